This design comes from an exercise in tuning for small area on the open sky130 flow, not from production work.
Where RTL was checked, it was by simulation tests only, not by an equivalence proof against the original.
Order is by start time. A run may have started before the one above it ended, and the first run may already hold edits.
The series may have gaps, and a smaller design here may also do less where the tests do not look.
For runs 1 to 3 and 11, only the layout was checked, not whether the RTL still works.

### design.v
module memory (
    input [3:0] addr1,
    input [3:0] addr2,
    input [3:0] addr3,
    input [2:0] opcode,
    input [15:0] valorGuardarRAM,
    input [2:0] stateCPU,
    input clk,
    input rst,
    output [15:0] v1RAM, 
	 output [15:0] v2RAM,
    output stored, read, cleared
);
	 reg [15:0] v1RAMReg;
	 reg [15:0] v2RAMReg;
	 reg storedReg;
	 reg readReg;
	 reg clearedReg;
    parameter OFF = 3'b000,
              FETCH = 3'b001,
              DECODE = 3'b010,
              READ = 3'b011,
              CALC = 3'b100,
				  WAIT = 3'b101,
				  STORE = 3'b110,
              SHOW = 3'b111;
    parameter LOAD = 3'b000,
              ADD = 3'b001,
              ADDI = 3'b010,
              SUB = 3'b011,
              SUBI = 3'b100,
              MUL = 3'b101,
              CLEAR = 3'b110,
              DISPLAY = 3'b111;
    reg [15:0] ram [15:0];  
    integer i;
	 integer j;
    always @ (posedge clk) begin
        if (rst) readReg <= 1'b0;
        else if (stateCPU == READ) begin
            case(opcode)
                ADD: begin
                    v1RAMReg <= ram[addr1];
                    v2RAMReg <= ram[addr2];
                end
                ADDI: v1RAMReg <= ram[addr1];
                SUB: begin
                    v1RAMReg <= ram[addr1];
                    v2RAMReg <= ram[addr2];
                end
                SUBI: v1RAMReg <= ram[addr1];
                MUL: v1RAMReg <= ram[addr1];
                DISPLAY: v1RAMReg <= ram[addr1];
                default: begin end  
            endcase
				readReg <= 1'b1;
        end
        else readReg <= 1'b0;
    end
    always @ (posedge clk) begin
        if (rst) begin
            storedReg <= 1'b0;
            clearedReg <= 1'b0;
        end
        else if (stateCPU == STORE) begin
            case(opcode)
                LOAD: ram[addr1] <= valorGuardarRAM;
                ADD: ram[addr3] <= valorGuardarRAM;
                ADDI: ram[addr2] <= valorGuardarRAM;
                SUB: ram[addr3] <= valorGuardarRAM;
                SUBI: ram[addr2] <= valorGuardarRAM;
                MUL: ram[addr2] <= valorGuardarRAM;
                CLEAR: for (i = 0; i < 16; i = i + 1) ram[i] <= 16'b0000000000000000;
                default: begin end  
            endcase
				storedReg <= 1'b1;
        end
		  else if (stateCPU == OFF && ~clearedReg) begin
			 for (j = 0; j < 16; j = j + 1) ram[j] <= 16'b0000000000000000;
		  end
		  else if (stateCPU == FETCH) begin
				storedReg <= 1'b0;
				clearedReg <= 1'b0;
		  end
    end
	 assign stored = storedReg;
	 assign read = readReg;
	 assign cleared = clearedReg;
	 assign v2RAM = v2RAMReg;
	 assign v1RAM = v1RAMReg;
endmodule
module module_alu (
    input [2:0] opcode,
    input sinalImm,
    input [5:0] Imm,
    input [15:0] v1ULA,
    input [15:0] v2ULA,
    input [2:0] stateCPU,
    input clk,
    input rst,
    output [15:0] valorGuardarULA,
    output decoded,
    output calculated
);
	 reg decodedReg;
	 reg calculatedReg;
	 reg [15:0] resultReg;
    parameter OFF = 3'b000,
              FETCH = 3'b001,
              DECODE = 3'b010,
              READ = 3'b011,
              CALC = 3'b100,
				  WAIT = 3'b101,
				  STORE = 3'b110,
              SHOW = 3'b111;
    parameter LOAD = 3'b000,
              ADD = 3'b001,
              ADDI = 3'b010,
              SUB = 3'b011,
              SUBI = 3'b100,
              MUL = 3'b101,
              CLEAR = 3'b110,
              DISPLAY = 3'b111;
    reg [2:0] state;  
    always @ (posedge clk) begin
        if (rst) decodedReg <= 1'b0;
        else if (stateCPU == DECODE) begin
            case(opcode)
                LOAD: state <= LOAD;
                ADD: state <= ADD;
                ADDI: state <= ADDI;
                SUB: state <= SUB;
                SUBI: state <= SUBI;
                MUL: state <= MUL;
                CLEAR: state <= CLEAR;
                DISPLAY: state <= DISPLAY;
            endcase
            decodedReg <= 1'b1;
        end
        else decodedReg <= 1'b0;
    end
    always @ (posedge clk) begin
        if (rst) calculatedReg <= 1'b0;
        else if (stateCPU == CALC) begin
            case(state)
                LOAD: resultReg <= {sinalImm, Imm}; 
                ADD: resultReg <= v1ULA + v2ULA;
                ADDI: begin
                    if (sinalImm) resultReg <= v1ULA - Imm;
                    else resultReg <= v1ULA + Imm;
                end
                SUB: resultReg <= v1ULA - v2ULA;
                SUBI: begin
                    if (sinalImm) resultReg <= v1ULA + Imm;
                    else resultReg <= v1ULA - Imm;
                end
                MUL: begin
                    if (sinalImm) resultReg <= v1ULA * Imm * -1;
                    else resultReg <= v1ULA * Imm;
                end
                CLEAR: resultReg <= 16'b0000000000000000;
                DISPLAY: resultReg <= v1ULA;
            endcase
            calculatedReg <= 1'b1;
        end
        else calculatedReg <= 1'b0;
    end
	 assign valorGuardarULA = resultReg;
	 assign calculated = calculatedReg;
	 assign decoded = decodedReg;
endmodule
module module_mini_cpu (
    input [2:0] opcode,
    input [3:0] addr1,
    input [3:0] addr2,
    input [6:0] addr3OuImm,  
    input ligar, enviar, clk,
    input rst,
    output [15:0] result,
	 output on,
	 output [2:0] estado,
	 output reg EN, RW, RS,
	 output reg [7:0] saidaLCD
);
    parameter OFF = 3'b000,
              FETCH = 3'b001,
              DECODE = 3'b010,
              READ = 3'b011,
              CALC = 3'b100,
			     ESPERA = 3'b101,
			     STORE = 3'b110,
              SHOW = 3'b111;
    parameter LOAD = 3'b000,
              ADD = 3'b001,
              ADDI = 3'b010,                                             
              SUB = 3'b011,
              SUBI = 3'b100,
              MUL = 3'b101,                                                               
              CLEAR = 3'b110,
              DISPLAY = 3'b111;
	 parameter MS = 5;
    parameter WRITE = 0, WAIT = 1;
    reg stateLCD;
    reg [7:0] instructions;
    reg [31:0] counter;
    reg [7:0] d_milhar, milhar, centena, dezena, unidade, dm, m, c, d, u;
    reg sinal;		  
    wire [15:0] resultadoULA; 
    wire [15:0] v1RAMpULALCD, v2RAMpULALCD; 
    reg [2:0] state;
    reg ligarApertou, enviarApertou; 
	 reg done;
	 reg doneligou;
	 reg ligou;
	 reg [2:0] opcodeReg; 
	 reg [3:0] addr1Reg;
	 reg [3:0] addr2Reg;
	 reg [6:0] addr3OuImmReg;
	 reg onReg;
	 reg [2:0] estadoReg;
	 reg signed [15:0] valorAbs;
	 reg signed [15:0] resultReg;
    wire decoded;
    wire calculated;
    wire stored;
    wire read;
	 wire cleared;
    memory memoriaRAM (
        .addr1(addr1Reg),
        .addr2(addr2Reg),
        .addr3(addr3OuImmReg[6:3]),
        .opcode(opcodeReg),
        .valorGuardarRAM(resultadoULA),
		  .stateCPU(state),
        .clk(clk),
        .rst(rst),
        .v1RAM(v1RAMpULALCD),
        .v2RAM(v2RAMpULALCD),
        .stored(stored),
        .read(read),
		  .cleared(cleared)
    );
    module_alu ula (
        .opcode(opcodeReg),
        .sinalImm(addr3OuImmReg[6]),
        .Imm(addr3OuImmReg[5:0]),
        .v1ULA(v1RAMpULALCD),
        .v2ULA(v2RAMpULALCD),
        .clk(clk),
        .rst(rst),
		  .stateCPU(state),
        .valorGuardarULA(resultadoULA),
        .decoded(decoded),
        .calculated(calculated)
    );
    always @ (posedge clk) begin
      if (rst) begin
        state <= OFF;
        ligou <= 0;
        ligarApertou <= 1'b0;
        enviarApertou <= 1'b0;
        onReg <= 1'b0;
        estadoReg <= OFF;
        resultReg <= 16'b0000000000000000;
      end else begin
        case(state)
            FETCH: begin   
					  if (~enviar) enviarApertou <= 1'b1;
					  else begin
							if (enviarApertou) begin
									enviarApertou <= 1'b0;
									opcodeReg <= opcode;
									addr1Reg <= addr1;
									addr2Reg <= addr2;
									addr3OuImmReg <= addr3OuImm;
									if (ligou) begin 
										state <= DECODE;
									end
									else begin 
										state <= DECODE;
									end
							end
					  end
					 onReg <= 1'b0;
					 estadoReg <= state;
            end
            DECODE: begin		
					 ligou <= 0;
					 if (decoded) state <= READ;
					 onReg <= 1'b0;
					 estadoReg <= state;
            end
            READ: begin
                if (read) state <= CALC;
					 onReg <= 1'b0;
					 estadoReg <= state;
            end
            CALC: begin
					if (calculated) state <= ESPERA;
					onReg <= 1'b0;
					estadoReg <= state;
            end
				ESPERA: begin
					state <= STORE;
				end
				STORE: begin
					if (stored) state <= SHOW;
					onReg <= 1'b0;
					estadoReg <= state;
				end
            SHOW: begin
				    resultReg <= resultadoULA;
					 if (done) state <= FETCH;
					 onReg <= 1'b0;
					 estadoReg <= state;
            end
            OFF: begin 
					 onReg <= 1'b1;
					 estadoReg <= state;
					 resultReg <= 16'b0000000000000000;
            end
        endcase
		  if (~ligar) ligarApertou <= 1'b1;
		  else begin
				if (ligarApertou) begin
						ligarApertou <= 1'b0;
						if (state == OFF) begin
							state <= FETCH;
							ligou <= 1;
						end
						else begin
							state <= OFF;
						end
				end
		  end
      end
    end
    always @ (posedge clk) begin
        if (rst) begin
            stateLCD <= WRITE;
            instructions <= 0;
            counter <= 0;
            done <= 0;
            doneligou <= 0;
        end
        else if (state == OFF) begin 
            case(stateLCD)
                WRITE: begin
                    if (counter == MS - 1) begin
                        counter <= 0;
                        stateLCD <= WAIT;
                    end
                    else counter <= counter + 1;
                end
                WAIT : begin
                    if(counter == MS - 1) begin
                        counter <= 0;
                        stateLCD <= WRITE;
                        if (instructions <=  1) instructions <= instructions + 1;
								else begin 
                            instructions <= 0;
                        end
                    end
                    else counter <= counter + 1;
                end
                default: begin end
            endcase
        end
        else if (state == SHOW) begin
            case(stateLCD)
                WRITE: begin
                    if(counter == MS - 1) begin
                        counter <= 0;
                        stateLCD <= WAIT;
                    end
                    else counter <= counter + 1;
                end
                WAIT: begin
                    if(counter == MS - 1) begin
                        counter <= 0;
                        stateLCD <= WRITE;
                        if (instructions < 40) instructions <= instructions + 1;
                        else begin 
								    done <= 1;
                            instructions <= 0;
                        end
                    end
                    else counter <= counter + 1;
                end
                default: begin end
            endcase
        end
		  else if (ligou && state == FETCH) begin
            case(stateLCD)
                WRITE: begin
                    if(counter == MS - 1) begin
                        counter <= 0;
                        stateLCD <= WAIT;
                    end
                    else counter <= counter + 1;
                end
                WAIT: begin
                    if(counter == MS - 1) begin
                        counter <= 0;
                        stateLCD <= WRITE;
                        if (instructions < 40) instructions <= instructions + 1;
                        else begin 
								    doneligou <= 1;
                            instructions <= 0;
                        end
                    end
                    else counter <= counter + 1;
                end
                default: begin end
            endcase
        end
		  else if (state == FETCH) begin
				done <= 0;
            instructions <= 0;
				stateLCD <= WRITE;
				counter <= 0;
		  end
		  else if (state == DECODE) begin
				doneligou <= 0;
		  end
	 end
    always @ (posedge clk) begin
		if (rst) begin
			d_milhar <= 0;
			milhar <= 0;
			centena <= 0;
			dezena <= 0;
			unidade <= 0;
			sinal <= 0;
			EN <= 0;
			RW <= 0;
			RS <= 0;
			saidaLCD <= 0;
		end
		else if (state == OFF || state == STORE) begin 
			 case (stateLCD)
				  WRITE: EN <= 1;
				  WAIT: EN <= 0;
				  default: EN <= EN;
			 endcase
			 case (instructions) 
				  1: begin saidaLCD <= 8'h08; RS <= 0; end  
			 endcase
		end
		else if (ligou && ~doneligou) begin
			case (stateLCD)
				  WRITE: EN <= 1;
				  WAIT: EN <= 0;
				  default: EN <= EN;
			endcase
		   case (instructions)
				1: begin saidaLCD <= 8'h38; RS <= 0; end  
				2: begin saidaLCD <= 8'h0E; RS <= 0; end  
				3: begin saidaLCD <= 8'h01; RS <= 0; end  
				4: begin saidaLCD <= 8'h02; RS <= 0; end  
				5: begin saidaLCD <= 8'h06; RS <= 0; end  
				6: begin saidaLCD <= 8'h2D; RS <= 1; end
				7: begin saidaLCD <= 8'h2D; RS <= 1; end
				8: begin saidaLCD <= 8'h2D; RS <= 1; end
				9: begin saidaLCD <= 8'h2D; RS <= 1; end
				10: begin saidaLCD <= 8'h20; RS <= 1; end  
				11: begin saidaLCD <= 8'h20; RS <= 1; end  
				12: begin saidaLCD <= 8'h20; RS <= 1; end  
				13: begin saidaLCD <= 8'h20; RS <= 1; end  
				14: begin saidaLCD <= 8'h20; RS <= 1; end  
				15: begin saidaLCD <= 8'h20; RS <= 1; end  
				16: begin saidaLCD <= 8'h5B; RS <= 1; end  
				17: begin saidaLCD <= 8'h2D; RS <= 1; end
				18: begin saidaLCD <= 8'h2D; RS <= 1; end
				19: begin saidaLCD <= 8'h2D; RS <= 1; end
				20: begin saidaLCD <= 8'h2D; RS <= 1; end
				21: begin saidaLCD <= 8'h5D; RS <= 1; end  
				22: begin saidaLCD <= 8'hC0; RS <= 0; end 
				23: begin saidaLCD <= 8'h20; RS <= 1; end  
				24: begin saidaLCD <= 8'h20; RS <= 1; end  
				25: begin saidaLCD <= 8'h20; RS <= 1; end  
				26: begin saidaLCD <= 8'h20; RS <= 1; end  
				27: begin saidaLCD <= 8'h20; RS <= 1; end  
				28: begin saidaLCD <= 8'h20; RS <= 1; end  
				29: begin saidaLCD <= 8'h20; RS <= 1; end  
				30: begin saidaLCD <= 8'h20; RS <= 1; end  
				31: begin saidaLCD <= 8'h20; RS <= 1; end  
				32: begin saidaLCD <= 8'h20; RS <= 1; end  
				33: begin saidaLCD <= 8'h2B; RS <= 1; end       
				34: begin saidaLCD <= 8'h30; RS <= 1; end
				35: begin saidaLCD <= 8'h30; RS <= 1; end
				36: begin saidaLCD <= 8'h30; RS <= 1; end
				37: begin saidaLCD <= 8'h30; RS <= 1; end
				38: begin saidaLCD <= 8'h30; RS <= 1; end
				39: begin saidaLCD <= 8'h0C; RS <= 0; end
			endcase
		end
		else if (state == SHOW) begin
			 case (stateLCD)
				  WRITE: EN <= 1;
				  WAIT: EN <= 0;
				  default: EN <= EN;
			 endcase
				  sinal <= resultReg < 0;
				  valorAbs = resultReg < 0 ? -resultReg : resultReg;
              unidade  <= valorAbs % 10;
              dezena   <= (valorAbs / 10) % 10;
              centena  <= (valorAbs / 100) % 10;
              milhar   <= (valorAbs / 1000) % 10;
              d_milhar <= (valorAbs / 10000) % 10;
				  case (instructions)
						1: begin saidaLCD <= 8'h38; RS <= 0; end  
						2: begin saidaLCD <= 8'h0E; RS <= 0; end  
						3: begin saidaLCD <= 8'h01; RS <= 0; end  
						4: begin saidaLCD <= 8'h02; RS <= 0; end  
						5: begin saidaLCD <= 8'h06; RS <= 0; end  
						6: begin 
							 if (opcodeReg == ADDI || opcodeReg == ADD) begin saidaLCD <= 8'h41; RS <= 1; end  
							 else if (opcodeReg == SUBI || opcodeReg == SUB) begin saidaLCD <= 8'h53; RS <= 1; end  
							 else if (opcodeReg == MUL) begin saidaLCD <= 8'h4D; RS <= 1; end  
							 else if (opcodeReg == DISPLAY) begin saidaLCD <= 8'h44; RS <= 1; end  
							 else if (opcodeReg == CLEAR) begin saidaLCD <= 8'h43; RS <= 1; end    
							 else if (opcodeReg == LOAD) begin saidaLCD <= 8'h4C; RS <= 1; end    
						end 
						7: begin 
							 if (opcodeReg == ADDI || opcodeReg == ADD) begin saidaLCD <= 8'h44; RS <= 1; end  
							 else if (opcodeReg == SUBI || opcodeReg == SUB || opcodeReg == MUL) begin saidaLCD <= 8'h55; RS <= 1; end  
							 else if (opcodeReg == DISPLAY) begin saidaLCD <= 8'h50; RS <= 1; end  
							 else if (opcodeReg == CLEAR) begin saidaLCD <= 8'h4C; RS <= 1; end  
										else if (opcodeReg == LOAD) begin saidaLCD <= 8'h4F; RS <= 1; end  
						end
						8:  begin 
							 if (opcodeReg == ADDI || opcodeReg == ADD) begin saidaLCD <= 8'h44; RS <= 1; end  
							 else if (opcodeReg == SUB || opcodeReg == SUBI) begin saidaLCD <= 8'h42; RS <= 1; end  
							 else if (opcodeReg == MUL || opcodeReg == DISPLAY) begin saidaLCD <= 8'h4C; RS <= 1; end  
							 else if (opcodeReg == CLEAR) begin saidaLCD <= 8'h45; RS <= 1; end  
										else if (opcodeReg == LOAD) begin saidaLCD <= 8'h41; RS <= 1; end  
						end
						9: begin 
							 if (opcodeReg == ADDI || opcodeReg == SUBI) begin saidaLCD <= 8'h49; RS <= 1; end    
							 else if (opcodeReg == CLEAR) begin saidaLCD <= 8'h41; RS <= 1; end  
										else if (opcodeReg == LOAD) begin saidaLCD <= 8'h44; RS <= 1; end  
							 else begin saidaLCD <= 8'h20; RS <= 1; end                                     
						end
						10: begin
							 if(opcodeReg == CLEAR) begin saidaLCD <= 8'h52; RS <= 1; end 
										else if (opcodeReg == LOAD) begin saidaLCD <= 8'h20; RS <= 1; end    
							 else begin saidaLCD <= 8'h20; RS <= 1; end  
						end
						11: begin saidaLCD <= 8'h20; RS <= 1; end  
						12: begin saidaLCD <= 8'h20; RS <= 1; end  
						13: begin saidaLCD <= 8'h20; RS <= 1; end  
						14: begin saidaLCD <= 8'h20; RS <= 1; end  
						15: begin saidaLCD <= 8'h20; RS <= 1; end  
						16: begin 
							 if (opcodeReg == CLEAR) begin saidaLCD <= 8'h20; RS <= 1; end  
							 else begin saidaLCD <= 8'h5B; RS <= 1; end  
						end
						17: begin 
							 if (opcodeReg == ADD || opcodeReg == SUB) begin
								  saidaLCD <= addr3OuImmReg[6]?8'h31 : 8'h30; RS <= 1;
							 end
							 else if (opcodeReg == ADDI || opcodeReg == SUBI || opcodeReg == MUL) begin 
								  saidaLCD <= addr2Reg[3]?8'h31 : 8'h30; RS <= 1;
							 end
							 else if (opcodeReg == DISPLAY || opcodeReg == LOAD) begin
								  saidaLCD <= addr1Reg[3]?8'h31 : 8'h30; RS <= 1;
							 end
							 else if (opcodeReg == CLEAR) begin 
								  saidaLCD <= 8'h20; RS <= 1;      
							 end 
						end
						18: begin
							 if (opcodeReg == ADD || opcodeReg == SUB) begin
								  saidaLCD <= addr3OuImmReg[5]?8'h31 : 8'h30; RS <= 1;
							 end
							 else if (opcodeReg == ADDI || opcodeReg == SUBI || opcodeReg == MUL) begin 
								  saidaLCD <= addr2Reg[2]?8'h31 : 8'h30; RS <= 1;
							 end
							 else if (opcodeReg == DISPLAY || opcodeReg == LOAD) begin
								  saidaLCD <= addr1Reg[2]?8'h31 : 8'h30; RS <= 1;
							 end
							 else if (opcodeReg == CLEAR) begin 
								  saidaLCD <= 8'h20; RS <= 1;      
							 end 
						end
						19: begin 
							 if (opcodeReg == ADD || opcodeReg == SUB) begin
								  saidaLCD <= addr3OuImmReg[4]?8'h31 : 8'h30; RS <= 1;
							 end
							 else if (opcodeReg == ADDI || opcodeReg == SUBI || opcodeReg == MUL) begin 
								  saidaLCD <= addr2Reg[1]?8'h31 : 8'h30; RS <= 1;
							 end
							 else if (opcodeReg == DISPLAY || opcodeReg == LOAD) begin
								  saidaLCD <= addr1Reg[1]?8'h31 : 8'h30; RS <= 1;
							 end
							 else if (opcodeReg == CLEAR) begin 
								  saidaLCD <= 8'h20; RS <= 1;      
							 end 
						end
						20: begin 
							 if (opcodeReg == ADD || opcodeReg == SUB) begin
								  saidaLCD <= addr3OuImmReg[3]?8'h31 : 8'h30; RS <= 1;
							 end
							 else if (opcodeReg == ADDI || opcodeReg == SUBI || opcodeReg == MUL) begin 
								  saidaLCD <= addr2Reg[0]?8'h31 : 8'h30; RS <= 1;
							 end
							 else if (opcodeReg == DISPLAY || opcodeReg == LOAD) begin
								  saidaLCD <= addr1Reg[0]?8'h31 : 8'h30; RS <= 1;
							 end
							 else if (opcodeReg == CLEAR) begin 
								  saidaLCD <= 8'h20; RS <= 1;      
							 end 
						end
						21: begin 
							 if (opcodeReg == CLEAR) begin saidaLCD <= 8'h20; RS <= 1; end  
							 else begin saidaLCD <= 8'h5D; RS <= 1; end  
						end
						22: begin saidaLCD <= 8'hC0; RS <= 0; end 
						23: begin saidaLCD <= 8'h20; RS <= 1; end  
						24: begin saidaLCD <= 8'h20; RS <= 1; end  
						25: begin saidaLCD <= 8'h20; RS <= 1; end  
						26: begin saidaLCD <= 8'h20; RS <= 1; end  
						27: begin saidaLCD <= 8'h20; RS <= 1; end  
						28: begin saidaLCD <= 8'h20; RS <= 1; end  
						29: begin saidaLCD <= 8'h20; RS <= 1; end  
						30: begin saidaLCD <= 8'h20; RS <= 1; end  
						31: begin saidaLCD <= 8'h20; RS <= 1; end  
						32: begin saidaLCD <= 8'h20; RS <= 1; end  
						33: begin 
							 if (opcodeReg == CLEAR) begin saidaLCD <= 8'h20; RS <= 1; end  
							 else begin
								  if (sinal == 0) begin  saidaLCD <= 8'h2B; RS <= 1; end        
								  else begin saidaLCD <= 8'h2D; RS <= 1; end                    
							 end
						end
						34: begin 
							 if (opcodeReg == CLEAR) begin saidaLCD <= 8'h20; RS <= 1; end  
							 else begin saidaLCD <= 8'h30 + d_milhar; RS <= 1; end
						end
						35: begin 
							 if (opcodeReg == CLEAR) begin saidaLCD <= 8'h20; RS <= 1; end  
							 else begin saidaLCD <= 8'h30 + milhar; RS <= 1; end
						end
						36: begin 
							 if (opcodeReg == CLEAR) begin saidaLCD <= 8'h20; RS <= 1; end  
							 else begin saidaLCD <= 8'h30 + centena; RS <= 1; end
						end
						37: begin 
							 if (opcodeReg == CLEAR) begin saidaLCD <= 8'h20; RS <= 1; end  
							 else begin saidaLCD <= 8'h30 + dezena; RS <= 1; end
						end
						38: begin 
							 if (opcodeReg == CLEAR) begin saidaLCD <= 8'h20; RS <= 1; end  
							 else begin saidaLCD <= 8'h30 + unidade; RS <= 1; end
						end
						39: begin
							 saidaLCD <= 8'h0C; RS <= 0; 
						end
				  endcase  
		end
   end
	 assign on = onReg;
	 assign result = resultReg;
	 assign estado = estadoReg;
endmodule
### run.sh
#!/bin/bash
# synth_recipe.tcl (not shown) runs the flow's synth.tcl, then flattens the netlist and writes it again
# the make line also repeats each setting of config.mk as NAME=value (left out here)
make -C /OpenROAD-flow-scripts/flow DESIGN_CONFIG=/design/flow/config.mk WORK_HOME=/design/flow/orfs CLKGATE_MAP_FILE= SYNTH_SCRIPT=/design/flow/synth_recipe.tcl finish
### config.mk
export PLATFORM = sky130hd
export DESIGN_NAME = module_mini_cpu
export DESIGN_NICKNAME = module_mini_cpu
export VERILOG_FILES = /design/flow/design.v
export SDC_FILE = /design/flow/constraint.sdc
export NUM_CORES = 4
export LEC_CHECK = 0
export CAP_MARGIN = 20
export CORE_MARGIN = 2
export CORE_UTILIZATION = 40
export SLEW_MARGIN = 20
### constraint.sdc
create_clock -name core_clock -period 12.0 [get_ports {clk}]
set_input_delay 2.4000 -clock core_clock [delete_from_list [all_inputs] [get_ports {clk}]]
set_output_delay 2.4000 -clock core_clock [all_outputs]
set_load 0.01 [all_outputs]
==> notes.md, run 1 <==
critical path's top delay family: compound AO/OA/AOI/OAI gates
hold path depth: 2
Syn Nets: 4128
worst rel slew slack: 35.0%
Post-Synth Adder-Cell Area: 6.26%
fin crit period: 11360 ps
Die ar.: 89300 µm²
Worst Tran Pin Value: 968 ps
Tcrit/Tclk final: 94.6%
clock buffer depth: 3
Pre-Repair DR Iteration Count: 6
Worst path max stage delay: 460 ps
largest family of logic cells by synthesized area: multiplexers
met2 GRT Util: 36.0%
skew final: 44.0 ps
register area share after synthesis: 27.8%
Synth async-reset ratio: 0%
min-delay src: centena[3]
most frequent CP cell: buf_4
area leader, netlist: dfxtp_1
most numerous cell in the Yosys netlist: nor2_1
top post-synthesis cells by area: dfxtp_1 (22%), mux4_2 (10%), mux2i_1 (8.5%)
IO Pins: 53
CTS Buf Count: 49
Skew-Pair Late Insertion Delay: 620 ps
Post-Synthesis Cells: 3966
fillcell total: 8433
post-synthesis compound-gate area fraction: 18.0%
Worst EP required: 12440 ps
final setup fails: 0
worst r2r src: resultReg[1]
DP Worst Slack: 18.7 ps
wire per inst: 20.1 µm
die width: 299 µm
DRT iter0 DRCs: 2975
clk root buf: clkbuf_16
FP Rows: 108
distinct cell type count after synthesis: 137
Top FF cell, synth: dfxtp_1
Final Hold Violating Endpoints: 0
critical path's slowest cell: a2111o_1
mux share of post-synthesis cell area: 19.3%
reg2reg setup slack: 640 ps
Via density: 5.91
met1 usage in global routing: 31.7%
first-pass GRT wire length: 163000 µm
GR Layer Usage met3: 2.45%
via count: 30400
max_cap viols: 0
post-cts hold buffer count: 0
post-synth top area share: 21.9%
CP Capture Type: register
Max Slew Vio Count: 0
Yosys reg bits: 449
starting density of the core: 40.2%
DRC: 0
NumNets Final: 4106
via count of the first global-routing pass: 28500
CTS sink cnt: 449
Synth Area in Simple Gates: 19.0%
most frequent cells after synthesis: nor2_1 (571), dfxtp_1 (380), nand2_1 (348)
fraction of layout cells with a size suffix above 1: 15.2%
EDFF count, synth: 69
kind of critical path: reg2reg
initial antenna violation count: 1
Min-Delay Path Class: reg2reg
Post-Synth XOR/XNOR Area: 4.79%
outcome: timing/DRC/antenna clean
Setup crit start kind: register
DRT Wirelength: 103000 µm
hpwl dp: 71000 µm
routability congestion estimate: 0.917
pin count of the biggest net entering global routing: 93
worst setup margin: 645 ps
Core Area: 86500 µm²
critical path arrival: 11790 ps
ANT cells: 0
crit path max fanout: 12
Endpoint, Worst Hold: centena[3]
post-route ant nets: 0
R2R depth: 57
Area growth, synth to finish: 12.1%
die height: 299 µm
syn_area_per_cell: 8.77 µm²
r2r endpoint: dezena[6]
htree depth: 2
TNS Setup: 0 ps
Fmax: 88.1 MHz
Yosys warning count: 3
global routing's busiest layer: met2
Tot GR Track Use: 22.4%
CP bufs+invs: 8
CTS tree: built
mapped cell area: 34800 µm²
Port-buffer cells: 51
Worst-path clk slew: 60 ps
GR Overflow Total: 0
==> worst max path at each step <==
stage | startpoint | endpoint | cells after the start
2_1_floorplan | resultReg[0] | dezena[6] | 55
3_3_place_gp | resultReg[0] | dezena[6] | 54
3_5_place_dp | resultReg[0] | dezena[6] | 54
4_1_cts | resultReg[0] | dezena[6] | 53
5_1_grt | resultReg[0] | dezena[6] | 58
6_report | resultReg[1] | dezena[6] | 57
==> state kept, by name, indices dropped and copies added, names as in the netlist, 16 cells and up <==
register             count
memoriaRAM.ram         256
counter                 32
memoriaRAM.v1RAMReg     16
memoriaRAM.v2RAMReg     16
resultReg               16
ula.resultReg           16
==> tightest hold or removal path, cell delays in order (launching register included) <==
cell and delay (ps):
dfxtp_1 310, nand2_1 50, a21oi_1 50
==> per-stage QoR <==
| stage | util [%] | hold slack, ps | cells | cell area (µm²) |
|---|---|---|---|---|
| CTS | 44.4 | 458 | 5114 | 38400 |
| floorplan | - | 424 | 3966 | 34800 |
| finish | 45.1 | 456 | 5138 | 39000 |
| detailed placement | 42.4 | 449 | 5024 | 36700 |
| global placement | 42.4 | 440 | 5024 | 36700 |
| global route | 45.1 | 476 | 5138 | 39000 |
==> cell type report <==
| cell class | count | area (µm²) | area share, % |
|---|---|---|---|
| sequential | 449 | 9680 | 24.8 |
| tap | 1155 | 1450 | 3.71 |
| timing repair buffer | 222 | 1810 | 4.64 |
| clock inverter | 17 | 264 | 0.677 |
| clock buffer | 73 | 1420 | 3.64 |
| inverter | 127 | 478 | 1.23 |
| multi-input combinational | 3095 | 23900 | 61.3 |
==> cell usage in the layout, fill, tap and decap left out, types with 41 or more instances in the layout <==
cell               n
nor2_1           559
dfxtp_1          380
nand2_1          348
mux2i_1          291
a21oi_1          193
buf_4            168
mux4_2           160
o21ai_0          148
inv_1            125
xnor2_1          119
nand3_1           96
ha_1              89
nor3_1            86
edfxtp_1          69
xor2_1            56
clkbuf_16         50
clkdlybuf4s50_1   50
fa_1              48
a211oi_1          41
==> per-layer routing <==
metal | share of wire, % | routed length (µm) | vias up
met3 | 5.7 | 5850 | 190
li1 | - | - | 14500
met5 | 0 | 0 | -
met4 | 2.9 | 3030 | 0
met2 | 45 | 47000 | 972
met1 | 46 | 47600 | 14700
==> timing repair <==
item                       4_1_cts  5_1_grt
setup buffers                    0       23
setup endpoints to repair        1       12
resized for setup                1       76
gates cloned                     0        1
pin swaps                        1       21
==> logic make-up (layout without fill, tap and decap cells) <==
logic type,after synthesis,after routing
other cells,1,1
xor+xnor,185,185
compound gates,874,875
fa+ha+maj,146,146
mux,467,467
buf+inv,423,439
simple gates,1421,1421
flops,449,449
Power of run 1 is not shown: the default activity estimate is doubtful for this run.
==> run 2, diff against run 1 <==
==> design.v (replaced) <==
module memory (
    input             clk,
    input      [3:0]  wr_hit,    
    input      [15:0] wdata,
    output     [63:0] heads      
);
    reg [255:0] ring;
    genvar b;
    generate
        for (b = 0; b < 4; b = b + 1) begin : bank
            always @(posedge clk) begin
                ring[b*64 +: 16]      <= ring[b*64 + 16 +: 16];
                ring[b*64 + 16 +: 16] <= ring[b*64 + 32 +: 16];
                ring[b*64 + 32 +: 16] <= ring[b*64 + 48 +: 16];
                ring[b*64 + 48 +: 16] <= wr_hit[b] ? wdata : ring[b*64 +: 16];
            end
            assign heads[b*16 +: 16] = ring[b*64 +: 16];
        end
    endgenerate
endmodule
module module_alu (
    input  [15:0] a,
    input  [15:0] b,
    input         sub,
    output [15:0] sum
);
    assign sum = a + (b ^ {16{sub}}) + {15'd0, sub};
endmodule
module module_mini_cpu (
    input [2:0] opcode,
    input [3:0] addr1,
    input [3:0] addr2,
    input [6:0] addr3OuImm,
    input ligar, enviar, clk,
    input rst,
    output [15:0] result,
    output on,
    output [2:0] estado,
    output reg EN,
    output RW,
    output reg RS,
    output reg [7:0] saidaLCD
);
    localparam OFF = 3'd0, FETCH = 3'd1, DECODE = 3'd2, READ = 3'd3,
               CALC = 3'd4, ESPERA = 3'd5, STORE = 3'd6, SHOW = 3'd7;
    localparam LOAD = 3'd0, ADD = 3'd1, ADDI = 3'd2, SUB = 3'd3,
               SUBI = 3'd4, MUL = 3'd5, CLEAR = 3'd6, DISPLAY = 3'd7;
    assign RW = 1'b0;
    reg [2:0] state, estadoReg;
    reg onReg, ligou, ligarApertou, enviarApertou;
    reg [2:0] opR;
    reg [3:0] a1R, a2R;
    reg [6:0] a3R;
    reg [15:0] resultReg;
    reg [15:0] R;             
    wire done;
    always @(posedge clk) begin
        if (rst) begin
            state <= OFF;
            ligou <= 1'b0;
            ligarApertou <= 1'b0;
            enviarApertou <= 1'b0;
            onReg <= 1'b0;
            estadoReg <= OFF;
            resultReg <= 16'd0;
        end else begin
            onReg <= (state == OFF);
            if (state != ESPERA) estadoReg <= state;
            case (state)
                FETCH:
                    if (~enviar) enviarApertou <= 1'b1;
                    else if (enviarApertou) begin
                        enviarApertou <= 1'b0;
                        opR <= opcode;
                        a1R <= addr1;
                        a2R <= addr2;
                        a3R <= addr3OuImm;
                        state <= DECODE;
                    end
                DECODE: begin
                    ligou <= 1'b0;
                    if (estadoReg == DECODE) state <= READ;
                end
                READ:   if (estadoReg == READ) state <= CALC;
                CALC:   if (estadoReg == CALC) state <= ESPERA;
                ESPERA: state <= STORE;
                STORE:  if (estadoReg == STORE) state <= SHOW;
                SHOW: begin
                    resultReg <= R;
                    if (done) state <= FETCH;
                end
                OFF: resultReg <= 16'd0;
            endcase
            if (~ligar) ligarApertou <= 1'b1;
            else if (ligarApertou) begin
                ligarApertou <= 1'b0;
                if (state == OFF) begin
                    state <= FETCH;
                    ligou <= 1'b1;
                end else state <= OFF;
            end
        end
    end
    assign on = onReg;
    assign estado = estadoReg;
    assign result = resultReg;
    reg [1:0] phase;
    reg [15:0] V;
    wire [63:0] heads;
    wire isLOAD = (opR == LOAD), isADD = (opR == ADD), isADDI = (opR == ADDI),
         isSUB = (opR == SUB), isSUBI = (opR == SUBI), isMUL = (opR == MUL),
         isCLEAR = (opR == CLEAR), isDISP = (opR == DISPLAY);
    wire sDEC = (state == DECODE), sREAD = (state == READ), sCALC = (state == CALC),
         sESP = (state == ESPERA), sSTORE = (state == STORE), sSHOW = (state == SHOW),
         sFETCH = (state == FETCH), sOFF = (state == OFF);
    wire c5 = sCALC & (estadoReg != CALC);
    wire c6 = sCALC & (estadoReg == CALC);
    wire c8 = sSTORE & (estadoReg != STORE);
    wire c9 = sSTORE & (estadoReg == STORE);
    wire W1 = sDEC | sREAD;
    wire W2 = sCALC | sESP | c8;
    wire WS = sCALC | sESP | sSTORE;
    wire hit1 = W1 & (phase == a1R[3:2]);
    wire hit2 = W2 & (phase == a2R[3:2]);
    wire [1:0] rbank = W1 ? a1R[1:0] : a2R[1:0];
    wire [15:0] tap = ligou ? 16'd0 : heads[rbank*16 +: 16];
    wire immk = c5 ? a3R[4] : c6 ? a3R[3] : sESP ? a3R[2] : c8 ? a3R[1] : a3R[0];
    wire zap = sOFF | (ligou & sFETCH);
    reg upd, sub;
    reg [1:0] asel;           
    reg [1:0] bsel;           
    always @* begin
        upd = 1'b0; sub = 1'b0; asel = 2'd0; bsel = 2'd0;
        if (zap) upd = 1'b1;
        else case (opR)
            LOAD, CLEAR: if (c5) begin upd = 1'b1; bsel = isLOAD ? 2'd3 : 2'd0; end
            DISPLAY: if (hit1) begin upd = 1'b1; bsel = 2'd1; end
            ADD, SUB: begin
                if (hit1) begin upd = 1'b1; bsel = 2'd1; end
                else if (hit2) begin upd = 1'b1; asel = 2'd1; bsel = 2'd1; sub = isSUB; end
            end
            ADDI, SUBI: begin
                if (hit1) begin upd = 1'b1; bsel = 2'd1; end
                else if (c5) begin upd = 1'b1; asel = 2'd1; bsel = 2'd3; sub = a3R[6] ^ isSUBI; end
            end
            MUL: begin
                sub = a3R[6];
                if (hit1) begin upd = 1'b1; bsel = a3R[5] ? 2'd1 : 2'd0; end
                else if (WS) begin upd = 1'b1; asel = 2'd2; bsel = immk ? 2'd2 : 2'd0; end
            end
        endcase
    end
    wire [15:0] imm = isLOAD ? {9'd0, a3R} : {10'd0, a3R[5:0]};
    wire [15:0] opa = (asel == 2'd1) ? R : (asel == 2'd2) ? {R[14:0], 1'b0} : 16'd0;
    wire [15:0] opb = (bsel == 2'd1) ? tap : (bsel == 2'd2) ? V : (bsel == 2'd3) ? imm : 16'd0;
    wire [15:0] sum;
    module_alu ula (.a(opa), .b(opb), .sub(sub), .sum(sum));
    wire [15:0] Rnext = upd ? sum : R;
    always @(posedge clk) begin
        R <= Rnext;
        if (hit1) V <= tap;
        phase <= rst ? 2'd0 : phase + 2'd1;
    end
    wire Wwr = c9 | sSHOW | (sFETCH & ~ligou);
    wire clr = sOFF | (ligou & (sFETCH | sDEC)) | (Wwr & isCLEAR);
    wire [3:0] dest = isLOAD ? a1R : (isADD | isSUB) ? a3R[6:3] : a2R;
    wire wen = Wwr & ~isCLEAR & ~isDISP & (phase == dest[3:2]);
    wire [3:0] wr_hit;
    assign wr_hit[0] = clr | (wen & (dest[1:0] == 2'd0));
    assign wr_hit[1] = clr | (wen & (dest[1:0] == 2'd1));
    assign wr_hit[2] = clr | (wen & (dest[1:0] == 2'd2));
    assign wr_hit[3] = clr | (wen & (dest[1:0] == 2'd3));
    memory memoriaRAM (.clk(clk), .wr_hit(wr_hit), .wdata(Rnext), .heads(heads));
    parameter MS = 5;
    reg stateLCD;             
    reg [5:0] instructions;
    reg [2:0] counter;
    reg doneR, doneligou;
    assign done = doneR;
    always @(posedge clk) begin
        if (rst) begin
            stateLCD <= 1'b0;
            instructions <= 6'd0;
            counter <= 3'd0;
            doneR <= 1'b0;
            doneligou <= 1'b0;
        end else if (sOFF | sSHOW | (ligou & sFETCH)) begin
            if (counter == MS - 1) begin
                counter <= 3'd0;
                stateLCD <= ~stateLCD;
                if (stateLCD) begin
                    if (sOFF) instructions <= (instructions <= 6'd1) ? instructions + 6'd1 : 6'd0;
                    else if (instructions < 6'd40) instructions <= instructions + 6'd1;
                    else begin
                        instructions <= 6'd0;
                        if (sSHOW) doneR <= 1'b1;
                        else doneligou <= 1'b1;
                    end
                end
            end else counter <= counter + 3'd1;
        end else if (sFETCH) begin
            doneR <= 1'b0;
            instructions <= 6'd0;
            stateLCD <= 1'b0;
            counter <= 3'd0;
        end else if (sDEC) begin
            doneligou <= 1'b0;
        end
    end
    reg [18:0] X;
    wire [15:0] rmag = resultReg[15] ? (~resultReg + 16'd1) : resultReg;
    reg [8:0] hbcd;
    integer i;
    always @* begin
        hbcd = 9'd0;
        for (i = 14; i >= 8; i = i - 1) begin
            if (hbcd[3:0] >= 5) hbcd[3:0] = hbcd[3:0] + 4'd3;
            if (hbcd[7:4] >= 5) hbcd[7:4] = hbcd[7:4] + 4'd3;
            hbcd = {hbcd[7:0], rmag[i]};
        end
    end
    wire [18:0] Xnext = {resultReg[15], rmag[15], hbcd, rmag[7:0]};
    wire neg = X[18];
    wire special = X[17];
    reg [17:0] bcd;
    always @* begin
        bcd = {9'd0, X[16:8]};
        for (i = 7; i >= 0; i = i - 1) begin
            if (bcd[3:0] >= 5) bcd[3:0] = bcd[3:0] + 4'd3;
            if (bcd[7:4] >= 5) bcd[7:4] = bcd[7:4] + 4'd3;
            if (bcd[11:8] >= 5) bcd[11:8] = bcd[11:8] + 4'd3;
            if (bcd[15:12] >= 5) bcd[15:12] = bcd[15:12] + 4'd3;
            bcd = {bcd[16:0], X[i]};
        end
    end
    wire startup = ligou & ~doneligou;
    reg [3:0] dig;
    reg [7:0] spc;
    always @* begin
        case (instructions[2:0])
            3'd2: begin dig = {2'd0, bcd[17:16]}; spc = 8'h2D; end    
            3'd3: begin dig = bcd[15:12]; spc = 8'h2E; end    
            3'd4: begin dig = bcd[11:8];  spc = 8'h29; end    
            3'd5: begin dig = bcd[7:4];   spc = 8'h2A; end    
            default: begin dig = bcd[3:0]; spc = 8'h28; end   
        endcase
    end
    wire [7:0] digchar = (special & ~startup) ? spc : {4'h3, dig & {4{~startup}}};
    reg [3:0] abit;
    always @* begin
        case (opR)
            ADD, SUB: abit = a3R[6:3];
            ADDI, SUBI, MUL: abit = a2R;
            default: abit = a1R;
        endcase
    end
    wire clrc = isCLEAR & ~startup;    
    reg [7:0] opc;
    always @* begin
        case (instructions[1:0])
            2'd2: case (opR)             
                ADD, ADDI: opc = 8'h41;
                SUB, SUBI: opc = 8'h53;
                MUL: opc = 8'h4D;
                DISPLAY: opc = 8'h44;
                CLEAR: opc = 8'h43;
                default: opc = 8'h4C;
            endcase
            2'd3: case (opR)             
                ADD, ADDI: opc = 8'h44;
                SUB, SUBI, MUL: opc = 8'h55;
                DISPLAY: opc = 8'h50;
                CLEAR: opc = 8'h4C;
                default: opc = 8'h4F;
            endcase
            2'd0: case (opR)             
                ADD, ADDI: opc = 8'h44;
                SUB, SUBI: opc = 8'h42;
                MUL, DISPLAY: opc = 8'h4C;
                CLEAR: opc = 8'h45;
                default: opc = 8'h41;
            endcase
            default: case (opR)          
                ADDI, SUBI: opc = 8'h49;
                CLEAR: opc = 8'h41;
                LOAD: opc = 8'h44;
                default: opc = 8'h20;
            endcase
        endcase
    end
    always @(posedge clk) begin
        if (rst) begin
            X <= 19'd0;
            EN <= 1'b0;
            RS <= 1'b0;
            saidaLCD <= 8'd0;
        end else if (sOFF | sSTORE) begin
            EN <= ~stateLCD;
            if (instructions == 6'd1) begin saidaLCD <= 8'h08; RS <= 1'b0; end
        end else if (startup | sSHOW) begin
            EN <= ~stateLCD;
            if (~startup) X <= Xnext;
            case (instructions)
                1: begin saidaLCD <= 8'h38; RS <= 0; end
                2: begin saidaLCD <= 8'h0E; RS <= 0; end
                3: begin saidaLCD <= 8'h01; RS <= 0; end
                4: begin saidaLCD <= 8'h02; RS <= 0; end
                5: begin saidaLCD <= 8'h06; RS <= 0; end
                6, 7, 8, 9: begin RS <= 1; saidaLCD <= startup ? 8'h2D : opc; end
                10: begin RS <= 1; saidaLCD <= clrc ? 8'h52 : 8'h20; end
                11, 12, 13, 14, 15, 23, 24, 25, 26, 27, 28, 29, 30, 31, 32:
                    begin saidaLCD <= 8'h20; RS <= 1; end
                16: begin RS <= 1; saidaLCD <= clrc ? 8'h20 : 8'h5B; end
                17: begin RS <= 1; saidaLCD <= startup ? 8'h2D : isCLEAR ? 8'h20 : {7'h18, abit[3]}; end
                18: begin RS <= 1; saidaLCD <= startup ? 8'h2D : isCLEAR ? 8'h20 : {7'h18, abit[2]}; end
                19: begin RS <= 1; saidaLCD <= startup ? 8'h2D : isCLEAR ? 8'h20 : {7'h18, abit[1]}; end
                20: begin RS <= 1; saidaLCD <= startup ? 8'h2D : isCLEAR ? 8'h20 : {7'h18, abit[0]}; end
                21: begin RS <= 1; saidaLCD <= clrc ? 8'h20 : 8'h5D; end
                22: begin saidaLCD <= 8'hC0; RS <= 0; end
                33: begin RS <= 1; saidaLCD <= clrc ? 8'h20 : ((neg & ~startup) ? 8'h2D : 8'h2B); end
                34, 35, 36, 37, 38: begin RS <= 1; saidaLCD <= clrc ? 8'h20 : digchar; end
                39: begin saidaLCD <= 8'h0C; RS <= 0; end
                default: ;
            endcase
        end
    end
endmodule
--- a/config.mk
+++ b/config.mk
@@ -5,7 +5,8 @@
 export SDC_FILE = /design/flow/constraint.sdc
 export NUM_CORES = 4
 export LEC_CHECK = 0
+export ABC_AREA = 1
 export CAP_MARGIN = 20
 export CORE_MARGIN = 2
-export CORE_UTILIZATION = 40
+export CORE_UTILIZATION = 60
 export SLEW_MARGIN = 20
==> run 2 against run 1 <==
Net effect:
- synthesized area is 52% lower
- critical endpoint is now saidaLCD[1]
- worst hold slack worse by 130 ps
- cell count decreased by 49%
- register-to-register slack improved by 4200 ps
- via count fell by 53%
- first-iteration DRC count shrank 62%
- routed wire length is 61% lower
- setup slack better by 4200 ps
- critical path depth decreased by 1
- clock skew is 16 ps lower
- die area shrank 67%
- still clean
==> notes.md, run 2 <==
outcome: timing/DRC/antenna clean (unchanged)
Worst-path clk slew: 70 ps (was 60 ps)
Post-Synth XOR/XNOR Area: 2.49% (was 4.79%)
die height: 171 µm (was 299 µm)
Syn Nets: 2227 (was 4128)
Skew-Pair Late Insertion Delay: 540 ps (was 620 ps)
Post-Synthesis Cells: 2144 (was 3966)
CTS sink cnt: 375 (was 449)
most frequent cells in the layout: nand2_1 (486), dfxtp_1 (341), inv_1 (290), nor2_1 (135), o21ai_0 (124) (was nor2_1 (559), dfxtp_1 (380), nand2_1 (348), mux2i_1 (291), a21oi_1 (193))
Fmax: 139 MHz (was 88.1 MHz)
Yosys reg bits: 375 (was 449)
post-synthesis compound-gate area fraction: 13.6% (was 18.0%)
Synth Area in Simple Gates: 24.4% (was 19.0%)
Core Area: 27700 µm² (was 86500 µm²)
CTS Buf Count: 37 (was 49)
worst setup margin: 4800 ps (was 645 ps)
FP Rows: 61 (was 108)
Synth async-reset ratio: 0% (unchanged)
Via density: 5.50 (was 5.91)
IO Pins: 53 (unchanged)
pin count of the biggest net entering global routing: 45 (was 93)
clk root buf: clkbuf_16 (unchanged)
Top Registers: memoriaRAM.ring x256, X x19 (was memoriaRAM.ram x256, counter x32)
RSZ-0062 raised after global routing: no
starting density of the core: 60.8% (was 40.2%)
most frequent CP cell: nand2_1 (was buf_4)
largest family of logic cells by synthesized area: simple AND/OR/NAND/NOR gates (was multiplexers)
distinct cell type count after synthesis: 61 (was 137)
initial antenna violation count: 0 (was 1)
top post-synthesis cells by area: dfxtp_1 (41%), nand2_1 (11%), inv_1 (6.5%) (was dfxtp_1 (22%), mux4_2 (10%), mux2i_1 (8.5%))
Area growth, synth to finish: 12.4% (was 12.1%)
area leader, netlist: dfxtp_1 (unchanged)
wire per inst: 15.7 µm (was 20.1 µm)
worst rel slew slack: 43.9% (was 35.0%)
Worst path max stage delay: 400 ps (was 460 ps)
post-CTS setup buffers: 0 (unchanged)
most numerous cell in the Yosys netlist: nand2_1 (was nor2_1)
via count: 14300 (was 30400)
Min-Delay Path Class: reg2reg (unchanged)
clock buffer depth: 3 (unchanged)
Max Slew Vio Count: 0 (unchanged)
critical path arrival: 7580 ps (was 11790 ps)
hpwl dp: 29300 µm (was 71000 µm)
TNS Setup: 0 ps (unchanged)
Pre-Repair DR Iteration Count: 5 (was 6)
register area share after synthesis: 46.6% (was 27.8%)
Tot GR Track Use: 28.0% (was 22.4%)
fraction of layout cells with a size suffix above 1: 8.69% (was 15.2%)
reg2reg setup slack: 4800 ps (was 640 ps)
fillcell total: 2255 (was 8433)
via count of the first global-routing pass: 13800 (was 28500)
Setup crit start kind: register (unchanged)
Top FF cell, synth: dfxtp_1 (unchanged)
CTS tree: built (unchanged)
kind of critical path: reg2reg (unchanged)
ANT cells: 0 (unchanged)
post-cts sizing count: 0 (was 1)
DRT iter0 DRCs: 1139 (was 2975)
final setup fails: 0 (unchanged)
Post-Synth Adder-Cell Area: 4.58% (was 6.26%)
fin crit period: 7200 ps (was 11360 ps)
DP Worst Slack: 4870 ps (was 18.7 ps)
EDFF count, synth: 34 (was 69)
Port-buffer cells: 51 (unchanged)
CP Capture Type: register (unchanged)
post-cts hold buffer count: 0 (unchanged)
mapped cell area: 16800 µm² (was 34800 µm²)
post-route ant nets: 0 (unchanged)
Worst EP required: 12380 ps (was 12440 ps)
most common cell after layout, fill and taps aside: nand2_1 (was nor2_1)
mux share of post-synthesis cell area: 0.0595% (was 19.3%)
syn_area_per_cell: 7.85 µm² (was 8.77 µm²)
DRC: 0 (unchanged)
GR Overflow Total: 0 (unchanged)
number of flip-flops in the largest register: 256 (unchanged)
most frequent cells after synthesis: nand2_1 (486), dfxtp_1 (341), inv_1 (290) (was nor2_1 (571), dfxtp_1 (380), nand2_1 (348))
Top reg by flops: memoriaRAM.ring (was memoriaRAM.ram)
Die ar.: 29400 µm² (was 89300 µm²)
htree depth: 2 (unchanged)
DRT Wirelength: 40700 µm (was 103000 µm)
Final Hold Violating Endpoints: 0 (unchanged)
Tcrit/Tclk final: 60.0% (was 94.6%)
Yosys warning count: 2 (was 3)
crit path max fanout: 6 (was 12)
routability congestion estimate: 0.908 (was 0.917)
post-synth top area share: 40.6% (was 21.9%)
critical path's slowest cell: dfxtp_1 (was a2111o_1)
die width: 171 µm (was 299 µm)
first-pass GRT wire length: 66200 µm (was 163000 µm)
max_cap viols: 0 (unchanged)
NumNets Final: 2278 (was 4106)
Worst Tran Pin Value: 836 ps (was 968 ps)
skew final: 28.2 ps (was 44.0 ps)
## run 2: cell types whose count changed after synthesis, sizes merged, moves of 65 or more
cell | previous run | this run
inv | 126 | 305
clkbuf | 230 | 43
nor2 | 575 | 136
nor3 | 100 | 35
mux2i | 294 | 1
mux4 | 160 | 0
xnor2 | 127 | 4
nand2 | 349 | 551
a21oi | 210 | 119
## run 2: layer usage
layer,routed length (µm),global-route usage (%)
met4,1400,11.1
met3,2060,3.82
met2,19400,47.9
met5,0,0
met1,17900,35.7
## run 2: kinds of logic (layout without fill, tap and decap cells)
logic type | after synthesis | in the layout
simple gates | 907 | 907
compound gates | 389 | 389
flops | 375 | 375
buf+inv | 363 | 441
fa+ha+maj | 61 | 61
xor+xnor | 47 | 47
other cells | 1 | 1
mux | 1 | 1
## run 2: metrics by stage
step	hold slack [ps]	instance area, µm²	instances	utilization, %
floorplan	310	16800	2144	-
global placement	310	17700	2534	63.9
detailed placement	312	17700	2534	63.9
CTS	325	18900	2600	68.3
global route	329	18900	2600	68.3
finish	323	18900	2600	68.3
## run 2: path summary, 6_finish.rpt
path,from,endpoint,depth (start not counted)
setup / recovery,X[12],saidaLCD[1],56
setup reg to reg,X[12],saidaLCD[1],56
hold / removal,memoriaRAM.ring[91],memoriaRAM.ring[75],0
hold reg to reg,memoriaRAM.ring[91],memoriaRAM.ring[75],0
## run 2: final cells by class
cell class                      instances  area [µm²]  area share [%]
Tap cell                              378         473            2.50
Multi-Input combinational cell       1406        7620            40.3
Clock buffer                           61        1140            6.02
Sequential cell                       375        7850            41.5
Timing Repair Buffer                   63         596            3.15
Inverter                              312        1170            6.20
Clock inverter                          5        77.6           0.410
## run 2: critical path: cells and delay by family, from the launching register on
kind,cells,cell delay [ps]
AO/OA/AOI/OAI,6,940
XOR/XNOR,2,680
buffers and inverters,12,860
AND/OR/NAND/NOR,28,2630
adder cells (fa/ha/maj),8,1560
flip-flops,1,400
Power of run 2 is not shown: the default activity estimate is doubtful for this run.
==> run 3, diff against run 2 <==
--- a/config.mk
+++ b/config.mk
@@ -5,8 +5,7 @@
 export SDC_FILE = /design/flow/constraint.sdc
 export NUM_CORES = 4
 export LEC_CHECK = 0
-export ABC_AREA = 1
 export CAP_MARGIN = 20
 export CORE_MARGIN = 2
-export CORE_UTILIZATION = 60
+export CORE_UTILIZATION = 40
 export SLEW_MARGIN = 20
==> run 3 against run 2 <==
Net effect:
- setup slack got worse by 1500 ps
- utilization decreased by 22 points
- routed wire length rose by 5.9%
- clock skew rose by 9.7 ps
- synthesized area up 7.0%
- synthesized cell count is 13% lower
- register-to-register slack got worse by 1500 ps
- via count down 3.3%
- sequential share of layout area is 2.9 points lower
- non-clock buffer count grew 4
- cell count shrank 4.3%
- critical path type unchanged
- critical endpoint is now saidaLCD[2]
- highest routed layer is now met5
==> notes.md, run 3 <==
distinct cell type count after synthesis: 119 (was 61)
Core Area: 44300 µm² (was 27700 µm²)
htree depth: 2 (unchanged)
TNS Setup: 0 ps (unchanged)
Top reg by flops: memoriaRAM.ring (unchanged)
starting density of the core: 40.6% (was 60.8%)
EDFF count, synth: 34 (unchanged)
final setup fails: 0 (unchanged)
most numerous cell in the Yosys netlist: dfxtp_1 (was nand2_1)
CP bufs+invs: 8 (was 12)
post-cts hold buffer count: 0 (unchanged)
Yosys reg bits: 375 (unchanged)
post-cts sizing count: 0 (unchanged)
fraction of layout cells with a size suffix above 1: 13.3% (was 8.69%)
CP Launch Point: X[8] (was X[12])
worst rel slew slack: 31.8% (was 43.9%)
worst r2r src: X[8] (was X[12])
DRC: 0 (unchanged)
NumNets Final: 1952 (was 2278)
r2r endpoint: saidaLCD[2] (was saidaLCD[1])
first-pass GRT wire length: 70400 µm (was 66200 µm)
Die ar.: 46800 µm² (was 29400 µm²)
Synth async-reset ratio: 0% (unchanged)
Tcrit/Tclk final: 72.3% (was 60.0%)
register area share after synthesis: 43.6% (was 46.6%)
Yosys warning count: 2 (unchanged)
hpwl dp: 30600 µm (was 29300 µm)
Tot GR Track Use: 18.2% (was 28.0%)
outcome: timing/DRC/antenna clean (unchanged)
post-synth top area share: 37.9% (was 40.6%)
Top Registers: memoriaRAM.ring x256, X x19 (unchanged)
CTS tree: built (unchanged)
skew final: 37.9 ps (was 28.2 ps)
Setup crit start kind: register (unchanged)
mapped cell area: 18000 µm² (was 16800 µm²)
Final Hold Violating Endpoints: 0 (unchanged)
area leader, netlist: dfxtp_1 (unchanged)
critical path arrival: 9090 ps (was 7580 ps)
Min-Delay Path Class: reg2reg (unchanged)
syn_area_per_cell: 9.67 µm² (was 7.85 µm²)
multi-input gate area in the final layout: 9520 µm² (was 7620 µm²)
most common cell after layout, fill and taps aside: dfxtp_1 (was nand2_1)
Top FF cell, synth: dfxtp_1 (unchanged)
CTS sink cnt: 375 (unchanged)
Worst EP required: 12410 ps (was 12380 ps)
kind of critical path: reg2reg (unchanged)
post-CTS setup buffers: 0 (unchanged)
critical path's top delay family: compound AO/OA/AOI/OAI gates (was simple AND/OR/NAND/NOR gates)
via count of the first global-routing pass: 13400 (was 13800)
FP Rows: 77 (was 61)
Worst Tran Pin Value: 1020 ps (was 836 ps)
R2R depth: 42 (was 56)
fin crit period: 8670 ps (was 7200 ps)
DRT Wirelength: 43100 µm (was 40700 µm)
CP Depth: 42 (was 56)
fillcell total: 4240 (was 2255)
number of flip-flops in the largest register: 256 (unchanged)
Post-Synthesis Cells: 1862 (was 2144)
CTS Buf Count: 37 (unchanged)
die width: 216 µm (was 171 µm)
clk root buf: clkbuf_16 (unchanged)
GR Overflow Total: 0 (unchanged)
top post-synthesis cells by area: dfxtp_1 (38%), edfxtp_1 (5.7%), mux2_2 (4.7%) (was dfxtp_1 (41%), nand2_1 (11%), inv_1 (6.5%))
Via density: 5.56 (was 5.50)
Skew-Pair Late Insertion Delay: 550 ps (was 540 ps)
IO Pins: 53 (unchanged)
crit path max fanout: 19 (was 6)
initial antenna violation count: 1 (was 0)
CP Capture Type: register (unchanged)
DRT iter0 DRCs: 1015 (was 1139)
RSZ-0062 raised after global routing: no (unchanged)
Port-buffer cells: 51 (unchanged)
Max Slew Vio Count: 0 (unchanged)
Fmax: 115 MHz (was 139 MHz)
Worst-path clk slew: 70 ps (about the same)
max_cap viols: 0 (unchanged)
Pre-Repair DR Iteration Count: 7 (was 5)
wire per inst: 17.3 µm (was 15.7 µm)
FF+latch area: 7850 µm² (unchanged)
critical path's slowest cell: dfxtp_1 (unchanged)
via count: 13800 (was 14300)
Worst path max stage delay: 780 ps (was 400 ps)
most frequent CP cell: inv_1 (was nand2_1)
pin count of the biggest net entering global routing: 65 (was 45)
die height: 216 µm (was 171 µm)
post-route ant nets: 0 (unchanged)
clock buffer depth: 3 (unchanged)
Syn Nets: 1945 (was 2227)
reg2reg setup slack: 3330 ps (was 4800 ps)
most frequent cells in the layout: dfxtp_1 (341), nor2_1 (159), nand2_1 (120), a21oi_1 (107), o21ai_0 (84) (was nand2_1 (486), dfxtp_1 (341), inv_1 (290), nor2_1 (135), o21ai_0 (124))
Area growth, synth to finish: 12.9% (was 12.4%)
ANT cells: 0 (unchanged)
routability congestion estimate: 0.902 (was 0.908)
hold path depth: 0 (unchanged)
most frequent cells after synthesis: dfxtp_1 (341), nor2_1 (160), nand2_1 (120) (was nand2_1 (486), dfxtp_1 (341), inv_1 (290))
worst setup path endpoint: saidaLCD[2] (was saidaLCD[1])
-- run 3: metrics by stage --
step                hold slack, ps  instances  cell area, µm²  setup WS, ps  util (%)
floorplan                      310       1862           18000          4480         -
global placement               310       2422           19000          3870      42.9
detailed placement             312       2422           19000          3450      42.9
CTS                            319       2488           20300          3370      45.9
global route                   323       2488           20300          2490      45.9
finish                         317       2488           20300          3330      45.9
-- run 3: cell type report --
cell class                 count  share of cell area, %
multi-input combinational   1312                   46.8
clock inverter                16                   1.29
clock buffer                  50                   5.19
tap                          592                   3.64
sequential                   375                   38.6
timing repair buffer          67                   3.07
inverter                      76                   1.43
-- run 3: worst min path at each step --
stage / startpoint / endpoint / slack (ps)
final: memoriaRAM.ring[170] / memoriaRAM.ring[154] / 320
after global routing: memoriaRAM.ring[147] / memoriaRAM.ring[131] / 320
after CTS: memoriaRAM.ring[170] / memoriaRAM.ring[154] / 320
after detailed placement: memoriaRAM.ring[146] / memoriaRAM.ring[130] / 310
after floorplan: memoriaRAM.ring[16] / memoriaRAM.ring[0] / 310
after global placement: memoriaRAM.ring[97] / memoriaRAM.ring[81] / 310
-- run 3: routing by layer --
metal	track usage (%)	share of wire [%]	up-vias	wire [µm]
li1	-	-	6864	-
met1	24.6	46	6633	20000
met2	30.7	48	284	20600
met3	2.44	3.9	53	1690
met4	5.11	2.0	2	859
met5	0	0.030	-	13
-- run 3: cells by family (layout without fill, tap and decap cells) --
| group | Yosys count | in the layout | synth area share, % |
|---|---|---|---|
| adders and majority gates | 61 | 61 | 4.28 |
| buffers and inverters | 175 | 209 | 3.92 |
| muxes | 124 | 124 | 8.69 |
| other | 1 | 1 | 0.0208 |
| AOI/OAI and AO/OA | 519 | 519 | 20.7 |
| and+or+nand+nor | 534 | 534 | 14.9 |
| xor gates and xnor gates | 73 | 73 | 3.92 |
| DFF | 375 | 375 | 43.6 |
Power of run 3 is not shown: the default activity estimate is doubtful for this run.
==> run 4, diff against run 3 <==
--- a/design.v
+++ b/design.v
@@ -130,23 +130,22 @@
     reg [1:0] asel;           
     reg [1:0] bsel;           
     always @* begin
-        upd = 1'b0; sub = 1'b0; asel = 2'd0; bsel = 2'd0;
-        if (zap) upd = 1'b1;
+        upd = 1'b0; sub = 1'b0; asel = 2'd1; bsel = 2'd0;
+        if (zap) begin upd = 1'b1; asel = 2'd0; end
         else case (opR)
-            LOAD, CLEAR: if (c5) begin upd = 1'b1; bsel = isLOAD ? 2'd3 : 2'd0; end
-            DISPLAY: if (hit1) begin upd = 1'b1; bsel = 2'd1; end
+            LOAD, CLEAR: if (c5) begin upd = 1'b1; asel = 2'd0; bsel = isLOAD ? 2'd3 : 2'd0; end
+            DISPLAY: if (hit1) begin upd = 1'b1; asel = 2'd0; bsel = 2'd1; end
             ADD, SUB: begin
-                if (hit1) begin upd = 1'b1; bsel = 2'd1; end
+                if (hit1) begin upd = 1'b1; asel = 2'd0; bsel = 2'd1; end
                 else if (hit2) begin upd = 1'b1; asel = 2'd1; bsel = 2'd1; sub = isSUB; end
             end
             ADDI, SUBI: begin
-                if (hit1) begin upd = 1'b1; bsel = 2'd1; end
+                if (hit1) begin upd = 1'b1; asel = 2'd0; bsel = 2'd1; end
                 else if (c5) begin upd = 1'b1; asel = 2'd1; bsel = 2'd3; sub = a3R[6] ^ isSUBI; end
             end
             MUL: begin
-                sub = a3R[6];
-                if (hit1) begin upd = 1'b1; bsel = a3R[5] ? 2'd1 : 2'd0; end
-                else if (WS) begin upd = 1'b1; asel = 2'd2; bsel = immk ? 2'd2 : 2'd0; end
+                if (hit1) begin upd = 1'b1; asel = 2'd0; sub = a3R[6]; bsel = a3R[5] ? 2'd1 : 2'd0; end
+                else if (WS) begin upd = 1'b1; asel = 2'd2; sub = a3R[6]; bsel = immk ? 2'd2 : 2'd0; end
             end
         endcase
     end
@@ -155,7 +154,7 @@
     wire [15:0] opb = (bsel == 2'd1) ? tap : (bsel == 2'd2) ? V : (bsel == 2'd3) ? imm : 16'd0;
     wire [15:0] sum;
     module_alu ula (.a(opa), .b(opb), .sub(sub), .sum(sum));
-    wire [15:0] Rnext = upd ? sum : R;
+    wire [15:0] Rnext = sum;
     always @(posedge clk) begin
         R <= Rnext;
         if (hit1) V <= tap;
--- a/config.mk
+++ b/config.mk
@@ -5,7 +5,8 @@
 export SDC_FILE = /design/flow/constraint.sdc
 export NUM_CORES = 4
 export LEC_CHECK = 0
+export ABC_AREA = 1
 export CAP_MARGIN = 20
 export CORE_MARGIN = 2
-export CORE_UTILIZATION = 40
+export CORE_UTILIZATION = 60
 export SLEW_MARGIN = 20
==> run 4 against run 3 <==
Net effect:
- clock skew is 16 ps lower
- critical path depth grew 11
- sequential share of layout area is 3.7 points higher
- utilization grew 23 points
- routed wire length fell by 9.8%
- still clean
- highest routed layer is now met4
- maximum frequency up 24%
- synthesized area shrank 8.4%
- count of clock-buffer cells in the layout decreased by 2
- cell area down 8.7%
==> notes.md, run 4 <==
fin cells: 2472 (was 2488)
DP Worst Slack: 5120 ps (was 3450 ps)
EDFF count, synth: 34 (unchanged)
routability congestion estimate: 0.892 (was 0.902)
CP Capture Type: register (unchanged)
Max Slew Vio Count: 0 (unchanged)
TNS Setup: 0 ps (unchanged)
first-pass GRT wire length: 64200 µm (was 70400 µm)
clock buffer depth: 3 (unchanged)
critical path's slowest cell: dfxtp_1 (unchanged)
Fmax: 143 MHz (was 115 MHz)
critical path's top delay family: simple AND/OR/NAND/NOR gates (was compound AO/OA/AOI/OAI gates)
Port-buffer cells: 51 (unchanged)
Finished Cell Area: 18600 µm² (was 20300 µm²)
die height: 170 µm (was 216 µm)
Die ar.: 28800 µm² (was 46800 µm²)
most frequent cells after synthesis: nand2_1 (440), dfxtp_1 (341), inv_1 (274) (was dfxtp_1 (341), nor2_1 (160), nand2_1 (120))
most numerous cell in the Yosys netlist: nand2_1 (was dfxtp_1)
Area growth, synth to finish: 12.7% (was 12.9%)
Worst Tran Pin Value: 1040 ps (was 1020 ps)
Post-Synthesis Cells: 2048 (was 1862)
via count: 13600 (was 13800)
Pre-Repair DR Iteration Count: 6 (was 7)
post-CTS setup buffers: 0 (unchanged)
post-cts hold buffer count: 0 (unchanged)
Min-Delay Path Class: reg2reg (unchanged)
Worst EP required: 12400 ps (was 12410 ps)
DRC: 0 (unchanged)
Top FF cell, synth: dfxtp_1 (unchanged)
final setup fails: 0 (unchanged)
Worst-path clk slew: 60 ps (was 70 ps)
Tot GR Track Use: 27.4% (was 18.2%)
post-route ant nets: 0 (unchanged)
CTS Buf Count: 38 (was 37)
CTS tree: built (unchanged)
kind of critical path: reg2reg (unchanged)
most frequent cells in the layout: nand2_1 (440), dfxtp_1 (341), inv_1 (274), o21ai_0 (146), nor2_1 (121) (was dfxtp_1 (341), nor2_1 (159), nand2_1 (120), a21oi_1 (107), o21ai_0 (84))
skew final: 21.9 ps (was 37.9 ps)
IO Pins: 53 (unchanged)
number of flip-flops in the largest register: 256 (unchanged)
pin count of the biggest net entering global routing: 48 (was 65)
wire per inst: 15.7 µm (was 17.3 µm)
Core Area: 27000 µm² (was 44300 µm²)
via count of the first global-routing pass: 13100 (was 13400)
max_cap viols: 0 (unchanged)
Worst path max stage delay: 370 ps (was 780 ps)
starting density of the core: 61.2% (was 40.6%)
outcome: timing/DRC/antenna clean (unchanged)
Area after DPL: 17300 µm² (was 19000 µm²)
R2R depth: 53 (was 42)
Top Registers: memoriaRAM.ring x256, X x19 (unchanged)
DRT Wirelength: 38900 µm (was 43100 µm)
register area share after synthesis: 47.6% (was 43.6%)
area leader, netlist: dfxtp_1 (unchanged)
worst r2r src: X[8] (unchanged)
worst rel slew slack: 30.5% (was 31.8%)
Tcrit/Tclk final: 58.3% (was 72.3%)
RSZ-0062 raised after global routing: no (unchanged)
CP Launch Point: X[8] (unchanged)
Top reg by flops: memoriaRAM.ring (unchanged)
reg2reg setup slack: 5000 ps (was 3330 ps)
Cells after DPL: 2403 (was 2422)
fraction of layout cells with a size suffix above 1: 8.35% (was 13.3%)
crit path max fanout: 6 (was 19)
Yosys reg bits: 375 (unchanged)
Via density: 5.51 (was 5.56)
Syn Nets: 2131 (was 1945)
post-cts sizing count: 0 (unchanged)
clk root buf: clkbuf_16 (unchanged)
GR Overflow Total: 0 (unchanged)
FP Rows: 60 (was 77)
Setup crit start kind: register (unchanged)
htree depth: 2 (unchanged)
initial antenna violation count: 0 (was 1)
distinct cell type count after synthesis: 64 (was 119)
worst setup margin: 5000 ps (was 3330 ps)
die width: 170 µm (was 216 µm)
fillcell total: 2120 (was 4240)
top post-synthesis cells by area: dfxtp_1 (41%), nand2_1 (10%), inv_1 (6.2%) (was dfxtp_1 (38%), edfxtp_1 (5.7%), mux2_2 (4.7%))
worst setup path endpoint: saidaLCD[1] (was saidaLCD[2])
Synth async-reset ratio: 0% (unchanged)
CTS sink cnt: 375 (unchanged)
syn_area_per_cell: 8.05 µm² (was 9.67 µm²)
NumNets Final: 2185 (was 1952)
most common cell after layout, fill and taps aside: nand2_1 (was dfxtp_1)
CP bufs+invs: 11 (was 8)
most frequent CP cell: nand2_1 (was inv_1)
CP Depth: 53 (was 42)
fin crit period: 7000 ps (was 8670 ps)
Final Hold Violating Endpoints: 0 (unchanged)
ANT cells: 0 (unchanged)
DRT iter0 DRCs: 1053 (was 1015)
critical path arrival: 7390 ps (was 9090 ps)
r2r endpoint: saidaLCD[1] (was saidaLCD[2])
mapped cell area: 16500 µm² (was 18000 µm²)
post-synth top area share: 41.4% (was 37.9%)
hpwl dp: 27600 µm (was 30600 µm)
Skew-Pair Late Insertion Delay: 540 ps (was 550 ps)
Yosys warning count: 2 (unchanged)
==> run 4: how the worst min path moves through the flow <==
stage	from	end	slack, ps	depth (start not counted)
3_5_place_dp	memoriaRAM.ring[59]	memoriaRAM.ring[43]	310	0
4_1_cts	memoriaRAM.ring[168]	memoriaRAM.ring[152]	320	0
2_1_floorplan	memoriaRAM.ring[16]	memoriaRAM.ring[0]	310	0
3_3_place_gp	memoriaRAM.ring[177]	memoriaRAM.ring[161]	310	0
5_1_grt	memoriaRAM.ring[181]	memoriaRAM.ring[165]	330	0
6_report	memoriaRAM.ring[191]	memoriaRAM.ring[175]	310	0
==> run 4: kinds of logic (layout without fill, tap and decap cells) <==
group,Yosys count,in the layout,share of synthesized area [%]
buf+inv,333,416,7.65
mux,1,1,0.0607
xor+xnor,65,65,3.50
other cells,1,1,0.0227
simple gates,820,820,22.6
flops,375,375,47.6
compound gates,392,392,13.9
fa+ha+maj,61,61,4.67
==> run 4: layout make-up <==
cell class | instances | area [µm²] | share of cell area, %
Tap cell | 341 | 427 | 2.30
Multi-Input combinational cell | 1340 | 7390 | 39.8
Inverter | 287 | 1080 | 5.80
Timing Repair Buffer | 60 | 573 | 3.08
Clock buffer | 48 | 1030 | 5.53
Clock inverter | 21 | 241 | 1.30
Sequential cell | 375 | 7850 | 42.2
==> run 4: worst reg2reg max path: cells and delay by family (launching register included) <==
kind	cells	cell delay, ps
simple gates	26	2350
xor+xnor	2	590
fa+ha+maj	7	1390
compound gates	7	1330
buf+inv	11	810
flops	1	370
==> run 4: per-layer routing <==
| metal | global-route usage (%) | vias to the layer above | share of wire, % |
|---|---|---|---|
| li1 | - | 6824 | - |
| met1 | 35.5 | 6375 | 44 |
| met2 | 48.1 | 355 | 48 |
| met3 | 3.57 | 59 | 5.0 |
| met4 | 7.66 | 0 | 2.1 |
| met5 | 0 | - | 0 |
==> run 4: metrics by stage <==
stage	util (%)	hold WS, ps
final	69.0	314
after global routing	69.0	326
after CTS	69.0	321
after detailed placement	64.2	312
after global placement	64.2	310
after floorplan	-	310
Power of run 4 is not shown: the default activity estimate is doubtful for this run.
==> run 5, diff against run 4 <==
--- a/config.mk
+++ b/config.mk
@@ -9,4 +9,6 @@
 export CAP_MARGIN = 20
 export CORE_MARGIN = 2
 export CORE_UTILIZATION = 60
+export CTS_BUF_LIST = sky130_fd_sc_hd__clkbuf_4
+export CTS_CLUSTER_SIZE = 30
 export SLEW_MARGIN = 20
==> run 5 against run 4 <==
Net effect:
- count of clock-buffer cells in the layout grew 89
- largest cell class unchanged
- global-route usage decreased by 0.56 points
- clock skew is 38 ps higher
- utilization is 0.44 points lower
- still clean
==> notes.md, run 5 <==
outcome: timing/DRC/antenna clean (unchanged)
htree depth: 3 (was 2)
routability congestion estimate: 0.892 (unchanged)
post-route ant nets: 0 (unchanged)
first-pass GRT wire length: 62900 µm (was 64200 µm)
distinct cell type count after synthesis: 64 (unchanged)
TNS Setup: 0 ps (unchanged)
post-synth top area share: 41.4% (unchanged)
CTS sink cnt: 375 (unchanged)
die width: 170 µm (unchanged)
R2R depth: 54 (was 53)
FF+latch area: 7850 µm² (unchanged)
Core Area: 27000 µm² (unchanged)
Worst EP required: 12550 ps (was 12400 ps)
Worst Tran Pin Value: 978 ps (was 1040 ps)
Syn Nets: 2131 (unchanged)
wire per inst: 14.8 µm (was 15.7 µm)
kind of critical path: reg2reg (unchanged)
Die ar.: 28800 µm² (unchanged)
syn_area_per_cell: 8.05 µm² (unchanged)
initial antenna violation count: 1 (was 0)
critical path's slowest cell: dfxtp_1 (unchanged)
EDFF count, synth: 34 (unchanged)
CTS tree: built (unchanged)
Setup crit start kind: register (unchanged)
max_cap viols: 0 (unchanged)
GR Overflow Total: 0 (unchanged)
area leader, netlist: dfxtp_1 (unchanged)
pin count of the biggest net entering global routing: 48 (unchanged)
most frequent cells in the layout: nand2_1 (440), dfxtp_1 (341), inv_1 (274), o21ai_0 (146), clkbuf_4 (137) (was nand2_1 (440), dfxtp_1 (341), inv_1 (274), o21ai_0 (146), nor2_1 (121))
Yosys reg bits: 375 (unchanged)
final setup fails: 0 (unchanged)
DRT iter0 DRCs: 870 (was 1053)
critical path arrival: 7510 ps (was 7390 ps)
top post-synthesis cells by area: dfxtp_1 (41%), nand2_1 (10%), inv_1 (6.2%) (unchanged)
die height: 170 µm (unchanged)
worst r2r src: X[8] (unchanged)
Fmax: 144 MHz (was 143 MHz)
crit path max fanout: 6 (unchanged)
global routing's busiest layer: met2 (unchanged)
via count of the first global-routing pass: 13300 (was 13100)
Yosys warning count: 2 (unchanged)
Skew-Pair Late Insertion Delay: 710 ps (was 540 ps)
post-cts sizing count: 0 (unchanged)
Top Registers: memoriaRAM.ring x256, X x19 (unchanged)
GR Layer Usage met3: 4.78% (was 3.57%)
min-delay src: memoriaRAM.ring[216] (was memoriaRAM.ring[191])
NumNets Final: 2237 (was 2185)
met1 usage in global routing: 34.0% (was 35.5%)
Max Slew Vio Count: 0 (unchanged)
Endpoint, Worst Hold: memoriaRAM.ring[200] (was memoriaRAM.ring[175])
Min-Delay Path Class: reg2reg (unchanged)
IO Pins: 53 (unchanged)
Pre-Repair DR Iteration Count: 6 (unchanged)
most common cell after layout, fill and taps aside: nand2_1 (unchanged)
via count: 13800 (was 13600)
register area share after synthesis: 47.6% (unchanged)
Via density: 5.37 (was 5.51)
fillcell total: 2200 (was 2120)
worst rel slew slack: 34.7% (was 30.5%)
FP Rows: 60 (unchanged)
fin crit period: 6970 ps (was 7000 ps)
Area growth, synth to finish: 12.0% (was 12.7%)
met2 GRT Util: 46.5% (was 48.1%)
hpwl dp: 27600 µm (unchanged)
CP bufs+invs: 11 (unchanged)
Tot GR Track Use: 26.8% (was 27.4%)
fraction of layout cells with a size suffix above 1: 11.8% (was 8.35%)
critical path's top delay family: simple AND/OR/NAND/NOR gates (unchanged)
multi-input gate area in the final layout: 7390 µm² (unchanged)
Post-Synthesis Cells: 2048 (unchanged)
Tcrit/Tclk final: 58.1% (was 58.3%)
Top reg by flops: memoriaRAM.ring (unchanged)
reg2reg setup slack: 5030 ps (was 5000 ps)
clk root buf: clkbuf_4 (was clkbuf_16)
Synth async-reset ratio: 0% (unchanged)
Worst path max stage delay: 360 ps (was 370 ps)
CTS Buf Count: 90 (was 38)
starting density of the core: 61.2% (unchanged)
Final Hold Violating Endpoints: 0 (unchanged)
DRC: 0 (unchanged)
clock buffer depth: 3 (unchanged)
most frequent CP cell: nand2_1 (unchanged)
most frequent cells after synthesis: nand2_1 (440), dfxtp_1 (341), inv_1 (274) (unchanged)
number of flip-flops in the largest register: 256 (unchanged)
r2r endpoint: saidaLCD[1] (unchanged)
Port-buffer cells: 51 (unchanged)
most numerous cell in the Yosys netlist: nand2_1 (unchanged)
Worst-path clk slew: 60 ps (about the same)
skew final: 59.7 ps (was 21.9 ps)
DRT Wirelength: 37900 µm (was 38900 µm)
post-cts hold buffer count: 0 (unchanged)
hold path depth: 0 (unchanged)
post-CTS setup buffers: 0 (unchanged)
RSZ-0062 raised after global routing: no (unchanged)
Top FF cell, synth: dfxtp_1 (unchanged)
mapped cell area: 16500 µm² (unchanged)
CP Capture Type: register (unchanged)
[run 5: changes by cell type in the layout (fill, tap and decap cells not counted), moves of 2 or more]
cell        previous run  this run
bufinv_16              3         0
clkbuf_1               6         0
clkbuf_16             38         0
clkbuf_4               0       137
clkbuf_8               4         0
clkinv_1               5        17
clkinv_2               8         3
clkinvlp_4             3         0
diode_2                0         2
inv_6                  1         3
[run 5: final cells by class]
class / count / share of cell area [%]
Sequential cell: 375 / 42.5
Multi-Input combinational cell: 1340 / 40.0
Tap cell: 341 / 2.31
Inverter: 287 / 5.83
Timing Repair Buffer: 60 / 3.10
Antenna cell: 2 / 0.0271
Clock inverter: 22 / 0.644
Clock buffer: 137 / 5.57
[run 5: worst reg2reg max path, delay by kind of cell, from the launching register on]
kind,cells,cell delay (ps)
compound gates,6,940
xor+xnor,2,590
fa+ha+maj,8,1580
buf+inv,11,860
flops,1,360
simple gates,27,2480
[run 5: how the worst max path moves through the flow]
stage	startpoint	end	depth (start not counted)	slack, ps
finish	X[8]	saidaLCD[1]	54	5030
CTS	X[12]	saidaLCD[1]	53	5090
global route	X[8]	saidaLCD[1]	53	4150
detailed placement	X[8]	saidaLCD[1]	53	5120
global placement	X[8]	saidaLCD[1]	53	5640
floorplan	X[8]	saidaLCD[1]	53	6090
[run 5: routing by layer]
layer  part of all wire [%]  vias up  wire length, µm
met5                      0        -                0
met4                    1.9        0              702
met3                    5.7       57             2160
met2                     48      368            18000
met1                     45     6355            17000
li1                       -     6984                -
[run 5: stage by stage]
| step | std cells | setup slack, ps | hold slack [ps] | area (µm²) | utilization (%) |
|---|---|---|---|---|---|
| global route | 2564 | 4150 | 290 | 18500 | 68.5 |
| detailed placement | 2403 | 5120 | 312 | 17300 | 64.2 |
| CTS | 2562 | 5090 | 291 | 18500 | 68.5 |
| finish | 2564 | 5030 | 295 | 18500 | 68.5 |
| global placement | 2403 | 5640 | 310 | 17300 | 64.2 |
| floorplan | 2048 | 6090 | 310 | 16500 | - |
[run 5: cells by family after synthesis]
group	Yosys count	share of synthesized area, %
fa+ha+maj	61	4.67
xor+xnor	65	3.50
buf+inv	333	7.65
compound gates	392	13.9
mux	1	0.0607
flops	375	47.6
other cells	1	0.0227
simple gates	820	22.6
Power of run 5 is not shown: the default activity estimate is doubtful for this run.
==> run 6, diff against run 5 <==
--- a/config.mk
+++ b/config.mk
@@ -9,6 +9,7 @@
 export CAP_MARGIN = 20
 export CORE_MARGIN = 2
 export CORE_UTILIZATION = 60
-export CTS_BUF_LIST = sky130_fd_sc_hd__clkbuf_4
-export CTS_CLUSTER_SIZE = 30
+export CTS_BUF_LIST = sky130_fd_sc_hd__clkbuf_16
+export CTS_CLUSTER_DIAMETER = 150
+export CTS_CLUSTER_SIZE = 22
 export SLEW_MARGIN = 20
==> run 6 against run 5 <==
Net effect:
- setup slack worse by 14 ps
- routed wire length fell by 1.8%
- via count down 3.0%
- clock skew is 31 ps lower
- global-route usage down 0.65 points
- cell area shrank 3.1%
- critical path depth fell by 1
- first-iteration DRC count fell by 0.57%
- worst hold slack better by 26 ps
- non-clock buffer count is the same
- synthesized area did not move
- sequential share of layout area is 1.4 points higher
- largest cell class unchanged
==> notes.md, run 6 <==
Top reg by flops: memoriaRAM.ring (unchanged)
Top FF cell, synth: dfxtp_1 (unchanged)
post-cts sizing count: 0 (unchanged)
distinct cell type count after synthesis: 64 (unchanged)
Pre-Repair DR Iteration Count: 6 (unchanged)
post-CTS setup buffers: 0 (unchanged)
GR Overflow Total: 0 (unchanged)
top post-synthesis cells by area: dfxtp_1 (41%), nand2_1 (10%), inv_1 (6.2%) (unchanged)
most common cell after layout, fill and taps aside: nand2_1 (unchanged)
clk root buf: clkbuf_16 (was clkbuf_4)
CP Launch Point: X[8] (unchanged)
reg2reg setup slack: 5020 ps (was 5030 ps)
FF+latch area: 7850 µm² (unchanged)
via count: 13400 (was 13800)
Tot GR Track Use: 26.2% (was 26.8%)
CTS Buf Count: 21 (was 90)
crit path max fanout: 6 (unchanged)
post-cts hold buffer count: 0 (unchanged)
IO Pins: 53 (unchanged)
wire per inst: 15.3 µm (was 14.8 µm)
FP Rows: 60 (unchanged)
min-delay src: memoriaRAM.ring[223] (was memoriaRAM.ring[216])
Core Area: 27000 µm² (unchanged)
Syn Nets: 2131 (unchanged)
TNS Setup: 0 ps (unchanged)
RSZ-0062 raised after global routing: no (unchanged)
Final Hold Violating Endpoints: 0 (unchanged)
most frequent cells after synthesis: nand2_1 (440), dfxtp_1 (341), inv_1 (274) (unchanged)
hpwl dp: 27600 µm (unchanged)
Setup crit start kind: register (unchanged)
Worst-path clk slew: 110 ps (was 60 ps)
final setup fails: 0 (unchanged)
die width: 170 µm (unchanged)
area leader, netlist: dfxtp_1 (unchanged)
Port-buffer cells: 51 (unchanged)
outcome: timing/DRC/antenna clean (unchanged)
number of flip-flops in the largest register: 256 (unchanged)
routability congestion estimate: 0.892 (unchanged)
hold path depth: 0 (unchanged)
Worst Tran Pin Value: 980 ps (was 978 ps)
Yosys reg bits: 375 (unchanged)
htree depth: 1 (was 3)
syn_area_per_cell: 8.05 µm² (unchanged)
post-route ant nets: 0 (unchanged)
Tcrit/Tclk final: 58.2% (was 58.1%)
Area growth, synth to finish: 8.49% (was 12.0%)
critical path arrival: 7380 ps (was 7510 ps)
initial antenna violation count: 0 (was 1)
pin count of the biggest net entering global routing: 48 (unchanged)
Min-Delay Path Class: reg2reg (unchanged)
Min Hold Slack: 321 ps (was 295 ps)
most frequent CP cell: nand2_1 (unchanged)
CTS tree: built (unchanged)
post-synth top area share: 41.4% (unchanged)
NumNets Final: 2168 (was 2237)
most frequent cells in the layout: nand2_1 (440), dfxtp_1 (341), inv_1 (281), o21ai_0 (146), nor2_1 (121) (was nand2_1 (440), dfxtp_1 (341), inv_1 (274), o21ai_0 (146), clkbuf_4 (137))
most numerous cell in the Yosys netlist: nand2_1 (unchanged)
clock buffer depth: 3 (unchanged)
DRT Wirelength: 37300 µm (was 37900 µm)
multi-input gate area in the final layout: 7390 µm² (unchanged)
Via density: 5.49 (was 5.37)
Yosys warning count: 2 (unchanged)
Die ar.: 28800 µm² (unchanged)
skew final: 28.9 ps (was 59.7 ps)
DRT iter0 DRCs: 865 (was 870)
r2r endpoint: saidaLCD[1] (unchanged)
DRC: 0 (unchanged)
fin crit period: 6980 ps (was 6970 ps)
worst setup margin: 5020 ps (was 5030 ps)
starting density of the core: 61.2% (unchanged)
ANT cells: 0 (was 2)
Post-Synthesis Cells: 2048 (unchanged)
worst r2r src: X[8] (unchanged)
Top Registers: memoriaRAM.ring x256, X x19 (unchanged)
Fmax: 143 MHz (was 144 MHz)
register area share after synthesis: 47.6% (unchanged)
R2R depth: 53 (was 54)
via count of the first global-routing pass: 12700 (was 13300)
Synth async-reset ratio: 0% (unchanged)
fraction of layout cells with a size suffix above 1: 6.64% (was 11.8%)
EDFF count, synth: 34 (unchanged)
critical path's slowest cell: dfxtp_1 (unchanged)
Max Slew Vio Count: 0 (unchanged)
Worst EP required: 12400 ps (was 12550 ps)
mapped cell area: 16500 µm² (unchanged)
fillcell total: 2232 (was 2200)
max_cap viols: 0 (unchanged)
Worst path max stage delay: 380 ps (was 360 ps)
die height: 170 µm (unchanged)
CTS sink cnt: 375 (unchanged)
kind of critical path: reg2reg (unchanged)
DP Worst Slack: 5120 ps (unchanged)
Skew-Pair Late Insertion Delay: 530 ps (was 710 ps)
first-pass GRT wire length: 61700 µm (was 62900 µm)
CP Capture Type: register (unchanged)
worst rel slew slack: 34.6% (was 34.7%)
Endpoint, Worst Hold: memoriaRAM.ring[207] (was memoriaRAM.ring[200])
-- run 6: kinds of logic (layout without fill, tap and decap cells) --
kind of cell | Yosys count | after routing | synth area share [%]
flops | 375 | 375 | 47.6
xor+xnor | 65 | 65 | 3.50
compound gates | 392 | 392 | 13.9
mux | 1 | 1 | 0.0607
other cells | 1 | 1 | 0.0227
fa+ha+maj | 61 | 61 | 4.67
buf+inv | 333 | 377 | 7.65
simple gates | 820 | 820 | 22.6
-- run 6: area by class of cell --
cell class,count,share of cell area (%)
Sequential cell,375,43.9
Clock inverter,9,0.301
Inverter,287,6.02
Timing Repair Buffer,60,3.20
Clock buffer,21,2.94
Tap cell,341,2.38
Multi-Input combinational cell,1340,41.3
-- run 6: worst max-delay path by stage --
stage / endpoint / slack, ps / cells past startpoint
CTS: saidaLCD[1] / 5110 / 53
finish: saidaLCD[1] / 5020 / 53
floorplan: saidaLCD[1] / 6090 / 53
detailed placement: saidaLCD[1] / 5120 / 53
global route: saidaLCD[1] / 4130 / 53
global placement: saidaLCD[1] / 5640 / 53
-- run 6: per-stage QoR --
step,instance area (µm²),utilization [%],instances
finish,17900,66.4,2433
global route,17900,66.4,2433
CTS,17900,66.4,2433
detailed placement,17300,64.2,2403
floorplan,16500,-,2048
global placement,17300,64.2,2403
-- run 6: worst max-delay path, delay by kind of cell, from the launching register on --
kind,cells,cell delay (ps)
xor+xnor,2,600
fa+ha+maj,7,1380
buf+inv,11,810
flops,1,380
simple gates,26,2350
compound gates,7,1320
-- run 6: layer usage --
metal | vias up | global-route usage [%] | wire length [µm]
met3 | 57 | 2.29 | 1790
met5 | - | 0 | 0
met2 | 310 | 46.1 | 17800
met1 | 6231 | 34.7 | 16900
met4 | 0 | 6.95 | 774
li1 | 6757 | - | -
Power of run 6 is not shown: the default activity estimate is doubtful for this run.
==> run 7, diff against run 6 <==
--- a/config.mk
+++ b/config.mk
@@ -11,5 +11,5 @@
 export CORE_UTILIZATION = 60
 export CTS_BUF_LIST = sky130_fd_sc_hd__clkbuf_16
 export CTS_CLUSTER_DIAMETER = 150
-export CTS_CLUSTER_SIZE = 22
+export CTS_CLUSTER_SIZE = 27
 export SLEW_MARGIN = 20
==> run 7 against run 6 <==
Net effect:
- register-to-register slack worse by 20 ps
- clock skew is 7.8 ps lower
- critical endpoint unchanged
- still clean
- routed wire length is 0.79% lower
- synthesized cell count stayed put
- highest routed layer unchanged
- synthesized area stayed put
- count of clock-buffer cells in the layout is 4 lower
==> notes.md, run 7 <==
final setup fails: 0 (unchanged)
TNS Setup: 0 ps (unchanged)
Max Slew Vio Count: 0 (unchanged)
Endpoint, Worst Hold: memoriaRAM.ring[207] (unchanged)
post-cts sizing count: 0 (unchanged)
Worst-path clk slew: 110 ps (about the same)
Tcrit/Tclk final: 58.3% (was 58.2%)
post-route ant nets: 0 (unchanged)
wire per inst: 15.2 µm (was 15.3 µm)
post-CTS setup buffers: 0 (unchanged)
CTS Buf Count: 17 (was 21)
min-delay src: memoriaRAM.ring[223] (unchanged)
kind of critical path: reg2reg (unchanged)
outcome: timing/DRC/antenna clean (unchanged)
R2R depth: 53 (unchanged)
reg2reg setup slack: 5000 ps (was 5020 ps)
CP bufs+invs: 11 (unchanged)
worst r2r src: X[8] (unchanged)
Setup crit start kind: register (unchanged)
most numerous cell in the Yosys netlist: nand2_1 (unchanged)
routability congestion estimate: 0.892 (unchanged)
number of flip-flops in the largest register: 256 (unchanged)
FP Rows: 60 (unchanged)
post-synth top area share: 41.4% (unchanged)
NumNets Final: 2164 (was 2168)
die width: 170 µm (unchanged)
RSZ-0062 raised after global routing: no (unchanged)
clk root buf: clkbuf_16 (unchanged)
Top FF cell, synth: dfxtp_1 (unchanged)
register area share after synthesis: 47.6% (unchanged)
max_cap viols: 0 (unchanged)
met1 usage in global routing: 34.2% (was 34.7%)
GR Overflow Total: 0 (unchanged)
most frequent cells in the layout: nand2_1 (440), dfxtp_1 (341), inv_1 (281), o21ai_0 (146), nor2_1 (121) (unchanged)
DRT iter0 DRCs: 822 (was 865)
via count of the first global-routing pass: 12700 (about the same)
crit path max fanout: 6 (unchanged)
Worst path max stage delay: 390 ps (was 380 ps)
critical path's slowest cell: dfxtp_1 (unchanged)
first-pass GRT wire length: 61200 µm (was 61700 µm)
syn_area_per_cell: 8.05 µm² (unchanged)
multi-input gate area in the final layout: 7390 µm² (unchanged)
global routing's busiest layer: met2 (unchanged)
critical path's top delay family: simple AND/OR/NAND/NOR gates (unchanged)
CTS sink cnt: 375 (unchanged)
critical path arrival: 7380 ps (about the same)
worst rel slew slack: 36.0% (was 34.6%)
Area growth, synth to finish: 7.74% (was 8.49%)
via count: 13400 (about the same)
FF+latch area: 7850 µm² (unchanged)
Post-Synthesis Cells: 2048 (unchanged)
Worst Tran Pin Value: 960 ps (was 980 ps)
distinct cell type count after synthesis: 64 (unchanged)
Worst EP required: 12380 ps (was 12400 ps)
Top Registers: memoriaRAM.ring x256, X x19 (unchanged)
skew final: 21.0 ps (was 28.9 ps)
Fmax: 143 MHz (about the same)
CTS tree: built (unchanged)
fin crit period: 7000 ps (was 6980 ps)
initial antenna violation count: 0 (unchanged)
Skew-Pair Late Insertion Delay: 510 ps (was 530 ps)
die height: 170 µm (unchanged)
CP Depth: 53 (unchanged)
Final Hold Violating Endpoints: 0 (unchanged)
EDFF count, synth: 34 (unchanged)
DRC: 0 (unchanged)
most frequent CP cell: nand2_1 (unchanged)
Yosys reg bits: 375 (unchanged)
Pre-Repair DR Iteration Count: 7 (was 6)
Core Area: 27000 µm² (unchanged)
ANT cells: 0 (unchanged)
htree depth: 1 (unchanged)
r2r endpoint: saidaLCD[1] (unchanged)
Syn Nets: 2131 (unchanged)
DRT Wirelength: 37000 µm (was 37300 µm)
mapped cell area: 16500 µm² (unchanged)
Min Hold Slack: 321 ps (about the same)
Min-Delay Path Class: reg2reg (unchanged)
top post-synthesis cells by area: dfxtp_1 (41%), nand2_1 (10%), inv_1 (6.2%) (unchanged)
most common cell after layout, fill and taps aside: nand2_1 (unchanged)
IO Pins: 53 (unchanged)
Die ar.: 28800 µm² (unchanged)
CP Capture Type: register (unchanged)
Via density: 5.50 (was 5.49)
GR Layer Usage met3: 2.24% (was 2.29%)
fillcell total: 2253 (was 2232)
Yosys warning count: 2 (unchanged)
pin count of the biggest net entering global routing: 48 (unchanged)
area leader, netlist: dfxtp_1 (unchanged)
met2 GRT Util: 45.9% (was 46.1%)
most frequent cells after synthesis: nand2_1 (440), dfxtp_1 (341), inv_1 (274) (unchanged)
fraction of layout cells with a size suffix above 1: 6.37% (was 6.64%)
post-cts hold buffer count: 0 (unchanged)
Top reg by flops: memoriaRAM.ring (unchanged)
clock buffer depth: 3 (unchanged)
Tot GR Track Use: 25.9% (was 26.2%)
Port-buffer cells: 51 (unchanged)
hpwl dp: 27600 µm (unchanged)
Synth async-reset ratio: 0% (unchanged)
hold path depth: 0 (unchanged)
starting density of the core: 61.2% (unchanged)
run 7: cell counts after synthesis:
Identical to the previous run, type by type.
run 7: cell families (layout without fill, tap and decap cells):
family                   Yosys count  count (layout)  synth area share, %
AND/OR/NAND/NOR                  820             820                 22.6
AO/OA/AOI/OAI                    392             392                 13.9
flip-flops                       375             375                 47.6
buffers and inverters            333             372                 7.65
XOR/XNOR                          65              65                 3.50
adder cells (fa/ha/maj)           61              61                 4.67
other                              1               1               0.0227
multiplexers                       1               1               0.0607
run 7: final cells by class:
cell class,instances,area share [%]
flip-flops and latches,375,44.2
repair buffers,60,3.22
well taps,341,2.40
multi-input cells,1340,41.6
inverters,287,6.06
clock buffers,17,2.39
clock inverters,8,0.169
run 7: worst register-to-register path, delay by kind of cell (launching register included):
| family | cells | cell delay [ps] |
|---|---|---|
| XOR/XNOR | 2 | 600 |
| AND/OR/NAND/NOR | 26 | 2380 |
| adder cells (fa/ha/maj) | 7 | 1390 |
| buffers and inverters | 11 | 820 |
| AO/OA/AOI/OAI | 7 | 1310 |
| flip-flops | 1 | 390 |
run 7: stage by stage:
stage          cells  utilization (%)  cell area, µm²  worst slack, ps
6_report        2428             65.9           17800             5000
3_5_place_dp    2403             64.2           17300             5120
5_1_grt         2428             65.9           17800             4120
2_1_floorplan   2048                -           16500             6090
3_3_place_gp    2403             64.2           17300             5640
4_1_cts         2428             65.9           17800             5090
run 7: worst max-delay path by stage:
stage                     slack [ps]  from          end
final                           5000  X[8]  saidaLCD[1]
after global routing            4120  X[8]  saidaLCD[1]
after CTS                       5090  X[8]  saidaLCD[1]
after detailed placement        5120  X[8]  saidaLCD[1]
after global placement          5640  X[8]  saidaLCD[1]
after floorplan                 6090  X[8]  saidaLCD[1]
run 7: metal layers:
layer	wire length (µm)	part of all wire [%]
met1	16800	45
met2	17700	48
met3	1690	4.6
met4	798	2.2
met5	0	0
Power of run 7 is not shown: the default activity estimate is doubtful for this run.
==> run 8, diff against run 7 <==
==> flow/run.sh (new file) <==
#!/bin/bash
# Layout flow: the standard ORFS flow with two changes:
#  - synthesis maps logic with flow/area.abc (via flow/abc_wrap.tcl); all other
#    synthesis steps, and so all registers, are those of synth_recipe.tcl;
#  - port buffers use the smallest buffer cell.
set -euo pipefail
W=$PWD
export FLOW_ABC_SCRIPT=$W/flow/area.abc
# synth_recipe.tcl with the ABC wrapper loaded before ORFS's synth.tcl
sed "s#^source \$::env(SCRIPTS_DIR)/synth.tcl#source $W/flow/abc_wrap.tcl\n&#" synth_recipe.tcl > $W/flow_synth.tcl
grep -q abc_wrap $W/flow_synth.tcl
# standard.sh with that synthesis script and extra settings
sed -e "s#SYNTH_SCRIPT=[^ ]*synth_recipe.tcl#SYNTH_SCRIPT=$W/flow_synth.tcl#" \
    -e "s#\"\${@:-finish}\"#BUFFER_PORTS_ARGS='-buffer_cell sky130_fd_sc_hd__buf_1' \"\${@:-finish}\"#" \
    standard.sh > $W/flow_standard.sh
grep -q flow_synth.tcl $W/flow_standard.sh
grep -q BUFFER_PORTS_ARGS $W/flow_standard.sh
bash $W/flow_standard.sh > $W/flow_make.log 2>&1
==> flow/abc_wrap.tcl (new file) <==
# Map the combinational logic with an area-oriented ABC script instead of the
# one ORFS picks; every other synthesis step is ORFS's own (synth_recipe.tcl).
proc abc {args} {
  set i [lsearch -exact $args -script]
  if { $i >= 0 } {
    lset args [expr { $i + 1 }] $::env(FLOW_ABC_SCRIPT)
  }
  yosys abc {*}$args
}
==> flow/area.abc (new file) <==
strash
dch
amap
strash
dch
amap
topo
==> standard.sh (new file) <==
#!/bin/bash
# synth_recipe.tcl (not shown) runs the flow's synth.tcl, then flattens the netlist and writes it again
# the make line also repeats each setting of config.mk as NAME=value (left out here)
make -C /OpenROAD-flow-scripts/flow DESIGN_CONFIG=/design/flow/config.mk WORK_HOME=/design/flow/orfs CLKGATE_MAP_FILE= SYNTH_SCRIPT=/design/flow/synth_recipe.tcl "${@:-finish}"
--- a/config.mk
+++ b/config.mk
@@ -9,7 +9,4 @@
 export CAP_MARGIN = 20
 export CORE_MARGIN = 2
 export CORE_UTILIZATION = 60
-export CTS_BUF_LIST = sky130_fd_sc_hd__clkbuf_16
-export CTS_CLUSTER_DIAMETER = 150
-export CTS_CLUSTER_SIZE = 27
 export SLEW_MARGIN = 20
removed: run.sh
==> run 8 against run 7 <==
Net effect:
- still clean on timing, DRC and antenna
- routed wire length up 0.44%
- worst hold slack improved by 0.79 ps
- clock skew shrank 2.1 ps
- utilization grew 3.1 points
- synthesized area fell by 9.5%
- critical path depth fell by 1
- count of clock-buffer cells in the layout up 39
- maximum frequency decreased by 26%
- die area shrank 9.3%
- critical path type unchanged
==> notes.md, run 8 <==
Yosys warning count: 2 (unchanged)
skew final: 18.9 ps (was 21.0 ps)
syn_area_per_cell: 8.69 µm² (was 8.05 µm²)
Fmax: 106 MHz (was 143 MHz)
post-cts hold buffer count: 0 (unchanged)
Final Hold Violating Endpoints: 0 (unchanged)
Syn Nets: 1801 (was 2131)
Post-Synth XOR/XNOR Area: 0.0587% (was 3.50%)
post-cts sizing count: 0 (unchanged)
starting density of the core: 61.2% (about the same)
pin count of the biggest net entering global routing: 64 (was 48)
fin crit period: 9440 ps (was 7000 ps)
Post-Synth Adder-Cell Area: 5.16% (was 4.67%)
RSZ-0062 raised after global routing: no (unchanged)
clock buffer depth: 3 (unchanged)
most numerous cell in the Yosys netlist: dfxtp_1 (was nand2_1)
Min-Delay Path Class: reg2reg (unchanged)
largest family of logic cells by synthesized area: compound AO/OA/AOI/OAI gates (was simple AND/OR/NAND/NOR gates)
die height: 162 µm (was 170 µm)
GR Overflow Total: 0 (unchanged)
max_cap viols: 0 (unchanged)
Setup crit start kind: register (unchanged)
number of flip-flops in the largest register: 256 (unchanged)
worst r2r src: X[8] (unchanged)
area leader, netlist: dfxtp_1 (unchanged)
mux share of post-synthesis cell area: 0% (was 0.0607%)
IO Pins: 53 (unchanged)
post-route ant nets: 0 (unchanged)
Area growth, synth to finish: 12.9% (was 7.74%)
Die ar.: 26200 µm² (was 28800 µm²)
post-CTS setup buffers: 0 (unchanged)
DRC: 0 (unchanged)
Worst Tran Pin Value: 937 ps (was 960 ps)
critical path arrival: 9890 ps (was 7380 ps)
distinct cell type count after synthesis: 46 (was 64)
EDFF count, synth: 34 (unchanged)
top post-synthesis cells by area: dfxtp_1 (46%), edfxtp_1 (6.8%), clkinv_1 (6.7%) (was dfxtp_1 (41%), nand2_1 (10%), inv_1 (6.2%))
clk root buf: clkbuf_16 (unchanged)
Skew-Pair Late Insertion Delay: 530 ps (was 510 ps)
die width: 162 µm (was 170 µm)
FP Rows: 57 (was 60)
Top reg by flops: memoriaRAM.ring (unchanged)
Port-buffer cells: 51 (unchanged)
Pre-Repair DR Iteration Count: 6 (was 7)
CTS tree: built (unchanged)
ANT cells: 0 (unchanged)
wire per inst: 17.1 µm (was 15.2 µm)
TNS Setup: 0 ps (unchanged)
CTS Buf Count: 36 (was 17)
Synth async-reset ratio: 0% (unchanged)
kind of critical path: reg2reg (unchanged)
Tcrit/Tclk final: 78.6% (was 58.3%)
initial antenna violation count: 0 (unchanged)
final setup fails: 0 (unchanged)
DP Worst Slack: 2650 ps (was 5120 ps)
CP Launch Point: X[8] (unchanged)
register area share after synthesis: 52.6% (was 47.6%)
Post-Synthesis Cells: 1718 (was 2048)
post-synthesis compound-gate area fraction: 21.8% (was 13.9%)
crit path max fanout: 5 (was 6)
min-delay src: memoriaRAM.ring[47] (was memoriaRAM.ring[223])
Max Slew Vio Count: 0 (unchanged)
Worst-path clk slew: 60 ps (was 110 ps)
DRT iter0 DRCs: 910 (was 822)
most frequent CP cell: clkinv_1 (was nand2_1)
htree depth: 2 (was 1)
via count of the first global-routing pass: 12100 (was 12700)
most common cell after layout, fill and taps aside: dfxtp_1 (was nand2_1)
worst setup margin: 2560 ps (was 5000 ps)
Worst path max stage delay: 500 ps (was 390 ps)
outcome: timing/DRC/antenna clean (unchanged)
Core Area: 24400 µm² (was 27000 µm²)
NumNets Final: 1904 (was 2164)
most frequent cells after synthesis: dfxtp_1 (341), clkinv_1 (265), nor2_1 (259) (was nand2_1 (440), dfxtp_1 (341), inv_1 (274))
Worst EP required: 12450 ps (was 12380 ps)
mapped cell area: 14900 µm² (was 16500 µm²)
worst rel slew slack: 36.9% (was 36.0%)
post-synth top area share: 45.7% (was 41.4%)
Via density: 5.79 (was 5.50)
Tot GR Track Use: 28.3% (was 25.9%)
CP Capture Type: register (unchanged)
DRT Wirelength: 37100 µm (was 37000 µm)
routability congestion estimate: 0.924 (was 0.892)
hpwl dp: 25300 µm (was 27600 µm)
most frequent cells in the layout: dfxtp_1 (341), clkinv_1 (265), nor2_1 (259), a21oi_1 (140), o22ai_1 (124) (was nand2_1 (440), dfxtp_1 (341), inv_1 (281), o21ai_0 (146), nor2_1 (121))
first-pass GRT wire length: 60000 µm (was 61200 µm)
Top FF cell, synth: dfxtp_1 (unchanged)
Yosys reg bits: 375 (unchanged)
Synth Area in Simple Gates: 13.6% (was 22.6%)
CTS sink cnt: 375 (unchanged)
Top Registers: memoriaRAM.ring x256, X x19 (unchanged)
fraction of layout cells with a size suffix above 1: 3.95% (was 6.37%)
critical path's slowest cell: a211oi_1 (was dfxtp_1)
via count: 12600 (was 13400)
==> run 8: cell families (layout without fill, tap and decap cells) <==
kind of cell    Yosys count  count (layout)
fa+ha+maj                61              61
simple gates            482             482
flops                   375             375
other cells               1               1
buf+inv                 268             398
compound gates          530             530
xor+xnor                  1               1
==> run 8: layout make-up <==
type,count,area (µm²)
fill,1860,7540
clock inverter,9,133
sequential,375,7850
multi-input combinational,1075,6080
tap,324,405
inverter,265,995
clock buffer,56,1070
timing repair buffer,68,320
==> run 8: per-layer routing <==
metal | vias up | track usage, % | wire [µm]
met4 | 0 | 11.1 | 1160
met3 | 86 | 4.24 | 2180
met1 | 5827 | 36.2 | 16400
met5 | - | 0 | 0
met2 | 399 | 48.5 | 17400
li1 | 6257 | - | -
==> run 8: per-stage QoR <==
step                cells  hold WS, ps  instance area (µm²)  util, %
floorplan            1718          310                14900        -
global placement     2107          309                15600     64.2
detailed placement   2107          312                15600     64.2
CTS                  2172          323                16800     69.1
global route         2172          329                16800     69.1
finish               2172          322                16800     69.1
==> run 8: critical path, delay by kind of cell (launching register included) <==
kind | cells | cell delay [ps]
simple gates | 15 | 1540
fa+ha+maj | 6 | 1320
buf+inv | 12 | 1390
flops | 1 | 410
compound gates | 19 | 4700
==> run 8: worst paths after layout <==
path	end	slack [ps]	depth (start not counted)
hold / removal	memoriaRAM.ring[31]	320	0
setup / recovery	saidaLCD[1]	2560	52
hold reg to reg	memoriaRAM.ring[31]	320	0
setup reg to reg	saidaLCD[1]	2560	52
Power of run 8 is not shown: the default activity estimate is doubtful for this run.
==> run 9, diff against run 8 <==
--- a/design.v
+++ b/design.v
@@ -206,15 +206,32 @@
             doneligou <= 1'b0;
         end
     end
+    function [3:0] add3;
+        input [3:0] d;
+        begin
+            add3[3] = d[3] | (d[2] & d[0]) | (d[2] & d[1]);
+            add3[2] = (d[3] & d[0]) | (d[2] & ~d[1] & ~d[0]);
+            add3[1] = (d[3] & ~d[0]) | (~d[2] & d[1]) | (d[1] & d[0]);
+            add3[0] = (d[3] & ~d[0]) | (~d[3] & ~d[2] & d[0]) | (d[2] & d[1] & ~d[0]);
+        end
+    endfunction
     reg [18:0] X;
-    wire [15:0] rmag = resultReg[15] ? (~resultReg + 16'd1) : resultReg;
+    wire [15:0] lowset;       
+    assign lowset[0] = 1'b0;
+    genvar g;
+    generate
+        for (g = 1; g < 16; g = g + 1) begin : absg
+            assign lowset[g] = lowset[g-1] | resultReg[g-1];
+        end
+    endgenerate
+    wire [15:0] rmag = resultReg ^ ({16{resultReg[15]}} & lowset);
     reg [8:0] hbcd;
     integer i;
     always @* begin
         hbcd = 9'd0;
         for (i = 14; i >= 8; i = i - 1) begin
-            if (hbcd[3:0] >= 5) hbcd[3:0] = hbcd[3:0] + 4'd3;
-            if (hbcd[7:4] >= 5) hbcd[7:4] = hbcd[7:4] + 4'd3;
+            hbcd[3:0] = add3(hbcd[3:0]);
+            hbcd[7:4] = add3(hbcd[7:4]);
             hbcd = {hbcd[7:0], rmag[i]};
         end
     end
@@ -225,10 +242,10 @@
     always @* begin
         bcd = {9'd0, X[16:8]};
         for (i = 7; i >= 0; i = i - 1) begin
-            if (bcd[3:0] >= 5) bcd[3:0] = bcd[3:0] + 4'd3;
-            if (bcd[7:4] >= 5) bcd[7:4] = bcd[7:4] + 4'd3;
-            if (bcd[11:8] >= 5) bcd[11:8] = bcd[11:8] + 4'd3;
-            if (bcd[15:12] >= 5) bcd[15:12] = bcd[15:12] + 4'd3;
+            bcd[3:0] = add3(bcd[3:0]);
+            bcd[7:4] = add3(bcd[7:4]);
+            bcd[11:8] = add3(bcd[11:8]);
+            bcd[15:12] = add3(bcd[15:12]);
             bcd = {bcd[16:0], X[i]};
         end
     end
--- a/config.mk
+++ b/config.mk
@@ -9,4 +9,7 @@
 export CAP_MARGIN = 20
 export CORE_MARGIN = 2
 export CORE_UTILIZATION = 60
+export CTS_BUF_LIST = sky130_fd_sc_hd__clkbuf_16
+export CTS_CLUSTER_DIAMETER = 150
+export CTS_CLUSTER_SIZE = 27
 export SLEW_MARGIN = 20
==> run 9 against run 8 <==
Net effect:
- cell count is 7.6% lower
- synthesized cell count is 6.5% lower
- non-clock buffer count is 5 lower
- cell area is 9.5% lower
- routed wire length is 8.1% lower
- worst hold slack better by 3.9 ps
- sequential share of layout area is 4.9 points higher
==> notes.md, run 9 <==
outcome: timing/DRC/antenna clean (unchanged)
Max Slew Vio Count: 0 (unchanged)
R2R depth: 31 (was 52)
CP Capture Type: register (unchanged)
fraction of layout cells with a size suffix above 1: 2.07% (was 3.95%)
DRC: 0 (unchanged)
Post-Synth XOR/XNOR Area: 0% (was 0.0587%)
htree depth: 1 (was 2)
final setup fails: 0 (unchanged)
syn_area_per_cell: 8.79 µm² (was 8.69 µm²)
max_cap viols: 0 (unchanged)
Area growth, synth to finish: 8.03% (was 12.9%)
IO Pins: 53 (unchanged)
Worst EP required: 12420 ps (was 12450 ps)
Via density: 5.76 (was 5.79)
fillcell total: 1949 (was 1860)
routability congestion estimate: 0.936 (was 0.924)
Fmax: 139 MHz (was 106 MHz)
CTS Buf Count: 17 (was 36)
most frequent cells in the layout: dfxtp_1 (341), nor2_1 (281), clkinv_1 (179), nand2_1 (148), o21ai_0 (140) (was dfxtp_1 (341), clkinv_1 (265), nor2_1 (259), a21oi_1 (140), o22ai_1 (124))
post-synth top area share: 48.4% (was 45.7%)
most frequent cells after synthesis: dfxtp_1 (341), nor2_1 (281), clkinv_1 (179) (was dfxtp_1 (341), clkinv_1 (265), nor2_1 (259))
Tot GR Track Use: 27.0% (was 28.3%)
starting density of the core: 60.7% (was 61.2%)
via count of the first global-routing pass: 10800 (was 12100)
Top FF cell, synth: dfxtp_1 (unchanged)
most frequent CP cell: nor2_1 (was clkinv_1)
number of flip-flops in the largest register: 256 (unchanged)
Min-Delay Path Class: reg2reg (unchanged)
die height: 157 µm (was 162 µm)
distinct cell type count after synthesis: 47 (was 46)
GR Overflow Total: 0 (unchanged)
DRT iter0 DRCs: 879 (was 910)
top post-synthesis cells by area: dfxtp_1 (48%), nor2_1 (7.5%), edfxtp_1 (7.2%) (was dfxtp_1 (46%), edfxtp_1 (6.8%), clkinv_1 (6.7%))
DRT Wirelength: 34100 µm (was 37100 µm)
Top reg by flops: memoriaRAM.ring (unchanged)
Yosys warning count: 2 (unchanged)
worst setup path endpoint: memoriaRAM.ring[191] (was saidaLCD[1])
NumNets Final: 1729 (was 1904)
Post-Synth Adder-Cell Area: 2.00% (was 5.16%)
mapped cell area: 14100 µm² (was 14900 µm²)
post-cts hold buffer count: 0 (unchanged)
kind of critical path: reg2reg (unchanged)
Top Registers: memoriaRAM.ring x256, X x19 (unchanged)
register area share after synthesis: 55.6% (was 52.6%)
post-CTS setup buffers: 0 (unchanged)
RSZ-0062 raised after global routing: no (unchanged)
Die ar.: 24800 µm² (was 26200 µm²)
hpwl dp: 24600 µm (was 25300 µm)
post-synthesis compound-gate area fraction: 20.8% (was 21.8%)
Synth Area in Simple Gates: 16.6% (was 13.6%)
CP Launch Point: state[1] (was X[8])
pin count of the biggest net entering global routing: 60 (was 64)
first-pass GRT wire length: 53800 µm (was 60000 µm)
Post-Synthesis Cells: 1606 (was 1718)
initial antenna violation count: 0 (unchanged)
largest family of logic cells by synthesized area: compound AO/OA/AOI/OAI gates (unchanged)
EDFF count, synth: 34 (unchanged)
Skew-Pair Late Insertion Delay: 510 ps (was 530 ps)
FP Rows: 56 (was 57)
area leader, netlist: dfxtp_1 (unchanged)
fin crit period: 7190 ps (was 9440 ps)
Core Area: 23300 µm² (was 24400 µm²)
clk root buf: clkbuf_16 (unchanged)
Tcrit/Tclk final: 59.9% (was 78.6%)
Synth async-reset ratio: 0% (unchanged)
crit path max fanout: 19 (was 5)
critical path's slowest cell: nor2_1 (was a211oi_1)
most numerous cell in the Yosys netlist: dfxtp_1 (unchanged)
Port-buffer cells: 51 (unchanged)
hold path depth: 0 (unchanged)
reg2reg setup slack: 4810 ps (was 2560 ps)
wire per inst: 17.0 µm (was 17.1 µm)
clock buffer depth: 3 (unchanged)
Final Hold Violating Endpoints: 0 (unchanged)
post-cts sizing count: 0 (unchanged)
Worst-path clk slew: 110 ps (was 60 ps)
post-route ant nets: 0 (unchanged)
via count: 11600 (was 12600)
Setup crit start kind: register (unchanged)
Pre-Repair DR Iteration Count: 7 (was 6)
Syn Nets: 1650 (was 1801)
CTS sink cnt: 375 (unchanged)
Yosys reg bits: 375 (unchanged)
TNS Setup: 0 ps (unchanged)
mux share of post-synthesis cell area: 0% (unchanged)
worst rel slew slack: 32.8% (was 36.9%)
worst r2r src: state[1] (was X[8])
Worst path max stage delay: 750 ps (was 500 ps)
skew final: 19.4 ps (was 18.9 ps)
die width: 157 µm (was 162 µm)
Worst Tran Pin Value: 998 ps (was 937 ps)
critical path arrival: 7600 ps (was 9890 ps)
most common cell after layout, fill and taps aside: dfxtp_1 (unchanged)
CTS tree: built (unchanged)
ANT cells: 0 (unchanged)
r2r endpoint: memoriaRAM.ring[191] (was saidaLCD[1])
[run 9: changes by cell type after synthesis, sizes merged, moves of 7 or more]
cell / previous run / this run
a21oi: 140 / 86
a22oi: 23 / 40
clkinv: 265 / 179
ha: 60 / 21
nand2: 110 / 148
nor2: 259 / 281
nor3: 40 / 49
o21ai: 122 / 140
o22ai: 126 / 81
or2: 7 / 14
[run 9: area by class of cell]
class / instances / area [µm²] / area share [%]
clock buffers: 17 / 425 / 2.79
clock inverters: 6 / 28.8 / 0.189
inverters: 179 / 672 / 4.41
multi-input cells: 1049 / 5590 / 36.7
flip-flops and latches: 375 / 7850 / 51.5
well taps: 319 / 399 / 2.62
repair buffers: 63 / 283 / 1.85
[run 9: worst min-delay path by stage]
stage                      endpoint  slack (ps)            startpoint
3_5_place_dp    memoriaRAM.ring[77]         310   memoriaRAM.ring[93]
2_1_floorplan    memoriaRAM.ring[0]         310   memoriaRAM.ring[16]
6_report        memoriaRAM.ring[91]         330  memoriaRAM.ring[107]
5_1_grt         memoriaRAM.ring[91]         330  memoriaRAM.ring[107]
4_1_cts         memoriaRAM.ring[91]         320  memoriaRAM.ring[107]
3_3_place_gp   memoriaRAM.ring[235]         310  memoriaRAM.ring[251]
[run 9: worst max-delay path: cells and delay by family (launching register included)]
family	cells	cell delay (ps)
AOI/OAI and AO/OA	14	2910
adders and majority gates	1	370
buffers and inverters	4	860
DFF	1	450
and+or+nand+nor	12	2470
[run 9: per-stage QoR]
stage | hold slack [ps] | cells | area, µm² | setup slack (ps) | utilization (%)
floorplan | 310 | 1606 | 14100 | 3120 | -
CTS | 321 | 2008 | 15200 | 4830 | 65.5
global route | 329 | 2008 | 15200 | 3890 | 65.5
global placement | 310 | 1985 | 14800 | 5150 | 63.6
detailed placement | 312 | 1985 | 14800 | 4970 | 63.6
finish | 326 | 2008 | 15200 | 4810 | 65.5
[run 9: layer usage]
layer	up-vias	GRT usage, %	wire [µm]
met5	-	0	0
met4	0	8.87	994
met3	77	4.32	1880
met2	311	46.2	16000
met1	5339	34.9	15200
li1	5830	-	-
[run 9: kinds of logic after synthesis]
| family | count (synthesis) |
|---|---|
| simple gates | 559 |
| compound gates | 467 |
| flops | 375 |
| buf+inv | 182 |
| fa+ha+maj | 22 |
| other cells | 1 |
Power of run 9 is not shown: the default activity estimate is doubtful for this run.
==> run 10, diff against run 9 <==
--- a/design.v
+++ b/design.v
@@ -157,7 +157,9 @@
     wire [15:0] Rnext = sum;
     always @(posedge clk) begin
         R <= Rnext;
-        if (hit1) V <= tap;
+        if (cld) V <= {rmag[11:0], 4'd0};
+        else if (cbusy) V <= {V[13:0], 2'd0};
+        else if (hit1) V <= tap;
         phase <= rst ? 2'd0 : phase + 2'd1;
     end
     wire Wwr = c9 | sSHOW | (sFETCH & ~ligou);
@@ -206,7 +208,7 @@
             doneligou <= 1'b0;
         end
     end
-    function [3:0] add3;
+    function [3:0] add3;      
         input [3:0] d;
         begin
             add3[3] = d[3] | (d[2] & d[0]) | (d[2] & d[1]);
@@ -215,7 +217,11 @@
             add3[0] = (d[3] & ~d[0]) | (~d[3] & ~d[2] & d[0]) | (d[2] & d[1] & ~d[0]);
         end
     endfunction
-    reg [18:0] X;
+    function [17:0] dab;      
+        input [17:0] d;
+        input b;
+        dab = {d[16], add3(d[15:12]), add3(d[11:8]), add3(d[7:4]), add3(d[3:0]), b};
+    endfunction
     wire [15:0] lowset;       
     assign lowset[0] = 1'b0;
     genvar g;
@@ -225,28 +231,41 @@
         end
     endgenerate
     wire [15:0] rmag = resultReg ^ ({16{resultReg[15]}} & lowset);
-    reg [8:0] hbcd;
+    wire isSmall = (rmag[15:7] == 9'd0);
+    reg [8:0] sbcd;           
     integer i;
     always @* begin
-        hbcd = 9'd0;
-        for (i = 14; i >= 8; i = i - 1) begin
-            hbcd[3:0] = add3(hbcd[3:0]);
-            hbcd[7:4] = add3(hbcd[7:4]);
-            hbcd = {hbcd[7:0], rmag[i]};
+        sbcd = 9'd0;
+        for (i = 6; i >= 0; i = i - 1) begin
+            sbcd[7:4] = add3(sbcd[7:4]);
+            sbcd[3:0] = add3(sbcd[3:0]);
+            sbcd = {sbcd[7:0], rmag[i]};
         end
     end
-    wire [18:0] Xnext = {resultReg[15], rmag[15], hbcd, rmag[7:0]};
-    wire neg = X[18];
-    wire special = X[17];
-    reg [17:0] bcd;
-    always @* begin
-        bcd = {9'd0, X[16:8]};
-        for (i = 7; i >= 0; i = i - 1) begin
-            bcd[3:0] = add3(bcd[3:0]);
-            bcd[7:4] = add3(bcd[7:4]);
-            bcd[11:8] = add3(bcd[11:8]);
-            bcd[15:12] = add3(bcd[15:12]);
-            bcd = {bcd[16:0], X[i]};
+    reg [17:0] D;             
+    reg neg, special;         
+    reg [2:0] ccnt;           
+    reg sh1;                  
+    wire cld = sSHOW & ((estadoReg != SHOW) | sh1);
+    wire cbusy = (ccnt != 3'd0);
+    always @(posedge clk) begin
+        if (rst) begin
+            D <= 18'd0;
+            neg <= 1'b0;
+            special <= 1'b0;
+            ccnt <= 3'd0;
+            sh1 <= 1'b0;
+        end else begin
+            sh1 <= sSHOW & (estadoReg != SHOW);
+            if (cld) begin
+                neg <= resultReg[15];
+                special <= rmag[15];
+                D <= isSmall ? {9'd0, sbcd} : {15'd0, rmag[14:12]};
+                ccnt <= isSmall ? 3'd0 : 3'd6;
+            end else if (cbusy) begin
+                D <= dab(dab(D, V[15]), V[14]);
+                ccnt <= ccnt - 3'd1;
+            end
         end
     end
     wire startup = ligou & ~doneligou;
@@ -254,11 +273,11 @@
     reg [7:0] spc;
     always @* begin
         case (instructions[2:0])
-            3'd2: begin dig = {2'd0, bcd[17:16]}; spc = 8'h2D; end    
-            3'd3: begin dig = bcd[15:12]; spc = 8'h2E; end    
-            3'd4: begin dig = bcd[11:8];  spc = 8'h29; end    
-            3'd5: begin dig = bcd[7:4];   spc = 8'h2A; end    
-            default: begin dig = bcd[3:0]; spc = 8'h28; end   
+            3'd2: begin dig = {2'd0, D[17:16]}; spc = 8'h2D; end    
+            3'd3: begin dig = D[15:12]; spc = 8'h2E; end    
+            3'd4: begin dig = D[11:8];  spc = 8'h29; end    
+            3'd5: begin dig = D[7:4];   spc = 8'h2A; end    
+            default: begin dig = D[3:0]; spc = 8'h28; end   
         endcase
     end
     wire [7:0] digchar = (special & ~startup) ? spc : {4'h3, dig & {4{~startup}}};
@@ -306,7 +325,6 @@
     end
     always @(posedge clk) begin
         if (rst) begin
-            X <= 19'd0;
             EN <= 1'b0;
             RS <= 1'b0;
             saidaLCD <= 8'd0;
@@ -315,7 +333,6 @@
             if (instructions == 6'd1) begin saidaLCD <= 8'h08; RS <= 1'b0; end
         end else if (startup | sSHOW) begin
             EN <= ~stateLCD;
-            if (~startup) X <= Xnext;
             case (instructions)
                 1: begin saidaLCD <= 8'h38; RS <= 0; end
                 2: begin saidaLCD <= 8'h0E; RS <= 0; end
==> run 10 against run 9 <==
Net effect:
- count of clock-buffer cells in the layout is 2 higher
- utilization is 1.0 points higher
- setup slack better by 600 ps
- synthesized cell count is 4.4% lower
- via count is 1.6% lower
- global-route usage is 1.8 points higher
- non-clock buffer count is 4 higher
- still clean on timing, DRC and antenna
- routed wire length is 3.6% higher
- worst hold slack worse by 9.8 ps
- synthesized area is 1.7% lower
- flip-flop and latch count is 5 higher
- register-to-register slack better by 600 ps
==> notes.md, run 10 <==
CP Capture Type: register (unchanged)
Via density: 5.95 (was 5.76)
htree depth: 1 (unchanged)
via count: 11400 (was 11600)
crit path max fanout: 18 (was 19)
EDFF count, synth: 30 (was 34)
most frequent CP cell: nor2_1 (unchanged)
Top Registers: memoriaRAM.ring x256, D x18 (was memoriaRAM.ring x256, X x19)
area leader, netlist: dfxtp_1 (unchanged)
Port-buffer cells: 51 (unchanged)
r2r endpoint: memoriaRAM.ring[62] (was memoriaRAM.ring[191])
Setup crit start kind: register (unchanged)
Yosys warning count: 2 (unchanged)
Pre-Repair DR Iteration Count: 7 (unchanged)
register area share after synthesis: 57.0% (was 55.6%)
Fmax: 152 MHz (was 139 MHz)
NumNets Final: 1666 (was 1729)
Area growth, synth to finish: 8.61% (was 8.03%)
reg2reg setup slack: 5410 ps (was 4810 ps)
top post-synthesis cells by area: dfxtp_1 (50%), edfxtp_1 (6.5%), clkinv_1 (6.4%) (was dfxtp_1 (48%), nor2_1 (7.5%), edfxtp_1 (7.2%))
skew final: 37.2 ps (was 19.4 ps)
number of flip-flops in the largest register: 256 (unchanged)
first-pass GRT wire length: 55800 µm (was 53800 µm)
Tcrit/Tclk final: 54.9% (was 59.9%)
CTS sink cnt: 380 (was 375)
kind of critical path: reg2reg (unchanged)
Worst path max stage delay: 580 ps (was 750 ps)
outcome: timing/DRC/antenna clean (unchanged)
TNS Setup: 0 ps (unchanged)
Die ar.: 24400 µm² (was 24800 µm²)
Post-Synthesis Cells: 1535 (was 1606)
R2R depth: 34 (was 31)
IO Pins: 53 (unchanged)
hpwl dp: 25800 µm (was 24600 µm)
syn_area_per_cell: 9.04 µm² (was 8.79 µm²)
Worst Tran Pin Value: 973 ps (was 998 ps)
GR Overflow Total: 0 (unchanged)
DRT iter0 DRCs: 957 (was 879)
Tot GR Track Use: 28.8% (was 27.0%)
Final Hold Violating Endpoints: 0 (unchanged)
pin count of the biggest net entering global routing: 48 (was 60)
Worst EP required: 12380 ps (was 12420 ps)
most numerous cell in the Yosys netlist: dfxtp_1 (unchanged)
post-synth top area share: 50.5% (was 48.4%)
wire per inst: 18.5 µm (was 17.0 µm)
Worst-path clk slew: 110 ps (about the same)
distinct cell type count after synthesis: 50 (was 47)
most frequent cells after synthesis: dfxtp_1 (350), clkinv_1 (238), nor2_1 (204) (was dfxtp_1 (341), nor2_1 (281), clkinv_1 (179))
via count of the first global-routing pass: 10700 (was 10800)
routability congestion estimate: 0.993 (was 0.936)
mapped cell area: 13900 µm² (was 14100 µm²)
die height: 156 µm (was 157 µm)
critical path's slowest cell: nand3_1 (was nor2_1)
Core Area: 22600 µm² (was 23300 µm²)
CTS Buf Count: 18 (was 17)
Top FF cell, synth: dfxtp_1 (unchanged)
die width: 156 µm (was 157 µm)
CTS tree: built (unchanged)
initial antenna violation count: 0 (unchanged)
most common cell after layout, fill and taps aside: dfxtp_1 (unchanged)
post-CTS setup buffers: 0 (unchanged)
post-cts hold buffer count: 0 (unchanged)
clock buffer depth: 3 (unchanged)
starting density of the core: 61.3% (was 60.7%)
final setup fails: 0 (unchanged)
Top reg by flops: memoriaRAM.ring (unchanged)
Skew-Pair Late Insertion Delay: 520 ps (was 510 ps)
RSZ-0062 raised after global routing: no (unchanged)
critical path arrival: 6970 ps (was 7600 ps)
most frequent cells in the layout: dfxtp_1 (350), clkinv_1 (238), nor2_1 (204), o22ai_1 (123), nand2_1 (118) (was dfxtp_1 (341), nor2_1 (281), clkinv_1 (179), nand2_1 (148), o21ai_0 (140))
worst rel slew slack: 34.9% (was 32.8%)
worst setup path endpoint: memoriaRAM.ring[62] (was memoriaRAM.ring[191])
Max Slew Vio Count: 0 (unchanged)
Min-Delay Path Class: reg2reg (unchanged)
Synth async-reset ratio: 0% (unchanged)
max_cap viols: 0 (unchanged)
post-route ant nets: 0 (unchanged)
ANT cells: 0 (unchanged)
DRT Wirelength: 35400 µm (was 34100 µm)
Syn Nets: 1581 (was 1650)
CP Launch Point: opR[0] (was state[1])
fin crit period: 6590 ps (was 7190 ps)
post-cts sizing count: 0 (unchanged)
fraction of layout cells with a size suffix above 1: 2.40% (was 2.07%)
FP Rows: 55 (was 56)
Yosys reg bits: 380 (was 375)
worst r2r src: opR[0] (was state[1])
DRC: 0 (unchanged)
clk root buf: clkbuf_16 (unchanged)
[run 10: cell count changes after synthesis, moves of 7 or more]
cell,previous run,this run
clkinv_1,179,238
o221ai_1,6,16
a32oi_1,8,0
nor2b_1,20,9
a22oi_1,40,21
a221oi_1,23,38
nand2_1,148,118
o22ai_1,81,124
dfxtp_1,341,350
nor2_1,281,204
or2_0,14,7
o21ai_0,140,108
[run 10: critical path: cells and delay by family, from the launching register on]
kind,cells,cell delay (ps)
adders and majority gates,1,400
buffers and inverters,4,750
AOI/OAI and AO/OA,15,2560
DFF,1,460
and+or+nand+nor,14,2250
[run 10: cell families (layout without fill, tap and decap cells)]
kind of cell / count (synthesis) / count (layout) / share of synthesized area [%]
flops: 380 / 380 / 57.0
simple gates: 424 / 424 / 12.8
other cells: 1 / 1 / 0.0270
compound gates: 466 / 466 / 21.4
fa+ha+maj: 24 / 24 / 2.22
buf+inv: 240 / 331 / 6.54
[run 10: how the worst min path moves through the flow]
| stage | end | from | cells after the start |
|---|---|---|---|
| after detailed placement | memoriaRAM.ring[109] | memoriaRAM.ring[125] | 0 |
| after global routing | memoriaRAM.ring[138] | memoriaRAM.ring[154] | 0 |
| after floorplan | memoriaRAM.ring[0] | memoriaRAM.ring[16] | 0 |
| after CTS | memoriaRAM.ring[138] | memoriaRAM.ring[154] | 0 |
| final | memoriaRAM.ring[138] | memoriaRAM.ring[154] | 0 |
| after global placement | memoriaRAM.ring[25] | memoriaRAM.ring[41] | 0 |
[run 10: stage by stage]
step / std cells / util [%] / setup slack [ps] / hold slack, ps / cell area, µm²
floorplan: 1535 / - / 5100 / 310 / 13900
global placement: 1885 / 64.2 / 5920 / 310 / 14500
detailed placement: 1885 / 64.2 / 5650 / 312 / 14500
CTS: 1911 / 66.6 / 5590 / 315 / 15100
global route: 1911 / 66.6 / 4730 / 321 / 15100
finish: 1911 / 66.6 / 5410 / 316 / 15100
[run 10: area by class of cell]
class | instances | area [µm²]
clock buffers | 19 | 475
clock inverters | 7 | 52.6
fillers | 1835 | 7570
inverters | 238 | 893
multi-input cells | 915 | 5080
flip-flops and latches | 380 | 7910
well taps | 285 | 357
repair buffers | 67 | 313
[run 10: metal layers]
metal  GRT usage [%]  part of all wire (%)  up-vias  wire length [µm]
li1                -                     -     5594                 -
met3            4.39                   6.4       93              2260
met1            36.8                    42     5273             15000
met2            49.6                    48      413             16800
met4            10.7                   3.6        0              1280
met5               0                     0        -                 0
Power of run 10 is not shown: the default activity estimate is doubtful for this run.
==> run 11, diff against run 10 <==
--- a/design.v
+++ b/design.v
@@ -123,8 +123,7 @@
     wire hit1 = W1 & (phase == a1R[3:2]);
     wire hit2 = W2 & (phase == a2R[3:2]);
     wire [1:0] rbank = W1 ? a1R[1:0] : a2R[1:0];
-    wire [15:0] tap = ligou ? 16'd0 : heads[rbank*16 +: 16];
-    wire immk = c5 ? a3R[4] : c6 ? a3R[3] : sESP ? a3R[2] : c8 ? a3R[1] : a3R[0];
+    wire immk = c6 ? a3R[3] : sESP ? a3R[2] : c8 ? a3R[1] : a3R[0];
     wire zap = sOFF | (ligou & sFETCH);
     reg upd, sub;
     reg [1:0] asel;           
@@ -144,14 +143,19 @@
                 else if (c5) begin upd = 1'b1; asel = 2'd1; bsel = 2'd3; sub = a3R[6] ^ isSUBI; end
             end
             MUL: begin
-                if (hit1) begin upd = 1'b1; asel = 2'd0; sub = a3R[6]; bsel = a3R[5] ? 2'd1 : 2'd0; end
+                if (hit1) begin upd = 1'b1; asel = 2'd0; sub = a3R[6]; bsel = 2'd1; end
+                else if (c5) begin upd = 1'b1; asel = a3R[5] ? 2'd2 : 2'd0; sub = a3R[6]; bsel = a3R[4] ? 2'd2 : 2'd0; end
                 else if (WS) begin upd = 1'b1; asel = 2'd2; sub = a3R[6]; bsel = immk ? 2'd2 : 2'd0; end
             end
         endcase
     end
     wire [15:0] imm = isLOAD ? {9'd0, a3R} : {10'd0, a3R[5:0]};
     wire [15:0] opa = (asel == 2'd1) ? R : (asel == 2'd2) ? {R[14:0], 1'b0} : 16'd0;
-    wire [15:0] opb = (bsel == 2'd1) ? tap : (bsel == 2'd2) ? V : (bsel == 2'd3) ? imm : 16'd0;
+    wire selTap = (bsel == 2'd1) & ~ligou;
+    wire [3:0] selH = {4{selTap}} & {rbank == 2'd3, rbank == 2'd2, rbank == 2'd1, rbank == 2'd0};
+    wire [15:0] opb = ({16{selH[0]}} & heads[15:0]) | ({16{selH[1]}} & heads[31:16])
+                    | ({16{selH[2]}} & heads[47:32]) | ({16{selH[3]}} & heads[63:48])
+                    | ({16{bsel == 2'd2}} & V) | ({16{bsel == 2'd3}} & imm);
     wire [15:0] sum;
     module_alu ula (.a(opa), .b(opb), .sub(sub), .sum(sum));
     wire [15:0] Rnext = sum;
@@ -159,7 +163,7 @@
         R <= Rnext;
         if (cld) V <= {rmag[11:0], 4'd0};
         else if (cbusy) V <= {V[13:0], 2'd0};
-        else if (hit1) V <= tap;
+        else if (hit1) V <= opb;
         phase <= rst ? 2'd0 : phase + 2'd1;
     end
     wire Wwr = c9 | sSHOW | (sFETCH & ~ligou);
@@ -323,6 +327,30 @@
             endcase
         endcase
     end
+    wire chValid = (instructions != 6'd0) & (instructions < 6'd40);
+    reg [7:0] ch;
+    reg chRS;
+    always @* begin
+        chRS = 1'b1;
+        ch = 8'h20;
+        case (instructions)
+            1: begin ch = 8'h38; chRS = 1'b0; end
+            2: begin ch = 8'h0E; chRS = 1'b0; end
+            3: begin ch = 8'h01; chRS = 1'b0; end
+            4: begin ch = 8'h02; chRS = 1'b0; end
+            5: begin ch = 8'h06; chRS = 1'b0; end
+            22: begin ch = 8'hC0; chRS = 1'b0; end
+            39: begin ch = 8'h0C; chRS = 1'b0; end
+            6, 7, 8, 9: ch = startup ? 8'h2D : opc;
+            10: ch = clrc ? 8'h52 : 8'h20;
+            16: ch = clrc ? 8'h20 : 8'h5B;
+            17, 18, 19, 20: ch = startup ? 8'h2D : isCLEAR ? 8'h20 : {7'h18, abit[2'd0 - instructions[1:0]]};
+            21: ch = clrc ? 8'h20 : 8'h5D;
+            33: ch = clrc ? 8'h20 : ((neg & ~startup) ? 8'h2D : 8'h2B);
+            34, 35, 36, 37, 38: ch = clrc ? 8'h20 : digchar;
+            default: ;
+        endcase
+    end
     always @(posedge clk) begin
         if (rst) begin
             EN <= 1'b0;
@@ -333,28 +361,7 @@
             if (instructions == 6'd1) begin saidaLCD <= 8'h08; RS <= 1'b0; end
         end else if (startup | sSHOW) begin
             EN <= ~stateLCD;
-            case (instructions)
-                1: begin saidaLCD <= 8'h38; RS <= 0; end
-                2: begin saidaLCD <= 8'h0E; RS <= 0; end
-                3: begin saidaLCD <= 8'h01; RS <= 0; end
-                4: begin saidaLCD <= 8'h02; RS <= 0; end
-                5: begin saidaLCD <= 8'h06; RS <= 0; end
-                6, 7, 8, 9: begin RS <= 1; saidaLCD <= startup ? 8'h2D : opc; end
-                10: begin RS <= 1; saidaLCD <= clrc ? 8'h52 : 8'h20; end
-                11, 12, 13, 14, 15, 23, 24, 25, 26, 27, 28, 29, 30, 31, 32:
-                    begin saidaLCD <= 8'h20; RS <= 1; end
-                16: begin RS <= 1; saidaLCD <= clrc ? 8'h20 : 8'h5B; end
-                17: begin RS <= 1; saidaLCD <= startup ? 8'h2D : isCLEAR ? 8'h20 : {7'h18, abit[3]}; end
-                18: begin RS <= 1; saidaLCD <= startup ? 8'h2D : isCLEAR ? 8'h20 : {7'h18, abit[2]}; end
-                19: begin RS <= 1; saidaLCD <= startup ? 8'h2D : isCLEAR ? 8'h20 : {7'h18, abit[1]}; end
-                20: begin RS <= 1; saidaLCD <= startup ? 8'h2D : isCLEAR ? 8'h20 : {7'h18, abit[0]}; end
-                21: begin RS <= 1; saidaLCD <= clrc ? 8'h20 : 8'h5D; end
-                22: begin saidaLCD <= 8'hC0; RS <= 0; end
-                33: begin RS <= 1; saidaLCD <= clrc ? 8'h20 : ((neg & ~startup) ? 8'h2D : 8'h2B); end
-                34, 35, 36, 37, 38: begin RS <= 1; saidaLCD <= clrc ? 8'h20 : digchar; end
-                39: begin saidaLCD <= 8'h0C; RS <= 0; end
-                default: ;
-            endcase
+            if (chValid) begin saidaLCD <= ch; RS <= chRS; end
         end
     end
 endmodule
--- a/config.mk
+++ b/config.mk
@@ -9,7 +9,7 @@
 export CAP_MARGIN = 20
 export CORE_MARGIN = 2
 export CORE_UTILIZATION = 60
-export CTS_BUF_LIST = sky130_fd_sc_hd__clkbuf_16
+export CTS_BUF_LIST = sky130_fd_sc_hd__clkbuf_8
 export CTS_CLUSTER_DIAMETER = 150
-export CTS_CLUSTER_SIZE = 27
+export CTS_CLUSTER_SIZE = 14
 export SLEW_MARGIN = 20
==> run 11 against run 10 <==
Net effect:
- register-to-register slack lost 240 ps
- global-route usage grew 0.58 points
- critical path type unchanged
- non-clock buffer count shrank 3
- flip-flop and latch count unchanged
- critical endpoint is now memoriaRAM.ring[190]
- sequential share of layout area grew 1.0 points
- cell count is 1.6% lower
- still clean on timing, DRC and antenna
- routed wire length up 0.19%
==> notes.md, run 11 <==
register area share after synthesis: 57.9% (was 57.0%)
top post-synthesis cells by area: dfxtp_1 (51%), clkinv_1 (6.7%), edfxtp_1 (6.6%) (was dfxtp_1 (50%), edfxtp_1 (6.5%), clkinv_1 (6.4%))
Min-Delay Path Class: reg2reg (unchanged)
Top reg by flops: memoriaRAM.ring (unchanged)
die width: 155 µm (was 156 µm)
Pre-Repair DR Iteration Count: 5 (was 7)
post-synth top area share: 51.3% (was 50.5%)
worst rel slew slack: 27.8% (was 34.9%)
most numerous cell in the Yosys netlist: dfxtp_1 (unchanged)
TNS Setup: 0 ps (unchanged)
most common cell after layout, fill and taps aside: dfxtp_1 (unchanged)
kind of critical path: reg2reg (unchanged)
initial antenna violation count: 0 (unchanged)
CTS tree: built (unchanged)
post-cts sizing count: 0 (unchanged)
syn_area_per_cell: 9.15 µm² (was 9.04 µm²)
DP Worst Slack: 5300 ps (was 5650 ps)
routability congestion estimate: 0.944 (was 0.993)
die height: 155 µm (was 156 µm)
area leader, netlist: dfxtp_1 (unchanged)
clock buffer depth: 3 (unchanged)
NumNets Final: 1634 (was 1666)
post-route ant nets: 0 (unchanged)
Fmax: 146 MHz (was 152 MHz)
DRT Wirelength: 35400 µm (about the same)
CTS sink cnt: 380 (unchanged)
Setup crit start kind: register (unchanged)
Post-Synthesis Cells: 1493 (was 1535)
pin count of the biggest net entering global routing: 51 (was 48)
most frequent cells in the layout: dfxtp_1 (350), clkinv_1 (244), nor2_1 (207), o22ai_1 (144), nand2_1 (103) (was dfxtp_1 (350), clkinv_1 (238), nor2_1 (204), o22ai_1 (123), nand2_1 (118))
post-cts hold buffer count: 0 (unchanged)
critical path arrival: 7310 ps (was 6970 ps)
first-pass GRT wire length: 56300 µm (was 55800 µm)
FP Rows: 55 (unchanged)
post-CTS setup buffers: 0 (unchanged)
Cells after DPL: 1840 (was 1885)
wire per inst: 18.9 µm (was 18.5 µm)
Skew-Pair Late Insertion Delay: 640 ps (was 520 ps)
EDFF count, synth: 30 (unchanged)
most frequent cells after synthesis: dfxtp_1 (350), clkinv_1 (244), nor2_1 (207) (was dfxtp_1 (350), clkinv_1 (238), nor2_1 (204))
CTS Buf Count: 31 (was 18)
Final Hold Violating Endpoints: 0 (unchanged)
crit path max fanout: 16 (was 18)
distinct cell type count after synthesis: 48 (was 50)
Top FF cell, synth: dfxtp_1 (unchanged)
mapped cell area: 13700 µm² (was 13900 µm²)
hpwl dp: 26300 µm (was 25800 µm)
htree depth: 1 (unchanged)
Synth async-reset ratio: 0% (unchanged)
CP bufs+invs: 2 (was 4)
Yosys warning count: 2 (unchanged)
number of flip-flops in the largest register: 256 (unchanged)
CP Capture Type: register (unchanged)
Max Slew Vio Count: 0 (unchanged)
fin util: 65.7% (was 66.6%)
outcome: timing/DRC/antenna clean (unchanged)
Yosys reg bits: 380 (unchanged)
IO Pins: 53 (unchanged)
Worst EP required: 12490 ps (was 12380 ps)
DRC: 0 (unchanged)
via count of the first global-routing pass: 10400 (was 10700)
fin crit period: 6830 ps (was 6590 ps)
via count: 11100 (was 11400)
Port-buffer cells: 51 (unchanged)
Via density: 5.90 (was 5.95)
Worst Tran Pin Value: 1060 ps (was 973 ps)
skew final: 51.9 ps (was 37.2 ps)
GR Overflow Total: 0 (unchanged)
critical path's slowest cell: nand4_1 (was nand3_1)
critical path's top delay family: compound AO/OA/AOI/OAI gates (unchanged)
Worst path max stage delay: 660 ps (was 580 ps)
Worst-path clk slew: 100 ps (was 110 ps)
fin cells: 1880 (was 1911)
fraction of layout cells with a size suffix above 1: 3.13% (was 2.40%)
Die ar.: 24000 µm² (was 24400 µm²)
DRT iter0 DRCs: 868 (was 957)
Top Registers: memoriaRAM.ring x256, D x18 (unchanged)
ANT cells: 0 (unchanged)
Tcrit/Tclk final: 56.9% (was 54.9%)
Core Area: 22500 µm² (was 22600 µm²)
worst setup margin: 5170 ps (was 5410 ps)
Area growth, synth to finish: 8.22% (was 8.61%)
starting density of the core: 60.7% (was 61.3%)
Tot GR Track Use: 29.4% (was 28.8%)
max_cap viols: 0 (unchanged)
RSZ-0062 raised after global routing: no (unchanged)
clk root buf: clkbuf_8 (was clkbuf_16)
Syn Nets: 1539 (was 1581)
final setup fails: 0 (unchanged)
run 11: changes by cell type after synthesis, sizes merged, moves of 4 or more:
| cell | change |
|---|---|
| o21ai | -33 |
| a221oi | -29 |
| o22ai | +20 |
| a21oi | -15 |
| nand2 | -15 |
| a211oi | +10 |
| a2111oi | +9 |
| a31oi | -6 |
| clkinv | +6 |
| a22oi | +5 |
| nor3 | -5 |
| nand4 | +4 |
run 11: cell type report:
cell class	count	area, µm²
tap	285	357
multi-input combinational	867	4840
fill	1847	7720
timing repair buffer	64	290
clock inverter	9	50.0
sequential	380	7910
inverter	244	916
clock buffer	31	427
run 11: path summary, 6_finish.rpt:
| kind | startpoint | end | slack (ps) | cells past startpoint |
|---|---|---|---|---|
| setup / recovery | opR[0] | memoriaRAM.ring[190] | 5170 | 33 |
| hold / removal | memoriaRAM.ring[165] | memoriaRAM.ring[149] | 300 | 0 |
| setup reg to reg | opR[0] | memoriaRAM.ring[190] | 5170 | 33 |
| hold reg to reg | memoriaRAM.ring[165] | memoriaRAM.ring[149] | 300 | 0 |
run 11: cell families (layout without fill, tap and decap cells):
family / count (synthesis) / count (layout) / share of synthesized area, %
adders and majority gates: 24 / 24 / 2.25
xor gates and xnor gates: 1 / 1 / 0.0641
other: 1 / 1 / 0.0274
AOI/OAI and AO/OA: 426 / 426 / 20.1
DFF: 380 / 380 / 57.9
and+or+nand+nor: 415 / 415 / 12.9
buffers and inverters: 246 / 348 / 6.81
run 11: routing by layer:
| layer | vias to the layer above | GRT usage (%) | part of all wire, % |
|---|---|---|---|
| met3 | 70 | 4.21 | 6.1 |
| met2 | 384 | 48.3 | 46 |
| met4 | 0 | 8.69 | 2.3 |
| met5 | - | 0 | 0 |
| met1 | 5213 | 40.7 | 45 |
| li1 | 5431 | - | - |
run 11: worst register-to-register path, delay by kind of cell, from the launching register on:
kind                     cells  cell delay (ps)
adder cells (fa/ha/maj)      1              410
AO/OA/AOI/OAI               18             3320
buffers and inverters        2              570
flip-flops                   1              500
AND/OR/NAND/NOR             12             1890
run 11: metrics by stage:
| step | instance area (µm²) | hold WS, ps |
|---|---|---|
| final | 14800 | 298 |
| after detailed placement | 14300 | 312 |
| after floorplan | 13700 | 310 |
| after global routing | 14800 | 305 |
| after global placement | 14300 | 310 |
| after CTS | 14800 | 301 |
Power of run 11 is not shown: the default activity estimate is doubtful for this run.
==> run 12, diff against run 11 <==
--- a/design.v
+++ b/design.v
@@ -166,9 +166,17 @@
         else if (hit1) V <= opb;
         phase <= rst ? 2'd0 : phase + 2'd1;
     end
+    reg [3:0] abit;
+    always @* begin
+        case (opR)
+            ADD, SUB: abit = a3R[6:3];
+            ADDI, SUBI, MUL: abit = a2R;
+            default: abit = a1R;
+        endcase
+    end
     wire Wwr = c9 | sSHOW | (sFETCH & ~ligou);
     wire clr = sOFF | (ligou & (sFETCH | sDEC)) | (Wwr & isCLEAR);
-    wire [3:0] dest = isLOAD ? a1R : (isADD | isSUB) ? a3R[6:3] : a2R;
+    wire [3:0] dest = abit;    
     wire wen = Wwr & ~isCLEAR & ~isDISP & (phase == dest[3:2]);
     wire [3:0] wr_hit;
     assign wr_hit[0] = clr | (wen & (dest[1:0] == 2'd0));
@@ -285,14 +293,6 @@
         endcase
     end
     wire [7:0] digchar = (special & ~startup) ? spc : {4'h3, dig & {4{~startup}}};
-    reg [3:0] abit;
-    always @* begin
-        case (opR)
-            ADD, SUB: abit = a3R[6:3];
-            ADDI, SUBI, MUL: abit = a2R;
-            default: abit = a1R;
-        endcase
-    end
     wire clrc = isCLEAR & ~startup;    
     reg [7:0] opc;
     always @* begin
==> run 12 against run 11 <==
Net effect:
- cell count shrank 0.27%
- routed wire length is 3.7% lower
- count of clock-buffer cells in the layout stayed put
- die area fell by 0.34%
- worst hold slack better by 15 ps
- sequential share of layout area increased by 0.17 points
- register-to-register slack lost 350 ps
- flip-flop and latch count is the same
- critical endpoint unchanged
==> notes.md, run 12 <==
most common cell after layout, fill and taps aside: dfxtp_1 (unchanged)
RSZ-0062 raised after global routing: no (unchanged)
fraction of layout cells with a size suffix above 1: 3.08% (was 3.13%)
Min-Delay Path Class: reg2reg (unchanged)
area leader, netlist: dfxtp_1 (unchanged)
Worst EP required: 12450 ps (was 12490 ps)
Post-Synthesis Cells: 1486 (was 1493)
R2R depth: 35 (was 33)
skew final: 43.7 ps (was 51.9 ps)
worst rel slew slack: 27.2% (was 27.8%)
clock buffer depth: 3 (unchanged)
TNS Setup: 0 ps (unchanged)
kind of critical path: reg2reg (unchanged)
CP Capture Type: register (unchanged)
die height: 155 µm (about the same)
routability congestion estimate: 0.965 (was 0.944)
top post-synthesis cells by area: dfxtp_1 (51%), edfxtp_1 (6.6%), clkinv_1 (6.3%) (was dfxtp_1 (51%), clkinv_1 (6.7%), edfxtp_1 (6.6%))
Max Slew Vio Count: 0 (unchanged)
GR Overflow Total: 0 (unchanged)
post-synth top area share: 51.5% (was 51.3%)
Tot GR Track Use: 28.2% (was 29.4%)
final setup fails: 0 (unchanged)
most frequent cells after synthesis: dfxtp_1 (350), clkinv_1 (227), nor2_1 (193) (was dfxtp_1 (350), clkinv_1 (244), nor2_1 (207))
syn_area_per_cell: 9.16 µm² (was 9.15 µm²)
hold path depth: 0 (unchanged)
CTS Buf Count: 31 (unchanged)
NumNets Final: 1629 (was 1634)
via count of the first global-routing pass: 10300 (was 10400)
Setup crit start kind: register (unchanged)
number of flip-flops in the largest register: 256 (unchanged)
CTS sink cnt: 380 (unchanged)
Syn Nets: 1532 (was 1539)
IO Pins: 53 (unchanged)
Area after DPL: 14300 µm² (about the same)
Finished Cell Area: 14700 µm² (was 14800 µm²)
most frequent cells in the layout: dfxtp_1 (350), clkinv_1 (227), nor2_1 (193), o21ai_0 (119), nand2_1 (118) (was dfxtp_1 (350), clkinv_1 (244), nor2_1 (207), o22ai_1 (144), nand2_1 (103))
clk root buf: clkbuf_8 (unchanged)
EDFF count, synth: 30 (unchanged)
Final Hold Violating Endpoints: 0 (unchanged)
Via density: 5.86 (was 5.90)
post-CTS setup buffers: 0 (unchanged)
Tcrit/Tclk final: 59.8% (was 56.9%)
Yosys reg bits: 380 (unchanged)
multi-input gate area in the final layout: 4840 µm² (about the same)
Port-buffer cells: 51 (unchanged)
DRT iter0 DRCs: 895 (was 868)
crit path max fanout: 9 (was 16)
Synth async-reset ratio: 0% (unchanged)
Worst Tran Pin Value: 1080 ps (was 1060 ps)
fillcell total: 1879 (was 1847)
post-cts sizing count: 0 (unchanged)
Fmax: 139 MHz (was 146 MHz)
DRT Wirelength: 34100 µm (was 35400 µm)
most frequent CP cell: nor2_1
max_cap viols: 0 (unchanged)
mapped cell area: 13600 µm² (was 13700 µm²)
post-route ant nets: 0 (unchanged)
outcome: timing/DRC/antenna clean (unchanged)
initial antenna violation count: 0 (unchanged)
CTS tree: built (unchanged)
Top FF cell, synth: dfxtp_1 (unchanged)
Top Registers: memoriaRAM.ring x256, D x18 (unchanged)
Die ar.: 23900 µm² (was 24000 µm²)
via count: 11000 (was 11100)
die width: 155 µm (about the same)
distinct cell type count after synthesis: 49 (was 48)
ANT cells: 0 (unchanged)
critical path's slowest cell: a2111oi_0 (was nand4_1)
Worst path max stage delay: 810 ps (was 660 ps)
most numerous cell in the Yosys netlist: dfxtp_1 (unchanged)
wire per inst: 18.2 µm (was 18.9 µm)
fin cells: 1875 (was 1880)
fin crit period: 7180 ps (was 6830 ps)
FP Rows: 55 (unchanged)
htree depth: 1 (unchanged)
Skew-Pair Late Insertion Delay: 620 ps (was 640 ps)
FF+latch area: 7910 µm² (unchanged)
pin count of the biggest net entering global routing: 50 (was 51)
reg2reg setup slack: 4820 ps (was 5170 ps)
Yosys warning count: 2 (unchanged)
critical path arrival: 7630 ps (was 7310 ps)
Area growth, synth to finish: 8.25% (was 8.22%)
starting density of the core: 60.7% (about the same)
post-cts hold buffer count: 0 (unchanged)
DRC: 0 (unchanged)
Cells after DPL: 1835 (was 1840)
first-pass GRT wire length: 53800 µm (was 56300 µm)
hpwl dp: 25200 µm (was 26300 µm)
Pre-Repair DR Iteration Count: 7 (was 5)
Worst-path clk slew: 110 ps (was 100 ps)
Core Area: 22400 µm² (was 22500 µm²)
Top reg by flops: memoriaRAM.ring (unchanged)
register area share after synthesis: 58.1% (was 57.9%)
==> run 12: worst paths after layout <==
path / start / end
min reg2reg: memoriaRAM.ring[117] / memoriaRAM.ring[101]
min: memoriaRAM.ring[117] / memoriaRAM.ring[101]
max: opR[0] / memoriaRAM.ring[190]
max reg2reg: opR[0] / memoriaRAM.ring[190]
==> run 12: cell type report <==
cell class,instances,share of cell area [%]
repair buffers,66,2.07
flip-flops and latches,380,53.6
inverters,227,5.78
clock inverters,9,0.340
well taps,285,2.42
clock buffers,31,2.89
multi-input cells,877,32.8
==> run 12: metrics by stage <==
stage / utilization [%] / hold slack (ps) / setup WS [ps]
6_report: 65.7 / 313 / 4820
5_1_grt: 65.7 / 317 / 4030
4_1_cts: 65.7 / 300 / 4990
3_5_place_dp: 63.6 / 312 / 5070
3_3_place_gp: 63.6 / 310 / 5340
2_1_floorplan: - / 310 / 5790
==> run 12: per-layer routing <==
metal  up-vias  routed length (µm)  global-route usage [%]
met5         -                   0                       0
met2       339               16100                    48.4
li1       5413                   -                       -
met1      5168               15200                    37.7
met3        61                1980                    3.81
met4         0                 801                    7.58
==> run 12: critical path: cells and delay by family, from the launching register on <==
kind,cells,cell delay (ps)
compound gates,14,3060
fa+ha+maj,1,460
buf+inv,4,840
flops,1,510
simple gates,16,2120
==> run 12: kinds of logic (layout without fill, tap and decap cells) <==
group                      Yosys count  in the layout  synth area share [%]
buffers and inverters              229            333                  6.37
and+or+nand+nor                    411            411                  12.7
other                                1              1                0.0275
adders and majority gates           24             24                  2.26
AOI/OAI and AO/OA                  441            441                  20.6
DFF                                380            380                  58.1
Power of run 12 is not shown: the default activity estimate is doubtful for this run.
==> run 13, diff against run 12 <==
==> flow/area.abc (replaced) <==
strash
dch
amap
strash
dch
amap
strash
dch
amap
strash
dch
amap
strash
dch
amap
strash
dch
amap
topo
--- a/config.mk
+++ b/config.mk
@@ -12,4 +12,5 @@
 export CTS_BUF_LIST = sky130_fd_sc_hd__clkbuf_8
 export CTS_CLUSTER_DIAMETER = 150
 export CTS_CLUSTER_SIZE = 14
+export GPL_TIMING_DRIVEN = 0
 export SLEW_MARGIN = 20
==> run 13 against run 12 <==
Net effect:
- cell count decreased by 2.3%
- still clean
- synthesized cell count decreased by 2.4%
- cell area decreased by 0.81%
- utilization increased by 1.1 points
- die area decreased by 1.2%
- register-to-register slack got worse by 1900 ps
- first-iteration DRC count decreased by 4.1%
- worst hold slack got worse by 0.60 ps
- routed wire length decreased by 1.2%
- maximum frequency decreased by 21%
- critical path depth increased by 2
- setup slack got worse by 1900 ps
==> notes.md, run 13 <==
EDFF count, synth: 30 (unchanged)
kind of critical path: reg2reg (unchanged)
Port-buffer cells: 51 (unchanged)
NumNets Final: 1590 (was 1629)
max_cap viols: 0 (unchanged)
Worst path max stage delay: 760 ps (was 810 ps)
FP Rows: 54 (was 55)
Top reg by flops: memoriaRAM.ring (unchanged)
DRC: 0 (unchanged)
Min-Delay Path Class: reg2reg (unchanged)
DRT Wirelength: 33700 µm (was 34100 µm)
Top Registers: memoriaRAM.ring x256, D x18 (unchanged)
Top FF cell, synth: dfxtp_1 (unchanged)
FF+latch area: 7910 µm² (unchanged)
GR Overflow Total: 0 (unchanged)
fraction of layout cells with a size suffix above 1: 3.55% (was 3.08%)
distinct cell type count after synthesis: 50 (was 49)
Fmax: 110 MHz (was 139 MHz)
via count: 10700 (was 11000)
pin count of the biggest net entering global routing: 39 (was 50)
post-synth top area share: 52.1% (was 51.5%)
TNS Setup: 0 ps (unchanged)
Worst EP required: 12470 ps (was 12450 ps)
fillcell total: 1846 (was 1879)
Post-Synthesis Cells: 1451 (was 1486)
CTS tree: built (unchanged)
Syn Nets: 1497 (was 1532)
final setup fails: 0 (unchanged)
hpwl dp: 24500 µm (was 25200 µm)
critical path arrival: 9550 ps (was 7630 ps)
ANT cells: 0 (unchanged)
routability congestion estimate: 0.936 (was 0.965)
Final Hold Violating Endpoints: 0 (unchanged)
clock buffer depth: 3 (unchanged)
outcome: timing/DRC/antenna clean (unchanged)
post-route ant nets: 0 (unchanged)
Worst-path clk slew: 100 ps (was 110 ps)
mapped cell area: 13500 µm² (was 13600 µm²)
worst rel slew slack: 40.6% (was 27.2%)
wire per inst: 18.4 µm (was 18.2 µm)
Synth async-reset ratio: 0% (unchanged)
most frequent cells in the layout: dfxtp_1 (350), nor2_1 (194), clkinv_1 (182), nand2_1 (148), o21ai_0 (130) (was dfxtp_1 (350), clkinv_1 (227), nor2_1 (193), o21ai_0 (119), nand2_1 (118))
syn_area_per_cell: 9.27 µm² (was 9.16 µm²)
post-CTS setup buffers: 0 (unchanged)
most common cell after layout, fill and taps aside: dfxtp_1 (unchanged)
post-cts hold buffer count: 0 (unchanged)
htree depth: 1 (unchanged)
Worst Tran Pin Value: 886 ps (was 1080 ps)
multi-input gate area in the final layout: 4890 µm² (was 4840 µm²)
Via density: 5.87 (was 5.86)
number of flip-flops in the largest register: 256 (unchanged)
DRT iter0 DRCs: 858 (was 895)
crit path max fanout: 16 (was 9)
most frequent cells after synthesis: dfxtp_1 (350), nor2_1 (197), clkinv_1 (182) (was dfxtp_1 (350), clkinv_1 (227), nor2_1 (193))
most frequent CP cell: nor2_1 (unchanged)
top post-synthesis cells by area: dfxtp_1 (52%), edfxtp_1 (6.7%), nor2_1 (5.5%) (was dfxtp_1 (51%), edfxtp_1 (6.6%), clkinv_1 (6.3%))
CTS Buf Count: 31 (unchanged)
CTS sink cnt: 380 (unchanged)
area leader, netlist: dfxtp_1 (unchanged)
via count of the first global-routing pass: 10200 (was 10300)
IO Pins: 53 (unchanged)
initial antenna violation count: 0 (unchanged)
starting density of the core: 61.4% (was 60.7%)
clk root buf: clkbuf_8 (unchanged)
Skew-Pair Late Insertion Delay: 640 ps (was 620 ps)
most numerous cell in the Yosys netlist: dfxtp_1 (unchanged)
Max Slew Vio Count: 0 (unchanged)
Min Hold Slack: 312 ps (was 313 ps)
Yosys reg bits: 380 (unchanged)
CP Capture Type: register (unchanged)
skew final: 46.1 ps (was 43.7 ps)
critical path's slowest cell: clkinv_1 (was a2111oi_0)
die height: 154 µm (was 155 µm)
Yosys warning count: 2 (unchanged)
post-cts sizing count: 0 (unchanged)
fin crit period: 9080 ps (was 7180 ps)
register area share after synthesis: 58.8% (was 58.1%)
Die ar.: 23600 µm² (was 23900 µm²)
Area growth, synth to finish: 8.71% (was 8.25%)
RSZ-0062 raised after global routing: no (unchanged)
first-pass GRT wire length: 53700 µm (was 53800 µm)
die width: 154 µm (was 155 µm)
Core Area: 21900 µm² (was 22400 µm²)
Tcrit/Tclk final: 75.7% (was 59.8%)
Pre-Repair DR Iteration Count: 7 (unchanged)
Tot GR Track Use: 28.5% (was 28.2%)
Setup crit start kind: register (unchanged)
==> run 13: cell types whose count changed in the layout (fill, tap and decap cells not counted), moves of 5 or more <==
cell,delta
clkinv_1,-45
nor3_1,-10
nand4_1,-5
or3_1,+9
buf_4,-10
nand2_1,+30
a22oi_1,-10
o22ai_1,-31
o21ai_0,+11
a222oi_1,+14
==> run 13: logic make-up after synthesis <==
group | count (synthesis) | synth area share (%)
AOI/OAI and AO/OA | 420 | 20.0
adders and majority gates | 24 | 2.29
buffers and inverters | 184 | 5.19
DFF | 380 | 58.8
other | 1 | 0.0279
and+or+nand+nor | 442 | 13.7
==> run 13: path summary, 6_finish.rpt <==
check	start	to	slack [ps]	cells after the start
hold reg to reg	memoriaRAM.ring[170]	memoriaRAM.ring[154]	310	0
setup / recovery	state[2]	memoriaRAM.ring[191]	2920	37
setup reg to reg	state[2]	memoriaRAM.ring[191]	2920	37
hold / removal	memoriaRAM.ring[170]	memoriaRAM.ring[154]	310	0
==> run 13: critical path: cells and delay by family (launching register included) <==
kind	cells	cell delay [ps]
AO/OA/AOI/OAI	13	3260
buffers and inverters	4	1650
AND/OR/NAND/NOR	19	3170
flip-flops	1	460
adder cells (fa/ha/maj)	1	370
==> run 13: area by class of cell <==
type / count / area share, %
buffer: 2 / 0.103
clock buffer: 31 / 2.92
clock inverter: 9 / 0.368
inverter: 182 / 4.67
multi-input combinational: 887 / 33.4
sequential: 380 / 54.1
tap: 280 / 2.40
timing repair buffer: 60 / 2.03
==> run 13: metrics by stage <==
step | cells | utilization [%] | area (µm²) | setup WS (ps)
2_1_floorplan | 1451 | - | 13500 | 5310
3_3_place_gp | 1782 | 63.9 | 14000 | 2040
3_5_place_dp | 1791 | 64.6 | 14100 | 3130
4_1_cts | 1831 | 66.8 | 14600 | 3070
5_1_grt | 1831 | 66.8 | 14600 | 2210
6_report | 1831 | 66.8 | 14600 | 2920
==> run 13: routing by layer <==
| metal | vias up | wire length [µm] | global-route usage, % |
|---|---|---|---|
| li1 | 5284 | - | - |
| met1 | 5016 | 14900 | 38.0 |
| met2 | 361 | 15300 | 46.7 |
| met3 | 87 | 2140 | 4.17 |
| met4 | 0 | 1400 | 11.8 |
| met5 | - | 0 | 0 |
Power of run 13 is not shown: the default activity estimate is doubtful for this run.
==> run 14, diff against run 13 <==
--- a/config.mk
+++ b/config.mk
@@ -12,5 +12,4 @@
 export CTS_BUF_LIST = sky130_fd_sc_hd__clkbuf_8
 export CTS_CLUSTER_DIAMETER = 150
 export CTS_CLUSTER_SIZE = 14
-export GPL_TIMING_DRIVEN = 0
 export SLEW_MARGIN = 20
==> run 14 against run 13 <==
Net effect:
- highest routed layer unchanged
- count of clock-buffer cells in the layout did not move
- still clean
- die area did not move
- via count rose by 0.46%
- cell area fell by 0.36%
==> notes.md, run 14 <==
NumNets Final: 1593 (was 1590)
DRC: 0 (unchanged)
Worst Tran Pin Value: 965 ps (was 886 ps)
ANT cells: 0 (unchanged)
Yosys reg bits: 380 (unchanged)
FP Rows: 54 (unchanged)
mapped cell area: 13500 µm² (unchanged)
post-CTS setup buffers: 0 (unchanged)
most frequent cells in the layout: dfxtp_1 (350), nor2_1 (197), clkinv_1 (182), nand2_1 (148), o21ai_0 (131) (was dfxtp_1 (350), nor2_1 (194), clkinv_1 (182), nand2_1 (148), o21ai_0 (130))
Max Slew Vio Count: 0 (unchanged)
fin crit period: 7630 ps (was 9080 ps)
EDFF count, synth: 30 (unchanged)
routability congestion estimate: 0.957 (was 0.936)
clock buffer depth: 3 (unchanged)
IO Pins: 53 (unchanged)
Syn Nets: 1497 (unchanged)
critical path arrival: 8100 ps (was 9550 ps)
Top Registers: memoriaRAM.ring x256, D x18 (unchanged)
post-synth top area share: 52.1% (unchanged)
Pre-Repair DR Iteration Count: 9 (was 7)
number of flip-flops in the largest register: 256 (unchanged)
DRT iter0 DRCs: 1035 (was 858)
Port-buffer cells: 51 (unchanged)
Skew-Pair Late Insertion Delay: 650 ps (was 640 ps)
hpwl dp: 25500 µm (was 24500 µm)
wire per inst: 18.8 µm (was 18.4 µm)
CTS tree: built (unchanged)
TNS Setup: 0 ps (unchanged)
via count of the first global-routing pass: 10300 (was 10200)
die height: 154 µm (unchanged)
DRT Wirelength: 34500 µm (was 33700 µm)
worst rel slew slack: 35.5% (was 40.6%)
Via density: 5.89 (was 5.87)
final setup fails: 0 (unchanged)
most frequent cells after synthesis: dfxtp_1 (350), nor2_1 (197), clkinv_1 (182) (unchanged)
skew final: 60.2 ps (was 46.1 ps)
Fmax: 131 MHz (was 110 MHz)
htree depth: 1 (unchanged)
area leader, netlist: dfxtp_1 (unchanged)
Tot GR Track Use: 29.0% (was 28.5%)
post-cts hold buffer count: 0 (unchanged)
Worst-path clk slew: 110 ps (was 100 ps)
via count: 10800 (was 10700)
top post-synthesis cells by area: dfxtp_1 (52%), edfxtp_1 (6.7%), nor2_1 (5.5%) (unchanged)
most common cell after layout, fill and taps aside: dfxtp_1 (unchanged)
kind of critical path: reg2reg (unchanged)
most numerous cell in the Yosys netlist: dfxtp_1 (unchanged)
Post-Synthesis Cells: 1451 (unchanged)
Synth async-reset ratio: 0% (unchanged)
Final Hold Violating Endpoints: 0 (unchanged)
first-pass GRT wire length: 54800 µm (was 53700 µm)
Min Hold Slack: 292 ps (was 312 ps)
fillcell total: 1753 (was 1846)
starting density of the core: 61.4% (unchanged)
pin count of the biggest net entering global routing: 49 (was 39)
post-route ant nets: 0 (unchanged)
max_cap viols: 0 (unchanged)
most frequent CP cell: nor2_1 (unchanged)
clk root buf: clkbuf_8 (unchanged)
post-cts sizing count: 0 (unchanged)
Yosys warning count: 2 (unchanged)
initial antenna violation count: 0 (unchanged)
Area growth, synth to finish: 8.32% (was 8.71%)
CTS sink cnt: 380 (unchanged)
Core Area: 21900 µm² (unchanged)
Tcrit/Tclk final: 63.5% (was 75.7%)
distinct cell type count after synthesis: 50 (unchanged)
die width: 154 µm (unchanged)
outcome: timing/DRC/antenna clean (unchanged)
GR Overflow Total: 0 (unchanged)
syn_area_per_cell: 9.27 µm² (unchanged)
register area share after synthesis: 58.8% (unchanged)
Min-Delay Path Class: reg2reg (unchanged)
fraction of layout cells with a size suffix above 1: 3.15% (was 3.55%)
RSZ-0062 raised after global routing: no (unchanged)
Die ar.: 23600 µm² (unchanged)
critical path's slowest cell: clkinv_1 (unchanged)
Top FF cell, synth: dfxtp_1 (unchanged)
Top reg by flops: memoriaRAM.ring (unchanged)
Worst path max stage delay: 470 ps (was 760 ps)
CP Capture Type: register (unchanged)
crit path max fanout: 16 (unchanged)
Setup crit start kind: register (unchanged)
CTS Buf Count: 31 (unchanged)
Worst EP required: 12470 ps (about the same)
run 14: layout make-up:
class | count | area [µm²] | area share, %
clock buffer | 31 | 427 | 2.93
clock inverter | 9 | 53.8 | 0.369
inverter | 182 | 683 | 4.69
multi-input combinational | 887 | 4850 | 33.3
sequential | 380 | 7910 | 54.3
tap | 280 | 350 | 2.40
timing repair buffer | 65 | 298 | 2.04
run 14: path summary, 6_finish.rpt:
check,start,to,slack [ps],depth (start not counted)
max,state[2],memoriaRAM.ring[191],4370,35
min,memoriaRAM.ring[216],memoriaRAM.ring[200],290,0
max reg2reg,state[2],memoriaRAM.ring[191],4370,35
min reg2reg,memoriaRAM.ring[216],memoriaRAM.ring[200],290,0
run 14: worst max-delay path, delay by kind of cell, from the launching register on:
family	cells	cell delay (ps)
adder cells (fa/ha/maj)	1	310
buffers and inverters	3	830
AND/OR/NAND/NOR	16	2240
AO/OA/AOI/OAI	15	3610
flip-flops	1	450
run 14: logic make-up (layout without fill, tap and decap cells):
logic type,after synthesis,in the layout,share of synthesized area (%)
simple gates,442,442,13.7
compound gates,420,420,20.0
flops,380,380,58.8
buf+inv,184,287,5.19
fa+ha+maj,24,24,2.29
other cells,1,1,0.0279
run 14: through the flow:
stage | cell area, µm² | setup slack [ps] | util, % | std cells
2_1_floorplan | 13500 | 5310 | - | 1451
3_3_place_gp | 14100 | 4850 | 64.4 | 1794
3_5_place_dp | 14100 | 4550 | 64.4 | 1794
4_1_cts | 14600 | 4470 | 66.6 | 1834
5_1_grt | 14600 | 3440 | 66.6 | 1834
6_report | 14600 | 4370 | 66.6 | 1834
run 14: layer usage:
metal | global-route usage (%) | wire length (µm) | share of wire, % | up-vias
met1 | 38.4 | 15200 | 44 | 5010
met3 | 4.82 | 2180 | 6.3 | 89
met5 | 0 | 0 | 0 | -
met4 | 12.0 | 1380 | 4.0 | 0
li1 | - | - | - | 5303
met2 | 47.6 | 15700 | 46 | 395
Power of run 14 is not shown: the default activity estimate is doubtful for this run.
==> run 15, diff against run 14 <==
--- a/config.mk
+++ b/config.mk
@@ -8,7 +8,7 @@
 export ABC_AREA = 1
 export CAP_MARGIN = 20
 export CORE_MARGIN = 2
-export CORE_UTILIZATION = 60
+export CORE_UTILIZATION = 72
 export CTS_BUF_LIST = sky130_fd_sc_hd__clkbuf_8
 export CTS_CLUSTER_DIAMETER = 150
 export CTS_CLUSTER_SIZE = 14
==> run 15 against run 14 <==
Net effect:
- utilization rose by 13 points
- cell area fell by 0.36%
- die area shrank 16%
==> notes.md, run 15 <==
crit path max fanout: 16 (unchanged)
Worst EP required: 12460 ps (was 12470 ps)
CP Capture Type: register (unchanged)
kind of critical path: reg2reg (unchanged)
starting density of the core: 74.1% (was 61.4%)
min-delay src: memoriaRAM.ring[89] (was memoriaRAM.ring[216])
Worst Tran Pin Value: 1160 ps (was 965 ps)
Worst path max stage delay: 570 ps (was 470 ps)
Max Slew Vio Count: 0 (unchanged)
die width: 141 µm (was 154 µm)
DRT iter0 DRCs: 1601 (was 1035)
mapped cell area: 13500 µm² (unchanged)
met1 usage in global routing: 48.7% (was 38.4%)
critical path arrival: 9240 ps (was 8100 ps)
mux share of post-synthesis cell area: 0% (unchanged)
routability congestion estimate: 0.994 (was 0.957)
htree depth: 1 (unchanged)
most frequent CP cell: nor2_1 (unchanged)
Syn Nets: 1497 (unchanged)
post-CTS setup buffers: 0 (unchanged)
DRC: 0 (unchanged)
Yosys reg bits: 380 (unchanged)
Endpoint, Worst Hold: memoriaRAM.ring[73] (was memoriaRAM.ring[200])
Post-Synthesis Cells: 1451 (unchanged)
post-route ant nets: 0 (unchanged)
wire per inst: 22.3 µm (was 18.8 µm)
Worst-path clk slew: 100 ps (was 110 ps)
FP Rows: 49 (was 54)
post-cts hold buffer count: 0 (unchanged)
Yosys warning count: 2 (unchanged)
DRT Wirelength: 39800 µm (was 34500 µm)
Setup crit start kind: register (unchanged)
Area growth, synth to finish: 7.93% (was 8.32%)
hold path depth: 0 (unchanged)
Via density: 6.61 (was 5.89)
EDFF count, synth: 30 (unchanged)
RSZ-0062 raised after global routing: no (unchanged)
Tcrit/Tclk final: 73.2% (was 63.5%)
worst rel slew slack: 21.5% (was 35.5%)
Pre-Repair DR Iteration Count: 9 (unchanged)
register area share after synthesis: 58.8% (unchanged)
die height: 141 µm (was 154 µm)
outcome: timing/DRC/antenna clean (unchanged)
most numerous cell in the Yosys netlist: dfxtp_1 (unchanged)
initial antenna violation count: 0 (unchanged)
Top Registers: memoriaRAM.ring x256, D x18 (unchanged)
clk root buf: clkbuf_8 (unchanged)
fin crit period: 8780 ps (was 7630 ps)
GR Layer Usage met3: 7.57% (was 4.82%)
skew final: 48.6 ps (was 60.2 ps)
global routing's busiest layer: met2 (unchanged)
most common cell after layout, fill and taps aside: dfxtp_1 (unchanged)
Fmax: 114 MHz (was 131 MHz)
fraction of layout cells with a size suffix above 1: 3.21% (was 3.15%)
Synth Area in Simple Gates: 13.7% (unchanged)
largest family of logic cells by synthesized area: compound AO/OA/AOI/OAI gates (unchanged)
distinct cell type count after synthesis: 50 (unchanged)
post-synthesis compound-gate area fraction: 20.0% (unchanged)
final setup fails: 0 (unchanged)
Port-buffer cells: 51 (unchanged)
Tot GR Track Use: 40.1% (was 29.0%)
reg2reg setup slack: 3220 ps (was 4370 ps)
Synth async-reset ratio: 0% (unchanged)
number of flip-flops in the largest register: 256 (unchanged)
hpwl dp: 27300 µm (was 25500 µm)
top post-synthesis cells by area: dfxtp_1 (52%), edfxtp_1 (6.7%), nor2_1 (5.5%) (unchanged)
CTS tree: built (unchanged)
Top FF cell, synth: dfxtp_1 (unchanged)
Post-Synth Adder-Cell Area: 2.29% (unchanged)
worst r2r src: state[2] (unchanged)
Post-Synth XOR/XNOR Area: 0% (unchanged)
CTS sink cnt: 380 (unchanged)
Die ar.: 19800 µm² (was 23600 µm²)
met2 GRT Util: 66.4% (was 47.6%)
post-cts sizing count: 0 (unchanged)
Skew-Pair Late Insertion Delay: 640 ps (was 650 ps)
max_cap viols: 0 (unchanged)
Min-Delay Path Class: reg2reg (unchanged)
GR Overflow Total: 0 (unchanged)
syn_area_per_cell: 9.27 µm² (unchanged)
post-synth top area share: 52.1% (unchanged)
IO Pins: 53 (unchanged)
TNS Setup: 0 ps (unchanged)
via count: 11800 (was 10800)
most frequent cells after synthesis: dfxtp_1 (350), nor2_1 (197), clkinv_1 (182) (unchanged)
area leader, netlist: dfxtp_1 (unchanged)
most frequent cells in the layout: dfxtp_1 (350), nor2_1 (197), clkinv_1 (182), nand2_1 (148), o21ai_0 (131) (unchanged)
first-pass GRT wire length: 62600 µm (was 54800 µm)
CTS Buf Count: 31 (unchanged)
NumNets Final: 1594 (was 1593)
via count of the first global-routing pass: 11600 (was 10300)
R2R depth: 37 (was 35)
Final Hold Violating Endpoints: 0 (unchanged)
pin count of the biggest net entering global routing: 49 (unchanged)
critical path's slowest cell: nand4_1 (was clkinv_1)
Core Area: 18100 µm² (was 21900 µm²)
clock buffer depth: 3 (unchanged)
ANT cells: 0 (unchanged)
r2r endpoint: memoriaRAM.ring[191] (unchanged)
Top reg by flops: memoriaRAM.ring (unchanged)
## run 15: cell counts after synthesis
Identical to the previous run, type by type.
## run 15: through the flow
stage	utilization (%)	setup WS, ps	hold WS (ps)	area, µm²	cells
global placement	77.3	4980	310	14000	1744
detailed placement	77.3	4100	312	14000	1744
global route	80.0	3000	321	14500	1785
floorplan	-	5310	310	13500	1451
finish	80.0	3220	323	14500	1785
CTS	80.0	3770	312	14500	1785
## run 15: kinds of logic after synthesis
kind of cell,after synthesis
simple gates,442
compound gates,420
buf+inv,184
fa+ha+maj,24
flops,380
other cells,1
## run 15: worst max-delay path by stage
stage	cells after the start	slack (ps)	endpoint	from
after floorplan	35	5310	memoriaRAM.ring[191]	state[2]
after global placement	35	4980	memoriaRAM.ring[191]	state[2]
after detailed placement	35	4100	memoriaRAM.ring[191]	state[2]
after CTS	35	3770	memoriaRAM.ring[191]	state[2]
after global routing	37	3000	memoriaRAM.ring[191]	state[2]
final	37	3220	memoriaRAM.ring[191]	state[2]
## run 15: layer usage
layer	share of wire, %	wire (µm)
met3	9.8	3910
met4	7.5	2990
met2	46	18400
met1	37	14600
met5	0	0
## run 15: area by class of cell
type,count,area [µm²]
Multi-Input combinational cell,887,4850
Timing Repair Buffer,66,305
Tap cell,229,287
Inverter,182,683
Sequential cell,380,7910
Fill cell,1092,3630
Clock inverter,10,57.6
Clock buffer,31,427
## run 15: critical path: cells and delay by family, from the launching register on
kind            cells  cell delay [ps]
flops               1              450
fa+ha+maj           1              390
buf+inv             4             1380
compound gates     13             3120
simple gates       19             3250
Power of run 15 is not shown: the default activity estimate is doubtful for this run.
==> run 16, diff against run 15 <==
--- a/design.v
+++ b/design.v
@@ -183,7 +183,9 @@
     assign wr_hit[1] = clr | (wen & (dest[1:0] == 2'd1));
     assign wr_hit[2] = clr | (wen & (dest[1:0] == 2'd2));
     assign wr_hit[3] = clr | (wen & (dest[1:0] == 2'd3));
-    memory memoriaRAM (.clk(clk), .wr_hit(wr_hit), .wdata(Rnext), .heads(heads));
+    wire offclr = sOFF | (ligou & (sFETCH | sDEC));
+    wire [15:0] wdata = Rnext & {16{~offclr}};
+    memory memoriaRAM (.clk(clk), .wr_hit(wr_hit), .wdata(wdata), .heads(heads));
     parameter MS = 5;
     reg stateLCD;             
     reg [5:0] instructions;
--- a/config.mk
+++ b/config.mk
@@ -8,7 +8,7 @@
 export ABC_AREA = 1
 export CAP_MARGIN = 20
 export CORE_MARGIN = 2
-export CORE_UTILIZATION = 72
+export CORE_UTILIZATION = 60
 export CTS_BUF_LIST = sky130_fd_sc_hd__clkbuf_8
 export CTS_CLUSTER_DIAMETER = 150
 export CTS_CLUSTER_SIZE = 14
==> run 16 against run 15 <==
Net effect:
- count of clock-buffer cells in the layout is the same
- die area grew 20%
- clock skew shrank 23 ps
- utilization shrank 14 points
- critical endpoint is now memoriaRAM.ring[127]
- largest cell class unchanged
- highest routed layer unchanged
==> notes.md, run 16 <==
most frequent cells in the layout: dfxtp_1 (350), clkinv_1 (208), nor2_1 (196), nand2_1 (124), o22ai_1 (111) (was dfxtp_1 (350), nor2_1 (197), clkinv_1 (182), nand2_1 (148), o21ai_0 (131))
EDFF count, synth: 30 (unchanged)
first-pass GRT wire length: 54300 µm (was 62600 µm)
hpwl dp: 25200 µm (was 27300 µm)
post-CTS setup buffers: 0 (unchanged)
DRT Wirelength: 34200 µm (was 39800 µm)
htree depth: 1 (unchanged)
Min-Delay Path Class: reg2reg (unchanged)
via count: 11000 (was 11800)
skew final: 25.7 ps (was 48.6 ps)
Post-Synthesis Cells: 1476 (was 1451)
met2 GRT Util: 47.6% (was 66.4%)
DRT iter0 DRCs: 846 (was 1601)
register area share after synthesis: 58.3% (was 58.8%)
Final Hold Violating Endpoints: 0 (unchanged)
met1 usage in global routing: 38.7% (was 48.7%)
Skew-Pair Late Insertion Delay: 600 ps (was 640 ps)
GR Layer Usage met3: 3.84% (was 7.57%)
syn_area_per_cell: 9.20 µm² (was 9.27 µm²)
starting density of the core: 60.5% (was 74.1%)
Max Slew Vio Count: 0 (unchanged)
Worst Tran Pin Value: 872 ps (was 1160 ps)
most common cell after layout, fill and taps aside: dfxtp_1 (unchanged)
initial antenna violation count: 0 (unchanged)
most frequent cells after synthesis: dfxtp_1 (350), clkinv_1 (208), nor2_1 (196) (was dfxtp_1 (350), nor2_1 (197), clkinv_1 (182))
IO Pins: 53 (unchanged)
distinct cell type count after synthesis: 48 (was 50)
Via density: 5.88 (was 6.61)
Setup crit start kind: register (unchanged)
clock buffer depth: 3 (unchanged)
ANT cells: 0 (unchanged)
area leader, netlist: dfxtp_1 (unchanged)
Core Area: 22400 µm² (was 18100 µm²)
R2R depth: 32 (was 37)
wire per inst: 18.3 µm (was 22.3 µm)
Yosys reg bits: 380 (unchanged)
Top FF cell, synth: dfxtp_1 (unchanged)
Fmax: 137 MHz (was 114 MHz)
number of flip-flops in the largest register: 256 (unchanged)
CP Capture Type: register (unchanged)
post-cts hold buffer count: 0 (unchanged)
max_cap viols: 0 (unchanged)
Tot GR Track Use: 28.3% (was 40.1%)
Die ar.: 23800 µm² (was 19800 µm²)
CP bufs+invs: 7 (was 4)
reg2reg setup slack: 4720 ps (was 3220 ps)
r2r endpoint: memoriaRAM.ring[127] (was memoriaRAM.ring[191])
CTS tree: built (unchanged)
most frequent CP cell: clkinv_1 (was nor2_1)
post-cts sizing count: 0 (unchanged)
critical path's top delay family: compound AO/OA/AOI/OAI gates (was simple AND/OR/NAND/NOR gates)
mapped cell area: 13600 µm² (was 13500 µm²)
Top reg by flops: memoriaRAM.ring (unchanged)
Worst EP required: 12500 ps (was 12460 ps)
NumNets Final: 1619 (was 1594)
Pre-Repair DR Iteration Count: 6 (was 9)
Yosys warning count: 2 (unchanged)
worst r2r src: state[2] (unchanged)
worst setup path endpoint: memoriaRAM.ring[127] (was memoriaRAM.ring[191])
die height: 154 µm (was 141 µm)
outcome: timing/DRC/antenna clean (unchanged)
GR Overflow Total: 0 (unchanged)
CP Launch Point: state[2] (unchanged)
fraction of layout cells with a size suffix above 1: 3.17% (was 3.21%)
fin crit period: 7280 ps (was 8780 ps)
routability congestion estimate: 0.990 (was 0.994)
Area growth, synth to finish: 8.29% (was 7.93%)
fillcell total: 1890 (was 1092)
crit path max fanout: 16 (unchanged)
post-route ant nets: 0 (unchanged)
critical path arrival: 7780 ps (was 9240 ps)
kind of critical path: reg2reg (unchanged)
via count of the first global-routing pass: 10200 (was 11600)
Worst-path clk slew: 100 ps (about the same)
DRC: 0 (unchanged)
CP Depth: 32 (was 37)
most numerous cell in the Yosys netlist: dfxtp_1 (unchanged)
top post-synthesis cells by area: dfxtp_1 (52%), edfxtp_1 (6.6%), clkinv_1 (5.8%) (was dfxtp_1 (52%), edfxtp_1 (6.7%), nor2_1 (5.5%))
TNS Setup: 0 ps (unchanged)
Tcrit/Tclk final: 60.7% (was 73.2%)
worst rel slew slack: 41.9% (was 21.5%)
FP Rows: 55 (was 49)
clk root buf: clkbuf_8 (unchanged)
CTS Buf Count: 31 (unchanged)
global routing's busiest layer: met2 (unchanged)
die width: 154 µm (was 141 µm)
pin count of the biggest net entering global routing: 48 (was 49)
post-synth top area share: 51.6% (was 52.1%)
Syn Nets: 1522 (was 1497)
Top Registers: memoriaRAM.ring x256, D x18 (unchanged)
CTS sink cnt: 380 (unchanged)
critical path's slowest cell: or3_1 (was nand4_1)
final setup fails: 0 (unchanged)
RSZ-0062 raised after global routing: no (unchanged)
Worst path max stage delay: 690 ps (was 570 ps)
Port-buffer cells: 51 (unchanged)
Synth async-reset ratio: 0% (unchanged)
## run 16: cell count changes after synthesis, sizes merged, moves of 10 or more
cell	before	now
o22ai	69	111
o221ai	10	22
nand2	148	124
or2	5	15
clkinv	182	208
a222oi	18	5
o21ai	133	94
a21oi	64	74
nand2b	1	12
## run 16: cell type report
type	count	area [µm²]	share of cell area, %
Timing Repair Buffer	66	305	2.08
Clock buffer	31	427	2.90
Inverter	208	781	5.31
Clock inverter	7	38.8	0.264
Tap cell	285	357	2.43
Sequential cell	380	7910	53.8
Multi-Input combinational cell	886	4880	33.2
## run 16: metrics by stage
step | instance area, µm² | setup WS (ps) | util (%) | std cells | hold WS, ps
4_1_cts | 14700 | 4820 | 65.5 | 1863 | 319
3_5_place_dp | 14200 | 4880 | 63.4 | 1825 | 312
6_report | 14700 | 4720 | 65.5 | 1863 | 321
2_1_floorplan | 13600 | 5470 | - | 1476 | 310
3_3_place_gp | 14200 | 5220 | 63.4 | 1825 | 310
5_1_grt | 14700 | 4010 | 65.5 | 1863 | 323
## run 16: how the worst min path moves through the flow
stage | start | to | slack [ps] | depth (start not counted)
6_report | memoriaRAM.ring[165] | memoriaRAM.ring[149] | 320 | 0
5_1_grt | memoriaRAM.ring[30] | memoriaRAM.ring[14] | 320 | 0
4_1_cts | memoriaRAM.ring[146] | memoriaRAM.ring[130] | 320 | 0
3_5_place_dp | memoriaRAM.ring[124] | memoriaRAM.ring[108] | 310 | 0
3_3_place_gp | memoriaRAM.ring[146] | memoriaRAM.ring[130] | 310 | 0
2_1_floorplan | memoriaRAM.ring[16] | memoriaRAM.ring[0] | 310 | 0
## run 16: kinds of logic (layout without fill, tap and decap cells)
family	count (synthesis)	in the layout	synth area share, %
buf+inv	210	312	5.86
simple gates	445	445	14.1
fa+ha+maj	24	24	2.27
other cells	1	1	0.0276
compound gates	416	416	19.5
flops	380	380	58.3
## run 16: routing by layer
| layer | wire length, µm | vias up |
|---|---|---|
| met5 | 0 | - |
| met4 | 712 | 0 |
| met3 | 2190 | 58 |
| met2 | 16100 | 410 |
| met1 | 15200 | 5110 |
| li1 | - | 5373 |
Power of run 16 is not shown: the default activity estimate is doubtful for this run.
==> run 17, diff against run 16 <==
==> flow/area.abc (replaced) <==
strash
dch
amap -F 3 -A 8 -m
strash
dch
amap -F 3 -A 8 -m
strash
dch
amap -F 3 -A 8 -m
strash
dch
amap -F 3 -A 8 -m
strash
dch
amap -F 3 -A 8 -m
strash
dch
amap -F 3 -A 8 -m
strash
dch
amap -F 3 -A 8 -m
strash
dch
amap -F 3 -A 8 -m
topo
==> run 17 against run 16 <==
Net effect:
- clock skew is 26 ps higher
- highest routed layer unchanged
- via count down 1.9%
- die area shrank 1.1%
- routed wire length rose by 2.7%
- count of clock-buffer cells in the layout did not move
- critical path type unchanged
- cell count fell by 2.1%
- flip-flop and latch count stayed put
- critical endpoint is now memoriaRAM.ring[63]
- global-route usage increased by 1.3 points
==> notes.md, run 17 <==
mapped cell area: 13400 µm² (was 13600 µm²)
mux share of post-synthesis cell area: 0% (unchanged)
NumNets Final: 1584 (was 1619)
max_cap viols: 0 (unchanged)
clk root buf: clkbuf_8 (unchanged)
post-cts sizing count: 0 (unchanged)
hpwl dp: 26300 µm (was 25200 µm)
Yosys warning count: 2 (unchanged)
top post-synthesis cells by area: dfxtp_1 (52%), edfxtp_1 (6.7%), nor2_1 (5.5%) (was dfxtp_1 (52%), edfxtp_1 (6.6%), clkinv_1 (5.8%))
post-synthesis compound-gate area fraction: 20.4% (was 19.5%)
Die ar.: 23600 µm² (was 23800 µm²)
EDFF count, synth: 30 (unchanged)
starting density of the core: 61.3% (was 60.5%)
die height: 154 µm (about the same)
TNS Setup: 0 ps (unchanged)
post-cts hold buffer count: 0 (unchanged)
CTS sink cnt: 380 (unchanged)
Post-Synth Adder-Cell Area: 2.29% (was 2.27%)
Top reg by flops: memoriaRAM.ring (unchanged)
most frequent cells in the layout: dfxtp_1 (350), nor2_1 (197), clkinv_1 (193), nand2_1 (125), o21ai_0 (124) (was dfxtp_1 (350), clkinv_1 (208), nor2_1 (196), nand2_1 (124), o22ai_1 (111))
CTS Buf Count: 31 (unchanged)
IO Pins: 53 (unchanged)
die width: 154 µm (about the same)
DRT iter0 DRCs: 1086 (was 846)
Tcrit/Tclk final: 59.7% (was 60.7%)
routability congestion estimate: 1.00 (was 0.990)
largest family of logic cells by synthesized area: compound AO/OA/AOI/OAI gates (unchanged)
Port-buffer cells: 51 (unchanged)
skew final: 51.5 ps (was 25.7 ps)
Via density: 5.89 (was 5.88)
post-route ant nets: 0 (unchanged)
Top Registers: memoriaRAM.ring x256, D x18 (unchanged)
fillcell total: 1796 (was 1890)
Yosys reg bits: 380 (unchanged)
DRC: 0 (unchanged)
first-pass GRT wire length: 56300 µm (was 54300 µm)
Worst Tran Pin Value: 1000 ps (was 872 ps)
CTS tree: built (unchanged)
RSZ-0062 raised after global routing: no (unchanged)
Worst path max stage delay: 670 ps (was 690 ps)
Top FF cell, synth: dfxtp_1 (unchanged)
Pre-Repair DR Iteration Count: 6 (unchanged)
DRT Wirelength: 35100 µm (was 34200 µm)
syn_area_per_cell: 9.31 µm² (was 9.20 µm²)
Syn Nets: 1488 (was 1522)
GR Overflow Total: 0 (unchanged)
Final Hold Violating Endpoints: 0 (unchanged)
critical path's slowest cell: nor2_1 (was or3_1)
via count: 10700 (was 11000)
final setup fails: 0 (unchanged)
via count of the first global-routing pass: 10400 (was 10200)
most frequent CP cell: nor2_1 (was clkinv_1)
most common cell after layout, fill and taps aside: dfxtp_1 (unchanged)
fin crit period: 7170 ps (was 7280 ps)
Core Area: 21900 µm² (was 22400 µm²)
Skew-Pair Late Insertion Delay: 620 ps (was 600 ps)
distinct cell type count after synthesis: 45 (was 48)
ANT cells: 0 (unchanged)
clock buffer depth: 3 (unchanged)
number of flip-flops in the largest register: 256 (unchanged)
Worst-path clk slew: 100 ps (about the same)
htree depth: 1 (unchanged)
critical path arrival: 7670 ps (was 7780 ps)
area leader, netlist: dfxtp_1 (unchanged)
post-CTS setup buffers: 0 (unchanged)
Min-Delay Path Class: reg2reg (unchanged)
register area share after synthesis: 58.9% (was 58.3%)
worst rel slew slack: 32.8% (was 41.9%)
pin count of the biggest net entering global routing: 46 (was 48)
Fmax: 140 MHz (was 137 MHz)
most frequent cells after synthesis: dfxtp_1 (350), nor2_1 (197), clkinv_1 (193) (was dfxtp_1 (350), clkinv_1 (208), nor2_1 (196))
FP Rows: 54 (was 55)
Tot GR Track Use: 29.7% (was 28.3%)
Post-Synth XOR/XNOR Area: 0% (unchanged)
most numerous cell in the Yosys netlist: dfxtp_1 (unchanged)
Worst EP required: 12510 ps (was 12500 ps)
kind of critical path: reg2reg (unchanged)
post-synth top area share: 52.2% (was 51.6%)
CP Capture Type: register (unchanged)
Max Slew Vio Count: 0 (unchanged)
initial antenna violation count: 0 (unchanged)
Synth Area in Simple Gates: 12.9% (was 14.1%)
outcome: timing/DRC/antenna clean (unchanged)
Setup crit start kind: register (unchanged)
reg2reg setup slack: 4830 ps (was 4720 ps)
Area growth, synth to finish: 8.21% (was 8.29%)
crit path max fanout: 11 (was 16)
wire per inst: 19.2 µm (was 18.3 µm)
Post-Synthesis Cells: 1442 (was 1476)
fraction of layout cells with a size suffix above 1: 3.04% (was 3.17%)
Synth async-reset ratio: 0% (unchanged)
[run 17: cell types whose count changed after synthesis, sizes merged, moves of 9 or more]
cell,previous run,this run
or3,10,1
clkinv,208,193
o22ai,111,82
o21ai,94,126
nand3,18,8
a222oi,5,26
[run 17: critical path, delay by kind of cell, from the launching register on]
kind                       cells  cell delay [ps]
AOI/OAI and AO/OA             16             3380
DFF                            1              430
adders and majority gates      1              270
and+or+nand+nor               13             2400
buffers and inverters          2              620
[run 17: path summary, 6_finish.rpt]
kind | start | to | depth (start not counted)
setup / recovery | opR[0] | memoriaRAM.ring[63] | 32
hold / removal | memoriaRAM.ring[254] | memoriaRAM.ring[238] | 0
setup reg to reg | opR[0] | memoriaRAM.ring[63] | 32
hold reg to reg | memoriaRAM.ring[254] | memoriaRAM.ring[238] | 0
[run 17: per-stage QoR]
stage          hold WS [ps]  instance area [µm²]  cells  utilization, %  setup slack, ps
3_3_place_gp            309                14100   1785            64.2             5370
6_report                301                14500   1824            66.4             4830
4_1_cts                 305                14500   1824            66.4             4980
5_1_grt                 297                14500   1824            66.4             3960
2_1_floorplan           310                13400   1442               -             5840
3_5_place_dp            312                14100   1785            64.2             5010
[run 17: logic make-up after synthesis]
kind of cell / Yosys count
DFF: 380
AOI/OAI and AO/OA: 429
buffers and inverters: 195
adders and majority gates: 24
and+or+nand+nor: 413
other: 1
[run 17: layout make-up]
type	instances	area (µm²)	share of cell area [%]
Timing Repair Buffer	65	298	2.05
Multi-Input combinational cell	867	4780	32.9
Sequential cell	380	7910	54.4
Clock buffer	31	427	2.94
Clock inverter	8	42.5	0.293
Inverter	193	724	4.99
Tap cell	280	350	2.41
[run 17: layer usage]
layer | vias up | share of wire (%) | GRT usage [%]
li1 | 5262 | - | -
met3 | 91 | 6.6 | 4.09
met1 | 4971 | 44 | 40.4
met2 | 423 | 46 | 48.9
met5 | - | 0 | 0
met4 | 0 | 3.6 | 10.3
Power of run 17 is not shown: the default activity estimate is doubtful for this run.
==> run 18, diff against run 17 <==
--- a/config.mk
+++ b/config.mk
@@ -9,7 +9,7 @@
 export CAP_MARGIN = 20
 export CORE_MARGIN = 2
 export CORE_UTILIZATION = 60
-export CTS_BUF_LIST = sky130_fd_sc_hd__clkbuf_8
+export CTS_BUF_LIST = sky130_fd_sc_hd__clkbuf_4 sky130_fd_sc_hd__clkbuf_8
 export CTS_CLUSTER_DIAMETER = 150
-export CTS_CLUSTER_SIZE = 14
+export CTS_CLUSTER_SIZE = 12
 export SLEW_MARGIN = 20
==> run 18 against run 17 <==
Net effect:
- largest cell class unchanged
- register-to-register slack got worse by 90 ps
- count of clock-buffer cells in the layout increased by 14
- routed wire length up 1.9%
- maximum frequency shrank 1.3%
- sequential share of layout area is 0.54 points lower
- critical path depth unchanged
- via count grew 1.7%
- first-iteration DRC count rose by 10%
- worst hold slack lost 5.7 ps
- critical endpoint unchanged
- still clean on timing, DRC and antenna
- cell count rose by 0.49%
- clock skew is 3.1 ps lower
==> notes.md, run 18 <==
Core Area: 21900 µm² (unchanged)
clk root buf: clkbuf_8 (unchanged)
Worst path max stage delay: 690 ps (was 670 ps)
GR Overflow Total: 0 (unchanged)
area leader, netlist: dfxtp_1 (unchanged)
outcome: timing/DRC/antenna clean (unchanged)
distinct cell type count after synthesis: 45 (unchanged)
die height: 154 µm (unchanged)
Synth Area in Simple Gates: 12.9% (unchanged)
Pre-Repair DR Iteration Count: 6 (unchanged)
top post-synthesis cells by area: dfxtp_1 (52%), edfxtp_1 (6.7%), nor2_1 (5.5%) (unchanged)
starting density of the core: 61.3% (unchanged)
Setup crit start kind: register (unchanged)
first-pass GRT wire length: 56900 µm (was 56300 µm)
DRT iter0 DRCs: 1195 (was 1086)
post-cts hold buffer count: 0 (unchanged)
Area growth, synth to finish: 9.29% (was 8.21%)
critical path's top delay family: compound AO/OA/AOI/OAI gates (unchanged)
most common cell after layout, fill and taps aside: dfxtp_1 (unchanged)
fraction of layout cells with a size suffix above 1: 4.06% (was 3.04%)
critical path arrival: 7720 ps (was 7670 ps)
NumNets Final: 1590 (was 1584)
CP bufs+invs: 2 (unchanged)
routability congestion estimate: 1.00 (unchanged)
Top reg by flops: memoriaRAM.ring (unchanged)
ANT cells: 0 (unchanged)
Worst-path clk slew: 100 ps (about the same)
multi-input gate area in the final layout: 4780 µm² (unchanged)
Worst Tran Pin Value: 1010 ps (was 1000 ps)
kind of critical path: reg2reg (unchanged)
Syn Nets: 1488 (unchanged)
skew final: 48.5 ps (was 51.5 ps)
DRC: 0 (unchanged)
crit path max fanout: 11 (unchanged)
post-synth top area share: 52.2% (unchanged)
post-cts sizing count: 0 (unchanged)
fillcell total: 1782 (was 1796)
pin count of the biggest net entering global routing: 46 (unchanged)
Yosys warning count: 2 (unchanged)
CTS tree: built (unchanged)
Post-Synth XOR/XNOR Area: 0% (unchanged)
DRT Wirelength: 35700 µm (was 35100 µm)
Port-buffer cells: 51 (unchanged)
max_cap viols: 0 (unchanged)
largest family of logic cells by synthesized area: compound AO/OA/AOI/OAI gates (unchanged)
worst r2r src: opR[0] (unchanged)
Top FF cell, synth: dfxtp_1 (unchanged)
Top Registers: memoriaRAM.ring x256, D x18 (unchanged)
min-delay src: memoriaRAM.ring[163] (was memoriaRAM.ring[254])
most frequent cells after synthesis: dfxtp_1 (350), nor2_1 (197), clkinv_1 (193) (unchanged)
uppermost layer routed: met4 (unchanged)
wire per inst: 19.5 µm (was 19.2 µm)
mux share of post-synthesis cell area: 0% (unchanged)
FF+latch area: 7910 µm² (unchanged)
Max Slew Vio Count: 0 (unchanged)
post-synthesis compound-gate area fraction: 20.4% (unchanged)
Min-Delay Path Class: reg2reg (unchanged)
Final Hold Violating Endpoints: 0 (unchanged)
most frequent cells in the layout: dfxtp_1 (350), nor2_1 (197), clkinv_1 (193), nand2_1 (125), o21ai_0 (124) (unchanged)
htree depth: 2 (was 1)
hpwl dp: 26300 µm (unchanged)
most frequent CP cell: nor2_1 (unchanged)
initial antenna violation count: 1 (was 0)
Fmax: 138 MHz (was 140 MHz)
final setup fails: 0 (unchanged)
FP Rows: 54 (unchanged)
CTS Buf Count: 37 (was 31)
worst rel slew slack: 32.3% (was 32.8%)
syn_area_per_cell: 9.31 µm² (unchanged)
Die ar.: 23600 µm² (unchanged)
mapped cell area: 13400 µm² (unchanged)
Via density: 5.97 (was 5.89)
fin crit period: 7260 ps (was 7170 ps)
Synth async-reset ratio: 0% (unchanged)
post-route ant nets: 0 (unchanged)
number of flip-flops in the largest register: 256 (unchanged)
via count: 10900 (was 10700)
post-CTS setup buffers: 0 (unchanged)
met2 WL: 16400 µm (was 16200 µm)
critical path's slowest cell: nor2_1 (unchanged)
clock buffer depth: 3 (unchanged)
CP Launch Point: opR[0] (unchanged)
met3 wire length: 2510 µm (was 2310 µm)
CTS sink cnt: 380 (unchanged)
Tcrit/Tclk final: 60.5% (was 59.7%)
Yosys reg bits: 380 (unchanged)
via count of the first global-routing pass: 10400 (about the same)
TNS Setup: 0 ps (unchanged)
EDFF count, synth: 30 (unchanged)
register area share after synthesis: 58.9% (unchanged)
RSZ-0062 raised after global routing: no (unchanged)
Post-Synth Adder-Cell Area: 2.29% (unchanged)
IO Pins: 53 (unchanged)
most numerous cell in the Yosys netlist: dfxtp_1 (unchanged)
Worst EP required: 12460 ps (was 12510 ps)
CP Capture Type: register (unchanged)
M1 WL: 15500 µm (was 15300 µm)
Skew-Pair Late Insertion Delay: 570 ps (was 620 ps)
Tot GR Track Use: 30.2% (was 29.7%)
Post-Synthesis Cells: 1442 (unchanged)
die width: 154 µm (unchanged)
==> run 18: stage by stage <==
| step | area (µm²) | setup WS [ps] | hold WS [ps] | cells | utilization, % |
|---|---|---|---|---|---|
| 3_5_place_dp | 14100 | 5010 | 312 | 1785 | 64.2 |
| 3_3_place_gp | 14100 | 5370 | 309 | 1785 | 64.2 |
| 4_1_cts | 14700 | 4970 | 302 | 1833 | 67.0 |
| 5_1_grt | 14700 | 3920 | 310 | 1833 | 67.0 |
| 6_report | 14700 | 4740 | 295 | 1833 | 67.0 |
| 2_1_floorplan | 13400 | 5840 | 310 | 1442 | - |
==> run 18: worst paths after layout <==
path	slack [ps]	to	cells after the start
worst max-delay path	4740	memoriaRAM.ring[63]	32
worst min-delay path	300	memoriaRAM.ring[147]	0
worst max register to register	4740	memoriaRAM.ring[63]	32
worst min register to register	300	memoriaRAM.ring[147]	0
==> run 18: cells by family (layout without fill, tap and decap cells) <==
group	count (synthesis)	after routing
compound gates	429	429
fa+ha+maj	24	24
buf+inv	195	306
flops	380	380
other cells	1	1
simple gates	413	413
==> run 18: cell type report <==
| type | instances | area share [%] |
|---|---|---|
| Clock buffer | 45 | 3.88 |
| Clock inverter | 3 | 0.307 |
| Inverter | 193 | 4.94 |
| Tap cell | 280 | 2.39 |
| Multi-Input combinational cell | 867 | 32.6 |
| Timing Repair Buffer | 65 | 2.03 |
| Sequential cell | 380 | 53.9 |
==> run 18: routing by layer <==
metal / vias to the layer above / track usage, %
li1: 5301 / -
met1: 5077 / 41.6
met2: 470 / 48.7
met3: 87 / 4.23
met4: 0 / 11.8
met5: - / 0
==> run 18: worst register-to-register path, delay by kind of cell (launching register included) <==
kind / cells / cell delay (ps)
AOI/OAI and AO/OA: 16 / 3420
adders and majority gates: 1 / 270
buffers and inverters: 2 / 610
DFF: 1 / 420
and+or+nand+nor: 13 / 2460
Power of run 18 is not shown: the default activity estimate is doubtful for this run.

==> afterwards: timing with drivers on the ports <==
Ports are ideal in the flow. The routed layouts listed here were re-timed in OpenROAD.
Step 1 (the two cells are an assumption about what drives the block):
set clk [get_ports {clk}]
set_driving_cell -lib_cell sky130_fd_sc_hd__clkbuf_16 $clk
set_driving_cell -lib_cell sky130_fd_sc_hd__buf_2 [delete_from_list [all_inputs] $clk]
Step 2, shift: input delay + t, output delay - t, t = (earliest + latest rising clock arrival at the registers) / 2. This alone moves slack from input paths to output paths.
Three values: ideal ports, drivers, drivers and shift; two values: the first two.
run | t (ns) | setup WS [ns] | hold slack, ns | worst setup path after step 2 | worst data-port slew with drivers (ns)
run 1 | 0.666 | 0.645 / 0.645 / 0.645 | 0.456 / 0.456 / 0.456 | register to register | 0.15
run 2 | 0.572 | 4.803 / 4.803 / 4.803 | 0.323 / 0.323 / 0.323 | register to register | 0.05
run 3 | 0.587 | 3.328 / 3.328 / 3.328 | 0.317 / 0.317 / 0.317 | register to register | 0.09
run 4 | 0.581 | 5.003 / 5.003 / 5.003 | 0.314 / 0.314 / 0.314 | register to register | 0.05
run 5 | 0.718 | 5.034 / 5.034 / 5.034 | 0.295 / 0.295 / 0.295 | register to register | 0.05
run 6 | 0.565 | 5.020 / 5.020 / 5.020 | 0.321 / 0.321 / 0.321 | register to register | 0.05
run 7 | 0.547 | 5.003 / 5.003 / 5.003 | 0.321 / 0.321 / 0.321 | register to register | 0.05
run 8 | 0.570 | 2.563 / 2.563 / 2.563 | 0.322 / 0.322 / 0.322 | register to register | 0.04
run 9 | 0.546 | 4.811 / 4.811 / 4.811 | 0.326 / 0.326 / 0.326 | register to register | 0.04
run 10 | 0.549 | 5.410 / 5.410 / 5.410 | 0.316 / 0.316 / 0.316 | register to register | 0.04
run 11 | 0.658 | 5.173 / 5.173 / 5.173 | 0.298 / 0.298 / 0.298 | register to register | 0.04
run 12 | 0.643 | 4.820 / 4.820 / 4.820 | 0.313 / 0.313 / 0.313 | register to register | 0.04
run 13 | 0.661 | 2.918 / 2.918 / 2.918 | 0.312 / 0.312 / 0.312 | register to register | 0.04
run 14 | 0.665 | 4.374 / 4.374 / 4.374 | 0.292 / 0.292 / 0.292 | register to register | 0.04
run 15 | 0.664 | 3.218 / 3.218 / 3.218 | 0.323 / 0.323 / 0.323 | register to register | 0.04
run 16 | 0.629 | 4.720 / 4.720 / 4.720 | 0.321 / 0.321 / 0.321 | register to register | 0.03
run 17 | 0.639 | 4.833 / 4.833 / 4.833 | 0.301 / 0.301 / 0.301 | register to register | 0.04
run 18 | 0.594 | 4.740 / 4.740 / 4.740 | 0.295 / 0.295 / 0.295 | register to register | 0.04
After both steps every run listed still meets setup and hold.
